Source: an optimization exercise on an open RTL-to-GDS flow (aim: small area and a short achievable clock period). Production flows keep margins and buffers that such runs may drop. In this exercise RTL edits were held to simulation tests only and were not proved equivalent to the original. Runs are listed by start time; runs that overlapped did not see each other's results, and the first one shown may already differ from the original design. The series may have gaps, and a smaller design here may also do less where the tests do not look. No activity file was given, so power comes from the tool's default toggle rates.

[flow/design.v]
module bit32_2to1mux(out,sel,in1,in2);
input [31:0] in1,in2;
output [31:0] out;
input sel;
assign out = sel ? in2 : in1;
endmodule
module bit32AND (out,in1,in2);
input [31:0] in1,in2;
output [31:0] out;
assign {out}=in1 &in2;
endmodule
module bit32OR (out,in1,in2);
input [31:0] in1,in2;
output [31:0] out;
assign {out}=in1 | in2;
endmodule
module FA_dataflow (Cout, Sum,In1,In2,Cin);
input[31:0] In1,In2;
input Cin;
output Cout;
output[31:0] Sum;
assign {Cout,Sum}=In1+In2+Cin;
endmodule
module bit32_3to1_mux(out,sel,in1,in2,in3);
    input [31:0] in1, in2, in3;
    output [31:0] out;
    input [1:0] sel;
    wire[31:0] out1;
    bit32_2to1mux mux1(out1,sel[0],in1,in2);
    bit32_2to1mux mux2(out,sel[1],out1,in3);
endmodule
module ALU(in1, in2,binvert,carryin,op,result,carryout);
    input [31:0] in1,in2;
    output [31:0] result;
    input [1:0] op;
    input carryin;
    input binvert;
    output carryout;
    wire [31:0] andresult,orresult,sum,
    binvertresult;
    wire[31:0] b_inv;
    assign b_inv = ~in2;    
    bit32_2to1mux mux1(binvertresult,
    binvert,in2,b_inv);
    bit32AND ander(andresult,in1,binvertresult);
    bit32OR orer(orresult,in1,binvertresult);
    FA_dataflow adde(carryout,sum,in1,binvertresult,
    carryin);
    bit32_3to1_mux mux2(result,op,andresult,
    orresult,sum);
endmodule
module alu_control(o0,o1,o2,op, ALUOp1, ALUOp0);
    output o0,o1,o2;
    input [5:0] op;
    input ALUOp1, ALUOp0;
    assign o2 = ALUOp0 | (ALUOp1 & op[1]);
    assign o1 = (~ALUOp1) | (~op[2]);
    assign o0 = ALUOp1 & (op[3] | op[0]);
endmodule
module ANDarray (RegDst,ALUSrc, MemtoReg, RegWrite, MemRead, MemWrite,Branch,ALUOp0,ALUOp1,Op);
input [5:0] Op;
output RegDst,ALUSrc,MemtoReg, RegWrite, MemRead, MemWrite,Branch,ALUOp0,ALUOp1;
wire Rformat, lw,sw,beq,addi;
assign Rformat= (~Op[0])& (~Op[1])& (~Op[2])& (~Op[3])& (~Op[4])& (~Op[5]);
assign lw = (Op[5]) & (~Op[4]) & (~Op[3]) & (~Op[2]) & (Op[1]) & (Op[0]);
assign sw = (Op[5]) & (~Op[4]) & (Op[3]) & (~Op[2]) & (Op[1]) & (Op[0]);
assign beq = (~Op[5]) & (~Op[4]) & (~Op[3]) & (Op[2]) & (~Op[1]) & (~Op[0]);
assign addi = (~Op[5]) & (~Op[4]) & (Op[3]) & (~Op[2]) & (~Op[1]) & (~Op[0]);
assign RegDst=Rformat;
assign ALUSrc = lw | sw | addi;
assign MemtoReg = lw;
assign RegWrite = Rformat | lw | addi;
assign MemRead = lw;
assign MemWrite = sw;
assign Branch = beq;
assign ALUOp1 = Rformat;
assign ALUOp0 = beq;
endmodule
module sign_extender(outp, inp);
output[31:0] outp;
input[15:0] inp;
assign outp = (inp[15]==1)? {16'hFFFF,inp} : {16'h0000,inp};
endmodule
module RegFile32(clk,reset,ReadReg1,ReadReg2,WriteData,WriteReg,RegWrite,ReadData1,ReadData2); 
input clk, reset, RegWrite;
input[31:0] WriteData;
output[31:0] ReadData1, ReadData2;
input[4:0] ReadReg1, ReadReg2, WriteReg;
reg[1023:0] registers;
always @ (posedge clk or negedge reset)
begin
if (!reset)
registers <= 1024'b00;
else if (RegWrite)
registers[WriteReg*32 +: 32] <= WriteData;
end
assign ReadData1 = registers[ReadReg1*32 +: 32];
assign ReadData2 = registers[ReadReg2*32 +: 32];
endmodule
module data_memory(clk,Address,WriteData,MemWrite,ReadData); 
input clk, MemWrite;
input[31:0] WriteData;
output[31:0] ReadData;
input[4:0] Address;
reg[1023:0] registers;
always @ (posedge clk)
begin
if (MemWrite)
registers[Address*32 +: 32] <= WriteData;
end
assign ReadData = registers[Address*32 +: 32];
endmodule
module SCDDataPath(ALUout, instr, reset, clk);
output[31:0] ALUout;
input clk, reset;
input[31:0] instr;
wire[31:0] ReadMemData,in1,in2,aluresult,signextended,instruction, ReadData1, ReadData2, WriteData;
wire RegDst, ALUSrc, MemtoReg, RegWrite, MemRead, MemWrite, Branch, ALUOp0, ALUOp1, ALUOp2;
wire o0, o1, o2, carryout;
wire[4:0] WriteReg;
assign instruction = instr;
ANDarray control_unit(RegDst,ALUSrc, MemtoReg, RegWrite, MemRead, MemWrite,Branch,ALUOp0,ALUOp1,instruction[31:26]);
assign WriteReg = (RegDst==1)? instruction[15:11] : instruction[20:16];
RegFile32 register_file(clk,reset,instruction[25:21],instruction[20:16],WriteData,WriteReg,RegWrite,ReadData1,ReadData2);
sign_extender sign_extend(signextended, instruction[15:0]);
bit32_2to1mux alu_src_mux(in2,ALUSrc,ReadData2,signextended);
alu_control alu_con_instancce(o0,o1,o2,instruction[5:0], ALUOp1, ALUOp0);
ALU alu_instance(ReadData1,in2,o2,o2,{o1,o0},ALUout,carryout);
data_memory data_mem_instance(clk,ALUout[4:0],ReadData2,MemWrite,ReadMemData);
bit32_2to1mux data_mem_mux(WriteData,MemtoReg,ALUout,ReadMemData);
endmodule
[flow/run.sh]
#!/bin/bash
# synth_recipe.tcl (not shown) runs the flow's synth.tcl, then flattens the netlist and writes it again
# the make line also repeats each setting of config.mk as NAME=value (left out here)
make -C /OpenROAD-flow-scripts/flow DESIGN_CONFIG=/design/flow/config.mk WORK_HOME=/design/flow/orfs CLKGATE_MAP_FILE= SYNTH_SCRIPT=/design/flow/synth_recipe.tcl finish
[flow/config.mk]
export PLATFORM = sky130hd
export DESIGN_NAME = SCDDataPath
export DESIGN_NICKNAME = SCDDataPath
export VERILOG_FILES = /design/flow/design.v
export SDC_FILE = /design/flow/constraint.sdc
export NUM_CORES = 4
export LEC_CHECK = 0
export CAP_MARGIN = 20
export CORE_MARGIN = 2
export CORE_UTILIZATION = 40
export SLEW_MARGIN = 20
[flow/constraint.sdc]
create_clock -name core_clock -period 10.5 [get_ports {clk}]
set_input_delay 2.1000 -clock core_clock [delete_from_list [all_inputs] [get_ports {clk}]]
set_output_delay 2.1000 -clock core_clock [all_outputs]
set_load 0.01 [all_outputs]
==> run_summary.xml, run 1 <==
<?xml version="1.0" encoding="UTF-8"?>
<metrics>
  <group name="clocking">
    <metric name="cts_buffers" unit="">221</metric>
    <metric name="clk_root_buffer_cell" unit="">clkbuf_16</metric>
    <metric name="clockBufferDepth" unit="">3</metric>
    <metric name="cts_hold_buffers" unit="">0</metric>
    <metric name="tritoncts" unit="">yes</metric>
    <metric name="cts.sink_count" unit="">2048</metric>
    <metric name="cts.reportedPaths.clkPinSlew" unit="ns">0.06</metric>
    <metric name="worstSkewPairLatency" unit="ns">0.90</metric>
    <metric name="number_of_h_tree_levels" unit="">4</metric>
  </group>
  <group name="synthesis">
    <metric name="postSynthNetCount" unit="">7922</metric>
    <metric name="yosys-top-cells-area" unit="">edfxtp_1 (28%), dfrtp_1 (23%), mux4_2 (18%)</metric>
    <metric name="synth.top_cell.area_share" unit="%">27.6</metric>
    <metric name="synthesis.area_per_instance" unit="um2">14.3</metric>
    <metric name="netlist_instances" unit="">7818</metric>
    <metric name="ys_warn_count" unit="">2</metric>
    <metric name="synth_area" unit="um2">112000</metric>
    <metric name="synth-async-reset-ratio" unit="%">50.0</metric>
    <metric name="most_common_cell_in_the_netlist" unit="">mux2_2</metric>
    <metric name="synth_top_cells_by_count" unit="">mux2_2 (1,378), dfrtp_1 (1,024), edfxtp_1 (1,024)</metric>
    <metric name="synth-edff-count" unit="">1024</metric>
    <metric name="synth_seq_cells" unit="">2048</metric>
    <metric name="cell_type_with_the_largest_total_area_after_synthesis" unit="">edfxtp_1</metric>
    <metric name="synth_seq_area_share" unit="%">50.5</metric>
    <metric name="ys.flop_type" unit="">edfxtp_1</metric>
    <metric name="yosys.cell_types.count" unit="">94</metric>
  </group>
  <group name="cells_and_area">
    <metric name="fin_nets" unit="">7737</metric>
    <metric name="final.fill_count" unit="">24300</metric>
    <metric name="layout_cells_sized_above_1" unit="%">39.7</metric>
    <metric name="seqCellArea" unit="um2">56400</metric>
    <metric name="fin_cells" unit="">11500</metric>
    <metric name="fin_util" unit="%">45.0</metric>
    <metric name="synthToLayoutAreaGrowth" unit="%">11.7</metric>
    <metric name="final_area" unit="um2">125000</metric>
    <metric name="multiInputGateArea" unit="um2">51900</metric>
  </group>
  <group name="drt">
    <metric name="vias_per_cell" unit="">6.37</metric>
    <metric name="totalWireLength" unit="um">355000</metric>
    <metric name="firstDrtPassIters" unit="">6</metric>
    <metric name="drc_violation_count_after_routing" unit="">0</metric>
    <metric name="via_count" unit="">73400</metric>
    <metric name="route.antenna.remaining_nets" unit="">0</metric>
    <metric name="drtIter0Drc" unit="">8576</metric>
    <metric name="routedWlPerCell" unit="um">30.8</metric>
  </group>
  <group name="power_and_ir_drop">
    <metric name="worst_ir_drop_vdd" unit="uV">142</metric>
    <metric name="sw_frac_of_total" unit="%">24.9</metric>
    <metric name="power.net_switching" unit="mW">4.64</metric>
    <metric name="leakagePower" unit="nW">46.4</metric>
    <metric name="power" unit="mW">18.6</metric>
    <metric name="pwr-share-seq" unit="%">45.7</metric>
    <metric name="share_clk_of_total_power" unit="%">43.7</metric>
    <metric name="power.internal" unit="mW">14.0</metric>
    <metric name="comb_power_share" unit="%">10.6</metric>
    <metric name="power.density_cell_area" unit="nW/um2">149</metric>
  </group>
  <group name="setup_path">
    <metric name="r2r_slack" unit="ns">3.31</metric>
    <metric name="crit-reg2reg-launch" unit="">register_file.registers[898]</metric>
    <metric name="largest_fanout_of_any_net_on_the_critical_path" unit="">25</metric>
    <metric name="worst-r2r-cell-count" unit="">20</metric>
    <metric name="start_kind" unit="">primary input</metric>
    <metric name="cp_data_arrival_time" unit="ns">8.19</metric>
    <metric name="crit_path_end_kind" unit="">output port</metric>
    <metric name="crit_path_end" unit="">ALUout[23]</metric>
    <metric name="timing.setup.critical_path_class" unit="">in -&gt; out</metric>
    <metric name="most_frequent_cp_cell" unit="">mux4_2</metric>
    <metric name="crit_path_cells" unit="">buf_8 -&gt; buf_12 -&gt; mux4_2 -&gt; mux4_2 -&gt; mux2_2 -&gt; mux2i_1 -&gt; xnor2_1 -&gt; ha_1 -&gt; a21o_1 -&gt; a221o_1 -&gt; a221oi_1 -&gt; o21ai_0 -&gt; a211oi_1 -&gt; o311a_1 -&gt; o31a_1 -&gt; clkdlybuf4s50_1</metric>
    <metric name="slowest_stage" unit="">clkdlybuf4s50_1</metric>
    <metric name="timing_startpoint_of_the_critical_path" unit="">instr[16]</metric>
    <metric name="cp_slowest_stage_delay" unit="ns">0.65</metric>
    <metric name="critical_path_required" unit="ns">8.40</metric>
    <metric name="r2r_end" unit="">data_mem_instance.registers[779]</metric>
  </group>
  <group name="timing">
    <metric name="timing.final.setup_violations" unit="">0</metric>
    <metric name="timing.max_slew.rel_slack" unit="%">22.1</metric>
    <metric name="period_share" unit="%">98.0</metric>
    <metric name="min_hold_slack" unit="ns">0.496</metric>
    <metric name="report.final.hold_viol_count" unit="">0</metric>
    <metric name="maxClockFrequency" unit="MHz">97.2</metric>
    <metric name="rsz_0062_raised_after_global_routing" unit="">no</metric>
    <metric name="finClkSkew" unit="ns">0.0945</metric>
    <metric name="maxSlewViolCount" unit="">0</metric>
    <metric name="timing_worst_slew_pin_value" unit="ns">1.17</metric>
    <metric name="final_critical_path_required_period" unit="ns">10.29</metric>
  </group>
  <group name="worst_hold_path">
    <metric name="worstHoldStart" unit="">register_file.registers[464]</metric>
    <metric name="hp-class" unit="">reg -&gt; reg</metric>
  </group>
  <group name="flow_run">
    <metric name="timing.max_cap.violations" unit="">0</metric>
  </group>
  <group name="global_route">
    <metric name="grt_pass1_vias" unit="">73300</metric>
    <metric name="grt_start_max_net_pins" unit="">183</metric>
    <metric name="groute.usage.overall" unit="%">24.6</metric>
    <metric name="grt_antenna_before_repair" unit="">15</metric>
    <metric name="grt_remaining_overflow" unit="">0</metric>
    <metric name="grt_first_pass_wirelength" unit="um">520000</metric>
  </group>
  <group name="floorplanning">
    <metric name="top_ports" unit="">66</metric>
    <metric name="die_h" unit="um">532</metric>
    <metric name="floorplan.core_area" unit="um2">277000</metric>
    <metric name="design.die.area" unit="um2">283000</metric>
    <metric name="fp-row-count" unit="">193</metric>
    <metric name="initial_core_util" unit="%">40.3</metric>
    <metric name="floorplan.die.width" unit="um">532</metric>
  </group>
  <group name="placement">
    <metric name="port_buffers" unit="">65</metric>
    <metric name="post_dp_cell_area" unit="um2">117000</metric>
    <metric name="place_congestion" unit="">0.887</metric>
    <metric name="dpl.cell_count" unit="">11100</metric>
    <metric name="place_hpwl" unit="um">225000</metric>
  </group>
  <group name="outcome">
    <metric name="run_status" unit="">complete, no violations</metric>
  </group>
</metrics>
==> cell usage in the layout (no fill, tap or decap), types with 98 or more instances in the layout <==
cell and n:
nand2_1 687, o221ai_1 128, edfxtp_1 1024, o21ai_0 573, buf_4 307, a22oi_1 140
nor2_1 98, dfrtp_1 1024, mux2i_1 167, clkbuf_16 223, mux2_2 1378, mux4_2 876
==> metrics by stage <==
stage          setup WS (ns)  setup TNS (ns)
2_1_floorplan         -24.58               -
3_3_place_gp        -0.00684        -0.00684
3_5_place_dp          0.0125               0
4_1_cts               0.0121               0
5_1_grt              0.00758               0
6_report               0.214               0
==> critical path, delay by kind of cell <==
kind	cells	cell delay [ns]
adders and majority gates	1	0.45
xor gates and xnor gates	1	0.15
AOI/OAI and AO/OA	7	2.34
buffers and inverters	3	1.26
muxes	4	1.77
==> registers in the layout, summed over array words and instances (netlist names) <==
| register | flops |
|---|---|
| data_mem_instance.registers | 1024 |
| register_file.registers | 1024 |
==> power groups by stage <==
| stage | combinational (mW) | clock, mW | sequential, mW |
|---|---|---|---|
| 6_report | 1.97 | 8.13 | 8.52 |
| 5_1_grt | 2.09 | 8.60 | 8.52 |
| 4_1_cts | 1.98 | 8.26 | 8.51 |
| 3_5_place_dp | 1.97 | 0 | 8.67 |
| 3_3_place_gp | 1.96 | 0 | 8.67 |
| 2_1_floorplan | 1.33 | 0 | 8.69 |
==> layer usage <==
metal	up-vias	global-route usage, %	wire length [um]
met3	697	4.93	27800
met1	39300	33.6	147000
li1	30200	-	-
met2	3261	39.2	167000
met5	-	0	28
met4	4	8.61	13400
==> logic make-up after synthesis <==
| logic type | after synthesis | share of synthesized area [%] |
|---|---|---|
| muxes | 2488 | 33.8 |
| DFF | 2048 | 50.5 |
| AOI/OAI and AO/OA | 1186 | 6.88 |
| and+or+nand+nor | 1059 | 4.12 |
| buffers and inverters | 912 | 3.50 |
| adders and majority gates | 70 | 0.792 |
| xor gates and xnor gates | 55 | 0.432 |
==> worst min path at each step <==
stage / endpoint / slack (ns) / cells past startpoint
after floorplan: register_file.registers[193] / 0.46 / 2
after global placement: register_file.registers[878] / 0.48 / 2
after detailed placement: register_file.registers[464] / 0.49 / 2
after CTS: register_file.registers[464] / 0.50 / 2
after global routing: register_file.registers[746] / 0.52 / 2
final: register_file.registers[464] / 0.50 / 2
==> final cells by class <==
class                      instances  share of cell area [%]
sequential                      2048                    45.2
multi-input combinational       4858                    41.6
clock buffer                     297                    4.96
tap                             3705                    3.72
timing repair buffer             412                    3.06
clock inverter                   112                    1.10
inverter                          92                   0.294
antenna                            8                  0.0161
==> timing repair <==
action,4_1_cts,5_1_grt
resized for setup,0,3
setup buffers,0,0
setup endpoints to repair,0,1
==> inputs of run 2 (changes only) <==
==> flow/design.v (replaced) <==
module bit32_2to1mux(out, sel, in1, in2);
input [31:0] in1, in2;
output [31:0] out;
input sel;
assign out = sel ? in2 : in1;
endmodule
module bop_bit(out, r, alusrc, k);
output out;
input r, alusrc, k;
assign out = (r & ~alusrc) ^ k;
endmodule
module g_inv(y, a);
output y;
input a;
assign y = ~a;
endmodule
module g_nand2(y, a, b);
output y;
input a, b;
assign y = ~(a & b);
endmodule
module g_nor2(y, a, b);
output y;
input a, b;
assign y = ~(a | b);
endmodule
module g_nand3(y, a, b, c);
output y;
input a, b, c;
assign y = ~(a & b & c);
endmodule
module g_and3(y, a, b, c);
output y;
input a, b, c;
assign y = a & b & c;
endmodule
module g_and2(y, a, b);
output y;
input a, b;
assign y = a & b;
endmodule
module g_nand4(y, a, b, c, d);
output y;
input a, b, c, d;
assign y = ~(a & b & c & d);
endmodule
module g_a22oi(y, a1, a2, b1, b2);
output y;
input a1, a2, b1, b2;
assign y = ~((a1 & a2) | (b1 & b2));
endmodule
module g_a21oi(y, a1, a2, b1);
output y;
input a1, a2, b1;
assign y = ~((a1 & a2) | b1);
endmodule
module g_o21ai(y, a1, a2, b1);
output y;
input a1, a2, b1;
assign y = ~((a1 | a2) & b1);
endmodule
module g_xor2(y, a, b);
output y;
input a, b;
assign y = a ^ b;
endmodule
module g_xnor2(y, a, b);
output y;
input a, b;
assign y = ~(a ^ b);
endmodule
module g_xor2o(y, a, b);
output y;
input a, b;
assign y = a ^ b;
endmodule
module g_xnor2o(y, a, b);
output y;
input a, b;
assign y = ~(a ^ b);
endmodule
module ks_carry(c, gn, tn);
output [31:0] c;
input [31:0] gn, tn;
wire G1_31;
wire T1_31;
wire G1_30;
wire T1_30;
wire G1_29;
wire T1_29;
wire G1_28;
wire T1_28;
wire G1_27;
wire T1_27;
wire G1_26;
wire T1_26;
wire G1_25;
wire T1_25;
wire G1_24;
wire T1_24;
wire G1_23;
wire T1_23;
wire G1_22;
wire T1_22;
wire G1_21;
wire T1_21;
wire G1_20;
wire T1_20;
wire G1_19;
wire T1_19;
wire G1_18;
wire T1_18;
wire G1_17;
wire T1_17;
wire G1_16;
wire T1_16;
wire G1_15;
wire T1_15;
wire G1_14;
wire T1_14;
wire G1_13;
wire T1_13;
wire G1_12;
wire T1_12;
wire G1_11;
wire T1_11;
wire G1_10;
wire T1_10;
wire G1_9;
wire T1_9;
wire G1_8;
wire T1_8;
wire G1_7;
wire T1_7;
wire G1_6;
wire T1_6;
wire G1_5;
wire T1_5;
wire G1_4;
wire T1_4;
wire G1_3;
wire T1_3;
wire G1_2;
wire T1_2;
wire G1_1;
wire G2_31;
wire T2_31;
wire G2_30;
wire T2_30;
wire G2_29;
wire T2_29;
wire G2_28;
wire T2_28;
wire G2_27;
wire T2_27;
wire G2_26;
wire T2_26;
wire G2_25;
wire T2_25;
wire G2_24;
wire T2_24;
wire G2_23;
wire T2_23;
wire G2_22;
wire T2_22;
wire G2_21;
wire T2_21;
wire G2_20;
wire T2_20;
wire G2_19;
wire T2_19;
wire G2_18;
wire T2_18;
wire G2_17;
wire T2_17;
wire G2_16;
wire T2_16;
wire G2_15;
wire T2_15;
wire G2_14;
wire T2_14;
wire G2_13;
wire T2_13;
wire G2_12;
wire T2_12;
wire G2_11;
wire T2_11;
wire G2_10;
wire T2_10;
wire G2_9;
wire T2_9;
wire G2_8;
wire T2_8;
wire G2_7;
wire T2_7;
wire G2_6;
wire T2_6;
wire G2_5;
wire T2_5;
wire G2_4;
wire T2_4;
wire G2_3;
wire G2_2;
wire gn_0_i;
wire G3_31;
wire T3_31;
wire G3_30;
wire T3_30;
wire G3_29;
wire T3_29;
wire G3_28;
wire T3_28;
wire G3_27;
wire T3_27;
wire G3_26;
wire T3_26;
wire G3_25;
wire T3_25;
wire G3_24;
wire T3_24;
wire G3_23;
wire T3_23;
wire G3_22;
wire T3_22;
wire G3_21;
wire T3_21;
wire G3_20;
wire T3_20;
wire G3_19;
wire T3_19;
wire G3_18;
wire T3_18;
wire G3_17;
wire T3_17;
wire G3_16;
wire T3_16;
wire G3_15;
wire T3_15;
wire G3_14;
wire T3_14;
wire G3_13;
wire T3_13;
wire G3_12;
wire T3_12;
wire G3_11;
wire T3_11;
wire G3_10;
wire T3_10;
wire G3_9;
wire T3_9;
wire G3_8;
wire T3_8;
wire G3_7;
wire G3_6;
wire G3_5;
wire G1_1_i;
wire G3_4;
wire G4_31;
wire T4_31;
wire G4_30;
wire T4_30;
wire G4_29;
wire T4_29;
wire G4_28;
wire T4_28;
wire G4_27;
wire T4_27;
wire G4_26;
wire T4_26;
wire G4_25;
wire T4_25;
wire G4_24;
wire T4_24;
wire G4_23;
wire T4_23;
wire G4_22;
wire T4_22;
wire G4_21;
wire T4_21;
wire G4_20;
wire T4_20;
wire G4_19;
wire T4_19;
wire G4_18;
wire T4_18;
wire G4_17;
wire T4_17;
wire G4_16;
wire T4_16;
wire G4_15;
wire G4_14;
wire G4_13;
wire G4_12;
wire G4_11;
wire G2_3_i;
wire G4_10;
wire G2_2_i;
wire G4_9;
wire G4_8;
wire G5_31;
wire G5_30;
wire G5_29;
wire G5_28;
wire G5_27;
wire G5_26;
wire G5_25;
wire G5_24;
wire G5_23;
wire G3_7_i;
wire G5_22;
wire G3_6_i;
wire G5_21;
wire G3_5_i;
wire G5_20;
wire G3_4_i;
wire G5_19;
wire G5_18;
wire G5_17;
wire G5_16;
wire G4_8_i;
wire G4_9_i;
wire G4_10_i;
wire G4_11_i;
wire G4_12_i;
wire G4_13_i;
wire G4_14_i;
wire G4_15_i;
g_o21ai u1(G1_31, tn[31], gn[30], gn[31]);
g_nor2 u2(T1_31, tn[31], tn[30]);
g_o21ai u3(G1_30, tn[30], gn[29], gn[30]);
g_nor2 u4(T1_30, tn[30], tn[29]);
g_o21ai u5(G1_29, tn[29], gn[28], gn[29]);
g_nor2 u6(T1_29, tn[29], tn[28]);
g_o21ai u7(G1_28, tn[28], gn[27], gn[28]);
g_nor2 u8(T1_28, tn[28], tn[27]);
g_o21ai u9(G1_27, tn[27], gn[26], gn[27]);
g_nor2 u10(T1_27, tn[27], tn[26]);
g_o21ai u11(G1_26, tn[26], gn[25], gn[26]);
g_nor2 u12(T1_26, tn[26], tn[25]);
g_o21ai u13(G1_25, tn[25], gn[24], gn[25]);
g_nor2 u14(T1_25, tn[25], tn[24]);
g_o21ai u15(G1_24, tn[24], gn[23], gn[24]);
g_nor2 u16(T1_24, tn[24], tn[23]);
g_o21ai u17(G1_23, tn[23], gn[22], gn[23]);
g_nor2 u18(T1_23, tn[23], tn[22]);
g_o21ai u19(G1_22, tn[22], gn[21], gn[22]);
g_nor2 u20(T1_22, tn[22], tn[21]);
g_o21ai u21(G1_21, tn[21], gn[20], gn[21]);
g_nor2 u22(T1_21, tn[21], tn[20]);
g_o21ai u23(G1_20, tn[20], gn[19], gn[20]);
g_nor2 u24(T1_20, tn[20], tn[19]);
g_o21ai u25(G1_19, tn[19], gn[18], gn[19]);
g_nor2 u26(T1_19, tn[19], tn[18]);
g_o21ai u27(G1_18, tn[18], gn[17], gn[18]);
g_nor2 u28(T1_18, tn[18], tn[17]);
g_o21ai u29(G1_17, tn[17], gn[16], gn[17]);
g_nor2 u30(T1_17, tn[17], tn[16]);
g_o21ai u31(G1_16, tn[16], gn[15], gn[16]);
g_nor2 u32(T1_16, tn[16], tn[15]);
g_o21ai u33(G1_15, tn[15], gn[14], gn[15]);
g_nor2 u34(T1_15, tn[15], tn[14]);
g_o21ai u35(G1_14, tn[14], gn[13], gn[14]);
g_nor2 u36(T1_14, tn[14], tn[13]);
g_o21ai u37(G1_13, tn[13], gn[12], gn[13]);
g_nor2 u38(T1_13, tn[13], tn[12]);
g_o21ai u39(G1_12, tn[12], gn[11], gn[12]);
g_nor2 u40(T1_12, tn[12], tn[11]);
g_o21ai u41(G1_11, tn[11], gn[10], gn[11]);
g_nor2 u42(T1_11, tn[11], tn[10]);
g_o21ai u43(G1_10, tn[10], gn[9], gn[10]);
g_nor2 u44(T1_10, tn[10], tn[9]);
g_o21ai u45(G1_9, tn[9], gn[8], gn[9]);
g_nor2 u46(T1_9, tn[9], tn[8]);
g_o21ai u47(G1_8, tn[8], gn[7], gn[8]);
g_nor2 u48(T1_8, tn[8], tn[7]);
g_o21ai u49(G1_7, tn[7], gn[6], gn[7]);
g_nor2 u50(T1_7, tn[7], tn[6]);
g_o21ai u51(G1_6, tn[6], gn[5], gn[6]);
g_nor2 u52(T1_6, tn[6], tn[5]);
g_o21ai u53(G1_5, tn[5], gn[4], gn[5]);
g_nor2 u54(T1_5, tn[5], tn[4]);
g_o21ai u55(G1_4, tn[4], gn[3], gn[4]);
g_nor2 u56(T1_4, tn[4], tn[3]);
g_o21ai u57(G1_3, tn[3], gn[2], gn[3]);
g_nor2 u58(T1_3, tn[3], tn[2]);
g_o21ai u59(G1_2, tn[2], gn[1], gn[2]);
g_nor2 u60(T1_2, tn[2], tn[1]);
g_o21ai u61(G1_1, tn[1], gn[0], gn[1]);
g_a21oi u62(G2_31, T1_31, G1_29, G1_31);
g_nand2 u63(T2_31, T1_31, T1_29);
g_a21oi u64(G2_30, T1_30, G1_28, G1_30);
g_nand2 u65(T2_30, T1_30, T1_28);
g_a21oi u66(G2_29, T1_29, G1_27, G1_29);
g_nand2 u67(T2_29, T1_29, T1_27);
g_a21oi u68(G2_28, T1_28, G1_26, G1_28);
g_nand2 u69(T2_28, T1_28, T1_26);
g_a21oi u70(G2_27, T1_27, G1_25, G1_27);
g_nand2 u71(T2_27, T1_27, T1_25);
g_a21oi u72(G2_26, T1_26, G1_24, G1_26);
g_nand2 u73(T2_26, T1_26, T1_24);
g_a21oi u74(G2_25, T1_25, G1_23, G1_25);
g_nand2 u75(T2_25, T1_25, T1_23);
g_a21oi u76(G2_24, T1_24, G1_22, G1_24);
g_nand2 u77(T2_24, T1_24, T1_22);
g_a21oi u78(G2_23, T1_23, G1_21, G1_23);
g_nand2 u79(T2_23, T1_23, T1_21);
g_a21oi u80(G2_22, T1_22, G1_20, G1_22);
g_nand2 u81(T2_22, T1_22, T1_20);
g_a21oi u82(G2_21, T1_21, G1_19, G1_21);
g_nand2 u83(T2_21, T1_21, T1_19);
g_a21oi u84(G2_20, T1_20, G1_18, G1_20);
g_nand2 u85(T2_20, T1_20, T1_18);
g_a21oi u86(G2_19, T1_19, G1_17, G1_19);
g_nand2 u87(T2_19, T1_19, T1_17);
g_a21oi u88(G2_18, T1_18, G1_16, G1_18);
g_nand2 u89(T2_18, T1_18, T1_16);
g_a21oi u90(G2_17, T1_17, G1_15, G1_17);
g_nand2 u91(T2_17, T1_17, T1_15);
g_a21oi u92(G2_16, T1_16, G1_14, G1_16);
g_nand2 u93(T2_16, T1_16, T1_14);
g_a21oi u94(G2_15, T1_15, G1_13, G1_15);
g_nand2 u95(T2_15, T1_15, T1_13);
g_a21oi u96(G2_14, T1_14, G1_12, G1_14);
g_nand2 u97(T2_14, T1_14, T1_12);
g_a21oi u98(G2_13, T1_13, G1_11, G1_13);
g_nand2 u99(T2_13, T1_13, T1_11);
g_a21oi u100(G2_12, T1_12, G1_10, G1_12);
g_nand2 u101(T2_12, T1_12, T1_10);
g_a21oi u102(G2_11, T1_11, G1_9, G1_11);
g_nand2 u103(T2_11, T1_11, T1_9);
g_a21oi u104(G2_10, T1_10, G1_8, G1_10);
g_nand2 u105(T2_10, T1_10, T1_8);
g_a21oi u106(G2_9, T1_9, G1_7, G1_9);
g_nand2 u107(T2_9, T1_9, T1_7);
g_a21oi u108(G2_8, T1_8, G1_6, G1_8);
g_nand2 u109(T2_8, T1_8, T1_6);
g_a21oi u110(G2_7, T1_7, G1_5, G1_7);
g_nand2 u111(T2_7, T1_7, T1_5);
g_a21oi u112(G2_6, T1_6, G1_4, G1_6);
g_nand2 u113(T2_6, T1_6, T1_4);
g_a21oi u114(G2_5, T1_5, G1_3, G1_5);
g_nand2 u115(T2_5, T1_5, T1_3);
g_a21oi u116(G2_4, T1_4, G1_2, G1_4);
g_nand2 u117(T2_4, T1_4, T1_2);
g_a21oi u118(G2_3, T1_3, G1_1, G1_3);
g_inv u119(gn_0_i, gn[0]);
g_a21oi u120(G2_2, T1_2, gn_0_i, G1_2);
g_o21ai u121(G3_31, T2_31, G2_27, G2_31);
g_nor2 u122(T3_31, T2_31, T2_27);
g_o21ai u123(G3_30, T2_30, G2_26, G2_30);
g_nor2 u124(T3_30, T2_30, T2_26);
g_o21ai u125(G3_29, T2_29, G2_25, G2_29);
g_nor2 u126(T3_29, T2_29, T2_25);
g_o21ai u127(G3_28, T2_28, G2_24, G2_28);
g_nor2 u128(T3_28, T2_28, T2_24);
g_o21ai u129(G3_27, T2_27, G2_23, G2_27);
g_nor2 u130(T3_27, T2_27, T2_23);
g_o21ai u131(G3_26, T2_26, G2_22, G2_26);
g_nor2 u132(T3_26, T2_26, T2_22);
g_o21ai u133(G3_25, T2_25, G2_21, G2_25);
g_nor2 u134(T3_25, T2_25, T2_21);
g_o21ai u135(G3_24, T2_24, G2_20, G2_24);
g_nor2 u136(T3_24, T2_24, T2_20);
g_o21ai u137(G3_23, T2_23, G2_19, G2_23);
g_nor2 u138(T3_23, T2_23, T2_19);
g_o21ai u139(G3_22, T2_22, G2_18, G2_22);
g_nor2 u140(T3_22, T2_22, T2_18);
g_o21ai u141(G3_21, T2_21, G2_17, G2_21);
g_nor2 u142(T3_21, T2_21, T2_17);
g_o21ai u143(G3_20, T2_20, G2_16, G2_20);
g_nor2 u144(T3_20, T2_20, T2_16);
g_o21ai u145(G3_19, T2_19, G2_15, G2_19);
g_nor2 u146(T3_19, T2_19, T2_15);
g_o21ai u147(G3_18, T2_18, G2_14, G2_18);
g_nor2 u148(T3_18, T2_18, T2_14);
g_o21ai u149(G3_17, T2_17, G2_13, G2_17);
g_nor2 u150(T3_17, T2_17, T2_13);
g_o21ai u151(G3_16, T2_16, G2_12, G2_16);
g_nor2 u152(T3_16, T2_16, T2_12);
g_o21ai u153(G3_15, T2_15, G2_11, G2_15);
g_nor2 u154(T3_15, T2_15, T2_11);
g_o21ai u155(G3_14, T2_14, G2_10, G2_14);
g_nor2 u156(T3_14, T2_14, T2_10);
g_o21ai u157(G3_13, T2_13, G2_9, G2_13);
g_nor2 u158(T3_13, T2_13, T2_9);
g_o21ai u159(G3_12, T2_12, G2_8, G2_12);
g_nor2 u160(T3_12, T2_12, T2_8);
g_o21ai u161(G3_11, T2_11, G2_7, G2_11);
g_nor2 u162(T3_11, T2_11, T2_7);
g_o21ai u163(G3_10, T2_10, G2_6, G2_10);
g_nor2 u164(T3_10, T2_10, T2_6);
g_o21ai u165(G3_9, T2_9, G2_5, G2_9);
g_nor2 u166(T3_9, T2_9, T2_5);
g_o21ai u167(G3_8, T2_8, G2_4, G2_8);
g_nor2 u168(T3_8, T2_8, T2_4);
g_o21ai u169(G3_7, T2_7, G2_3, G2_7);
g_o21ai u170(G3_6, T2_6, G2_2, G2_6);
g_inv u171(G1_1_i, G1_1);
g_o21ai u172(G3_5, T2_5, G1_1_i, G2_5);
g_o21ai u173(G3_4, T2_4, gn[0], G2_4);
g_a21oi u174(G4_31, T3_31, G3_23, G3_31);
g_nand2 u175(T4_31, T3_31, T3_23);
g_a21oi u176(G4_30, T3_30, G3_22, G3_30);
g_nand2 u177(T4_30, T3_30, T3_22);
g_a21oi u178(G4_29, T3_29, G3_21, G3_29);
g_nand2 u179(T4_29, T3_29, T3_21);
g_a21oi u180(G4_28, T3_28, G3_20, G3_28);
g_nand2 u181(T4_28, T3_28, T3_20);
g_a21oi u182(G4_27, T3_27, G3_19, G3_27);
g_nand2 u183(T4_27, T3_27, T3_19);
g_a21oi u184(G4_26, T3_26, G3_18, G3_26);
g_nand2 u185(T4_26, T3_26, T3_18);
g_a21oi u186(G4_25, T3_25, G3_17, G3_25);
g_nand2 u187(T4_25, T3_25, T3_17);
g_a21oi u188(G4_24, T3_24, G3_16, G3_24);
g_nand2 u189(T4_24, T3_24, T3_16);
g_a21oi u190(G4_23, T3_23, G3_15, G3_23);
g_nand2 u191(T4_23, T3_23, T3_15);
g_a21oi u192(G4_22, T3_22, G3_14, G3_22);
g_nand2 u193(T4_22, T3_22, T3_14);
g_a21oi u194(G4_21, T3_21, G3_13, G3_21);
g_nand2 u195(T4_21, T3_21, T3_13);
g_a21oi u196(G4_20, T3_20, G3_12, G3_20);
g_nand2 u197(T4_20, T3_20, T3_12);
g_a21oi u198(G4_19, T3_19, G3_11, G3_19);
g_nand2 u199(T4_19, T3_19, T3_11);
g_a21oi u200(G4_18, T3_18, G3_10, G3_18);
g_nand2 u201(T4_18, T3_18, T3_10);
g_a21oi u202(G4_17, T3_17, G3_9, G3_17);
g_nand2 u203(T4_17, T3_17, T3_9);
g_a21oi u204(G4_16, T3_16, G3_8, G3_16);
g_nand2 u205(T4_16, T3_16, T3_8);
g_a21oi u206(G4_15, T3_15, G3_7, G3_15);
g_a21oi u207(G4_14, T3_14, G3_6, G3_14);
g_a21oi u208(G4_13, T3_13, G3_5, G3_13);
g_a21oi u209(G4_12, T3_12, G3_4, G3_12);
g_inv u210(G2_3_i, G2_3);
g_a21oi u211(G4_11, T3_11, G2_3_i, G3_11);
g_inv u212(G2_2_i, G2_2);
g_a21oi u213(G4_10, T3_10, G2_2_i, G3_10);
g_a21oi u214(G4_9, T3_9, G1_1, G3_9);
g_a21oi u215(G4_8, T3_8, gn_0_i, G3_8);
g_o21ai u216(G5_31, T4_31, G4_15, G4_31);
g_o21ai u217(G5_30, T4_30, G4_14, G4_30);
g_o21ai u218(G5_29, T4_29, G4_13, G4_29);
g_o21ai u219(G5_28, T4_28, G4_12, G4_28);
g_o21ai u220(G5_27, T4_27, G4_11, G4_27);
g_o21ai u221(G5_26, T4_26, G4_10, G4_26);
g_o21ai u222(G5_25, T4_25, G4_9, G4_25);
g_o21ai u223(G5_24, T4_24, G4_8, G4_24);
g_inv u224(G3_7_i, G3_7);
g_o21ai u225(G5_23, T4_23, G3_7_i, G4_23);
g_inv u226(G3_6_i, G3_6);
g_o21ai u227(G5_22, T4_22, G3_6_i, G4_22);
g_inv u228(G3_5_i, G3_5);
g_o21ai u229(G5_21, T4_21, G3_5_i, G4_21);
g_inv u230(G3_4_i, G3_4);
g_o21ai u231(G5_20, T4_20, G3_4_i, G4_20);
g_o21ai u232(G5_19, T4_19, G2_3, G4_19);
g_o21ai u233(G5_18, T4_18, G2_2, G4_18);
g_o21ai u234(G5_17, T4_17, G1_1_i, G4_17);
g_o21ai u235(G5_16, T4_16, gn[0], G4_16);
assign c[0] = gn_0_i;
assign c[1] = G1_1;
assign c[2] = G2_2_i;
assign c[3] = G2_3_i;
assign c[4] = G3_4;
assign c[5] = G3_5;
assign c[6] = G3_6;
assign c[7] = G3_7;
g_inv u236(G4_8_i, G4_8);
assign c[8] = G4_8_i;
g_inv u237(G4_9_i, G4_9);
assign c[9] = G4_9_i;
g_inv u238(G4_10_i, G4_10);
assign c[10] = G4_10_i;
g_inv u239(G4_11_i, G4_11);
assign c[11] = G4_11_i;
g_inv u240(G4_12_i, G4_12);
assign c[12] = G4_12_i;
g_inv u241(G4_13_i, G4_13);
assign c[13] = G4_13_i;
g_inv u242(G4_14_i, G4_14);
assign c[14] = G4_14_i;
g_inv u243(G4_15_i, G4_15);
assign c[15] = G4_15_i;
assign c[16] = G5_16;
assign c[17] = G5_17;
assign c[18] = G5_18;
assign c[19] = G5_19;
assign c[20] = G5_20;
assign c[21] = G5_21;
assign c[22] = G5_22;
assign c[23] = G5_23;
assign c[24] = G5_24;
assign c[25] = G5_25;
assign c[26] = G5_26;
assign c[27] = G5_27;
assign c[28] = G5_28;
assign c[29] = G5_29;
assign c[30] = G5_30;
assign c[31] = G5_31;
endmodule
module predec5(pa, pb, a);
output [3:0] pa;
output [7:0] pb;
input [4:0] a;
assign pa = 4'b1 << a[1:0];
assign pb = 8'b1 << a[4:2];
endmodule
module ALU(in1, in2, carryin, op, result, resout);
input [31:0] in1, in2;
input carryin;
input [1:0] op;
output [31:0] result, resout;
wire [31:0] gn, tn, hn, c, pre;
wire cin = carryin & op[1];
alu_pg pg(gn, tn, hn, in1, in2, op[1], cin);
alu_pre pl(pre, tn, hn, op);
ks_carry ks(c, gn, tn);
genvar j;
generate
for (j = 0; j < 32; j = j + 1) begin : bt
  if (j == 0) begin
    g_xor2 x(result[j], pre[j], cin);
    g_xor2o xo(resout[j], pre[j], cin);
  end else begin
    g_xor2 x(result[j], pre[j], c[j-1]);
    g_xor2o xo(resout[j], pre[j], c[j-1]);
  end
end
endgenerate
endmodule
module alu_pre(pre, tn, hn, op);
output [31:0] pre;
input [31:0] tn, hn;
input [1:0] op;
genvar j;
generate
for (j = 0; j < 32; j = j + 1) begin : bt
  pre_bit p(pre[j], tn[j], hn[j], op[1], op[0]);
end
endgenerate
endmodule
module pre_bit(pre, tn, hn, o1, o0);
output pre;
input tn, hn, o1, o0;
assign pre = o1 ? (~tn & hn) : (o0 ? ~tn : ~hn);
endmodule
module alu_pg(gn, tn, hn, a, b, en, cin);
output [31:0] gn, tn, hn;
input [31:0] a, b;
input en, cin;
genvar j;
generate
for (j = 0; j < 32; j = j + 1) begin : bt
  if (j == 0) begin
    assign gn[0] = ~((a[0] & b[0] & en) | ((a[0] | b[0]) & cin));
  end else begin
    g_nand3 n(gn[j], a[j], b[j], en);
  end
  g_nor2 t(tn[j], a[j], b[j]);
  g_nand2 h(hn[j], a[j], b[j]);
end
endgenerate
endmodule
module alu_control(o0,o1,o2,op, ALUOp1, ALUOp0);
    output o0,o1,o2;
    input [5:0] op;
    input ALUOp1, ALUOp0;
    assign o2 = ALUOp0 | (ALUOp1 & op[1]);
    assign o1 = (~ALUOp1) | (~op[2]);
    assign o0 = ALUOp1 & (op[3] | op[0]);
endmodule
module alu_early(k, imm, alusrc, o2);
output [31:0] k;
input [31:0] imm;
input alusrc, o2;
assign k = alusrc ? imm : {32{o2}};
endmodule
module ANDarray (RegDst,ALUSrc, MemtoReg, RegWrite, MemRead, MemWrite,Branch,ALUOp0,ALUOp1,Op);
input [5:0] Op;
output RegDst,ALUSrc,MemtoReg, RegWrite, MemRead, MemWrite, Branch, ALUOp0, ALUOp1;
wire Rformat, lw,sw,beq,addi;
assign Rformat= (~Op[0])& (~Op[1])& (~Op[2])& (~Op[3])& (~Op[4])& (~Op[5]);
assign lw = (Op[5]) & (~Op[4]) & (~Op[3]) & (~Op[2]) & (Op[1]) & (Op[0]);
assign sw = (Op[5]) & (~Op[4]) & (Op[3]) & (~Op[2]) & (Op[1]) & (Op[0]);
assign beq = (~Op[5]) & (~Op[4]) & (~Op[3]) & (Op[2]) & (~Op[1]) & (~Op[0]);
assign addi = (~Op[5]) & (~Op[4]) & (Op[3]) & (~Op[2]) & (~Op[1]) & (~Op[0]);
assign RegDst=Rformat;
assign ALUSrc = lw | sw | addi;
assign MemtoReg = lw;
assign RegWrite = Rformat | lw | addi;
assign MemRead = lw;
assign MemWrite = sw;
assign Branch = beq;
assign ALUOp1 = Rformat;
assign ALUOp0 = beq;
endmodule
module sign_extender(outp, inp);
output[31:0] outp;
input[15:0] inp;
assign outp = {{16{inp[15]}}, inp};
endmodule
module RegFile32(clk, reset, ReadReg1, ReadReg2, WriteData, WriteReg, RegWrite,
                 ReadData1, H2);
input clk, reset, RegWrite;
input [31:0] WriteData;
input [4:0] ReadReg1, ReadReg2, WriteReg;
output [31:0] ReadData1;
output [63:0] H2;
reg [31:0] regs [0:31];
reg [31:0] valid;
wire [31:0] sel1, sel2;
wire [1023:0] flat;
wire [127:0] Q1, Q2;
wire [63:0] H1;
wire [3:0] pa1, pa2;
wire [7:0] pb1, pb2;
predec5 pd1(pa1, pb1, ReadReg1);
predec5 pd2(pa2, pb2, ReadReg2);
genvar i, j;
generate
for (i = 0; i < 32; i = i + 1) begin : g
  always @(posedge clk)
    if (RegWrite && WriteReg == i) regs[i] <= WriteData;
  always @(posedge clk or negedge reset)
    if (!reset) valid[i] <= 1'b0;
    else if (RegWrite && WriteReg == i) valid[i] <= 1'b1;
  g_and3 s1(sel1[i], pa1[i % 4], pb1[i / 4], valid[i]);
  g_and3 s2(sel2[i], pa2[i % 4], pb2[i / 4], valid[i]);
end
for (i = 0; i < 32; i = i + 1) begin : f
  assign flat[i*32 +: 32] = regs[i];
end
endgenerate
andor32q t1(Q1, sel1, flat);
andor32q t2(Q2, sel2, flat);
qcomb c1(H1, Q1);
qcomb c2(H2, Q2);
for (j = 0; j < 32; j = j + 1) begin : ot
  g_nand2 f1(ReadData1[j], H1[2*j], H1[2*j+1]);
end
endmodule
module andor32q(q, sel, d);
output [127:0] q;
input [31:0] sel;
input [1023:0] d;
reg [31:0] r [0:3];
integer k, m;
always @* begin
  for (m = 0; m < 4; m = m + 1) begin
    r[m] = 32'b0;
    for (k = 0; k < 8; k = k + 1)
      r[m] = r[m] | ({32{sel[8*m+k]}} & d[(8*m+k)*32 +: 32]);
  end
end
genvar j, n;
generate
for (j = 0; j < 32; j = j + 1) begin : bt
  for (n = 0; n < 4; n = n + 1) begin : qt
    assign q[4*j+n] = r[n][j];
  end
end
endgenerate
endmodule
module qcomb(h, q);
output [63:0] h;
input [127:0] q;
genvar j;
generate
for (j = 0; j < 64; j = j + 1) begin : bt
  g_nor2 n(h[j], q[2*j], q[2*j+1]);
end
endgenerate
endmodule
module data_memory(clk, Address, WriteData, MemWrite, ReadData);
input clk, MemWrite;
input [31:0] WriteData;
output [31:0] ReadData;
input [4:0] Address;
reg [31:0] mem [0:31];
wire [31:0] sel;
wire [1023:0] flat;
wire [127:0] Q;
wire [63:0] H;
wire [3:0] pa;
wire [7:0] pb;
predec5 pd(pa, pb, Address);
genvar i, j;
generate
for (i = 0; i < 32; i = i + 1) begin : g
  always @(posedge clk)
    if (MemWrite && Address == i) mem[i] <= WriteData;
  g_and2 s(sel[i], pa[i % 4], pb[i / 4]);
end
for (i = 0; i < 32; i = i + 1) begin : f
  assign flat[i*32 +: 32] = mem[i];
end
endgenerate
andor32q t(Q, sel, flat);
qcomb c(H, Q);
for (j = 0; j < 32; j = j + 1) begin : ot
  g_nand2 f(ReadData[j], H[2*j], H[2*j+1]);
end
endmodule
module SCDDataPath(ALUout, instr, reset, clk);
output [31:0] ALUout;
input clk, reset;
input [31:0] instr;
wire RegDst, ALUSrc, MemtoReg, RegWrite, MemRead, MemWrite, Branch, ALUOp0, ALUOp1;
wire o0, o1, o2;
wire [31:0] ReadData1, ReadData2, BOperand, AluRes, WriteData, ReadMemData, signextended, k;
wire [63:0] H2;
wire [4:0] WriteReg;
ANDarray control_unit(RegDst, ALUSrc, MemtoReg, RegWrite, MemRead, MemWrite, Branch, ALUOp0, ALUOp1, instr[31:26]);
alu_control alu_con(o0, o1, o2, instr[5:0], ALUOp1, ALUOp0);
sign_extender sign_extend(signextended, instr[15:0]);
alu_early early(k, signextended, ALUSrc, o2);
assign WriteReg = RegDst ? instr[15:11] : instr[20:16];
RegFile32 register_file(clk, reset, instr[25:21], instr[20:16], WriteData, WriteReg, RegWrite,
                        ReadData1, H2);
genvar j;
generate
for (j = 0; j < 32; j = j + 1) begin : bt
  wire rb;
  g_nand2 rd2(ReadData2[j], H2[2*j], H2[2*j+1]);
  g_a21oi rbm(rb, H2[2*j], H2[2*j+1], ALUSrc);
  g_xor2 bx(BOperand[j], rb, k[j]);
end
endgenerate
bit32_2to1mux wd(WriteData, MemtoReg, AluRes, ReadMemData);
ALU alu_instance(ReadData1, BOperand, o2, {o1, o0}, AluRes, ALUout);
data_memory data_mem(clk, AluRes[4:0], ReadData2, MemWrite, ReadMemData);
endmodule
--- a/flow/config.mk
+++ b/flow/config.mk
@@ -8,4 +8,9 @@
 export CAP_MARGIN = 20
 export CORE_MARGIN = 2
 export CORE_UTILIZATION = 40
+export CTS_BUF_LIST = sky130_fd_sc_hd__clkbuf_8 sky130_fd_sc_hd__clkbuf_16
+export CTS_CLUSTER_DIAMETER = 100
+export CTS_CLUSTER_SIZE = 30
+export SETUP_SLACK_MARGIN = 3
 export SLEW_MARGIN = 20
+export SYNTH_HIERARCHICAL = 1
==> run 2 against run 1 <==
Sequential cell count grew 32. Global-route usage grew 2.5 points. Critical endpoint is now ALUout[28]. Largest power group unchanged. Highest routed layer unchanged. Non-clock buffer count grew 168. Largest cell class unchanged.
==> run_summary.xml, run 2 <==
<?xml version="1.0" encoding="UTF-8"?>
<metrics>
  <group name="cells_and_area">
    <metric name="layout_cells_sized_above_1" unit="%">26.6</metric>
    <metric name="fin_nets" unit="">5893</metric>
    <metric name="seqCellArea" unit="um2">62300</metric>
    <metric name="multiInputGateArea" unit="um2">26600</metric>
    <metric name="highest_count_cells_in_the_layout_ignoring_fill_and_taps" unit="">edfxtp_1 (2,048), a22oi_1 (1,441), nand4_1 (386)</metric>
    <metric name="final.fill_count" unit="">18300</metric>
    <metric name="final_common_cell" unit="">edfxtp_1</metric>
    <metric name="fin_util" unit="%">47.0</metric>
    <metric name="synthToLayoutAreaGrowth" unit="%">16.7</metric>
    <metric name="top_regs" unit="">data_mem.mem: 1024 flops, register_file.regs: 1024 flops, register_file.valid: 32 flops</metric>
    <metric name="final_area" unit="um2">101000</metric>
  </group>
  <group name="drt">
    <metric name="drtIter0Drc" unit="">9404</metric>
    <metric name="routedWlPerCell" unit="um">35.3</metric>
    <metric name="firstDrtPassIters" unit="">8</metric>
    <metric name="via_count" unit="">58500</metric>
    <metric name="route.antenna.remaining_nets" unit="">0</metric>
    <metric name="totalWireLength" unit="um">309000</metric>
    <metric name="vias_per_cell" unit="">6.70</metric>
    <metric name="drc_violation_count_after_routing" unit="">0</metric>
  </group>
  <group name="clocking">
    <metric name="number_of_h_tree_levels" unit="">3</metric>
    <metric name="clockBufferDepth" unit="">3</metric>
    <metric name="cts.reportedPaths.clkPinSlew" unit="ns">0.11</metric>
    <metric name="clk_root_buffer_cell" unit="">clkbuf_16</metric>
    <metric name="worstSkewPairLatency" unit="ns">0.81</metric>
    <metric name="cts.sink_count" unit="">2080</metric>
    <metric name="tritoncts" unit="">yes</metric>
    <metric name="cts_buffers" unit="">84</metric>
  </group>
  <group name="timing">
    <metric name="timing_worst_slew_pin_value" unit="ns">1.20</metric>
    <metric name="finClkSkew" unit="ns">0.0406</metric>
    <metric name="maxSlewViolCount" unit="">0</metric>
    <metric name="period_share" unit="%">74.7</metric>
    <metric name="min_hold_slack" unit="ns">0.517</metric>
    <metric name="report.final.hold_viol_count" unit="">0</metric>
    <metric name="setup_total_negative_slack" unit="ns">0</metric>
    <metric name="timing.final.setup_violations" unit="">0</metric>
    <metric name="maxClockFrequency" unit="MHz">127</metric>
    <metric name="timing.max_slew.rel_slack" unit="%">20.1</metric>
    <metric name="worst_slack" unit="ns">2.65</metric>
    <metric name="rsz_0062_raised_after_global_routing" unit="">yes</metric>
    <metric name="final_critical_path_required_period" unit="ns">7.85</metric>
  </group>
  <group name="synthesis">
    <metric name="synth_area" unit="um2">86500</metric>
    <metric name="netlist_instances" unit="">5562</metric>
    <metric name="synthesis.area_per_instance" unit="um2">15.6</metric>
    <metric name="ys_warn_count" unit="">12</metric>
    <metric name="postSynthNetCount" unit="">5596</metric>
  </group>
  <group name="setup_path">
    <metric name="crit_path_end_kind" unit="">output port</metric>
    <metric name="cp_data_arrival_time" unit="ns">5.75</metric>
    <metric name="critical_path_required" unit="ns">8.40</metric>
    <metric name="start_kind" unit="">primary input</metric>
    <metric name="timing.setup.critical_path_class" unit="">in -&gt; out</metric>
    <metric name="cell_type_group_with_the_largest_total_delay_on_the_critical_path" unit="">buffers and inverters</metric>
    <metric name="cp_slowest_stage_delay" unit="ns">0.28</metric>
    <metric name="crit_path_cells" unit="">buf_12 -&gt; nor2b_4 -&gt; buf_8 -&gt; and3_4 -&gt; buf_12 -&gt; buf_4 -&gt; a22oi_2 -&gt; nand4_1 -&gt; nor2_4 -&gt; a21oi_2 -&gt; xor2_2 -&gt; buf_4 -&gt; nor2_4 -&gt; o21ai_2 -&gt; buf_4 -&gt; a21oi_4 -&gt; buf_12 -&gt; o21ai_4 -&gt; a21oi_4 -&gt; o21ai_4 -&gt; xor2_4 -&gt; buf_6</metric>
    <metric name="critical_path_buf_inv_count" unit="">8</metric>
    <metric name="slowest_stage" unit="">nand4_1</metric>
    <metric name="largest_fanout_of_any_net_on_the_critical_path" unit="">7</metric>
  </group>
  <group name="placement">
    <metric name="port_buffers" unit="">65</metric>
    <metric name="post_dp_cell_area" unit="um2">91800</metric>
    <metric name="place_congestion" unit="">0.958</metric>
    <metric name="pre_cts_slack" unit="ns">0.839</metric>
    <metric name="place_hpwl" unit="um">187000</metric>
  </group>
  <group name="power_and_ir_drop">
    <metric name="power.density_cell_area" unit="nW/um2">147</metric>
    <metric name="leakagePower" unit="nW">31.6</metric>
    <metric name="worst_ir_drop_vdd" unit="uV">141</metric>
  </group>
  <group name="global_route">
    <metric name="grt_remaining_overflow" unit="">0</metric>
    <metric name="grt_start_max_net_pins" unit="">52</metric>
    <metric name="grt_pass1_vias" unit="">55000</metric>
    <metric name="grt_first_pass_wirelength" unit="um">423000</metric>
    <metric name="groute.usage.overall" unit="%">27.2</metric>
    <metric name="grt_antenna_before_repair" unit="">23</metric>
  </group>
  <group name="floorplanning">
    <metric name="die_h" unit="um">469</metric>
    <metric name="fp-row-count" unit="">170</metric>
    <metric name="design.die.area" unit="um2">220000</metric>
    <metric name="top_ports" unit="">66</metric>
    <metric name="floorplan.core_area" unit="um2">215000</metric>
    <metric name="floorplan.die.width" unit="um">469</metric>
    <metric name="initial_core_util" unit="%">40.3</metric>
  </group>
  <group name="outcome">
    <metric name="run_status" unit="">complete, no violations</metric>
  </group>
  <group name="flow_run">
    <metric name="timing.max_cap.violations" unit="">0</metric>
  </group>
  <group name="worst_hold_path">
    <metric name="hp-class" unit="">reg -&gt; reg</metric>
  </group>
</metrics>
-- run 2: path summary, 6_finish.rpt --
| path | endpoint | depth (start not counted) | start | slack [ns] |
|---|---|---|---|---|
| setup / recovery | ALUout[28] | 22 | instr[17] | 2.65 |
| hold / removal | register_file.valid[8] | 1 | register_file.valid[8] | 0.52 |
| setup reg to reg | register_file.regs[16][11] | 23 | register_file.valid[19] | 4.08 |
| hold reg to reg | register_file.valid[8] | 1 | register_file.valid[8] | 0.52 |
| max in group asynchronous | register_file.valid[29] | 2 | reset | 8.32 |
| min in group asynchronous | register_file.valid[15] | 2 | reset | 1.78 |
-- run 2: power by group --
group | switching, mW | total (mW) | internal [mW]
logic | 1.02 | 1.40 | 0.379
registers | 0.0151 | 9.27 | 9.25
clock network | 2.60 | 4.16 | 1.56
-- run 2: metal layers --
layer,global-route usage (%),share of wire (%),vias to the layer above
met5,0,0.0084,-
met4,13.9,6.1,4
met3,6.84,12,761
met2,40.6,44,4244
met1,36.7,38,30000
li1,-,-,23500
-- run 2: through the flow --
step | power [mW] | cells
finish | 14.8 | 8737
global route | 15.1 | 8724
CTS | 14.8 | 8644
detailed placement | 10.6 | 8349
global placement | 10.6 | 8348
floorplan | 10.0 | 5562
-- run 2: area by class of cell --
cell class	count	share of cell area, %
Antenna cell	13	0.0322
Clock buffer	85	2.11
Clock inverter	28	0.377
Inverter	16	0.0843
Multi-Input combinational cell	3097	26.4
Sequential cell	2080	61.7
Tap cell	2838	3.52
Timing Repair Buffer	580	5.81
-- run 2: repair_timing --
item | 4_1_cts | 5_1_grt
hold buffers | 0 | 0
buffers inserted | 156 | 72
setup endpoints to repair | 1479 | 1056
resized for setup | 947 | 175
pin swaps | 253 | 148
cloned | 26 | 7
==> inputs of run 3 (changes only) <==
--- a/flow/design.v
+++ b/flow/design.v
@@ -4,6 +4,11 @@
 input sel;
 assign out = sel ? in2 : in1;
 endmodule
+module addr_add(addr, a, imm);
+output [4:0] addr;
+input [4:0] a, imm;
+assign addr = a + imm;
+endmodule
 module bop_bit(out, r, alusrc, k);
 output out;
 input r, alusrc, k;
@@ -44,6 +49,16 @@
 input a, b, c, d;
 assign y = ~(a & b & c & d);
 endmodule
+module g_nor3(y, a, b, c);
+output y;
+input a, b, c;
+assign y = ~(a | b | c);
+endmodule
+module g_a21o(y, a1, a2, b1);
+output y;
+input a1, a2, b1;
+assign y = (a1 & a2) | b1;
+endmodule
 module g_a22oi(y, a1, a2, b1, b2);
 output y;
 input a1, a2, b1, b2;
@@ -676,7 +691,23 @@
 output [31:0] k;
 input [31:0] imm;
 input alusrc, o2;
-assign k = alusrc ? imm : {32{o2}};
+genvar j;
+generate
+for (j = 0; j < 32; j = j + 1) begin : bt
+  g_a21o a(k[j], alusrc, imm[j], o2);
+end
+endgenerate
+endmodule
+module alusrc_dec(alusrc, op);
+output alusrc;
+input [5:0] op;
+wire a, b0, b, y, z;
+g_nand3 ga(a, op[5], op[1], op[0]);
+g_nor3 gb0(b0, op[5], op[1], op[0]);
+g_nand2 gb(b, op[3], b0);
+g_nand2 gy(y, a, b);
+g_nor2 gz(z, op[4], op[2]);
+g_and2 gs(alusrc, y, z);
 endmodule
 module ANDarray (RegDst,ALUSrc, MemtoReg, RegWrite, MemRead, MemWrite,Branch,ALUOp0,ALUOp1,Op);
 input [5:0] Op;
@@ -813,7 +844,9 @@
 wire [31:0] ReadData1, ReadData2, BOperand, AluRes, WriteData, ReadMemData, signextended, k;
 wire [63:0] H2;
 wire [4:0] WriteReg;
-ANDarray control_unit(RegDst, ALUSrc, MemtoReg, RegWrite, MemRead, MemWrite, Branch, ALUOp0, ALUOp1, instr[31:26]);
+wire ALUSrcCtl;
+ANDarray control_unit(RegDst, ALUSrcCtl, MemtoReg, RegWrite, MemRead, MemWrite, Branch, ALUOp0, ALUOp1, instr[31:26]);
+alusrc_dec alusrc_fast(ALUSrc, instr[31:26]);
 alu_control alu_con(o0, o1, o2, instr[5:0], ALUOp1, ALUOp0);
 sign_extender sign_extend(signextended, instr[15:0]);
 alu_early early(k, signextended, ALUSrc, o2);
@@ -831,5 +864,7 @@
 endgenerate
 bit32_2to1mux wd(WriteData, MemtoReg, AluRes, ReadMemData);
 ALU alu_instance(ReadData1, BOperand, o2, {o1, o0}, AluRes, ALUout);
-data_memory data_mem(clk, AluRes[4:0], ReadData2, MemWrite, ReadMemData);
+wire [4:0] MemAddr;
+addr_add aadd(MemAddr, ReadData1[4:0], instr[4:0]);
+data_memory data_mem(clk, MemAddr, ReadData2, MemWrite, ReadMemData);
 endmodule
--- a/flow/config.mk
+++ b/flow/config.mk
@@ -9,8 +9,8 @@
 export CORE_MARGIN = 2
 export CORE_UTILIZATION = 40
 export CTS_BUF_LIST = sky130_fd_sc_hd__clkbuf_8 sky130_fd_sc_hd__clkbuf_16
-export CTS_CLUSTER_DIAMETER = 100
-export CTS_CLUSTER_SIZE = 30
+export CTS_CLUSTER_DIAMETER = 80
+export CTS_CLUSTER_SIZE = 20
 export SETUP_SLACK_MARGIN = 3
 export SLEW_MARGIN = 20
 export SYNTH_HIERARCHICAL = 1
==> run 3 against run 2 <==
Area after synthesis shrank 0.17%. Global-route usage decreased by 0.39 points. Utilization grew 0.35 points. Critical endpoint is now ALUout[25]. Critical path type unchanged. Setup slack worse by 0.014 ns.
==> run_summary.xml, run 3 <==
<?xml version="1.0" encoding="UTF-8"?>
<metrics>
  <group name="synthesis">
    <metric name="ys_warn_count" unit="">12</metric>
    <metric name="synth_area" unit="um2">86400</metric>
    <metric name="netlist_instances" unit="">5578</metric>
    <metric name="postSynthNetCount" unit="">5617</metric>
    <metric name="synthesis.area_per_instance" unit="um2">15.5</metric>
  </group>
  <group name="setup_path">
    <metric name="crit_path_cells" unit="">buf_8 -&gt; and2_4 -&gt; and3_1 -&gt; buf_6 -&gt; a22oi_1 -&gt; nand4_1 -&gt; nor2_4 -&gt; a21oi_2 -&gt; xor2_2 -&gt; nor2_4 -&gt; o21ai_4 -&gt; buf_4 -&gt; a21oi_4 -&gt; o21ai_1 -&gt; a21oi_2 -&gt; o21ai_4 -&gt; xor2_2 -&gt; buf_2</metric>
    <metric name="critical_path_required" unit="ns">8.40</metric>
    <metric name="largest_fanout_of_any_net_on_the_critical_path" unit="">19</metric>
    <metric name="cp_data_arrival_time" unit="ns">5.76</metric>
    <metric name="timing.setup.critical_path_class" unit="">in -&gt; out</metric>
    <metric name="crit_path_end_kind" unit="">output port</metric>
    <metric name="slowest_stage" unit="">nand4_1</metric>
    <metric name="start_kind" unit="">primary input</metric>
    <metric name="cp_slowest_stage_delay" unit="ns">0.55</metric>
  </group>
  <group name="cells_and_area">
    <metric name="fin_nets" unit="">5959</metric>
    <metric name="top_regs" unit="">data_mem.mem: 1024 flops, register_file.regs: 1024 flops, register_file.valid: 32 flops</metric>
    <metric name="highest_count_cells_in_the_layout_ignoring_fill_and_taps" unit="">edfxtp_1 (2,048), a22oi_1 (1,450), nand4_1 (386)</metric>
    <metric name="fin_util" unit="%">47.4</metric>
    <metric name="fin_cells" unit="">8827</metric>
    <metric name="final_common_cell" unit="">edfxtp_1</metric>
    <metric name="layout_cells_sized_above_1" unit="%">25.4</metric>
    <metric name="final.fill_count" unit="">18100</metric>
    <metric name="synthToLayoutAreaGrowth" unit="%">17.6</metric>
  </group>
  <group name="clocking">
    <metric name="number_of_h_tree_levels" unit="">3</metric>
    <metric name="clk_root_buffer_cell" unit="">clkbuf_16</metric>
    <metric name="cts.reportedPaths.clkPinSlew" unit="ns">0.09</metric>
    <metric name="cts_buffers" unit="">116</metric>
    <metric name="cts.sink_count" unit="">2080</metric>
    <metric name="worstSkewPairLatency" unit="ns">0.81</metric>
    <metric name="clockBufferDepth" unit="">3</metric>
    <metric name="tritoncts" unit="">yes</metric>
  </group>
  <group name="floorplanning">
    <metric name="fp-row-count" unit="">170</metric>
    <metric name="design.die.area" unit="um2">220000</metric>
    <metric name="die_h" unit="um">469</metric>
    <metric name="floorplan.die.width" unit="um">469</metric>
    <metric name="top_ports" unit="">66</metric>
    <metric name="initial_core_util" unit="%">40.3</metric>
    <metric name="floorplan.core_area" unit="um2">215000</metric>
  </group>
  <group name="drt">
    <metric name="totalWireLength" unit="um">305000</metric>
    <metric name="routedWlPerCell" unit="um">34.5</metric>
    <metric name="firstDrtPassIters" unit="">6</metric>
    <metric name="route.antenna.remaining_nets" unit="">0</metric>
    <metric name="drc_violation_count_after_routing" unit="">0</metric>
    <metric name="drtIter0Drc" unit="">9203</metric>
    <metric name="vias_per_cell" unit="">6.54</metric>
    <metric name="via_count" unit="">57700</metric>
  </group>
  <group name="power_and_ir_drop">
    <metric name="sw_frac_of_total" unit="%">24.0</metric>
    <metric name="power.density_cell_area" unit="nW/um2">151</metric>
    <metric name="worst_ir_drop_vdd" unit="uV">173</metric>
    <metric name="comb_power_share" unit="%">9.1</metric>
    <metric name="pwr-share-seq" unit="%">60.2</metric>
    <metric name="power.internal" unit="mW">11.7</metric>
    <metric name="leakagePower" unit="nW">33.0</metric>
    <metric name="power.net_switching" unit="mW">3.70</metric>
    <metric name="power" unit="mW">15.4</metric>
    <metric name="share_clk_of_total_power" unit="%">30.6</metric>
  </group>
  <group name="flow_run">
    <metric name="timing.max_cap.violations" unit="">0</metric>
  </group>
  <group name="timing">
    <metric name="period_share" unit="%">74.9</metric>
    <metric name="min_hold_slack" unit="ns">0.498</metric>
    <metric name="timing.max_slew.rel_slack" unit="%">30.7</metric>
    <metric name="finClkSkew" unit="ns">0.0533</metric>
    <metric name="maxSlewViolCount" unit="">0</metric>
    <metric name="maxClockFrequency" unit="MHz">127</metric>
    <metric name="timing.final.setup_violations" unit="">0</metric>
    <metric name="rsz_0062_raised_after_global_routing" unit="">yes</metric>
    <metric name="setup_total_negative_slack" unit="ns">0</metric>
    <metric name="timing_worst_slew_pin_value" unit="ns">1.04</metric>
    <metric name="report.final.hold_viol_count" unit="">0</metric>
    <metric name="final_critical_path_required_period" unit="ns">7.86</metric>
  </group>
  <group name="global_route">
    <metric name="grt_first_pass_wirelength" unit="um">418000</metric>
    <metric name="use_met2" unit="%">39.4</metric>
    <metric name="grt_pass1_vias" unit="">54100</metric>
    <metric name="grt_remaining_overflow" unit="">0</metric>
    <metric name="groute.usage.overall" unit="%">26.8</metric>
    <metric name="met1_usage" unit="%">37.0</metric>
    <metric name="grt_antenna_before_repair" unit="">12</metric>
    <metric name="globalRouteMet3Util" unit="%">6.38</metric>
    <metric name="global_route.peak_usage_layer" unit="">met2</metric>
    <metric name="grt_start_max_net_pins" unit="">53</metric>
  </group>
  <group name="outcome">
    <metric name="run_status" unit="">complete, no violations</metric>
  </group>
  <group name="placement">
    <metric name="port_buffers" unit="">65</metric>
    <metric name="place_congestion" unit="">0.930</metric>
    <metric name="place_hpwl" unit="um">183000</metric>
    <metric name="dpl.cell_count" unit="">8390</metric>
  </group>
  <group name="worst_hold_path">
    <metric name="hp-class" unit="">reg -&gt; reg</metric>
  </group>
</metrics>
## run 3: per-stage QoR
step / cell area, um2 / worst slack, ns
after floorplan: 86400 / 3.12
after global placement: 90700 / 0.498
after detailed placement: 90800 / 0.455
after CTS: 99700 / 2.76
after global routing: 102000 / 2.61
final: 102000 / 2.64
## run 3: critical path, delay by kind of cell
kind | cells | cell delay, ns
simple gates | 5 | 1.66
xor+xnor | 2 | 0.40
buf+inv | 4 | 0.65
compound gates | 7 | 0.92
## run 3: final timing paths
path	from	endpoint	slack, ns	cells after the start
max	instr[17]	ALUout[25]	2.64	18
min	register_file.valid[31]	register_file.valid[31]	0.50	1
max reg2reg	register_file.valid[19]	register_file.regs[0][31]	4.45	21
min reg2reg	register_file.valid[31]	register_file.valid[31]	0.50	1
max in group asynchronous	reset	register_file.valid[14]	8.45	2
min in group asynchronous	reset	register_file.valid[17]	1.69	2
## run 3: power by group through the flow
stage | sequential (mW) | clock, mW | combinational, mW
CTS | 9.26 | 4.73 | 1.31
global placement | 9.45 | 0 | 1.15
global route | 9.26 | 5.01 | 1.44
detailed placement | 9.45 | 0 | 1.17
floorplan | 9.44 | 0 | 0.525
finish | 9.26 | 4.71 | 1.41
## run 3: area by class of cell
type	count	area, um2	share of cell area (%)
Timing Repair Buffer	599	6570	6.47
Tap cell	2838	3550	3.49
Clock inverter	56	297	0.292
Clock buffer	120	2990	2.94
Sequential cell	2080	62300	61.3
Inverter	20	96.3	0.0948
Multi-Input combinational cell	3103	25800	25.4
Antenna cell	11	27.5	0.0271
## run 3: timing repair
action / CTS / global route
buffers inserted: 152 / 66
hold buffers: 0 / 0
gates cloned: 25 / 5
resized for setup: 1006 / 248
setup endpoints to repair: 1192 / 1055
pin swaps: 289 / 227
## run 3: metal layers
metal	vias up	share of wire (%)
met3	591	11
met2	3748	44
li1	23700	-
met5	-	0.027
met4	14	6.0
met1	29700	39
==> inputs of run 4 (changes only) <==
==> flow/design.v (replaced) <==
module bit32_2to1mux(out, sel, in1, in2);
input [31:0] in1, in2;
output [31:0] out;
input sel;
assign out = sel ? in2 : in1;
endmodule
module wdata_n(out, sel, alu, h);
input [31:0] alu;
input [63:0] h;
output [31:0] out;
input sel;
genvar j;
generate
for (j = 0; j < 32; j = j + 1) begin : bt
  assign out[j] = ~(sel ? (h[2*j] | h[2*j+1]) : alu[j]);
end
endgenerate
endmodule
module addr_add(addr, an, imm);
output [4:0] addr;
input [4:0] an, imm;
assign addr = ~an + imm;
endmodule
module bop_bit(out, r, alusrc, k);
output out;
input r, alusrc, k;
assign out = (r & ~alusrc) ^ k;
endmodule
module g_inv(y, a);
output y;
input a;
assign y = ~a;
endmodule
module g_nand2(y, a, b);
output y;
input a, b;
assign y = ~(a & b);
endmodule
module g_nor2(y, a, b);
output y;
input a, b;
assign y = ~(a | b);
endmodule
module g_nand3(y, a, b, c);
output y;
input a, b, c;
assign y = ~(a & b & c);
endmodule
module g_and3(y, a, b, c);
output y;
input a, b, c;
assign y = a & b & c;
endmodule
module g_and2(y, a, b);
output y;
input a, b;
assign y = a & b;
endmodule
module g_nand4(y, a, b, c, d);
output y;
input a, b, c, d;
assign y = ~(a & b & c & d);
endmodule
module g_nor3(y, a, b, c);
output y;
input a, b, c;
assign y = ~(a | b | c);
endmodule
module g_a21o(y, a1, a2, b1);
output y;
input a1, a2, b1;
assign y = (a1 & a2) | b1;
endmodule
module g_a22oi(y, a1, a2, b1, b2);
output y;
input a1, a2, b1, b2;
assign y = ~((a1 & a2) | (b1 & b2));
endmodule
module g_a21oi(y, a1, a2, b1);
output y;
input a1, a2, b1;
assign y = ~((a1 & a2) | b1);
endmodule
module g_o21ai(y, a1, a2, b1);
output y;
input a1, a2, b1;
assign y = ~((a1 | a2) & b1);
endmodule
module g_xor2(y, a, b);
output y;
input a, b;
assign y = a ^ b;
endmodule
module g_xnor2(y, a, b);
output y;
input a, b;
assign y = ~(a ^ b);
endmodule
module g_xor2o(y, a, b);
output y;
input a, b;
assign y = a ^ b;
endmodule
module g_xnor2o(y, a, b);
output y;
input a, b;
assign y = ~(a ^ b);
endmodule
module ks_carry(c, g, t);
output [31:0] c;
input [31:0] g, t;
wire G1_31;
wire T1_31;
wire G1_30;
wire T1_30;
wire G1_29;
wire T1_29;
wire G1_28;
wire T1_28;
wire G1_27;
wire T1_27;
wire G1_26;
wire T1_26;
wire G1_25;
wire T1_25;
wire G1_24;
wire T1_24;
wire G1_23;
wire T1_23;
wire G1_22;
wire T1_22;
wire G1_21;
wire T1_21;
wire G1_20;
wire T1_20;
wire G1_19;
wire T1_19;
wire G1_18;
wire T1_18;
wire G1_17;
wire T1_17;
wire G1_16;
wire T1_16;
wire G1_15;
wire T1_15;
wire G1_14;
wire T1_14;
wire G1_13;
wire T1_13;
wire G1_12;
wire T1_12;
wire G1_11;
wire T1_11;
wire G1_10;
wire T1_10;
wire G1_9;
wire T1_9;
wire G1_8;
wire T1_8;
wire G1_7;
wire T1_7;
wire G1_6;
wire T1_6;
wire G1_5;
wire T1_5;
wire G1_4;
wire T1_4;
wire G1_3;
wire T1_3;
wire G1_2;
wire T1_2;
wire G1_1;
wire G2_31;
wire T2_31;
wire G2_30;
wire T2_30;
wire G2_29;
wire T2_29;
wire G2_28;
wire T2_28;
wire G2_27;
wire T2_27;
wire G2_26;
wire T2_26;
wire G2_25;
wire T2_25;
wire G2_24;
wire T2_24;
wire G2_23;
wire T2_23;
wire G2_22;
wire T2_22;
wire G2_21;
wire T2_21;
wire G2_20;
wire T2_20;
wire G2_19;
wire T2_19;
wire G2_18;
wire T2_18;
wire G2_17;
wire T2_17;
wire G2_16;
wire T2_16;
wire G2_15;
wire T2_15;
wire G2_14;
wire T2_14;
wire G2_13;
wire T2_13;
wire G2_12;
wire T2_12;
wire G2_11;
wire T2_11;
wire G2_10;
wire T2_10;
wire G2_9;
wire T2_9;
wire G2_8;
wire T2_8;
wire G2_7;
wire T2_7;
wire G2_6;
wire T2_6;
wire G2_5;
wire T2_5;
wire G2_4;
wire T2_4;
wire G2_3;
wire G2_2;
wire g_0_i;
wire G3_31;
wire T3_31;
wire G3_30;
wire T3_30;
wire G3_29;
wire T3_29;
wire G3_28;
wire T3_28;
wire G3_27;
wire T3_27;
wire G3_26;
wire T3_26;
wire G3_25;
wire T3_25;
wire G3_24;
wire T3_24;
wire G3_23;
wire T3_23;
wire G3_22;
wire T3_22;
wire G3_21;
wire T3_21;
wire G3_20;
wire T3_20;
wire G3_19;
wire T3_19;
wire G3_18;
wire T3_18;
wire G3_17;
wire T3_17;
wire G3_16;
wire T3_16;
wire G3_15;
wire T3_15;
wire G3_14;
wire T3_14;
wire G3_13;
wire T3_13;
wire G3_12;
wire T3_12;
wire G3_11;
wire T3_11;
wire G3_10;
wire T3_10;
wire G3_9;
wire T3_9;
wire G3_8;
wire T3_8;
wire G3_7;
wire G3_6;
wire G3_5;
wire G1_1_i;
wire G3_4;
wire G4_31;
wire T4_31;
wire G4_30;
wire T4_30;
wire G4_29;
wire T4_29;
wire G4_28;
wire T4_28;
wire G4_27;
wire T4_27;
wire G4_26;
wire T4_26;
wire G4_25;
wire T4_25;
wire G4_24;
wire T4_24;
wire G4_23;
wire T4_23;
wire G4_22;
wire T4_22;
wire G4_21;
wire T4_21;
wire G4_20;
wire T4_20;
wire G4_19;
wire T4_19;
wire G4_18;
wire T4_18;
wire G4_17;
wire T4_17;
wire G4_16;
wire T4_16;
wire G4_15;
wire G4_14;
wire G4_13;
wire G4_12;
wire G4_11;
wire G2_3_i;
wire G4_10;
wire G2_2_i;
wire G4_9;
wire G4_8;
wire G5_31;
wire G5_30;
wire G5_29;
wire G5_28;
wire G5_27;
wire G5_26;
wire G5_25;
wire G5_24;
wire G5_23;
wire G3_7_i;
wire G5_22;
wire G3_6_i;
wire G5_21;
wire G3_5_i;
wire G5_20;
wire G3_4_i;
wire G5_19;
wire G5_18;
wire G5_17;
wire G5_16;
wire G5_16_i;
wire G5_17_i;
wire G5_18_i;
wire G5_19_i;
wire G5_20_i;
wire G5_21_i;
wire G5_22_i;
wire G5_23_i;
wire G5_24_i;
wire G5_25_i;
wire G5_26_i;
wire G5_27_i;
wire G5_28_i;
wire G5_29_i;
wire G5_30_i;
wire G5_31_i;
g_a21oi u1(G1_31, t[31], g[30], g[31]);
g_nand2 u2(T1_31, t[31], t[30]);
g_a21oi u3(G1_30, t[30], g[29], g[30]);
g_nand2 u4(T1_30, t[30], t[29]);
g_a21oi u5(G1_29, t[29], g[28], g[29]);
g_nand2 u6(T1_29, t[29], t[28]);
g_a21oi u7(G1_28, t[28], g[27], g[28]);
g_nand2 u8(T1_28, t[28], t[27]);
g_a21oi u9(G1_27, t[27], g[26], g[27]);
g_nand2 u10(T1_27, t[27], t[26]);
g_a21oi u11(G1_26, t[26], g[25], g[26]);
g_nand2 u12(T1_26, t[26], t[25]);
g_a21oi u13(G1_25, t[25], g[24], g[25]);
g_nand2 u14(T1_25, t[25], t[24]);
g_a21oi u15(G1_24, t[24], g[23], g[24]);
g_nand2 u16(T1_24, t[24], t[23]);
g_a21oi u17(G1_23, t[23], g[22], g[23]);
g_nand2 u18(T1_23, t[23], t[22]);
g_a21oi u19(G1_22, t[22], g[21], g[22]);
g_nand2 u20(T1_22, t[22], t[21]);
g_a21oi u21(G1_21, t[21], g[20], g[21]);
g_nand2 u22(T1_21, t[21], t[20]);
g_a21oi u23(G1_20, t[20], g[19], g[20]);
g_nand2 u24(T1_20, t[20], t[19]);
g_a21oi u25(G1_19, t[19], g[18], g[19]);
g_nand2 u26(T1_19, t[19], t[18]);
g_a21oi u27(G1_18, t[18], g[17], g[18]);
g_nand2 u28(T1_18, t[18], t[17]);
g_a21oi u29(G1_17, t[17], g[16], g[17]);
g_nand2 u30(T1_17, t[17], t[16]);
g_a21oi u31(G1_16, t[16], g[15], g[16]);
g_nand2 u32(T1_16, t[16], t[15]);
g_a21oi u33(G1_15, t[15], g[14], g[15]);
g_nand2 u34(T1_15, t[15], t[14]);
g_a21oi u35(G1_14, t[14], g[13], g[14]);
g_nand2 u36(T1_14, t[14], t[13]);
g_a21oi u37(G1_13, t[13], g[12], g[13]);
g_nand2 u38(T1_13, t[13], t[12]);
g_a21oi u39(G1_12, t[12], g[11], g[12]);
g_nand2 u40(T1_12, t[12], t[11]);
g_a21oi u41(G1_11, t[11], g[10], g[11]);
g_nand2 u42(T1_11, t[11], t[10]);
g_a21oi u43(G1_10, t[10], g[9], g[10]);
g_nand2 u44(T1_10, t[10], t[9]);
g_a21oi u45(G1_9, t[9], g[8], g[9]);
g_nand2 u46(T1_9, t[9], t[8]);
g_a21oi u47(G1_8, t[8], g[7], g[8]);
g_nand2 u48(T1_8, t[8], t[7]);
g_a21oi u49(G1_7, t[7], g[6], g[7]);
g_nand2 u50(T1_7, t[7], t[6]);
g_a21oi u51(G1_6, t[6], g[5], g[6]);
g_nand2 u52(T1_6, t[6], t[5]);
g_a21oi u53(G1_5, t[5], g[4], g[5]);
g_nand2 u54(T1_5, t[5], t[4]);
g_a21oi u55(G1_4, t[4], g[3], g[4]);
g_nand2 u56(T1_4, t[4], t[3]);
g_a21oi u57(G1_3, t[3], g[2], g[3]);
g_nand2 u58(T1_3, t[3], t[2]);
g_a21oi u59(G1_2, t[2], g[1], g[2]);
g_nand2 u60(T1_2, t[2], t[1]);
g_a21oi u61(G1_1, t[1], g[0], g[1]);
g_o21ai u62(G2_31, T1_31, G1_29, G1_31);
g_nor2 u63(T2_31, T1_31, T1_29);
g_o21ai u64(G2_30, T1_30, G1_28, G1_30);
g_nor2 u65(T2_30, T1_30, T1_28);
g_o21ai u66(G2_29, T1_29, G1_27, G1_29);
g_nor2 u67(T2_29, T1_29, T1_27);
g_o21ai u68(G2_28, T1_28, G1_26, G1_28);
g_nor2 u69(T2_28, T1_28, T1_26);
g_o21ai u70(G2_27, T1_27, G1_25, G1_27);
g_nor2 u71(T2_27, T1_27, T1_25);
g_o21ai u72(G2_26, T1_26, G1_24, G1_26);
g_nor2 u73(T2_26, T1_26, T1_24);
g_o21ai u74(G2_25, T1_25, G1_23, G1_25);
g_nor2 u75(T2_25, T1_25, T1_23);
g_o21ai u76(G2_24, T1_24, G1_22, G1_24);
g_nor2 u77(T2_24, T1_24, T1_22);
g_o21ai u78(G2_23, T1_23, G1_21, G1_23);
g_nor2 u79(T2_23, T1_23, T1_21);
g_o21ai u80(G2_22, T1_22, G1_20, G1_22);
g_nor2 u81(T2_22, T1_22, T1_20);
g_o21ai u82(G2_21, T1_21, G1_19, G1_21);
g_nor2 u83(T2_21, T1_21, T1_19);
g_o21ai u84(G2_20, T1_20, G1_18, G1_20);
g_nor2 u85(T2_20, T1_20, T1_18);
g_o21ai u86(G2_19, T1_19, G1_17, G1_19);
g_nor2 u87(T2_19, T1_19, T1_17);
g_o21ai u88(G2_18, T1_18, G1_16, G1_18);
g_nor2 u89(T2_18, T1_18, T1_16);
g_o21ai u90(G2_17, T1_17, G1_15, G1_17);
g_nor2 u91(T2_17, T1_17, T1_15);
g_o21ai u92(G2_16, T1_16, G1_14, G1_16);
g_nor2 u93(T2_16, T1_16, T1_14);
g_o21ai u94(G2_15, T1_15, G1_13, G1_15);
g_nor2 u95(T2_15, T1_15, T1_13);
g_o21ai u96(G2_14, T1_14, G1_12, G1_14);
g_nor2 u97(T2_14, T1_14, T1_12);
g_o21ai u98(G2_13, T1_13, G1_11, G1_13);
g_nor2 u99(T2_13, T1_13, T1_11);
g_o21ai u100(G2_12, T1_12, G1_10, G1_12);
g_nor2 u101(T2_12, T1_12, T1_10);
g_o21ai u102(G2_11, T1_11, G1_9, G1_11);
g_nor2 u103(T2_11, T1_11, T1_9);
g_o21ai u104(G2_10, T1_10, G1_8, G1_10);
g_nor2 u105(T2_10, T1_10, T1_8);
g_o21ai u106(G2_9, T1_9, G1_7, G1_9);
g_nor2 u107(T2_9, T1_9, T1_7);
g_o21ai u108(G2_8, T1_8, G1_6, G1_8);
g_nor2 u109(T2_8, T1_8, T1_6);
g_o21ai u110(G2_7, T1_7, G1_5, G1_7);
g_nor2 u111(T2_7, T1_7, T1_5);
g_o21ai u112(G2_6, T1_6, G1_4, G1_6);
g_nor2 u113(T2_6, T1_6, T1_4);
g_o21ai u114(G2_5, T1_5, G1_3, G1_5);
g_nor2 u115(T2_5, T1_5, T1_3);
g_o21ai u116(G2_4, T1_4, G1_2, G1_4);
g_nor2 u117(T2_4, T1_4, T1_2);
g_o21ai u118(G2_3, T1_3, G1_1, G1_3);
g_inv u119(g_0_i, g[0]);
g_o21ai u120(G2_2, T1_2, g_0_i, G1_2);
g_a21oi u121(G3_31, T2_31, G2_27, G2_31);
g_nand2 u122(T3_31, T2_31, T2_27);
g_a21oi u123(G3_30, T2_30, G2_26, G2_30);
g_nand2 u124(T3_30, T2_30, T2_26);
g_a21oi u125(G3_29, T2_29, G2_25, G2_29);
g_nand2 u126(T3_29, T2_29, T2_25);
g_a21oi u127(G3_28, T2_28, G2_24, G2_28);
g_nand2 u128(T3_28, T2_28, T2_24);
g_a21oi u129(G3_27, T2_27, G2_23, G2_27);
g_nand2 u130(T3_27, T2_27, T2_23);
g_a21oi u131(G3_26, T2_26, G2_22, G2_26);
g_nand2 u132(T3_26, T2_26, T2_22);
g_a21oi u133(G3_25, T2_25, G2_21, G2_25);
g_nand2 u134(T3_25, T2_25, T2_21);
g_a21oi u135(G3_24, T2_24, G2_20, G2_24);
g_nand2 u136(T3_24, T2_24, T2_20);
g_a21oi u137(G3_23, T2_23, G2_19, G2_23);
g_nand2 u138(T3_23, T2_23, T2_19);
g_a21oi u139(G3_22, T2_22, G2_18, G2_22);
g_nand2 u140(T3_22, T2_22, T2_18);
g_a21oi u141(G3_21, T2_21, G2_17, G2_21);
g_nand2 u142(T3_21, T2_21, T2_17);
g_a21oi u143(G3_20, T2_20, G2_16, G2_20);
g_nand2 u144(T3_20, T2_20, T2_16);
g_a21oi u145(G3_19, T2_19, G2_15, G2_19);
g_nand2 u146(T3_19, T2_19, T2_15);
g_a21oi u147(G3_18, T2_18, G2_14, G2_18);
g_nand2 u148(T3_18, T2_18, T2_14);
g_a21oi u149(G3_17, T2_17, G2_13, G2_17);
g_nand2 u150(T3_17, T2_17, T2_13);
g_a21oi u151(G3_16, T2_16, G2_12, G2_16);
g_nand2 u152(T3_16, T2_16, T2_12);
g_a21oi u153(G3_15, T2_15, G2_11, G2_15);
g_nand2 u154(T3_15, T2_15, T2_11);
g_a21oi u155(G3_14, T2_14, G2_10, G2_14);
g_nand2 u156(T3_14, T2_14, T2_10);
g_a21oi u157(G3_13, T2_13, G2_9, G2_13);
g_nand2 u158(T3_13, T2_13, T2_9);
g_a21oi u159(G3_12, T2_12, G2_8, G2_12);
g_nand2 u160(T3_12, T2_12, T2_8);
g_a21oi u161(G3_11, T2_11, G2_7, G2_11);
g_nand2 u162(T3_11, T2_11, T2_7);
g_a21oi u163(G3_10, T2_10, G2_6, G2_10);
g_nand2 u164(T3_10, T2_10, T2_6);
g_a21oi u165(G3_9, T2_9, G2_5, G2_9);
g_nand2 u166(T3_9, T2_9, T2_5);
g_a21oi u167(G3_8, T2_8, G2_4, G2_8);
g_nand2 u168(T3_8, T2_8, T2_4);
g_a21oi u169(G3_7, T2_7, G2_3, G2_7);
g_a21oi u170(G3_6, T2_6, G2_2, G2_6);
g_inv u171(G1_1_i, G1_1);
g_a21oi u172(G3_5, T2_5, G1_1_i, G2_5);
g_a21oi u173(G3_4, T2_4, g[0], G2_4);
g_o21ai u174(G4_31, T3_31, G3_23, G3_31);
g_nor2 u175(T4_31, T3_31, T3_23);
g_o21ai u176(G4_30, T3_30, G3_22, G3_30);
g_nor2 u177(T4_30, T3_30, T3_22);
g_o21ai u178(G4_29, T3_29, G3_21, G3_29);
g_nor2 u179(T4_29, T3_29, T3_21);
g_o21ai u180(G4_28, T3_28, G3_20, G3_28);
g_nor2 u181(T4_28, T3_28, T3_20);
g_o21ai u182(G4_27, T3_27, G3_19, G3_27);
g_nor2 u183(T4_27, T3_27, T3_19);
g_o21ai u184(G4_26, T3_26, G3_18, G3_26);
g_nor2 u185(T4_26, T3_26, T3_18);
g_o21ai u186(G4_25, T3_25, G3_17, G3_25);
g_nor2 u187(T4_25, T3_25, T3_17);
g_o21ai u188(G4_24, T3_24, G3_16, G3_24);
g_nor2 u189(T4_24, T3_24, T3_16);
g_o21ai u190(G4_23, T3_23, G3_15, G3_23);
g_nor2 u191(T4_23, T3_23, T3_15);
g_o21ai u192(G4_22, T3_22, G3_14, G3_22);
g_nor2 u193(T4_22, T3_22, T3_14);
g_o21ai u194(G4_21, T3_21, G3_13, G3_21);
g_nor2 u195(T4_21, T3_21, T3_13);
g_o21ai u196(G4_20, T3_20, G3_12, G3_20);
g_nor2 u197(T4_20, T3_20, T3_12);
g_o21ai u198(G4_19, T3_19, G3_11, G3_19);
g_nor2 u199(T4_19, T3_19, T3_11);
g_o21ai u200(G4_18, T3_18, G3_10, G3_18);
g_nor2 u201(T4_18, T3_18, T3_10);
g_o21ai u202(G4_17, T3_17, G3_9, G3_17);
g_nor2 u203(T4_17, T3_17, T3_9);
g_o21ai u204(G4_16, T3_16, G3_8, G3_16);
g_nor2 u205(T4_16, T3_16, T3_8);
g_o21ai u206(G4_15, T3_15, G3_7, G3_15);
g_o21ai u207(G4_14, T3_14, G3_6, G3_14);
g_o21ai u208(G4_13, T3_13, G3_5, G3_13);
g_o21ai u209(G4_12, T3_12, G3_4, G3_12);
g_inv u210(G2_3_i, G2_3);
g_o21ai u211(G4_11, T3_11, G2_3_i, G3_11);
g_inv u212(G2_2_i, G2_2);
g_o21ai u213(G4_10, T3_10, G2_2_i, G3_10);
g_o21ai u214(G4_9, T3_9, G1_1, G3_9);
g_o21ai u215(G4_8, T3_8, g_0_i, G3_8);
g_a21oi u216(G5_31, T4_31, G4_15, G4_31);
g_a21oi u217(G5_30, T4_30, G4_14, G4_30);
g_a21oi u218(G5_29, T4_29, G4_13, G4_29);
g_a21oi u219(G5_28, T4_28, G4_12, G4_28);
g_a21oi u220(G5_27, T4_27, G4_11, G4_27);
g_a21oi u221(G5_26, T4_26, G4_10, G4_26);
g_a21oi u222(G5_25, T4_25, G4_9, G4_25);
g_a21oi u223(G5_24, T4_24, G4_8, G4_24);
g_inv u224(G3_7_i, G3_7);
g_a21oi u225(G5_23, T4_23, G3_7_i, G4_23);
g_inv u226(G3_6_i, G3_6);
g_a21oi u227(G5_22, T4_22, G3_6_i, G4_22);
g_inv u228(G3_5_i, G3_5);
g_a21oi u229(G5_21, T4_21, G3_5_i, G4_21);
g_inv u230(G3_4_i, G3_4);
g_a21oi u231(G5_20, T4_20, G3_4_i, G4_20);
g_a21oi u232(G5_19, T4_19, G2_3, G4_19);
g_a21oi u233(G5_18, T4_18, G2_2, G4_18);
g_a21oi u234(G5_17, T4_17, G1_1_i, G4_17);
g_a21oi u235(G5_16, T4_16, g[0], G4_16);
assign c[0] = g[0];
assign c[1] = G1_1_i;
assign c[2] = G2_2;
assign c[3] = G2_3;
assign c[4] = G3_4_i;
assign c[5] = G3_5_i;
assign c[6] = G3_6_i;
assign c[7] = G3_7_i;
assign c[8] = G4_8;
assign c[9] = G4_9;
assign c[10] = G4_10;
assign c[11] = G4_11;
assign c[12] = G4_12;
assign c[13] = G4_13;
assign c[14] = G4_14;
assign c[15] = G4_15;
g_inv u236(G5_16_i, G5_16);
assign c[16] = G5_16_i;
g_inv u237(G5_17_i, G5_17);
assign c[17] = G5_17_i;
g_inv u238(G5_18_i, G5_18);
assign c[18] = G5_18_i;
g_inv u239(G5_19_i, G5_19);
assign c[19] = G5_19_i;
g_inv u240(G5_20_i, G5_20);
assign c[20] = G5_20_i;
g_inv u241(G5_21_i, G5_21);
assign c[21] = G5_21_i;
g_inv u242(G5_22_i, G5_22);
assign c[22] = G5_22_i;
g_inv u243(G5_23_i, G5_23);
assign c[23] = G5_23_i;
g_inv u244(G5_24_i, G5_24);
assign c[24] = G5_24_i;
g_inv u245(G5_25_i, G5_25);
assign c[25] = G5_25_i;
g_inv u246(G5_26_i, G5_26);
assign c[26] = G5_26_i;
g_inv u247(G5_27_i, G5_27);
assign c[27] = G5_27_i;
g_inv u248(G5_28_i, G5_28);
assign c[28] = G5_28_i;
g_inv u249(G5_29_i, G5_29);
assign c[29] = G5_29_i;
g_inv u250(G5_30_i, G5_30);
assign c[30] = G5_30_i;
g_inv u251(G5_31_i, G5_31);
assign c[31] = G5_31_i;
endmodule
module predec5(pa, pb, a);
output [3:0] pa;
output [7:0] pb;
input [4:0] a;
assign pa = 4'b1 << a[1:0];
assign pb = 8'b1 << a[4:2];
endmodule
module ALU(an, bn, carryin, op, o1n, result, resout);
input [31:0] an, bn;
input carryin, o1n;
input [1:0] op;
output [31:0] result, resout;
wire [31:0] g, t, c, pre;
wire cin = carryin & op[1];
wire [31:0] h;
alu_pg pg(g, t, h, an, bn, o1n, cin);
alu_pre pl(pre, t, h, op);
ks_carry ks(c, g, t);
genvar j;
generate
for (j = 0; j < 32; j = j + 1) begin : bt
  if (j == 0) begin
    g_xor2 x(result[j], pre[j], cin);
    g_xor2o xo(resout[j], pre[j], cin);
  end else begin
    g_xor2 x(result[j], pre[j], c[j-1]);
    g_xor2o xo(resout[j], pre[j], c[j-1]);
  end
end
endgenerate
endmodule
module alu_pre(pre, t, h, op);
output [31:0] pre;
input [31:0] t, h;
input [1:0] op;
genvar j;
generate
for (j = 0; j < 32; j = j + 1) begin : bt
  pre_bit p(pre[j], t[j], h[j], op[1], op[0]);
end
endgenerate
endmodule
module pre_bit(pre, t, h, o1, o0);
output pre;
input t, h, o1, o0;
assign pre = o1 ? (t & ~h) : (o0 ? t : h);
endmodule
module alu_pg(g, t, h, an, bn, o1n, cin);
output [31:0] g, t, h;
input [31:0] an, bn;
input o1n, cin;
genvar j;
generate
for (j = 0; j < 32; j = j + 1) begin : bt
  if (j == 0) begin
    assign g[0] = ~(an[0] | bn[0] | o1n) | (~(an[0] & bn[0]) & cin);
  end else begin
    g_nor3 n(g[j], an[j], bn[j], o1n);
  end
  g_nand2 tt(t[j], an[j], bn[j]);
  g_nor2 hh(h[j], an[j], bn[j]);
end
endgenerate
endmodule
module alu_control(o0,o1,o2,op, ALUOp1, ALUOp0);
    output o0,o1,o2;
    input [5:0] op;
    input ALUOp1, ALUOp0;
    assign o2 = ALUOp0 | (ALUOp1 & op[1]);
    assign o1 = (~ALUOp1) | (~op[2]);
    assign o0 = ALUOp1 & (op[3] | op[0]);
endmodule
module alu_logic(o1n, op, ALUOp1);
    output o1n;
    input [5:0] op;
    input ALUOp1;
    assign o1n = ALUOp1 & op[2];
endmodule
module alu_early(k, imm, alusrc, o2);
output [31:0] k;
input [31:0] imm;
input alusrc, o2;
genvar j;
generate
for (j = 0; j < 32; j = j + 1) begin : bt
  g_a21o a(k[j], alusrc, imm[j], o2);
end
endgenerate
endmodule
module alusrc_dec(alusrc, alusrcn, op);
output alusrc, alusrcn;
input [5:0] op;
wire a, b0, b, y, z;
g_nand3 ga(a, op[5], op[1], op[0]);
g_nor3 gb0(b0, op[5], op[1], op[0]);
g_nand2 gb(b, op[3], b0);
g_nand2 gy(y, a, b);
g_nor2 gz(z, op[4], op[2]);
g_and2 gs(alusrc, y, z);
g_nand2 gsn(alusrcn, y, z);
endmodule
module ANDarray (RegDst,ALUSrc, MemtoReg, RegWrite, MemRead, MemWrite,Branch,ALUOp0,ALUOp1,Op);
input [5:0] Op;
output RegDst,ALUSrc,MemtoReg, RegWrite, MemRead, MemWrite, Branch, ALUOp0, ALUOp1;
wire Rformat, lw,sw,beq,addi;
assign Rformat= (~Op[0])& (~Op[1])& (~Op[2])& (~Op[3])& (~Op[4])& (~Op[5]);
assign lw = (Op[5]) & (~Op[4]) & (~Op[3]) & (~Op[2]) & (Op[1]) & (Op[0]);
assign sw = (Op[5]) & (~Op[4]) & (Op[3]) & (~Op[2]) & (Op[1]) & (Op[0]);
assign beq = (~Op[5]) & (~Op[4]) & (~Op[3]) & (Op[2]) & (~Op[1]) & (~Op[0]);
assign addi = (~Op[5]) & (~Op[4]) & (Op[3]) & (~Op[2]) & (~Op[1]) & (~Op[0]);
assign RegDst=Rformat;
assign ALUSrc = lw | sw | addi;
assign MemtoReg = lw;
assign RegWrite = Rformat | lw | addi;
assign MemRead = lw;
assign MemWrite = sw;
assign Branch = beq;
assign ALUOp1 = Rformat;
assign ALUOp0 = beq;
endmodule
module sign_extender(outp, inp);
output[31:0] outp;
input[15:0] inp;
assign outp = {{16{inp[15]}}, inp};
endmodule
module RegFile32(clk, reset, ReadReg1, ReadReg2, WriteDataN, WriteReg, RegWrite,
                 ReadData1N, H2);
input clk, reset, RegWrite;
input [31:0] WriteDataN;
input [4:0] ReadReg1, ReadReg2, WriteReg;
output [31:0] ReadData1N;
output [63:0] H2;
reg [31:0] regs [0:31];
reg [31:0] valid;
wire [31:0] sel1, sel2;
wire [1023:0] flat;
wire [255:0] Q1, Q2;
wire [63:0] H1;
wire [3:0] pa1, pa2;
wire [7:0] pb1, pb2;
predec5 pd1(pa1, pb1, ReadReg1);
predec5 pd2(pa2, pb2, ReadReg2);
genvar i, j;
generate
for (i = 0; i < 32; i = i + 1) begin : g
  always @(posedge clk)
    if (RegWrite && WriteReg == i) regs[i] <= WriteDataN;
  always @(posedge clk or negedge reset)
    if (!reset) valid[i] <= 1'b0;
    else if (RegWrite && WriteReg == i) valid[i] <= 1'b1;
  g_nand3 s1(sel1[i], pa1[i % 4], pb1[i / 4], valid[i]);
  g_nand3 s2(sel2[i], pa2[i % 4], pb2[i / 4], valid[i]);
end
for (i = 0; i < 32; i = i + 1) begin : f
  assign flat[i*32 +: 32] = regs[i];
end
endgenerate
andor32q t1(Q1, sel1, flat);
andor32q t2(Q2, sel2, flat);
qcomb c1(H1, Q1);
qcomb c2(H2, Q2);
for (j = 0; j < 32; j = j + 1) begin : ot
  g_nor2 f1(ReadData1N[j], H1[2*j], H1[2*j+1]);
end
endmodule
module andor32q(q, seln, dn);
output [255:0] q;
input [31:0] seln;
input [1023:0] dn;
reg [31:0] r [0:7];
integer k, m;
always @* begin
  for (m = 0; m < 8; m = m + 1) begin
    r[m] = 32'b0;
    for (k = 0; k < 4; k = k + 1)
      r[m] = r[m] | ~({32{seln[4*m+k]}} | dn[(4*m+k)*32 +: 32]);
  end
end
genvar j, n;
generate
for (j = 0; j < 32; j = j + 1) begin : bt
  for (n = 0; n < 8; n = n + 1) begin : qt
    assign q[8*j+n] = ~r[n][j];
  end
end
endgenerate
endmodule
module qcomb(h, q);
output [63:0] h;
input [255:0] q;
genvar j;
generate
for (j = 0; j < 64; j = j + 1) begin : bt
  g_nand4 n(h[j], q[4*j], q[4*j+1], q[4*j+2], q[4*j+3]);
end
endgenerate
endmodule
module data_memory(clk, Address, WriteDataN, MemWrite, H);
input clk, MemWrite;
input [31:0] WriteDataN;
output [63:0] H;
input [4:0] Address;
reg [31:0] mem [0:31];
wire [31:0] sel;
wire [1023:0] flat;
wire [255:0] Q;
wire [3:0] pa;
wire [7:0] pb;
predec5 pd(pa, pb, Address);
genvar i, j;
generate
for (i = 0; i < 32; i = i + 1) begin : g
  always @(posedge clk)
    if (MemWrite && Address == i) mem[i] <= WriteDataN;
  g_nand2 s(sel[i], pa[i % 4], pb[i / 4]);
end
for (i = 0; i < 32; i = i + 1) begin : f
  assign flat[i*32 +: 32] = mem[i];
end
endgenerate
andor32q t(Q, sel, flat);
qcomb c(H, Q);
endmodule
module SCDDataPath(ALUout, instr, reset, clk);
output [31:0] ALUout;
input clk, reset;
input [31:0] instr;
wire RegDst, ALUSrc, ALUSrcN, MemtoReg, RegWrite, MemRead, MemWrite, Branch, ALUOp0, ALUOp1;
wire o0, o1, o2, o1n;
wire [31:0] ReadData1N, ReadData2N, BOperandN, AluRes, WriteDataN, signextended, k;
wire [63:0] H2, HM;
wire [4:0] WriteReg;
wire ALUSrcCtl;
ANDarray control_unit(RegDst, ALUSrcCtl, MemtoReg, RegWrite, MemRead, MemWrite, Branch, ALUOp0, ALUOp1, instr[31:26]);
alusrc_dec alusrc_fast(ALUSrc, ALUSrcN, instr[31:26]);
alu_control alu_con(o0, o1, o2, instr[5:0], ALUOp1, ALUOp0);
alu_logic alu_lg(o1n, instr[5:0], ALUOp1);
sign_extender sign_extend(signextended, instr[15:0]);
alu_early early(k, signextended, ALUSrc, o2);
assign WriteReg = RegDst ? instr[15:11] : instr[20:16];
RegFile32 register_file(clk, reset, instr[25:21], instr[20:16], WriteDataN, WriteReg, RegWrite,
                        ReadData1N, H2);
genvar j;
generate
for (j = 0; j < 32; j = j + 1) begin : bt
  wire rbn;
  g_nor2 rd2(ReadData2N[j], H2[2*j], H2[2*j+1]);
  g_o21ai rbm(rbn, H2[2*j], H2[2*j+1], ALUSrcN);
  g_xor2 bx(BOperandN[j], rbn, k[j]);
end
endgenerate
wdata_n wd(WriteDataN, MemtoReg, AluRes, HM);
ALU alu_instance(ReadData1N, BOperandN, o2, {o1, o0}, o1n, AluRes, ALUout);
wire [4:0] MemAddr;
addr_add aadd(MemAddr, ReadData1N[4:0], instr[4:0]);
data_memory data_mem(clk, MemAddr, ReadData2N, MemWrite, HM);
endmodule
==> run 4 against run 3 <==
Critical path depth grew 4. Final area increased by 0.58%. Sequential power hardly changed. Die area down 0.98%. Register-to-register slack got worse by 0.59 ns. Synthesized cell count is 7.7% higher. Total power up 0.12%. Via count rose by 6.3%. Fmax down 2.0%. Utilization is 0.79 points higher.
==> run_summary.xml, run 4 <==
<?xml version="1.0" encoding="UTF-8"?>
<metrics>
  <group name="drt">
    <metric name="firstDrtPassIters" unit="">8</metric>
    <metric name="wl_met2" unit="um">140000</metric>
    <metric name="routedWlPerCell" unit="um">32.9</metric>
    <metric name="routed-wl-met3" unit="um">38800</metric>
    <metric name="vias_per_cell" unit="">6.49</metric>
    <metric name="routed.top_layer" unit="">met5</metric>
    <metric name="via_count" unit="">61300</metric>
    <metric name="totalWireLength" unit="um">311000</metric>
    <metric name="routedLengthMet1" unit="um">112000</metric>
    <metric name="drc_violation_count_after_routing" unit="">0</metric>
    <metric name="drtIter0Drc" unit="">9863</metric>
    <metric name="route.antenna.remaining_nets" unit="">0</metric>
  </group>
  <group name="power_and_ir_drop">
    <metric name="power.net_switching" unit="mW">3.69</metric>
    <metric name="comb_power_share" unit="%">9.0</metric>
    <metric name="share_clk_of_total_power" unit="%">30.7</metric>
    <metric name="worst_ir_drop_vdd" unit="uV">151</metric>
    <metric name="leakagePower" unit="nW">32.8</metric>
    <metric name="power.density_cell_area" unit="nW/um2">151</metric>
    <metric name="power.internal" unit="mW">11.7</metric>
    <metric name="pwr-share-seq" unit="%">60.3</metric>
    <metric name="sw_frac_of_total" unit="%">24.0</metric>
  </group>
  <group name="floorplanning">
    <metric name="fp-row-count" unit="">169</metric>
    <metric name="floorplan.die.width" unit="um">466</metric>
    <metric name="design.die.area" unit="um2">218000</metric>
    <metric name="die_h" unit="um">466</metric>
    <metric name="floorplan.core_area" unit="um2">212000</metric>
    <metric name="top_ports" unit="">66</metric>
    <metric name="initial_core_util" unit="%">40.3</metric>
  </group>
  <group name="timing">
    <metric name="timing.final.setup_violations" unit="">0</metric>
    <metric name="report.final.hold_viol_count" unit="">0</metric>
    <metric name="setup_total_negative_slack" unit="ns">0</metric>
    <metric name="rsz_0062_raised_after_global_routing" unit="">yes</metric>
    <metric name="min_hold_slack" unit="ns">0.581</metric>
    <metric name="worst_slack" unit="ns">2.48</metric>
    <metric name="maxClockFrequency" unit="MHz">125</metric>
    <metric name="timing.max_slew.rel_slack" unit="%">19.0</metric>
    <metric name="timing_worst_slew_pin_value" unit="ns">1.21</metric>
    <metric name="final_critical_path_required_period" unit="ns">8.02</metric>
    <metric name="maxSlewViolCount" unit="">0</metric>
    <metric name="period_share" unit="%">76.4</metric>
    <metric name="finClkSkew" unit="ns">0.0424</metric>
  </group>
  <group name="clocking">
    <metric name="tritoncts" unit="">yes</metric>
    <metric name="worstSkewPairLatency" unit="ns">0.82</metric>
    <metric name="cts.reportedPaths.clkPinSlew" unit="ns">0.08</metric>
    <metric name="cts_buffers" unit="">117</metric>
    <metric name="clockBufferDepth" unit="">3</metric>
    <metric name="cts_hold_buffers" unit="">0</metric>
    <metric name="clk_root_buffer_cell" unit="">clkbuf_16</metric>
    <metric name="number_of_h_tree_levels" unit="">3</metric>
    <metric name="cts.sink_count" unit="">2080</metric>
  </group>
  <group name="setup_path">
    <metric name="r2r_slack" unit="ns">3.86</metric>
    <metric name="start_kind" unit="">primary input</metric>
    <metric name="worst-r2r-cell-count" unit="">40</metric>
    <metric name="critical_path_buf_inv_count" unit="">9</metric>
    <metric name="crit_path_end_kind" unit="">output port</metric>
    <metric name="cp_slowest_stage_delay" unit="ns">0.51</metric>
    <metric name="crit_path_cells" unit="">buf_6 -&gt; and3b_2 -&gt; buf_12 -&gt; nand3_4 -&gt; buf_12 -&gt; bufbuf_16 -&gt; buf_4 -&gt; o22ai_1 -&gt; nor2_1 -&gt; nand4_1 -&gt; nor2_4 -&gt; nand2_4 -&gt; a21oi_4 -&gt; buf_6 -&gt; o21ai_4 -&gt; a21oi_4 -&gt; buf_4 -&gt; o21ai_2 -&gt; a21oi_2 -&gt; inv_2 -&gt; xor2_4 -&gt; buf_6</metric>
    <metric name="largest_fanout_of_any_net_on_the_critical_path" unit="">8</metric>
    <metric name="crit-reg2reg-launch" unit="">register_file.valid[12]</metric>
    <metric name="slowest_stage" unit="">nand4_1</metric>
    <metric name="most_frequent_cp_cell" unit="">buf_6</metric>
    <metric name="cp_data_arrival_time" unit="ns">5.92</metric>
    <metric name="cell_type_group_with_the_largest_total_delay_on_the_critical_path" unit="">simple AND/OR/NAND/NOR gates</metric>
    <metric name="critical_path_required" unit="ns">8.40</metric>
    <metric name="timing.setup.critical_path_class" unit="">in -&gt; out</metric>
    <metric name="r2r_end" unit="">register_file.regs[11][21]</metric>
  </group>
  <group name="placement">
    <metric name="place_congestion" unit="">0.938</metric>
    <metric name="place_hpwl" unit="um">183000</metric>
    <metric name="pre_cts_slack" unit="ns">0.271</metric>
    <metric name="port_buffers" unit="">65</metric>
  </group>
  <group name="global_route">
    <metric name="grt_first_pass_wirelength" unit="um">423000</metric>
    <metric name="grt_antenna_before_repair" unit="">17</metric>
    <metric name="grt_pass1_vias" unit="">56300</metric>
    <metric name="groute.usage.overall" unit="%">27.3</metric>
    <metric name="grt_remaining_overflow" unit="">0</metric>
    <metric name="grt_start_max_net_pins" unit="">65</metric>
  </group>
  <group name="worst_hold_path">
    <metric name="worst_hold_path.num_cells" unit="">1</metric>
    <metric name="worstHoldStart" unit="">register_file.valid[7]</metric>
    <metric name="hp-class" unit="">reg -&gt; reg</metric>
    <metric name="whs_endpoint" unit="">register_file.valid[7]</metric>
  </group>
  <group name="cells_and_area">
    <metric name="final_common_cell" unit="">edfxtp_1</metric>
    <metric name="fin_nets" unit="">6623</metric>
    <metric name="synthToLayoutAreaGrowth" unit="%">19.5</metric>
    <metric name="highest_count_cells_in_the_layout_ignoring_fill_and_taps" unit="">edfxtp_1 (2,048), o22ai_1 (1,495), nor2_1 (798)</metric>
    <metric name="top_regs" unit="">data_mem.mem: 1024 flops, register_file.regs: 1024 flops, register_file.valid: 32 flops</metric>
    <metric name="fin_util" unit="%">48.1</metric>
    <metric name="final.fill_count" unit="">17800</metric>
    <metric name="layout_cells_sized_above_1" unit="%">24.4</metric>
  </group>
  <group name="synthesis">
    <metric name="synth_area" unit="um2">85500</metric>
    <metric name="netlist_instances" unit="">6008</metric>
    <metric name="synthesis.area_per_instance" unit="um2">14.2</metric>
    <metric name="postSynthNetCount" unit="">6047</metric>
    <metric name="ys_warn_count" unit="">12</metric>
  </group>
  <group name="outcome">
    <metric name="run_status" unit="">complete, no violations</metric>
  </group>
  <group name="flow_run">
    <metric name="timing.max_cap.violations" unit="">0</metric>
  </group>
</metrics>
run 4: changes by cell type in the layout (fill, tap and decap cells not counted), moves of 39 or more:
cell,previous run,this run
nor2_4,211,100
nand3_4,5,52
buf_6,85,124
o22ai_1,0,1495
nand4_1,386,194
a22oi_2,86,0
nor2_1,85,798
buf_4,348,522
o22ai_2,0,63
a22oi_1,1450,0
run 4: worst max path at each step:
stage	start	to	slack [ns]	cells past startpoint
CTS	instr[19]	ALUout[23]	2.49	22
detailed placement	instr[17]	ALUout[27]	0.27	19
global route	instr[24]	ALUout[29]	2.44	24
finish	instr[25]	ALUout[25]	2.48	22
global placement	instr[17]	ALUout[27]	0.12	19
floorplan	instr[26]	ALUout[24]	3.01	14
run 4: metal layers:
layer,vias to the layer above,global-route usage [%]
li1,25100,-
met1,30800,35.9
met2,4553,42.1
met3,927,6.24
met4,10,14.7
met5,-,0
run 4: area by class of cell:
cell class / instances / area [um2] / share of cell area (%)
diodes: 7 / 17.5 / 0.0171
clock buffers: 118 / 2940 / 2.88
clock inverters: 40 / 338 / 0.330
inverters: 62 / 244 / 0.239
multi-input cells: 3494 / 24100 / 23.6
flip-flops and latches: 2080 / 62300 / 60.9
well taps: 2821 / 3530 / 3.45
repair buffers: 829 / 8710 / 8.53
run 4: power by group through the flow:
stage	logic (mW)	registers (mW)	clock network, mW
finish	1.39	9.28	4.73
floorplan	0.556	9.46	0
global route	1.43	9.28	5.03
detailed placement	1.17	9.46	0
global placement	1.15	9.46	0
CTS	1.29	9.28	4.74
run 4: repair_timing:
| action | in CTS | in global routing |
|---|---|---|
| buffers inserted | 311 | 115 |
| gates resized for setup | 747 | 318 |
| endpoints found under the setup margin | 1092 | 1022 |
| pin swaps | 190 | 172 |
| cloned | 30 | 7 |
run 4: per-stage QoR:
step,cell area [um2],total power [mW],instances
finish,102000,15.4,9451
CTS,99700,15.3,9322
global route,102000,15.7,9445
detailed placement,90300,10.6,8823
global placement,90300,10.6,8822
floorplan,85600,10.0,6008
run 4: worst reg2reg max path, delay by kind of cell (launching register included):
family	cells	cell delay, ns
flops	1	0.74
compound gates	7	1.01
xor+xnor	2	0.54
buf+inv	27	3.50
simple gates	4	0.58
==> inputs of run 5 (changes only) <==
==> flow/design.v: back to that of run 3 <==
--- a/flow/config.mk
+++ b/flow/config.mk
@@ -7,7 +7,7 @@
 export LEC_CHECK = 0
 export CAP_MARGIN = 20
 export CORE_MARGIN = 2
-export CORE_UTILIZATION = 40
+export CORE_UTILIZATION = 50
 export CTS_BUF_LIST = sky130_fd_sc_hd__clkbuf_8 sky130_fd_sc_hd__clkbuf_16
 export CTS_CLUSTER_DIAMETER = 80
 export CTS_CLUSTER_SIZE = 20
==> run 5 against run 4 <==
First-iteration DRC count shrank 15%. Critical path type unchanged. Worst hold slack lost 0.070 ns. Clock-buffer cell count grew 8. Combinational power shrank 7%. Clock skew grew 0.010 ns. Cell count shrank 13%. Sequential share of layout area grew 1.5 points. Critical endpoint is now ALUout[22]. Area after synthesis grew 1.0%. Via count shrank 6.1%. Sequential power is essentially flat. Final area shrank 2.3%.
==> run_summary.xml, run 5 <==
<?xml version="1.0" encoding="UTF-8"?>
<metrics>
  <group name="outcome">
    <metric name="run_status" unit="">complete, no violations</metric>
  </group>
  <group name="power_and_ir_drop">
    <metric name="power.internal" unit="mW">11.8</metric>
    <metric name="power.density_cell_area" unit="nW/um2">155</metric>
    <metric name="power.net_switching" unit="mW">3.66</metric>
    <metric name="pwr-share-seq" unit="%">59.9</metric>
    <metric name="worst_ir_drop_vdd" unit="uV">161</metric>
    <metric name="leakagePower" unit="nW">32.2</metric>
    <metric name="comb_power_share" unit="%">8.4</metric>
    <metric name="sw_frac_of_total" unit="%">23.7</metric>
    <metric name="share_clk_of_total_power" unit="%">31.7</metric>
  </group>
  <group name="placement">
    <metric name="place_hpwl" unit="um">181000</metric>
    <metric name="post_dp_cell_area" unit="um2">90400</metric>
    <metric name="port_buffers" unit="">65</metric>
    <metric name="place_congestion" unit="">0.980</metric>
  </group>
  <group name="synthesis">
    <metric name="postSynthNetCount" unit="">5617</metric>
    <metric name="synth_area" unit="um2">86400</metric>
    <metric name="synthesis.area_per_instance" unit="um2">15.5</metric>
    <metric name="ys_warn_count" unit="">12</metric>
    <metric name="netlist_instances" unit="">5578</metric>
  </group>
  <group name="cells_and_area">
    <metric name="final.fill_count" unit="">13000</metric>
    <metric name="final_common_cell" unit="">edfxtp_1</metric>
    <metric name="highest_count_cells_in_the_layout_ignoring_fill_and_taps" unit="">edfxtp_1 (2,048), a22oi_1 (1,488), nand4_1 (386)</metric>
    <metric name="multiInputGateArea" unit="um2">25200</metric>
    <metric name="synthToLayoutAreaGrowth" unit="%">15.6</metric>
    <metric name="fin_nets" unit="">5913</metric>
    <metric name="seqCellArea" unit="um2">62300</metric>
    <metric name="final_area" unit="um2">99800</metric>
    <metric name="layout_cells_sized_above_1" unit="%">24.0</metric>
    <metric name="top_regs" unit="">data_mem.mem: 1024 flops, register_file.regs: 1024 flops, register_file.valid: 32 flops</metric>
    <metric name="fin_util" unit="%">58.1</metric>
  </group>
  <group name="drt">
    <metric name="drtIter0Drc" unit="">8391</metric>
    <metric name="routedWlPerCell" unit="um">35.9</metric>
    <metric name="via_count" unit="">57600</metric>
    <metric name="firstDrtPassIters" unit="">7</metric>
    <metric name="drc_violation_count_after_routing" unit="">0</metric>
    <metric name="totalWireLength" unit="um">296000</metric>
    <metric name="vias_per_cell" unit="">6.99</metric>
    <metric name="route.antenna.remaining_nets" unit="">0</metric>
  </group>
  <group name="timing">
    <metric name="report.final.hold_viol_count" unit="">0</metric>
    <metric name="setup_total_negative_slack" unit="ns">0</metric>
    <metric name="maxClockFrequency" unit="MHz">129</metric>
    <metric name="rsz_0062_raised_after_global_routing" unit="">yes</metric>
    <metric name="timing.max_slew.rel_slack" unit="%">22.6</metric>
    <metric name="final_critical_path_required_period" unit="ns">7.78</metric>
    <metric name="maxSlewViolCount" unit="">0</metric>
    <metric name="timing.final.setup_violations" unit="">0</metric>
    <metric name="timing_worst_slew_pin_value" unit="ns">1.16</metric>
    <metric name="finClkSkew" unit="ns">0.0528</metric>
    <metric name="period_share" unit="%">74.1</metric>
  </group>
  <group name="setup_path">
    <metric name="crit_path_cells" unit="">buf_12 -&gt; and3b_2 -&gt; buf_4 -&gt; and3_4 -&gt; a22oi_1 -&gt; nand4_1 -&gt; nor2_1 -&gt; a21oi_2 -&gt; xor2_2 -&gt; nor2_4 -&gt; buf_12 -&gt; nor2_4 -&gt; nand2_4 -&gt; nor2_4 -&gt; nand2_1 -&gt; o21ai_4 -&gt; xor2_4 -&gt; clkdlybuf4s15_2</metric>
    <metric name="cp_slowest_stage_delay" unit="ns">0.41</metric>
    <metric name="timing.setup.critical_path_class" unit="">in -&gt; out</metric>
    <metric name="largest_fanout_of_any_net_on_the_critical_path" unit="">12</metric>
    <metric name="r2r_slack" unit="ns">4.32</metric>
    <metric name="cp_data_arrival_time" unit="ns">5.68</metric>
    <metric name="critical_path_buf_inv_count" unit="">4</metric>
    <metric name="cell_type_group_with_the_largest_total_delay_on_the_critical_path" unit="">simple AND/OR/NAND/NOR gates</metric>
    <metric name="most_frequent_cp_cell" unit="">nor2_4</metric>
    <metric name="critical_path_required" unit="ns">8.40</metric>
    <metric name="crit_path_end_kind" unit="">output port</metric>
    <metric name="slowest_stage" unit="">and3_4</metric>
    <metric name="start_kind" unit="">primary input</metric>
  </group>
  <group name="clocking">
    <metric name="worstSkewPairLatency" unit="ns">0.84</metric>
    <metric name="cts.sink_count" unit="">2080</metric>
    <metric name="number_of_h_tree_levels" unit="">3</metric>
    <metric name="clk_root_buffer_cell" unit="">clkbuf_16</metric>
    <metric name="clockBufferDepth" unit="">3</metric>
    <metric name="tritoncts" unit="">yes</metric>
    <metric name="cts_hold_buffers" unit="">0</metric>
    <metric name="cts.reportedPaths.clkPinSlew" unit="ns">0.08</metric>
    <metric name="cts_buffers" unit="">121</metric>
  </group>
  <group name="floorplanning">
    <metric name="fp-row-count" unit="">152</metric>
    <metric name="top_ports" unit="">66</metric>
    <metric name="floorplan.core_area" unit="um2">172000</metric>
    <metric name="floorplan.die.width" unit="um">420</metric>
    <metric name="die_h" unit="um">420</metric>
    <metric name="initial_core_util" unit="%">50.3</metric>
    <metric name="design.die.area" unit="um2">176000</metric>
  </group>
  <group name="global_route">
    <metric name="met1_usage" unit="%">42.7</metric>
    <metric name="grt_pass1_vias" unit="">55000</metric>
    <metric name="grt_first_pass_wirelength" unit="um">409000</metric>
    <metric name="grt_start_max_net_pins" unit="">71</metric>
    <metric name="global_route.peak_usage_layer" unit="">met2</metric>
    <metric name="globalRouteMet3Util" unit="%">6.07</metric>
    <metric name="grt_antenna_before_repair" unit="">10</metric>
    <metric name="grt_remaining_overflow" unit="">0</metric>
    <metric name="groute.usage.overall" unit="%">32.8</metric>
    <metric name="use_met2" unit="%">52.2</metric>
  </group>
  <group name="worst_hold_path">
    <metric name="hp-class" unit="">reg -&gt; reg</metric>
  </group>
  <group name="flow_run">
    <metric name="timing.max_cap.violations" unit="">0</metric>
  </group>
</metrics>
[run 5: cell type report]
class / count / share of cell area (%)
Sequential cell: 2080 / 62.4
Multi-Input combinational cell: 3105 / 25.2
Timing Repair Buffer: 546 / 5.86
Clock buffer: 126 / 3.15
Tap cell: 2310 / 2.89
Clock inverter: 38 / 0.348
Inverter: 20 / 0.0952
Antenna cell: 9 / 0.0226
[run 5: worst register-to-register path, stage by stage (launching register included)]
cell,delay (ns)
dfrtp_1,0.61
and3_2,0.38
buf_4,0.30
a22oi_1,0.12
nand4_1,0.14
nor2_1,0.09
nand2_4,0.13
inv_1,0.08
fa_1,0.76
clkinvlp_4,0.37
nor2b_1,0.43
and2_1,0.32
buf_4,0.27
a22oi_1,0.23
nand4_1,0.31
nor2_1,0.74
nand2_1,0.13
mux2_4,0.44
[run 5: metal layers]
| layer | vias to the layer above | routed length (um) |
|---|---|---|
| li1 | 23500 | - |
| met5 | - | 11 |
| met3 | 856 | 27900 |
| met2 | 3656 | 138000 |
| met1 | 29500 | 110000 |
| met4 | 2 | 20500 |
[run 5: worst paths after layout]
| path | start | end | depth (start not counted) |
|---|---|---|---|
| worst min register to register | register_file.valid[18] | register_file.valid[18] | 1 |
| min in group asynchronous | reset | register_file.valid[4] | 2 |
| worst max-delay path | instr[18] | ALUout[22] | 18 |
| max in group asynchronous | reset | register_file.valid[24] | 2 |
| worst max register to register | register_file.valid[31] | register_file.regs[4][6] | 17 |
| worst min-delay path | register_file.valid[18] | register_file.valid[18] | 1 |
[run 5: power groups by stage]
| stage | Combinational (mW) | Sequential [mW] | Clock (mW) |
|---|---|---|---|
| finish | 1.29 | 9.26 | 4.90 |
| global route | 1.33 | 9.26 | 5.19 |
| CTS | 1.22 | 9.26 | 4.93 |
| detailed placement | 1.10 | 9.45 | 0 |
| global placement | 1.08 | 9.45 | 0 |
| floorplan | 0.525 | 9.44 | 0 |
[run 5: what timing repair did]
item / CTS / global route
hold endpoints to repair: 0 / 0
pin swaps: 201 / 132
endpoints found under the setup margin: 1143 / 917
gates resized for setup: 903 / 176
setup buffers: 123 / 53
cloned: 14 / 8
[run 5: through the flow]
| step | setup slack, ns | power [mW] | hold slack, ns | std cells |
|---|---|---|---|---|
| 2_1_floorplan | 3.12 | 9.97 | 0.451 | 5578 |
| 3_3_place_gp | 0.667 | 10.5 | 0.469 | 7858 |
| 3_5_place_dp | 0.778 | 10.5 | 0.475 | 7861 |
| 4_1_cts | 2.81 | 15.4 | 0.507 | 8162 |
| 5_1_grt | 2.72 | 15.8 | 0.533 | 8227 |
| 6_report | 2.72 | 15.5 | 0.511 | 8234 |
==> inputs of run 6 (changes only) <==
--- a/flow/config.mk
+++ b/flow/config.mk
@@ -11,6 +11,7 @@
 export CTS_BUF_LIST = sky130_fd_sc_hd__clkbuf_8 sky130_fd_sc_hd__clkbuf_16
 export CTS_CLUSTER_DIAMETER = 80
 export CTS_CLUSTER_SIZE = 20
+export GPL_ROUTABILITY_DRIVEN = 0
 export SETUP_SLACK_MARGIN = 3
 export SLEW_MARGIN = 20
 export SYNTH_HIERARCHICAL = 1
==> run 6 against run 5 <==
Largest power group unchanged. Register-to-register slack got worse by 0.27 ns. Fmax decreased by 0.60%. Synthesized cell count is the same. Critical endpoint is now ALUout[26]. Still clean.
==> run_summary.xml, run 6 <==
<?xml version="1.0" encoding="UTF-8"?>
<metrics>
  <group name="synthesis">
    <metric name="postSynthNetCount" unit="">5617</metric>
    <metric name="netlist_instances" unit="">5578</metric>
    <metric name="synthesis.area_per_instance" unit="um2">15.5</metric>
    <metric name="synth_area" unit="um2">86400</metric>
    <metric name="ys_warn_count" unit="">12</metric>
  </group>
  <group name="cells_and_area">
    <metric name="synthToLayoutAreaGrowth" unit="%">16.8</metric>
    <metric name="layout_cells_sized_above_1" unit="%">25.5</metric>
    <metric name="final_common_cell" unit="">edfxtp_1</metric>
    <metric name="fin_cells" unit="">8313</metric>
    <metric name="fin_nets" unit="">5993</metric>
    <metric name="highest_count_cells_in_the_layout_ignoring_fill_and_taps" unit="">edfxtp_1 (2,048), a22oi_1 (1,469), nand4_1 (386)</metric>
    <metric name="fin_util" unit="%">58.8</metric>
    <metric name="top_regs" unit="">data_mem.mem: 1024 flops, register_file.regs: 1024 flops, register_file.valid: 32 flops</metric>
  </group>
  <group name="floorplanning">
    <metric name="floorplan.core_area" unit="um2">172000</metric>
    <metric name="fp-row-count" unit="">152</metric>
    <metric name="initial_core_util" unit="%">50.3</metric>
    <metric name="die_h" unit="um">420</metric>
    <metric name="top_ports" unit="">66</metric>
    <metric name="floorplan.die.width" unit="um">420</metric>
    <metric name="design.die.area" unit="um2">176000</metric>
  </group>
  <group name="power_and_ir_drop">
    <metric name="power.net_switching" unit="mW">3.81</metric>
    <metric name="leakagePower" unit="nW">32.7</metric>
    <metric name="power.internal" unit="mW">12.0</metric>
    <metric name="comb_power_share" unit="%">8.5</metric>
    <metric name="pwr-share-seq" unit="%">58.8</metric>
    <metric name="worst_ir_drop_vdd" unit="uV">179</metric>
    <metric name="power.density_cell_area" unit="nW/um2">156</metric>
    <metric name="sw_frac_of_total" unit="%">24.2</metric>
    <metric name="share_clk_of_total_power" unit="%">32.8</metric>
  </group>
  <group name="placement">
    <metric name="pre_cts_slack" unit="ns">0.551</metric>
    <metric name="place_hpwl" unit="um">178000</metric>
    <metric name="dpl.cell_count" unit="">7855</metric>
    <metric name="port_buffers" unit="">65</metric>
  </group>
  <group name="timing">
    <metric name="worst_slack" unit="ns">2.68</metric>
    <metric name="setup_total_negative_slack" unit="ns">0</metric>
    <metric name="final_critical_path_required_period" unit="ns">7.82</metric>
    <metric name="timing.final.setup_violations" unit="">0</metric>
    <metric name="report.final.hold_viol_count" unit="">0</metric>
    <metric name="rsz_0062_raised_after_global_routing" unit="">yes</metric>
    <metric name="timing_worst_slew_pin_value" unit="ns">1.06</metric>
    <metric name="maxClockFrequency" unit="MHz">128</metric>
    <metric name="period_share" unit="%">74.5</metric>
    <metric name="maxSlewViolCount" unit="">0</metric>
    <metric name="finClkSkew" unit="ns">0.0360</metric>
    <metric name="timing.max_slew.rel_slack" unit="%">29.1</metric>
  </group>
  <group name="drt">
    <metric name="routedWlPerCell" unit="um">36.3</metric>
    <metric name="route.antenna.remaining_nets" unit="">0</metric>
    <metric name="vias_per_cell" unit="">7.04</metric>
    <metric name="via_count" unit="">58500</metric>
    <metric name="firstDrtPassIters" unit="">8</metric>
    <metric name="drc_violation_count_after_routing" unit="">0</metric>
    <metric name="totalWireLength" unit="um">301000</metric>
    <metric name="drtIter0Drc" unit="">9299</metric>
  </group>
  <group name="worst_hold_path">
    <metric name="whs_endpoint" unit="">register_file.valid[30]</metric>
    <metric name="worstHoldStart" unit="">register_file.valid[30]</metric>
    <metric name="worst_hold_path.num_cells" unit="">1</metric>
    <metric name="hp-class" unit="">reg -&gt; reg</metric>
  </group>
  <group name="global_route">
    <metric name="grt_pass1_vias" unit="">55400</metric>
    <metric name="grt_antenna_before_repair" unit="">8</metric>
    <metric name="grt_start_max_net_pins" unit="">95</metric>
    <metric name="grt_first_pass_wirelength" unit="um">414000</metric>
    <metric name="groute.usage.overall" unit="%">33.4</metric>
    <metric name="grt_remaining_overflow" unit="">0</metric>
  </group>
  <group name="setup_path">
    <metric name="start_kind" unit="">primary input</metric>
    <metric name="crit_path_end_kind" unit="">output port</metric>
    <metric name="r2r_end" unit="">register_file.regs[10][1]</metric>
    <metric name="timing.setup.critical_path_class" unit="">in -&gt; out</metric>
    <metric name="r2r_slack" unit="ns">4.05</metric>
    <metric name="crit-reg2reg-launch" unit="">register_file.valid[31]</metric>
    <metric name="cp_data_arrival_time" unit="ns">5.72</metric>
    <metric name="largest_fanout_of_any_net_on_the_critical_path" unit="">8</metric>
    <metric name="critical_path_required" unit="ns">8.40</metric>
    <metric name="worst-r2r-cell-count" unit="">19</metric>
  </group>
  <group name="outcome">
    <metric name="run_status" unit="">complete, no violations</metric>
  </group>
  <group name="clocking">
    <metric name="cts.reportedPaths.clkPinSlew" unit="ns">0.09</metric>
    <metric name="cts.sink_count" unit="">2080</metric>
    <metric name="worstSkewPairLatency" unit="ns">0.84</metric>
    <metric name="tritoncts" unit="">yes</metric>
    <metric name="cts_buffers" unit="">130</metric>
    <metric name="number_of_h_tree_levels" unit="">4</metric>
    <metric name="clockBufferDepth" unit="">3</metric>
    <metric name="clk_root_buffer_cell" unit="">clkbuf_16</metric>
  </group>
  <group name="flow_run">
    <metric name="timing.max_cap.violations" unit="">0</metric>
  </group>
</metrics>
## run 6: per-layer routing
| metal | wire (um) | track usage, % | vias up |
|---|---|---|---|
| met4 | 21500 | 20.2 | 4 |
| met1 | 109000 | 42.9 | 29800 |
| li1 | - | - | 23800 |
| met5 | 22 | 0 | - |
| met2 | 139000 | 52.3 | 4025 |
| met3 | 31700 | 7.09 | 918 |
## run 6: how the worst max path moves through the flow
stage / endpoint / slack [ns] / startpoint
6_report: ALUout[26] / 2.68 / instr[17]
5_1_grt: ALUout[26] / 2.64 / instr[17]
4_1_cts: ALUout[31] / 2.82 / instr[17]
3_5_place_dp: ALUout[17] / 0.55 / instr[16]
3_3_place_gp: ALUout[17] / 0.59 / instr[16]
2_1_floorplan: data_mem.mem[28][0] / 3.12 / instr[23]
## run 6: through the flow
stage	total power, mW	hold WS (ns)	instance area (um2)
floorplan	9.97	0.451	86400
global placement	10.5	0.487	90400
detailed placement	10.6	0.482	90400
CTS	15.7	0.521	99400
global route	16.1	0.534	101000
finish	15.8	0.528	101000
## run 6: worst max-delay path, cell delays in order
cell and delay, ns:
buf_12 0.12, nor2b_4 0.14, buf_6 0.14, and3_4 0.18, buf_12 0.16, buf_12 0.16, a22oi_2 0.14, nand4_1 0.32
nor2_4 0.25, a21oi_4 0.09, xor2_4 0.19, nor2_4 0.25, o21ai_4 0.15, a21oi_4 0.23, o21ai_4 0.11, a21oi_4 0.34
o21ai_2 0.12, xor2_1 0.17, buf_4 0.19, buf_6 0.12
## run 6: what timing repair did
action	in CTS	in global routing
cloned	31	4
buffers inserted	172	70
endpoints found under the hold margin	0	0
endpoints found under the setup margin	1056	832
pin swaps	282	184
gates resized for setup	946	199
hold buffers	0	0
## run 6: power groups by stage
stage	registers, mW	clock network, mW	logic, mW
2_1_floorplan	9.44	0	0.525
3_3_place_gp	9.45	0	1.10
3_5_place_dp	9.45	0	1.12
4_1_cts	9.26	5.21	1.25
5_1_grt	9.26	5.47	1.37
6_report	9.26	5.17	1.33
## run 6: cell type report
cell class	count	area (um2)
inverters	20	90.1
well taps	2310	2890
diodes	5	12.5
fillers	12800	70800
flip-flops and latches	2080	62300
clock inverters	43	489
clock buffers	133	3320
repair buffers	606	6400
multi-input cells	3116	25400
==> inputs of run 7 (changes only) <==
--- a/flow/design.v
+++ b/flow/design.v
@@ -59,6 +59,11 @@
 input a1, a2, b1;
 assign y = (a1 & a2) | b1;
 endmodule
+module g_or3(y, a, b, c);
+output y;
+input a, b, c;
+assign y = a | b | c;
+endmodule
 module g_a22oi(y, a1, a2, b1, b2);
 output y;
 input a1, a2, b1, b2;
@@ -795,6 +800,38 @@
 end
 endgenerate
 endmodule
+module andor32g(g, sel, d);
+output [351:0] g;
+input [31:0] sel;
+input [1023:0] d;
+genvar j, m;
+generate
+for (j = 0; j < 32; j = j + 1) begin : bt
+  for (m = 0; m < 11; m = m + 1) begin : gt
+    if (m < 10) begin
+      assign g[11*j+m] = ~((sel[3*m] & d[(3*m)*32+j]) | (sel[3*m+1] & d[(3*m+1)*32+j])
+                           | (sel[3*m+2] & d[(3*m+2)*32+j]));
+    end else begin
+      assign g[11*j+m] = ~((sel[30] & d[30*32+j]) | (sel[31] & d[31*32+j]));
+    end
+  end
+end
+endgenerate
+endmodule
+module gcomb(out, g);
+output [31:0] out;
+input [351:0] g;
+genvar j;
+generate
+for (j = 0; j < 32; j = j + 1) begin : bt
+  wire [2:0] h;
+  g_nand4 n0(h[0], g[11*j], g[11*j+1], g[11*j+2], g[11*j+3]);
+  g_nand4 n1(h[1], g[11*j+4], g[11*j+5], g[11*j+6], g[11*j+7]);
+  g_nand3 n2(h[2], g[11*j+8], g[11*j+9], g[11*j+10]);
+  g_or3 o(out[j], h[0], h[1], h[2]);
+end
+endgenerate
+endmodule
 module qcomb(h, q);
 output [63:0] h;
 input [127:0] q;
@@ -813,8 +850,7 @@
 reg [31:0] mem [0:31];
 wire [31:0] sel;
 wire [1023:0] flat;
-wire [127:0] Q;
-wire [63:0] H;
+wire [351:0] Q;
 wire [3:0] pa;
 wire [7:0] pb;
 predec5 pd(pa, pb, Address);
@@ -829,11 +865,8 @@
   assign flat[i*32 +: 32] = mem[i];
 end
 endgenerate
-andor32q t(Q, sel, flat);
-qcomb c(H, Q);
-for (j = 0; j < 32; j = j + 1) begin : ot
-  g_nand2 f(ReadData[j], H[2*j], H[2*j+1]);
-end
+andor32g t(Q, sel, flat);
+gcomb c(ReadData, Q);
 endmodule
 module SCDDataPath(ALUout, instr, reset, clk);
 output [31:0] ALUout;
--- a/flow/config.mk
+++ b/flow/config.mk
@@ -11,7 +11,6 @@
 export CTS_BUF_LIST = sky130_fd_sc_hd__clkbuf_8 sky130_fd_sc_hd__clkbuf_16
 export CTS_CLUSTER_DIAMETER = 80
 export CTS_CLUSTER_SIZE = 20
-export GPL_ROUTABILITY_DRIVEN = 0
 export SETUP_SLACK_MARGIN = 3
 export SLEW_MARGIN = 20
 export SYNTH_HIERARCHICAL = 1
==> run 7 against run 6 <==
Largest power group unchanged. Wire length down 3.0%. Sequential power about the same. Total power about the same. Via count down 1.7%. Area after synthesis down 0.76%. Synthesized cell count down 4.6%. Clock power about the same. Worst hold slack worse by 0.0084 ns. Cell count down 5.1%. Fmax down 1.2%.
==> run_summary.xml, run 7 <==
<?xml version="1.0" encoding="UTF-8"?>
<metrics>
  <group name="clocking">
    <metric name="cts.reportedPaths.clkPinSlew" unit="ns">0.08</metric>
    <metric name="cts_buffers" unit="">130</metric>
    <metric name="tritoncts" unit="">yes</metric>
    <metric name="cts_hold_buffers" unit="">0</metric>
    <metric name="worstSkewPairLatency" unit="ns">0.83</metric>
    <metric name="number_of_h_tree_levels" unit="">4</metric>
    <metric name="cts.sink_count" unit="">2080</metric>
    <metric name="clk_root_buffer_cell" unit="">clkbuf_16</metric>
    <metric name="clockBufferDepth" unit="">3</metric>
  </group>
  <group name="power_and_ir_drop">
    <metric name="power.net_switching" unit="mW">3.72</metric>
    <metric name="pwr-share-seq" unit="%">58.7</metric>
    <metric name="power.density_cell_area" unit="nW/um2">159</metric>
    <metric name="power.internal" unit="mW">12.1</metric>
    <metric name="worst_ir_drop_vdd" unit="uV">181</metric>
    <metric name="power" unit="mW">15.8</metric>
    <metric name="sw_frac_of_total" unit="%">23.6</metric>
    <metric name="share_clk_of_total_power" unit="%">32.9</metric>
    <metric name="leakagePower" unit="nW">32.2</metric>
    <metric name="comb_power_share" unit="%">8.4</metric>
  </group>
  <group name="timing">
    <metric name="finClkSkew" unit="ns">0.0402</metric>
    <metric name="timing.max_slew.rel_slack" unit="%">18.6</metric>
    <metric name="worst_slack" unit="ns">2.58</metric>
    <metric name="period_share" unit="%">75.4</metric>
    <metric name="maxClockFrequency" unit="MHz">126</metric>
    <metric name="timing.final.setup_violations" unit="">0</metric>
    <metric name="report.final.hold_viol_count" unit="">0</metric>
    <metric name="setup_total_negative_slack" unit="ns">0</metric>
    <metric name="maxSlewViolCount" unit="">0</metric>
    <metric name="final_critical_path_required_period" unit="ns">7.92</metric>
    <metric name="timing_worst_slew_pin_value" unit="ns">1.22</metric>
    <metric name="rsz_0062_raised_after_global_routing" unit="">yes</metric>
  </group>
  <group name="floorplanning">
    <metric name="design.die.area" unit="um2">175000</metric>
    <metric name="floorplan.die.width" unit="um">418</metric>
    <metric name="top_ports" unit="">66</metric>
    <metric name="floorplan.core_area" unit="um2">170000</metric>
    <metric name="die_h" unit="um">418</metric>
    <metric name="initial_core_util" unit="%">50.5</metric>
    <metric name="fp-row-count" unit="">151</metric>
  </group>
  <group name="setup_path">
    <metric name="start_kind" unit="">primary input</metric>
    <metric name="cp_data_arrival_time" unit="ns">5.82</metric>
    <metric name="timing.setup.critical_path_class" unit="">in -&gt; out</metric>
    <metric name="critical_path_required" unit="ns">8.40</metric>
    <metric name="crit_path_end_kind" unit="">output port</metric>
    <metric name="largest_fanout_of_any_net_on_the_critical_path" unit="">8</metric>
  </group>
  <group name="synthesis">
    <metric name="synth_area" unit="um2">85700</metric>
    <metric name="ys_warn_count" unit="">12</metric>
    <metric name="netlist_instances" unit="">5322</metric>
    <metric name="postSynthNetCount" unit="">5361</metric>
    <metric name="synthesis.area_per_instance" unit="um2">16.1</metric>
  </group>
  <group name="cells_and_area">
    <metric name="fin_util" unit="%">58.2</metric>
    <metric name="final.fill_count" unit="">12700</metric>
    <metric name="layout_cells_sized_above_1" unit="%">25.3</metric>
    <metric name="highest_count_cells_in_the_layout_ignoring_fill_and_taps" unit="">edfxtp_1 (2,048), a22oi_1 (1,014), buf_4 (349)</metric>
    <metric name="final_common_cell" unit="">edfxtp_1</metric>
    <metric name="synthToLayoutAreaGrowth" unit="%">15.4</metric>
    <metric name="fin_cells" unit="">7886</metric>
    <metric name="fin_nets" unit="">5647</metric>
    <metric name="top_regs" unit="">data_mem.mem: 1024 flops, register_file.regs: 1024 flops, register_file.valid: 32 flops</metric>
  </group>
  <group name="drt">
    <metric name="firstDrtPassIters" unit="">10</metric>
    <metric name="drc_violation_count_after_routing" unit="">0</metric>
    <metric name="totalWireLength" unit="um">292000</metric>
    <metric name="drtIter0Drc" unit="">11000</metric>
    <metric name="routedWlPerCell" unit="um">37.1</metric>
    <metric name="route.antenna.remaining_nets" unit="">0</metric>
    <metric name="vias_per_cell" unit="">7.29</metric>
    <metric name="via_count" unit="">57500</metric>
  </group>
  <group name="worst_hold_path">
    <metric name="hp-class" unit="">reg -&gt; reg</metric>
  </group>
  <group name="outcome">
    <metric name="run_status" unit="">complete, no violations</metric>
  </group>
  <group name="global_route">
    <metric name="grt_first_pass_wirelength" unit="um">401000</metric>
    <metric name="use_met2" unit="%">49.1</metric>
    <metric name="grt_pass1_vias" unit="">53100</metric>
    <metric name="global_route.peak_usage_layer" unit="">met2</metric>
    <metric name="met1_usage" unit="%">45.1</metric>
    <metric name="groute.usage.overall" unit="%">32.3</metric>
    <metric name="grt_start_max_net_pins" unit="">96</metric>
    <metric name="grt_antenna_before_repair" unit="">13</metric>
    <metric name="grt_remaining_overflow" unit="">0</metric>
    <metric name="globalRouteMet3Util" unit="%">6.22</metric>
  </group>
  <group name="placement">
    <metric name="pre_cts_slack" unit="ns">0.825</metric>
    <metric name="port_buffers" unit="">65</metric>
    <metric name="place_congestion" unit="">0.961</metric>
    <metric name="place_hpwl" unit="um">183000</metric>
    <metric name="dpl.cell_count" unit="">7525</metric>
  </group>
  <group name="flow_run">
    <metric name="timing.max_cap.violations" unit="">0</metric>
  </group>
</metrics>
==> run 7: final cells by class <==
| cell class | instances | area, um2 | share of cell area [%] |
|---|---|---|---|
| Clock inverter | 47 | 505 | 0.511 |
| Sequential cell | 2080 | 62300 | 63.0 |
| Inverter | 20 | 83.8 | 0.0847 |
| Clock buffer | 134 | 3350 | 3.39 |
| Timing Repair Buffer | 522 | 5070 | 5.13 |
| Tap cell | 2218 | 2780 | 2.81 |
| Antenna cell | 11 | 27.5 | 0.0278 |
| Multi-Input combinational cell | 2854 | 24800 | 25.1 |
==> run 7: critical path, cell delays in order <==
cell	delay (ns)
buf_12	0.11
nor2b_4	0.12
buf_6	0.13
and3_4	0.25
buf_12	0.14
buf_16	0.15
a22oi_1	0.18
nand4_1	0.31
nor2_4	0.26
a21oi_2	0.10
xor2_2	0.27
nand3_2	0.18
o21ai_4	0.25
a21oi_4	0.11
o21ai_2	0.22
a21oi_4	0.07
buf_12	0.13
o21ai_4	0.24
xor2_2	0.26
buf_2	0.18
==> run 7: worst paths after layout <==
check | slack (ns) | from | cells past startpoint | to
max reg2reg | 4.39 | register_file.valid[19] | 18 | register_file.regs[5][1]
max | 2.58 | instr[16] | 20 | ALUout[27]
max in group asynchronous | 8.47 | reset | 2 | register_file.valid[0]
min in group asynchronous | 1.70 | reset | 2 | register_file.valid[21]
min reg2reg | 0.52 | register_file.valid[10] | 1 | register_file.valid[10]
min | 0.52 | register_file.valid[10] | 1 | register_file.valid[10]
==> run 7: stage by stage <==
| step | hold slack, ns | area (um2) |
|---|---|---|
| 2_1_floorplan | 0.451 | 85700 |
| 3_3_place_gp | 0.479 | 89100 |
| 3_5_place_dp | 0.478 | 89200 |
| 4_1_cts | 0.502 | 97700 |
| 5_1_grt | 0.529 | 98900 |
| 6_report | 0.520 | 98900 |
==> run 7: power by group through the flow <==
stage	Sequential [mW]	Combinational [mW]	Clock, mW
5_1_grt	9.26	1.35	5.50
6_report	9.26	1.32	5.19
3_5_place_dp	9.45	1.08	0
2_1_floorplan	9.44	0.523	0
3_3_place_gp	9.45	1.06	0
4_1_cts	9.26	1.21	5.24
==> run 7: layer usage <==
metal / up-vias / routed length, um
met3: 693 / 35000
met1: 29500 / 109000
met5: - / 69
met4: 10 / 16000
li1: 23000 / -
met2: 4292 / 132000
==> run 7: what timing repair did <==
item,CTS,global route
cloned,13,10
buffers inserted,100,46
pin swaps,274,169
resized for setup,969,158
setup endpoints to repair,1210,1056
==> inputs of run 8 (changes only) <==
==> flow/design.v (replaced) <==
module bit32_2to1mux(out, sel, in1, in2);
input [31:0] in1, in2;
output [31:0] out;
input sel;
assign out = sel ? in2 : in1;
endmodule
module wdata(out, sel, alu, h);
input [31:0] alu;
input [95:0] h;
output [31:0] out;
input sel;
genvar j;
generate
for (j = 0; j < 32; j = j + 1) begin : bt
  assign out[j] = sel ? (h[3*j] | h[3*j+1] | h[3*j+2]) : alu[j];
end
endgenerate
endmodule
module addr_add(addr, an, imm);
output [4:0] addr;
input [4:0] an, imm;
assign addr = ~an + imm;
endmodule
module bop_bit(out, r, alusrc, k);
output out;
input r, alusrc, k;
assign out = (r & ~alusrc) ^ k;
endmodule
module g_inv(y, a);
output y;
input a;
assign y = ~a;
endmodule
module g_nand2(y, a, b);
output y;
input a, b;
assign y = ~(a & b);
endmodule
module g_nor2(y, a, b);
output y;
input a, b;
assign y = ~(a | b);
endmodule
module g_nand3(y, a, b, c);
output y;
input a, b, c;
assign y = ~(a & b & c);
endmodule
module g_and3(y, a, b, c);
output y;
input a, b, c;
assign y = a & b & c;
endmodule
module g_and2(y, a, b);
output y;
input a, b;
assign y = a & b;
endmodule
module g_nand4(y, a, b, c, d);
output y;
input a, b, c, d;
assign y = ~(a & b & c & d);
endmodule
module g_nor3(y, a, b, c);
output y;
input a, b, c;
assign y = ~(a | b | c);
endmodule
module g_a21o(y, a1, a2, b1);
output y;
input a1, a2, b1;
assign y = (a1 & a2) | b1;
endmodule
module g_or3(y, a, b, c);
output y;
input a, b, c;
assign y = a | b | c;
endmodule
module g_o31ai(y, a1, a2, a3, b1);
output y;
input a1, a2, a3, b1;
assign y = ~((a1 | a2 | a3) & b1);
endmodule
module g_a22oi(y, a1, a2, b1, b2);
output y;
input a1, a2, b1, b2;
assign y = ~((a1 & a2) | (b1 & b2));
endmodule
module g_a21oi(y, a1, a2, b1);
output y;
input a1, a2, b1;
assign y = ~((a1 & a2) | b1);
endmodule
module g_o21ai(y, a1, a2, b1);
output y;
input a1, a2, b1;
assign y = ~((a1 | a2) & b1);
endmodule
module g_xor2(y, a, b);
output y;
input a, b;
assign y = a ^ b;
endmodule
module g_xnor2(y, a, b);
output y;
input a, b;
assign y = ~(a ^ b);
endmodule
module g_xor2o(y, a, b);
output y;
input a, b;
assign y = a ^ b;
endmodule
module g_xnor2o(y, a, b);
output y;
input a, b;
assign y = ~(a ^ b);
endmodule
module ks_carry(c, g, t);
output [31:0] c;
input [31:0] g, t;
wire G1_31;
wire T1_31;
wire G1_30;
wire T1_30;
wire G1_29;
wire T1_29;
wire G1_28;
wire T1_28;
wire G1_27;
wire T1_27;
wire G1_26;
wire T1_26;
wire G1_25;
wire T1_25;
wire G1_24;
wire T1_24;
wire G1_23;
wire T1_23;
wire G1_22;
wire T1_22;
wire G1_21;
wire T1_21;
wire G1_20;
wire T1_20;
wire G1_19;
wire T1_19;
wire G1_18;
wire T1_18;
wire G1_17;
wire T1_17;
wire G1_16;
wire T1_16;
wire G1_15;
wire T1_15;
wire G1_14;
wire T1_14;
wire G1_13;
wire T1_13;
wire G1_12;
wire T1_12;
wire G1_11;
wire T1_11;
wire G1_10;
wire T1_10;
wire G1_9;
wire T1_9;
wire G1_8;
wire T1_8;
wire G1_7;
wire T1_7;
wire G1_6;
wire T1_6;
wire G1_5;
wire T1_5;
wire G1_4;
wire T1_4;
wire G1_3;
wire T1_3;
wire G1_2;
wire T1_2;
wire G1_1;
wire G2_31;
wire T2_31;
wire G2_30;
wire T2_30;
wire G2_29;
wire T2_29;
wire G2_28;
wire T2_28;
wire G2_27;
wire T2_27;
wire G2_26;
wire T2_26;
wire G2_25;
wire T2_25;
wire G2_24;
wire T2_24;
wire G2_23;
wire T2_23;
wire G2_22;
wire T2_22;
wire G2_21;
wire T2_21;
wire G2_20;
wire T2_20;
wire G2_19;
wire T2_19;
wire G2_18;
wire T2_18;
wire G2_17;
wire T2_17;
wire G2_16;
wire T2_16;
wire G2_15;
wire T2_15;
wire G2_14;
wire T2_14;
wire G2_13;
wire T2_13;
wire G2_12;
wire T2_12;
wire G2_11;
wire T2_11;
wire G2_10;
wire T2_10;
wire G2_9;
wire T2_9;
wire G2_8;
wire T2_8;
wire G2_7;
wire T2_7;
wire G2_6;
wire T2_6;
wire G2_5;
wire T2_5;
wire G2_4;
wire T2_4;
wire G2_3;
wire G2_2;
wire g_0_i;
wire G3_31;
wire T3_31;
wire G3_30;
wire T3_30;
wire G3_29;
wire T3_29;
wire G3_28;
wire T3_28;
wire G3_27;
wire T3_27;
wire G3_26;
wire T3_26;
wire G3_25;
wire T3_25;
wire G3_24;
wire T3_24;
wire G3_23;
wire T3_23;
wire G3_22;
wire T3_22;
wire G3_21;
wire T3_21;
wire G3_20;
wire T3_20;
wire G3_19;
wire T3_19;
wire G3_18;
wire T3_18;
wire G3_17;
wire T3_17;
wire G3_16;
wire T3_16;
wire G3_15;
wire T3_15;
wire G3_14;
wire T3_14;
wire G3_13;
wire T3_13;
wire G3_12;
wire T3_12;
wire G3_11;
wire T3_11;
wire G3_10;
wire T3_10;
wire G3_9;
wire T3_9;
wire G3_8;
wire T3_8;
wire G3_7;
wire G3_6;
wire G3_5;
wire G1_1_i;
wire G3_4;
wire G4_31;
wire T4_31;
wire G4_30;
wire T4_30;
wire G4_29;
wire T4_29;
wire G4_28;
wire T4_28;
wire G4_27;
wire T4_27;
wire G4_26;
wire T4_26;
wire G4_25;
wire T4_25;
wire G4_24;
wire T4_24;
wire G4_23;
wire T4_23;
wire G4_22;
wire T4_22;
wire G4_21;
wire T4_21;
wire G4_20;
wire T4_20;
wire G4_19;
wire T4_19;
wire G4_18;
wire T4_18;
wire G4_17;
wire T4_17;
wire G4_16;
wire T4_16;
wire G4_15;
wire G4_14;
wire G4_13;
wire G4_12;
wire G4_11;
wire G2_3_i;
wire G4_10;
wire G2_2_i;
wire G4_9;
wire G4_8;
wire G5_31;
wire G5_30;
wire G5_29;
wire G5_28;
wire G5_27;
wire G5_26;
wire G5_25;
wire G5_24;
wire G5_23;
wire G3_7_i;
wire G5_22;
wire G3_6_i;
wire G5_21;
wire G3_5_i;
wire G5_20;
wire G3_4_i;
wire G5_19;
wire G5_18;
wire G5_17;
wire G5_16;
wire G5_16_i;
wire G5_17_i;
wire G5_18_i;
wire G5_19_i;
wire G5_20_i;
wire G5_21_i;
wire G5_22_i;
wire G5_23_i;
wire G5_24_i;
wire G5_25_i;
wire G5_26_i;
wire G5_27_i;
wire G5_28_i;
wire G5_29_i;
wire G5_30_i;
wire G5_31_i;
g_a21oi u1(G1_31, t[31], g[30], g[31]);
g_nand2 u2(T1_31, t[31], t[30]);
g_a21oi u3(G1_30, t[30], g[29], g[30]);
g_nand2 u4(T1_30, t[30], t[29]);
g_a21oi u5(G1_29, t[29], g[28], g[29]);
g_nand2 u6(T1_29, t[29], t[28]);
g_a21oi u7(G1_28, t[28], g[27], g[28]);
g_nand2 u8(T1_28, t[28], t[27]);
g_a21oi u9(G1_27, t[27], g[26], g[27]);
g_nand2 u10(T1_27, t[27], t[26]);
g_a21oi u11(G1_26, t[26], g[25], g[26]);
g_nand2 u12(T1_26, t[26], t[25]);
g_a21oi u13(G1_25, t[25], g[24], g[25]);
g_nand2 u14(T1_25, t[25], t[24]);
g_a21oi u15(G1_24, t[24], g[23], g[24]);
g_nand2 u16(T1_24, t[24], t[23]);
g_a21oi u17(G1_23, t[23], g[22], g[23]);
g_nand2 u18(T1_23, t[23], t[22]);
g_a21oi u19(G1_22, t[22], g[21], g[22]);
g_nand2 u20(T1_22, t[22], t[21]);
g_a21oi u21(G1_21, t[21], g[20], g[21]);
g_nand2 u22(T1_21, t[21], t[20]);
g_a21oi u23(G1_20, t[20], g[19], g[20]);
g_nand2 u24(T1_20, t[20], t[19]);
g_a21oi u25(G1_19, t[19], g[18], g[19]);
g_nand2 u26(T1_19, t[19], t[18]);
g_a21oi u27(G1_18, t[18], g[17], g[18]);
g_nand2 u28(T1_18, t[18], t[17]);
g_a21oi u29(G1_17, t[17], g[16], g[17]);
g_nand2 u30(T1_17, t[17], t[16]);
g_a21oi u31(G1_16, t[16], g[15], g[16]);
g_nand2 u32(T1_16, t[16], t[15]);
g_a21oi u33(G1_15, t[15], g[14], g[15]);
g_nand2 u34(T1_15, t[15], t[14]);
g_a21oi u35(G1_14, t[14], g[13], g[14]);
g_nand2 u36(T1_14, t[14], t[13]);
g_a21oi u37(G1_13, t[13], g[12], g[13]);
g_nand2 u38(T1_13, t[13], t[12]);
g_a21oi u39(G1_12, t[12], g[11], g[12]);
g_nand2 u40(T1_12, t[12], t[11]);
g_a21oi u41(G1_11, t[11], g[10], g[11]);
g_nand2 u42(T1_11, t[11], t[10]);
g_a21oi u43(G1_10, t[10], g[9], g[10]);
g_nand2 u44(T1_10, t[10], t[9]);
g_a21oi u45(G1_9, t[9], g[8], g[9]);
g_nand2 u46(T1_9, t[9], t[8]);
g_a21oi u47(G1_8, t[8], g[7], g[8]);
g_nand2 u48(T1_8, t[8], t[7]);
g_a21oi u49(G1_7, t[7], g[6], g[7]);
g_nand2 u50(T1_7, t[7], t[6]);
g_a21oi u51(G1_6, t[6], g[5], g[6]);
g_nand2 u52(T1_6, t[6], t[5]);
g_a21oi u53(G1_5, t[5], g[4], g[5]);
g_nand2 u54(T1_5, t[5], t[4]);
g_a21oi u55(G1_4, t[4], g[3], g[4]);
g_nand2 u56(T1_4, t[4], t[3]);
g_a21oi u57(G1_3, t[3], g[2], g[3]);
g_nand2 u58(T1_3, t[3], t[2]);
g_a21oi u59(G1_2, t[2], g[1], g[2]);
g_nand2 u60(T1_2, t[2], t[1]);
g_a21oi u61(G1_1, t[1], g[0], g[1]);
g_o21ai u62(G2_31, T1_31, G1_29, G1_31);
g_nor2 u63(T2_31, T1_31, T1_29);
g_o21ai u64(G2_30, T1_30, G1_28, G1_30);
g_nor2 u65(T2_30, T1_30, T1_28);
g_o21ai u66(G2_29, T1_29, G1_27, G1_29);
g_nor2 u67(T2_29, T1_29, T1_27);
g_o21ai u68(G2_28, T1_28, G1_26, G1_28);
g_nor2 u69(T2_28, T1_28, T1_26);
g_o21ai u70(G2_27, T1_27, G1_25, G1_27);
g_nor2 u71(T2_27, T1_27, T1_25);
g_o21ai u72(G2_26, T1_26, G1_24, G1_26);
g_nor2 u73(T2_26, T1_26, T1_24);
g_o21ai u74(G2_25, T1_25, G1_23, G1_25);
g_nor2 u75(T2_25, T1_25, T1_23);
g_o21ai u76(G2_24, T1_24, G1_22, G1_24);
g_nor2 u77(T2_24, T1_24, T1_22);
g_o21ai u78(G2_23, T1_23, G1_21, G1_23);
g_nor2 u79(T2_23, T1_23, T1_21);
g_o21ai u80(G2_22, T1_22, G1_20, G1_22);
g_nor2 u81(T2_22, T1_22, T1_20);
g_o21ai u82(G2_21, T1_21, G1_19, G1_21);
g_nor2 u83(T2_21, T1_21, T1_19);
g_o21ai u84(G2_20, T1_20, G1_18, G1_20);
g_nor2 u85(T2_20, T1_20, T1_18);
g_o21ai u86(G2_19, T1_19, G1_17, G1_19);
g_nor2 u87(T2_19, T1_19, T1_17);
g_o21ai u88(G2_18, T1_18, G1_16, G1_18);
g_nor2 u89(T2_18, T1_18, T1_16);
g_o21ai u90(G2_17, T1_17, G1_15, G1_17);
g_nor2 u91(T2_17, T1_17, T1_15);
g_o21ai u92(G2_16, T1_16, G1_14, G1_16);
g_nor2 u93(T2_16, T1_16, T1_14);
g_o21ai u94(G2_15, T1_15, G1_13, G1_15);
g_nor2 u95(T2_15, T1_15, T1_13);
g_o21ai u96(G2_14, T1_14, G1_12, G1_14);
g_nor2 u97(T2_14, T1_14, T1_12);
g_o21ai u98(G2_13, T1_13, G1_11, G1_13);
g_nor2 u99(T2_13, T1_13, T1_11);
g_o21ai u100(G2_12, T1_12, G1_10, G1_12);
g_nor2 u101(T2_12, T1_12, T1_10);
g_o21ai u102(G2_11, T1_11, G1_9, G1_11);
g_nor2 u103(T2_11, T1_11, T1_9);
g_o21ai u104(G2_10, T1_10, G1_8, G1_10);
g_nor2 u105(T2_10, T1_10, T1_8);
g_o21ai u106(G2_9, T1_9, G1_7, G1_9);
g_nor2 u107(T2_9, T1_9, T1_7);
g_o21ai u108(G2_8, T1_8, G1_6, G1_8);
g_nor2 u109(T2_8, T1_8, T1_6);
g_o21ai u110(G2_7, T1_7, G1_5, G1_7);
g_nor2 u111(T2_7, T1_7, T1_5);
g_o21ai u112(G2_6, T1_6, G1_4, G1_6);
g_nor2 u113(T2_6, T1_6, T1_4);
g_o21ai u114(G2_5, T1_5, G1_3, G1_5);
g_nor2 u115(T2_5, T1_5, T1_3);
g_o21ai u116(G2_4, T1_4, G1_2, G1_4);
g_nor2 u117(T2_4, T1_4, T1_2);
g_o21ai u118(G2_3, T1_3, G1_1, G1_3);
g_inv u119(g_0_i, g[0]);
g_o21ai u120(G2_2, T1_2, g_0_i, G1_2);
g_a21oi u121(G3_31, T2_31, G2_27, G2_31);
g_nand2 u122(T3_31, T2_31, T2_27);
g_a21oi u123(G3_30, T2_30, G2_26, G2_30);
g_nand2 u124(T3_30, T2_30, T2_26);
g_a21oi u125(G3_29, T2_29, G2_25, G2_29);
g_nand2 u126(T3_29, T2_29, T2_25);
g_a21oi u127(G3_28, T2_28, G2_24, G2_28);
g_nand2 u128(T3_28, T2_28, T2_24);
g_a21oi u129(G3_27, T2_27, G2_23, G2_27);
g_nand2 u130(T3_27, T2_27, T2_23);
g_a21oi u131(G3_26, T2_26, G2_22, G2_26);
g_nand2 u132(T3_26, T2_26, T2_22);
g_a21oi u133(G3_25, T2_25, G2_21, G2_25);
g_nand2 u134(T3_25, T2_25, T2_21);
g_a21oi u135(G3_24, T2_24, G2_20, G2_24);
g_nand2 u136(T3_24, T2_24, T2_20);
g_a21oi u137(G3_23, T2_23, G2_19, G2_23);
g_nand2 u138(T3_23, T2_23, T2_19);
g_a21oi u139(G3_22, T2_22, G2_18, G2_22);
g_nand2 u140(T3_22, T2_22, T2_18);
g_a21oi u141(G3_21, T2_21, G2_17, G2_21);
g_nand2 u142(T3_21, T2_21, T2_17);
g_a21oi u143(G3_20, T2_20, G2_16, G2_20);
g_nand2 u144(T3_20, T2_20, T2_16);
g_a21oi u145(G3_19, T2_19, G2_15, G2_19);
g_nand2 u146(T3_19, T2_19, T2_15);
g_a21oi u147(G3_18, T2_18, G2_14, G2_18);
g_nand2 u148(T3_18, T2_18, T2_14);
g_a21oi u149(G3_17, T2_17, G2_13, G2_17);
g_nand2 u150(T3_17, T2_17, T2_13);
g_a21oi u151(G3_16, T2_16, G2_12, G2_16);
g_nand2 u152(T3_16, T2_16, T2_12);
g_a21oi u153(G3_15, T2_15, G2_11, G2_15);
g_nand2 u154(T3_15, T2_15, T2_11);
g_a21oi u155(G3_14, T2_14, G2_10, G2_14);
g_nand2 u156(T3_14, T2_14, T2_10);
g_a21oi u157(G3_13, T2_13, G2_9, G2_13);
g_nand2 u158(T3_13, T2_13, T2_9);
g_a21oi u159(G3_12, T2_12, G2_8, G2_12);
g_nand2 u160(T3_12, T2_12, T2_8);
g_a21oi u161(G3_11, T2_11, G2_7, G2_11);
g_nand2 u162(T3_11, T2_11, T2_7);
g_a21oi u163(G3_10, T2_10, G2_6, G2_10);
g_nand2 u164(T3_10, T2_10, T2_6);
g_a21oi u165(G3_9, T2_9, G2_5, G2_9);
g_nand2 u166(T3_9, T2_9, T2_5);
g_a21oi u167(G3_8, T2_8, G2_4, G2_8);
g_nand2 u168(T3_8, T2_8, T2_4);
g_a21oi u169(G3_7, T2_7, G2_3, G2_7);
g_a21oi u170(G3_6, T2_6, G2_2, G2_6);
g_inv u171(G1_1_i, G1_1);
g_a21oi u172(G3_5, T2_5, G1_1_i, G2_5);
g_a21oi u173(G3_4, T2_4, g[0], G2_4);
g_o21ai u174(G4_31, T3_31, G3_23, G3_31);
g_nor2 u175(T4_31, T3_31, T3_23);
g_o21ai u176(G4_30, T3_30, G3_22, G3_30);
g_nor2 u177(T4_30, T3_30, T3_22);
g_o21ai u178(G4_29, T3_29, G3_21, G3_29);
g_nor2 u179(T4_29, T3_29, T3_21);
g_o21ai u180(G4_28, T3_28, G3_20, G3_28);
g_nor2 u181(T4_28, T3_28, T3_20);
g_o21ai u182(G4_27, T3_27, G3_19, G3_27);
g_nor2 u183(T4_27, T3_27, T3_19);
g_o21ai u184(G4_26, T3_26, G3_18, G3_26);
g_nor2 u185(T4_26, T3_26, T3_18);
g_o21ai u186(G4_25, T3_25, G3_17, G3_25);
g_nor2 u187(T4_25, T3_25, T3_17);
g_o21ai u188(G4_24, T3_24, G3_16, G3_24);
g_nor2 u189(T4_24, T3_24, T3_16);
g_o21ai u190(G4_23, T3_23, G3_15, G3_23);
g_nor2 u191(T4_23, T3_23, T3_15);
g_o21ai u192(G4_22, T3_22, G3_14, G3_22);
g_nor2 u193(T4_22, T3_22, T3_14);
g_o21ai u194(G4_21, T3_21, G3_13, G3_21);
g_nor2 u195(T4_21, T3_21, T3_13);
g_o21ai u196(G4_20, T3_20, G3_12, G3_20);
g_nor2 u197(T4_20, T3_20, T3_12);
g_o21ai u198(G4_19, T3_19, G3_11, G3_19);
g_nor2 u199(T4_19, T3_19, T3_11);
g_o21ai u200(G4_18, T3_18, G3_10, G3_18);
g_nor2 u201(T4_18, T3_18, T3_10);
g_o21ai u202(G4_17, T3_17, G3_9, G3_17);
g_nor2 u203(T4_17, T3_17, T3_9);
g_o21ai u204(G4_16, T3_16, G3_8, G3_16);
g_nor2 u205(T4_16, T3_16, T3_8);
g_o21ai u206(G4_15, T3_15, G3_7, G3_15);
g_o21ai u207(G4_14, T3_14, G3_6, G3_14);
g_o21ai u208(G4_13, T3_13, G3_5, G3_13);
g_o21ai u209(G4_12, T3_12, G3_4, G3_12);
g_inv u210(G2_3_i, G2_3);
g_o21ai u211(G4_11, T3_11, G2_3_i, G3_11);
g_inv u212(G2_2_i, G2_2);
g_o21ai u213(G4_10, T3_10, G2_2_i, G3_10);
g_o21ai u214(G4_9, T3_9, G1_1, G3_9);
g_o21ai u215(G4_8, T3_8, g_0_i, G3_8);
g_a21oi u216(G5_31, T4_31, G4_15, G4_31);
g_a21oi u217(G5_30, T4_30, G4_14, G4_30);
g_a21oi u218(G5_29, T4_29, G4_13, G4_29);
g_a21oi u219(G5_28, T4_28, G4_12, G4_28);
g_a21oi u220(G5_27, T4_27, G4_11, G4_27);
g_a21oi u221(G5_26, T4_26, G4_10, G4_26);
g_a21oi u222(G5_25, T4_25, G4_9, G4_25);
g_a21oi u223(G5_24, T4_24, G4_8, G4_24);
g_inv u224(G3_7_i, G3_7);
g_a21oi u225(G5_23, T4_23, G3_7_i, G4_23);
g_inv u226(G3_6_i, G3_6);
g_a21oi u227(G5_22, T4_22, G3_6_i, G4_22);
g_inv u228(G3_5_i, G3_5);
g_a21oi u229(G5_21, T4_21, G3_5_i, G4_21);
g_inv u230(G3_4_i, G3_4);
g_a21oi u231(G5_20, T4_20, G3_4_i, G4_20);
g_a21oi u232(G5_19, T4_19, G2_3, G4_19);
g_a21oi u233(G5_18, T4_18, G2_2, G4_18);
g_a21oi u234(G5_17, T4_17, G1_1_i, G4_17);
g_a21oi u235(G5_16, T4_16, g[0], G4_16);
assign c[0] = g[0];
assign c[1] = G1_1_i;
assign c[2] = G2_2;
assign c[3] = G2_3;
assign c[4] = G3_4_i;
assign c[5] = G3_5_i;
assign c[6] = G3_6_i;
assign c[7] = G3_7_i;
assign c[8] = G4_8;
assign c[9] = G4_9;
assign c[10] = G4_10;
assign c[11] = G4_11;
assign c[12] = G4_12;
assign c[13] = G4_13;
assign c[14] = G4_14;
assign c[15] = G4_15;
g_inv u236(G5_16_i, G5_16);
assign c[16] = G5_16_i;
g_inv u237(G5_17_i, G5_17);
assign c[17] = G5_17_i;
g_inv u238(G5_18_i, G5_18);
assign c[18] = G5_18_i;
g_inv u239(G5_19_i, G5_19);
assign c[19] = G5_19_i;
g_inv u240(G5_20_i, G5_20);
assign c[20] = G5_20_i;
g_inv u241(G5_21_i, G5_21);
assign c[21] = G5_21_i;
g_inv u242(G5_22_i, G5_22);
assign c[22] = G5_22_i;
g_inv u243(G5_23_i, G5_23);
assign c[23] = G5_23_i;
g_inv u244(G5_24_i, G5_24);
assign c[24] = G5_24_i;
g_inv u245(G5_25_i, G5_25);
assign c[25] = G5_25_i;
g_inv u246(G5_26_i, G5_26);
assign c[26] = G5_26_i;
g_inv u247(G5_27_i, G5_27);
assign c[27] = G5_27_i;
g_inv u248(G5_28_i, G5_28);
assign c[28] = G5_28_i;
g_inv u249(G5_29_i, G5_29);
assign c[29] = G5_29_i;
g_inv u250(G5_30_i, G5_30);
assign c[30] = G5_30_i;
g_inv u251(G5_31_i, G5_31);
assign c[31] = G5_31_i;
endmodule
module predec5(pa, pb, a);
output [3:0] pa;
output [7:0] pb;
input [4:0] a;
assign pa = 4'b1 << a[1:0];
assign pb = 8'b1 << a[4:2];
endmodule
module ALU(an, bn, carryin, op, o1n, result, resout);
input [31:0] an, bn;
input carryin, o1n;
input [1:0] op;
output [31:0] result, resout;
wire [31:0] g, t, c, pre;
wire cin = carryin & op[1];
wire [31:0] h;
alu_pg pg(g, t, h, an, bn, o1n, cin);
alu_pre pl(pre, t, h, op);
ks_carry ks(c, g, t);
genvar j;
generate
for (j = 0; j < 32; j = j + 1) begin : bt
  if (j == 0) begin
    g_xor2 x(result[j], pre[j], cin);
    g_xor2o xo(resout[j], pre[j], cin);
  end else begin
    g_xor2 x(result[j], pre[j], c[j-1]);
    g_xor2o xo(resout[j], pre[j], c[j-1]);
  end
end
endgenerate
endmodule
module alu_pre(pre, t, h, op);
output [31:0] pre;
input [31:0] t, h;
input [1:0] op;
genvar j;
generate
for (j = 0; j < 32; j = j + 1) begin : bt
  pre_bit p(pre[j], t[j], h[j], op[1], op[0]);
end
endgenerate
endmodule
module pre_bit(pre, t, h, o1, o0);
output pre;
input t, h, o1, o0;
assign pre = o1 ? (t & ~h) : (o0 ? t : h);
endmodule
module alu_pg(g, t, h, an, bn, o1n, cin);
output [31:0] g, t, h;
input [31:0] an, bn;
input o1n, cin;
genvar j;
generate
for (j = 0; j < 32; j = j + 1) begin : bt
  if (j == 0) begin
    assign g[0] = ~(an[0] | bn[0] | o1n) | (~(an[0] & bn[0]) & cin);
  end else begin
    g_nor3 n(g[j], an[j], bn[j], o1n);
  end
  g_nand2 tt(t[j], an[j], bn[j]);
  g_nor2 hh(h[j], an[j], bn[j]);
end
endgenerate
endmodule
module alu_control(o0,o1,o2,op, ALUOp1, ALUOp0);
    output o0,o1,o2;
    input [5:0] op;
    input ALUOp1, ALUOp0;
    assign o2 = ALUOp0 | (ALUOp1 & op[1]);
    assign o1 = (~ALUOp1) | (~op[2]);
    assign o0 = ALUOp1 & (op[3] | op[0]);
endmodule
module alu_logic(o1n, op, ALUOp1);
    output o1n;
    input [5:0] op;
    input ALUOp1;
    assign o1n = ALUOp1 & op[2];
endmodule
module alu_early(k, imm, alusrc, o2);
output [31:0] k;
input [31:0] imm;
input alusrc, o2;
genvar j;
generate
for (j = 0; j < 32; j = j + 1) begin : bt
  g_a21o a(k[j], alusrc, imm[j], o2);
end
endgenerate
endmodule
module alusrc_dec(alusrc, alusrcn, op);
output alusrc, alusrcn;
input [5:0] op;
wire a, b0, b, y, z;
g_nand3 ga(a, op[5], op[1], op[0]);
g_nor3 gb0(b0, op[5], op[1], op[0]);
g_nand2 gb(b, op[3], b0);
g_nand2 gy(y, a, b);
g_nor2 gz(z, op[4], op[2]);
g_and2 gs(alusrc, y, z);
g_nand2 gsn(alusrcn, y, z);
endmodule
module ANDarray (RegDst,ALUSrc, MemtoReg, RegWrite, MemRead, MemWrite,Branch,ALUOp0,ALUOp1,Op);
input [5:0] Op;
output RegDst,ALUSrc,MemtoReg, RegWrite, MemRead, MemWrite, Branch, ALUOp0, ALUOp1;
wire Rformat, lw,sw,beq,addi;
assign Rformat= (~Op[0])& (~Op[1])& (~Op[2])& (~Op[3])& (~Op[4])& (~Op[5]);
assign lw = (Op[5]) & (~Op[4]) & (~Op[3]) & (~Op[2]) & (Op[1]) & (Op[0]);
assign sw = (Op[5]) & (~Op[4]) & (Op[3]) & (~Op[2]) & (Op[1]) & (Op[0]);
assign beq = (~Op[5]) & (~Op[4]) & (~Op[3]) & (Op[2]) & (~Op[1]) & (~Op[0]);
assign addi = (~Op[5]) & (~Op[4]) & (Op[3]) & (~Op[2]) & (~Op[1]) & (~Op[0]);
assign RegDst=Rformat;
assign ALUSrc = lw | sw | addi;
assign MemtoReg = lw;
assign RegWrite = Rformat | lw | addi;
assign MemRead = lw;
assign MemWrite = sw;
assign Branch = beq;
assign ALUOp1 = Rformat;
assign ALUOp0 = beq;
endmodule
module sign_extender(outp, inp);
output[31:0] outp;
input[15:0] inp;
assign outp = {{16{inp[15]}}, inp};
endmodule
module RegFile32(clk, reset, ReadReg1, ReadReg2, WriteData, WriteReg, RegWrite,
                 ReadData1N, H2);
input clk, reset, RegWrite;
input [31:0] WriteData;
input [4:0] ReadReg1, ReadReg2, WriteReg;
output [31:0] ReadData1N;
output [95:0] H2;
reg [31:0] regs [0:31];
reg [31:0] valid;
wire [31:0] sel1, sel2;
wire [1023:0] flat;
wire [351:0] Q1, Q2;
wire [95:0] H1;
wire [3:0] pa1, pa2;
wire [7:0] pb1, pb2;
predec5 pd1(pa1, pb1, ReadReg1);
predec5 pd2(pa2, pb2, ReadReg2);
genvar i, j;
generate
for (i = 0; i < 32; i = i + 1) begin : g
  always @(posedge clk)
    if (RegWrite && WriteReg == i) regs[i] <= WriteData;
  always @(posedge clk or negedge reset)
    if (!reset) valid[i] <= 1'b0;
    else if (RegWrite && WriteReg == i) valid[i] <= 1'b1;
  g_and3 s1(sel1[i], pa1[i % 4], pb1[i / 4], valid[i]);
  g_and3 s2(sel2[i], pa2[i % 4], pb2[i / 4], valid[i]);
end
for (i = 0; i < 32; i = i + 1) begin : f
  assign flat[i*32 +: 32] = regs[i];
end
endgenerate
andor32g t1(Q1, sel1, flat);
andor32g t2(Q2, sel2, flat);
gcomb c1(H1, Q1);
gcomb c2(H2, Q2);
for (j = 0; j < 32; j = j + 1) begin : ot
  g_nor3 f1(ReadData1N[j], H1[3*j], H1[3*j+1], H1[3*j+2]);
end
endmodule
module andor32g(g, sel, d);
output [351:0] g;
input [31:0] sel;
input [1023:0] d;
genvar j, m;
generate
for (j = 0; j < 32; j = j + 1) begin : bt
  for (m = 0; m < 11; m = m + 1) begin : gt
    if (m < 10) begin
      assign g[11*j+m] = ~((sel[3*m] & d[(3*m)*32+j]) | (sel[3*m+1] & d[(3*m+1)*32+j])
                           | (sel[3*m+2] & d[(3*m+2)*32+j]));
    end else begin
      assign g[11*j+m] = ~((sel[30] & d[30*32+j]) | (sel[31] & d[31*32+j]));
    end
  end
end
endgenerate
endmodule
module gcomb(h, g);
output [95:0] h;
input [351:0] g;
genvar j;
generate
for (j = 0; j < 32; j = j + 1) begin : bt
  g_nand4 n0(h[3*j], g[11*j], g[11*j+1], g[11*j+2], g[11*j+3]);
  g_nand4 n1(h[3*j+1], g[11*j+4], g[11*j+5], g[11*j+6], g[11*j+7]);
  g_nand3 n2(h[3*j+2], g[11*j+8], g[11*j+9], g[11*j+10]);
end
endgenerate
endmodule
module data_memory(clk, Address, WriteData, MemWrite, H);
input clk, MemWrite;
input [31:0] WriteData;
output [95:0] H;
input [4:0] Address;
reg [31:0] mem [0:31];
wire [31:0] sel;
wire [1023:0] flat;
wire [351:0] Q;
wire [3:0] pa;
wire [7:0] pb;
predec5 pd(pa, pb, Address);
genvar i, j;
generate
for (i = 0; i < 32; i = i + 1) begin : g
  always @(posedge clk)
    if (MemWrite && Address == i) mem[i] <= WriteData;
  g_and2 s(sel[i], pa[i % 4], pb[i / 4]);
end
for (i = 0; i < 32; i = i + 1) begin : f
  assign flat[i*32 +: 32] = mem[i];
end
endgenerate
andor32g t(Q, sel, flat);
gcomb c(H, Q);
endmodule
module SCDDataPath(ALUout, instr, reset, clk);
output [31:0] ALUout;
input clk, reset;
input [31:0] instr;
wire RegDst, ALUSrc, ALUSrcN, MemtoReg, RegWrite, MemRead, MemWrite, Branch, ALUOp0, ALUOp1;
wire o0, o1, o2, o1n;
wire [31:0] ReadData1N, ReadData2, BOperandN, AluRes, WriteData, signextended, k;
wire [95:0] H2, HM;
wire [4:0] WriteReg;
wire ALUSrcCtl;
ANDarray control_unit(RegDst, ALUSrcCtl, MemtoReg, RegWrite, MemRead, MemWrite, Branch, ALUOp0, ALUOp1, instr[31:26]);
alusrc_dec alusrc_fast(ALUSrc, ALUSrcN, instr[31:26]);
alu_control alu_con(o0, o1, o2, instr[5:0], ALUOp1, ALUOp0);
alu_logic alu_lg(o1n, instr[5:0], ALUOp1);
sign_extender sign_extend(signextended, instr[15:0]);
alu_early early(k, signextended, ALUSrc, o2);
assign WriteReg = RegDst ? instr[15:11] : instr[20:16];
RegFile32 register_file(clk, reset, instr[25:21], instr[20:16], WriteData, WriteReg, RegWrite,
                        ReadData1N, H2);
genvar j;
generate
for (j = 0; j < 32; j = j + 1) begin : bt
  wire rbn;
  g_or3 rd2(ReadData2[j], H2[3*j], H2[3*j+1], H2[3*j+2]);
  g_o31ai rbm(rbn, H2[3*j], H2[3*j+1], H2[3*j+2], ALUSrcN);
  g_xor2 bx(BOperandN[j], rbn, k[j]);
end
endgenerate
wdata wd(WriteData, MemtoReg, AluRes, HM);
ALU alu_instance(ReadData1N, BOperandN, o2, {o1, o0}, o1n, AluRes, ALUout);
wire [4:0] MemAddr;
addr_add aadd(MemAddr, ReadData1N[4:0], instr[4:0]);
data_memory data_mem(clk, MemAddr, ReadData2, MemWrite, HM);
endmodule
==> run 8 against run 7 <==
First-iteration DRC count rose by 31%. Clock skew up 0.0064 ns. Setup slack got worse by 0.21 ns. Total power shrank 3.2%. Sequential share of layout area up 0.91 points. Cell count decreased by 3.4%. Area after synthesis decreased by 1.2%. Sequential cell count stayed put. Clock-buffer cell count shrank 15. Final area shrank 1.4%. Die area decreased by 1.2%.
==> run_summary.xml, run 8 <==
<?xml version="1.0" encoding="UTF-8"?>
<metrics>
  <group name="cells_and_area">
    <metric name="top_regs" unit="">data_mem.mem: 1024 flops, register_file.regs: 1024 flops, register_file.valid: 32 flops</metric>
    <metric name="layout_cells_sized_above_1" unit="%">26.1</metric>
    <metric name="final_common_cell" unit="">edfxtp_1</metric>
    <metric name="synthToLayoutAreaGrowth" unit="%">15.1</metric>
    <metric name="highest_count_cells_in_the_layout_ignoring_fill_and_taps" unit="">edfxtp_1 (2,048), a222oi_1 (960), buf_4 (479)</metric>
    <metric name="final.fill_count" unit="">12800</metric>
    <metric name="fin_nets" unit="">5401</metric>
    <metric name="final_area" unit="um2">97500</metric>
  </group>
  <group name="synthesis">
    <metric name="synth_area" unit="um2">84700</metric>
    <metric name="ys_warn_count" unit="">10</metric>
    <metric name="netlist_instances" unit="">4889</metric>
    <metric name="postSynthNetCount" unit="">4928</metric>
    <metric name="synthesis.area_per_instance" unit="um2">17.3</metric>
  </group>
  <group name="global_route">
    <metric name="grt_remaining_overflow" unit="">0</metric>
    <metric name="grt_pass1_vias" unit="">54000</metric>
    <metric name="global_route.peak_usage_layer" unit="">met2</metric>
    <metric name="groute.usage.overall" unit="%">33.4</metric>
    <metric name="use_met2" unit="%">53.7</metric>
    <metric name="grt_start_max_net_pins" unit="">66</metric>
    <metric name="grt_first_pass_wirelength" unit="um">409000</metric>
    <metric name="globalRouteMet3Util" unit="%">6.56</metric>
    <metric name="met1_usage" unit="%">42.3</metric>
    <metric name="grt_antenna_before_repair" unit="">12</metric>
  </group>
  <group name="timing">
    <metric name="setup_total_negative_slack" unit="ns">0</metric>
    <metric name="maxClockFrequency" unit="MHz">123</metric>
    <metric name="maxSlewViolCount" unit="">0</metric>
    <metric name="timing.max_slew.rel_slack" unit="%">30.8</metric>
    <metric name="report.final.hold_viol_count" unit="">0</metric>
    <metric name="timing.final.setup_violations" unit="">0</metric>
    <metric name="final_critical_path_required_period" unit="ns">8.13</metric>
    <metric name="finClkSkew" unit="ns">0.0466</metric>
    <metric name="rsz_0062_raised_after_global_routing" unit="">yes</metric>
    <metric name="period_share" unit="%">77.4</metric>
    <metric name="timing_worst_slew_pin_value" unit="ns">1.04</metric>
    <metric name="worst_slack" unit="ns">2.37</metric>
  </group>
  <group name="floorplanning">
    <metric name="top_ports" unit="">66</metric>
    <metric name="initial_core_util" unit="%">50.2</metric>
    <metric name="floorplan.die.width" unit="um">416</metric>
    <metric name="design.die.area" unit="um2">173000</metric>
    <metric name="die_h" unit="um">416</metric>
    <metric name="fp-row-count" unit="">151</metric>
    <metric name="floorplan.core_area" unit="um2">169000</metric>
  </group>
  <group name="clocking">
    <metric name="worstSkewPairLatency" unit="ns">0.80</metric>
    <metric name="cts.sink_count" unit="">2080</metric>
    <metric name="cts.reportedPaths.clkPinSlew" unit="ns">0.08</metric>
    <metric name="tritoncts" unit="">yes</metric>
    <metric name="number_of_h_tree_levels" unit="">3</metric>
    <metric name="clockBufferDepth" unit="">3</metric>
    <metric name="cts_buffers" unit="">117</metric>
    <metric name="clk_root_buffer_cell" unit="">clkbuf_16</metric>
    <metric name="cts_hold_buffers" unit="">0</metric>
  </group>
  <group name="setup_path">
    <metric name="most_frequent_cp_cell" unit="">buf_6</metric>
    <metric name="slowest_stage" unit="">a222oi_1</metric>
    <metric name="timing.setup.critical_path_class" unit="">in -&gt; out</metric>
    <metric name="crit_path_cells" unit="">buf_12 -&gt; and2_4 -&gt; buf_6 -&gt; and3_4 -&gt; buf_12 -&gt; a222oi_1 -&gt; nand4_1 -&gt; buf_6 -&gt; o31ai_4 -&gt; xor2_2 -&gt; nand2_2 -&gt; buf_4 -&gt; nand2_2 -&gt; o21ai_4 -&gt; a21oi_2 -&gt; buf_4 -&gt; o21ai_4 -&gt; buf_6 -&gt; a21oi_4 -&gt; inv_2 -&gt; xor2_4 -&gt; buf_6</metric>
    <metric name="r2r_slack" unit="ns">3.78</metric>
    <metric name="worst-r2r-cell-count" unit="">41</metric>
    <metric name="critical_path_required" unit="ns">8.40</metric>
    <metric name="cp_data_arrival_time" unit="ns">6.03</metric>
    <metric name="cell_type_group_with_the_largest_total_delay_on_the_critical_path" unit="">buffers and inverters</metric>
    <metric name="crit_path_end_kind" unit="">output port</metric>
    <metric name="critical_path_buf_inv_count" unit="">9</metric>
    <metric name="largest_fanout_of_any_net_on_the_critical_path" unit="">7</metric>
    <metric name="path_depth" unit="">22</metric>
    <metric name="start_kind" unit="">primary input</metric>
    <metric name="cp_slowest_stage_delay" unit="ns">0.34</metric>
  </group>
  <group name="placement">
    <metric name="place_hpwl" unit="um">187000</metric>
    <metric name="pre_cts_slack" unit="ns">0.465</metric>
    <metric name="place_congestion" unit="">0.961</metric>
    <metric name="post_dp_cell_area" unit="um2">88900</metric>
    <metric name="port_buffers" unit="">65</metric>
  </group>
  <group name="power_and_ir_drop">
    <metric name="pwr-share-seq" unit="%">60.7</metric>
    <metric name="power.net_switching" unit="mW">3.57</metric>
    <metric name="comb_power_share" unit="%">8.8</metric>
    <metric name="sw_frac_of_total" unit="%">23.4</metric>
    <metric name="power.density_cell_area" unit="nW/um2">157</metric>
    <metric name="share_clk_of_total_power" unit="%">30.5</metric>
    <metric name="leakagePower" unit="nW">32.4</metric>
    <metric name="worst_ir_drop_vdd" unit="uV">144</metric>
    <metric name="power.internal" unit="mW">11.7</metric>
  </group>
  <group name="drt">
    <metric name="route.antenna.remaining_nets" unit="">0</metric>
    <metric name="routedWlPerCell" unit="um">39.5</metric>
    <metric name="totalWireLength" unit="um">301000</metric>
    <metric name="drtIter0Drc" unit="">14400</metric>
    <metric name="drc_violation_count_after_routing" unit="">0</metric>
    <metric name="vias_per_cell" unit="">7.45</metric>
    <metric name="firstDrtPassIters" unit="">14</metric>
    <metric name="via_count" unit="">56800</metric>
  </group>
  <group name="worst_hold_path">
    <metric name="hp-class" unit="">reg -&gt; reg</metric>
    <metric name="worst_hold_path.num_cells" unit="">1</metric>
  </group>
  <group name="outcome">
    <metric name="run_status" unit="">complete, no violations</metric>
  </group>
  <group name="flow_run">
    <metric name="timing.max_cap.violations" unit="">0</metric>
  </group>
</metrics>
==> run 8: power by group through the flow <==
stage,logic [mW],clock network (mW),registers (mW)
3_5_place_dp,1.15,0,9.45
3_3_place_gp,1.14,0,9.45
2_1_floorplan,0.527,0,9.45
6_report,1.35,4.66,9.26
5_1_grt,1.39,4.95,9.26
4_1_cts,1.25,4.68,9.26
==> run 8: per-layer routing <==
layer  part of all wire [%]  vias up  routed length, um
met5                  0.013        -                 38
met4                    7.1        4              21400
met3                     12      886              36800
met2                     47     4639             141000
met1                     34    28700             102000
li1                       -    22600                  -
==> run 8: worst register-to-register path, delay by kind of cell (launching register included) <==
kind                      cells  cell delay (ns)
DFF                           1             0.41
AOI/OAI and AO/OA             8             1.49
buffers and inverters        27             3.21
xor gates and xnor gates      2             0.45
and+or+nand+nor               4             0.91
==> run 8: worst paths after layout <==
kind,startpoint,end
setup / recovery,instr[17],ALUout[27]
hold / removal,register_file.valid[30],register_file.valid[30]
setup reg to reg,register_file.valid[10],register_file.regs[22][28]
hold reg to reg,register_file.valid[30],register_file.valid[30]
max in group asynchronous,reset,register_file.valid[30]
min in group asynchronous,reset,register_file.valid[8]
==> run 8: metrics by stage <==
stage	hold slack, ns	util (%)	power, mW	std cells
2_1_floorplan	0.451	-	9.97	4889
3_3_place_gp	0.467	52.6	10.6	7175
3_5_place_dp	0.471	52.7	10.6	7175
4_1_cts	0.498	56.6	15.2	7511
5_1_grt	0.526	57.7	15.6	7614
6_report	0.500	57.7	15.3	7618
==> run 8: timing repair <==
item / CTS / global route
pin swaps: 224 / 186
setup buffers: 178 / 95
setup endpoints to repair: 1136 / 886
resized for setup: 569 / 253
gates cloned: 5 / 8
==> run 8: cell type report <==
type,instances,area [um2],area share (%)
Clock buffer,119,2980,3.05
Antenna cell,4,10.0,0.0103
Multi-Input combinational cell,2369,21700,22.3
Sequential cell,2080,62300,63.9
Timing Repair Buffer,732,7230,7.42
Clock inverter,34,223,0.228
Inverter,62,250,0.257
Tap cell,2218,2780,2.85
==> inputs of run 9 (changes only) <==
==> flow/design.v: back to that of run 3 <==
--- a/flow/config.mk
+++ b/flow/config.mk
@@ -7,7 +7,7 @@
 export LEC_CHECK = 0
 export CAP_MARGIN = 20
 export CORE_MARGIN = 2
-export CORE_UTILIZATION = 50
+export CORE_UTILIZATION = 55
 export CTS_BUF_LIST = sky130_fd_sc_hd__clkbuf_8 sky130_fd_sc_hd__clkbuf_16
 export CTS_CLUSTER_DIAMETER = 80
 export CTS_CLUSTER_SIZE = 20
==> run 9 against run 8 <==
Sequential cell count did not move. Worst hold slack better by 0.0061 ns. Critical path type unchanged. Global-route usage increased by 3.0 points. Still clean. Total power is 1.5% higher. Critical path depth shrank 3. Clock skew grew 0.015 ns. Fmax up 1.3%. Highest routed layer is now met4. Sequential power is essentially flat. First-iteration DRC count shrank 36%. Via count up 2.4%. Synthesized cell count increased by 14%. Non-clock buffer count fell by 199.
==> run_summary.xml, run 9 <==
<?xml version="1.0" encoding="UTF-8"?>
<metrics>
  <group name="setup_path">
    <metric name="largest_fanout_of_any_net_on_the_critical_path" unit="">7</metric>
    <metric name="cp_data_arrival_time" unit="ns">5.92</metric>
    <metric name="crit-reg2reg-launch" unit="">register_file.valid[3]</metric>
    <metric name="r2r_end" unit="">register_file.regs[29][8]</metric>
    <metric name="critical_path_required" unit="ns">8.40</metric>
    <metric name="r2r_slack" unit="ns">4.56</metric>
    <metric name="start_kind" unit="">primary input</metric>
    <metric name="worst-r2r-cell-count" unit="">17</metric>
    <metric name="timing.setup.critical_path_class" unit="">in -&gt; out</metric>
    <metric name="timing_startpoint_of_the_critical_path" unit="">instr[20]</metric>
    <metric name="crit_path_end" unit="">ALUout[26]</metric>
    <metric name="crit_path_end_kind" unit="">output port</metric>
  </group>
  <group name="placement">
    <metric name="place_hpwl" unit="um">189000</metric>
    <metric name="post_dp_cell_area" unit="um2">90000</metric>
    <metric name="port_buffers" unit="">65</metric>
    <metric name="place_congestion" unit="">1.05</metric>
    <metric name="dpl.cell_count" unit="">7631</metric>
    <metric name="pre_cts_slack" unit="ns">0.695</metric>
  </group>
  <group name="synthesis">
    <metric name="synthesis.area_per_instance" unit="um2">15.5</metric>
    <metric name="ys_warn_count" unit="">12</metric>
    <metric name="postSynthNetCount" unit="">5617</metric>
    <metric name="netlist_instances" unit="">5578</metric>
    <metric name="synth_area" unit="um2">86400</metric>
  </group>
  <group name="timing">
    <metric name="report.final.hold_viol_count" unit="">0</metric>
    <metric name="period_share" unit="%">76.4</metric>
    <metric name="timing.final.setup_violations" unit="">0</metric>
    <metric name="final_critical_path_required_period" unit="ns">8.02</metric>
    <metric name="setup_total_negative_slack" unit="ns">0</metric>
    <metric name="finClkSkew" unit="ns">0.0617</metric>
    <metric name="timing.max_slew.rel_slack" unit="%">26.6</metric>
    <metric name="timing_worst_slew_pin_value" unit="ns">1.10</metric>
    <metric name="maxClockFrequency" unit="MHz">125</metric>
    <metric name="worst_slack" unit="ns">2.48</metric>
    <metric name="rsz_0062_raised_after_global_routing" unit="">yes</metric>
    <metric name="maxSlewViolCount" unit="">0</metric>
  </group>
  <group name="floorplanning">
    <metric name="top_ports" unit="">66</metric>
    <metric name="initial_core_util" unit="%">55.4</metric>
    <metric name="floorplan.die.width" unit="um">400</metric>
    <metric name="fp-row-count" unit="">145</metric>
    <metric name="floorplan.core_area" unit="um2">156000</metric>
    <metric name="die_h" unit="um">400</metric>
    <metric name="design.die.area" unit="um2">160000</metric>
  </group>
  <group name="drt">
    <metric name="route.antenna.remaining_nets" unit="">0</metric>
    <metric name="routed.top_layer" unit="">met4</metric>
    <metric name="routedLengthMet1" unit="um">116000</metric>
    <metric name="routed-wl-met3" unit="um">38000</metric>
    <metric name="firstDrtPassIters" unit="">8</metric>
    <metric name="drc_violation_count_after_routing" unit="">0</metric>
    <metric name="totalWireLength" unit="um">299000</metric>
    <metric name="via_count" unit="">58100</metric>
    <metric name="routedWlPerCell" unit="um">37.4</metric>
    <metric name="wl_met2" unit="um">130000</metric>
    <metric name="vias_per_cell" unit="">7.28</metric>
    <metric name="drtIter0Drc" unit="">9188</metric>
  </group>
  <group name="clocking">
    <metric name="clk_root_buffer_cell" unit="">clkbuf_16</metric>
    <metric name="clockBufferDepth" unit="">3</metric>
    <metric name="worstSkewPairLatency" unit="ns">0.80</metric>
    <metric name="cts_hold_buffers" unit="">0</metric>
    <metric name="cts_buffers" unit="">119</metric>
    <metric name="cts.reportedPaths.clkPinSlew" unit="ns">0.08</metric>
    <metric name="tritoncts" unit="">yes</metric>
    <metric name="number_of_h_tree_levels" unit="">3</metric>
    <metric name="cts.sink_count" unit="">2080</metric>
  </group>
  <group name="power_and_ir_drop">
    <metric name="leakagePower" unit="nW">32.1</metric>
    <metric name="power.density_cell_area" unit="nW/um2">157</metric>
    <metric name="worst_ir_drop_vdd" unit="uV">164</metric>
  </group>
  <group name="outcome">
    <metric name="run_status" unit="">complete, no violations</metric>
  </group>
  <group name="cells_and_area">
    <metric name="fin_cells" unit="">7984</metric>
    <metric name="final_area" unit="um2">98800</metric>
    <metric name="synthToLayoutAreaGrowth" unit="%">14.4</metric>
    <metric name="fin_nets" unit="">5899</metric>
    <metric name="top_regs" unit="">data_mem.mem: 1024 flops, register_file.regs: 1024 flops, register_file.valid: 32 flops</metric>
    <metric name="highest_count_cells_in_the_layout_ignoring_fill_and_taps" unit="">edfxtp_1 (2,048), a22oi_1 (1,510), nand4_1 (386)</metric>
    <metric name="layout_cells_sized_above_1" unit="%">23.4</metric>
    <metric name="final_common_cell" unit="">edfxtp_1</metric>
  </group>
  <group name="global_route">
    <metric name="grt_remaining_overflow" unit="">0</metric>
    <metric name="grt_antenna_before_repair" unit="">24</metric>
    <metric name="grt_pass1_vias" unit="">54100</metric>
    <metric name="grt_start_max_net_pins" unit="">95</metric>
    <metric name="grt_first_pass_wirelength" unit="um">411000</metric>
    <metric name="groute.usage.overall" unit="%">36.4</metric>
  </group>
  <group name="flow_run">
    <metric name="timing.max_cap.violations" unit="">0</metric>
  </group>
  <group name="worst_hold_path">
    <metric name="hp-class" unit="">reg -&gt; reg</metric>
  </group>
</metrics>
==> run 9: area by class of cell <==
cell class,count,area (um2)
antenna,17,42.5
tap,2058,2570
timing repair buffer,533,5280
fill,11500,57200
inverter,20,115
multi-input combinational,3106,25000
sequential,2080,62300
clock inverter,46,430
clock buffer,124,3100
==> run 9: per-layer routing <==
layer	vias up	global-route usage, %
met2	4074	53.0
met4	0	14.6
li1	23500	-
met5	-	0
met1	29900	52.4
met3	609	9.57
==> run 9: worst max-delay path: stages <==
cell	delay, ns
buf_12	0.12
buf_6	0.11
and3_4	0.19
and3_4	0.22
buf_12	0.14
buf_4	0.16
a22oi_1	0.21
nand4_1	0.47
nor2_2	0.33
a21oi_2	0.10
xor2_2	0.27
nand3_1	0.19
o21ai_2	0.31
a21oi_2	0.12
o21ai_1	0.24
a21oi_2	0.08
o21ai_4	0.11
xor2_4	0.25
clkbuf_2	0.18
==> run 9: report_power, final <==
part	switching [mW]	internal (mW)
registers	0.0126	9.25
logic	1.02	0.348
clock network	2.66	2.21
==> run 9: how the worst min path moves through the flow <==
| stage | from | endpoint | depth (start not counted) |
|---|---|---|---|
| 2_1_floorplan | register_file.valid[0] | register_file.valid[0] | 1 |
| 3_3_place_gp | register_file.valid[28] | register_file.valid[28] | 1 |
| 5_1_grt | register_file.valid[23] | register_file.valid[23] | 1 |
| 3_5_place_dp | register_file.valid[25] | register_file.valid[25] | 1 |
| 6_report | register_file.valid[19] | register_file.valid[19] | 1 |
| 4_1_cts | register_file.valid[19] | register_file.valid[19] | 1 |
==> run 9: through the flow <==
stage / power, mW / hold slack, ns / utilization (%)
2_1_floorplan: 9.97 / 0.451 / -
3_3_place_gp: 10.6 / 0.469 / 57.7
3_5_place_dp: 10.6 / 0.474 / 57.7
4_1_cts: 15.4 / 0.503 / 62.7
5_1_grt: 15.8 / 0.518 / 63.3
6_report: 15.5 / 0.506 / 63.3
==> run 9: timing repair <==
| action | CTS | global route |
|---|---|---|
| buffers inserted | 105 | 50 |
| endpoints found under the setup margin | 1056 | 1056 |
| pin swaps | 208 | 117 |
| gates resized for setup | 915 | 164 |
| gates cloned | 10 | 1 |
==> inputs of run 10 (changes only) <==
--- a/flow/config.mk
+++ b/flow/config.mk
@@ -7,10 +7,10 @@
 export LEC_CHECK = 0
 export CAP_MARGIN = 20
 export CORE_MARGIN = 2
-export CORE_UTILIZATION = 55
+export CORE_UTILIZATION = 50
 export CTS_BUF_LIST = sky130_fd_sc_hd__clkbuf_8 sky130_fd_sc_hd__clkbuf_16
-export CTS_CLUSTER_DIAMETER = 80
-export CTS_CLUSTER_SIZE = 20
+export CTS_CLUSTER_DIAMETER = 90
+export CTS_CLUSTER_SIZE = 24
 export SETUP_SLACK_MARGIN = 3
 export SLEW_MARGIN = 20
 export SYNTH_HIERARCHICAL = 1
==> run 10 against run 9 <==
Still clean. Clock skew fell by 0.0066 ns. Total power fell by 3.5%. Clock power decreased by 9.4%. Utilization decreased by 5.7 points. Non-clock buffer count up 2. Clock-buffer cell count is 24 lower. Wire length fell by 1.5%. Largest power group unchanged. Highest routed layer is now met5.
==> run_summary.xml, run 10 <==
<?xml version="1.0" encoding="UTF-8"?>
<metrics>
  <group name="floorplanning">
    <metric name="fp-row-count" unit="">152</metric>
    <metric name="die_h" unit="um">420</metric>
    <metric name="floorplan.core_area" unit="um2">172000</metric>
    <metric name="initial_core_util" unit="%">50.3</metric>
    <metric name="top_ports" unit="">66</metric>
    <metric name="floorplan.die.width" unit="um">420</metric>
    <metric name="design.die.area" unit="um2">176000</metric>
  </group>
  <group name="worst_hold_path">
    <metric name="hp-class" unit="">reg -&gt; reg</metric>
  </group>
  <group name="timing">
    <metric name="timing.final.setup_violations" unit="">0</metric>
    <metric name="maxClockFrequency" unit="MHz">129</metric>
    <metric name="report.final.hold_viol_count" unit="">0</metric>
    <metric name="setup_total_negative_slack" unit="ns">0</metric>
    <metric name="timing_worst_slew_pin_value" unit="ns">1.05</metric>
    <metric name="maxSlewViolCount" unit="">0</metric>
    <metric name="timing.max_slew.rel_slack" unit="%">30.1</metric>
    <metric name="final_critical_path_required_period" unit="ns">7.74</metric>
    <metric name="finClkSkew" unit="ns">0.0551</metric>
    <metric name="rsz_0062_raised_after_global_routing" unit="">yes</metric>
    <metric name="period_share" unit="%">73.7</metric>
    <metric name="worst_slack" unit="ns">2.76</metric>
  </group>
  <group name="synthesis">
    <metric name="synth_area" unit="um2">86400</metric>
    <metric name="synthesis.area_per_instance" unit="um2">15.5</metric>
    <metric name="ys_warn_count" unit="">12</metric>
    <metric name="netlist_instances" unit="">5578</metric>
    <metric name="postSynthNetCount" unit="">5617</metric>
  </group>
  <group name="drt">
    <metric name="route.antenna.remaining_nets" unit="">0</metric>
    <metric name="totalWireLength" unit="um">294000</metric>
    <metric name="vias_per_cell" unit="">7.00</metric>
    <metric name="drtIter0Drc" unit="">8255</metric>
    <metric name="drc_violation_count_after_routing" unit="">0</metric>
    <metric name="firstDrtPassIters" unit="">10</metric>
    <metric name="routedWlPerCell" unit="um">35.9</metric>
    <metric name="via_count" unit="">57400</metric>
  </group>
  <group name="power_and_ir_drop">
    <metric name="sw_frac_of_total" unit="%">24.0</metric>
    <metric name="power.density_cell_area" unit="nW/um2">151</metric>
    <metric name="power.internal" unit="mW">11.4</metric>
    <metric name="power.net_switching" unit="mW">3.58</metric>
    <metric name="leakagePower" unit="nW">31.8</metric>
    <metric name="worst_ir_drop_vdd" unit="uV">185</metric>
    <metric name="share_clk_of_total_power" unit="%">29.5</metric>
    <metric name="pwr-share-seq" unit="%">61.9</metric>
    <metric name="comb_power_share" unit="%">8.6</metric>
  </group>
  <group name="clocking">
    <metric name="cts_buffers" unit="">100</metric>
    <metric name="cts.sink_count" unit="">2080</metric>
    <metric name="cts_hold_buffers" unit="">0</metric>
    <metric name="clockBufferDepth" unit="">3</metric>
    <metric name="cts.reportedPaths.clkPinSlew" unit="ns">0.09</metric>
    <metric name="number_of_h_tree_levels" unit="">3</metric>
    <metric name="clk_root_buffer_cell" unit="">clkbuf_16</metric>
    <metric name="tritoncts" unit="">yes</metric>
    <metric name="worstSkewPairLatency" unit="ns">0.81</metric>
  </group>
  <group name="global_route">
    <metric name="groute.usage.overall" unit="%">32.6</metric>
    <metric name="grt_remaining_overflow" unit="">0</metric>
    <metric name="grt_antenna_before_repair" unit="">6</metric>
    <metric name="grt_pass1_vias" unit="">54600</metric>
    <metric name="grt_first_pass_wirelength" unit="um">406000</metric>
    <metric name="grt_start_max_net_pins" unit="">71</metric>
  </group>
  <group name="placement">
    <metric name="place_hpwl" unit="um">181000</metric>
    <metric name="port_buffers" unit="">65</metric>
    <metric name="dpl.cell_count" unit="">7861</metric>
    <metric name="place_congestion" unit="">0.980</metric>
    <metric name="pre_cts_slack" unit="ns">0.778</metric>
  </group>
  <group name="cells_and_area">
    <metric name="highest_count_cells_in_the_layout_ignoring_fill_and_taps" unit="">edfxtp_1 (2,048), a22oi_1 (1,496), nand4_1 (386)</metric>
    <metric name="final.fill_count" unit="">13000</metric>
    <metric name="fin_cells" unit="">8200</metric>
    <metric name="top_regs" unit="">data_mem.mem: 1024 flops, register_file.regs: 1024 flops, register_file.valid: 32 flops</metric>
    <metric name="synthToLayoutAreaGrowth" unit="%">14.7</metric>
    <metric name="final_common_cell" unit="">edfxtp_1</metric>
    <metric name="layout_cells_sized_above_1" unit="%">23.5</metric>
    <metric name="fin_nets" unit="">5882</metric>
  </group>
  <group name="setup_path">
    <metric name="slowest_stage" unit="">and3_4</metric>
    <metric name="cp_data_arrival_time" unit="ns">5.64</metric>
    <metric name="start_kind" unit="">primary input</metric>
    <metric name="timing.setup.critical_path_class" unit="">in -&gt; out</metric>
    <metric name="critical_path_buf_inv_count" unit="">8</metric>
    <metric name="critical_path_required" unit="ns">8.40</metric>
    <metric name="largest_fanout_of_any_net_on_the_critical_path" unit="">8</metric>
    <metric name="most_frequent_cp_cell" unit="">buf_4</metric>
    <metric name="cp_slowest_stage_delay" unit="ns">0.38</metric>
    <metric name="crit_path_end_kind" unit="">output port</metric>
    <metric name="cell_type_group_with_the_largest_total_delay_on_the_critical_path" unit="">buffers and inverters</metric>
    <metric name="crit_path_cells" unit="">buf_6 -&gt; nor2_4 -&gt; and3_4 -&gt; clkbuf_16 -&gt; a22oi_1 -&gt; nand4_1 -&gt; nor2_1 -&gt; buf_4 -&gt; a21oi_4 -&gt; xor2_2 -&gt; buf_4 -&gt; nor2_4 -&gt; buf_4 -&gt; nor2_4 -&gt; nand2_4 -&gt; o21ai_4 -&gt; buf_6 -&gt; a21oi_4 -&gt; o21ai_4 -&gt; xor2_2 -&gt; buf_4 -&gt; buf_6</metric>
  </group>
  <group name="outcome">
    <metric name="run_status" unit="">complete, no violations</metric>
  </group>
  <group name="flow_run">
    <metric name="timing.max_cap.violations" unit="">0</metric>
  </group>
</metrics>
## run 10: changes by cell type in the layout (fill, tap and decap cells not counted), sizes merged
cell / delta
and2: -1
and3: -1
buf: -1
bufbuf: -3
bufinv: -2
clkbuf: -19
clkdlybuf4s50: +1
clkinv: +5
clkinvlp: -1
diode: -13
inv: -3
nand2: +1
o21a: +1
## run 10: layout make-up
type | count | area, um2 | area share, %
Inverter | 20 | 88.8 | 0.0897
Clock buffer | 100 | 2500 | 2.53
Sequential cell | 2080 | 62300 | 62.9
Antenna cell | 4 | 10.0 | 0.0101
Clock inverter | 45 | 395 | 0.399
Tap cell | 2310 | 2890 | 2.92
Timing Repair Buffer | 535 | 5550 | 5.60
Multi-Input combinational cell | 3106 | 25300 | 25.6
## run 10: worst register-to-register path: cells and delay by family (launching register included)
family / cells / cell delay [ns]
flip-flops: 1 / 0.64
adder cells (fa/ha/maj): 1 / 0.71
buffers and inverters: 4 / 1.06
AND/OR/NAND/NOR: 9 / 2.64
AO/OA/AOI/OAI: 2 / 0.30
multiplexers: 1 / 0.47
## run 10: metal layers
metal | vias to the layer above | GRT usage, % | routed length, um
met3 | 848 | 5.71 | 27700
met5 | - | 0 | 14
met1 | 29300 | 42.7 | 109000
met4 | 2 | 17.3 | 19800
li1 | 23500 | - | -
met2 | 3732 | 52.1 | 137000
## run 10: worst paths after layout
check,from,end,slack (ns),cells past startpoint
worst max-delay path,instr[16],ALUout[30],2.76,22
worst min-delay path,register_file.valid[18],register_file.valid[18],0.51,1
worst max register to register,register_file.valid[31],register_file.regs[0][27],4.31,17
worst min register to register,register_file.valid[18],register_file.valid[18],0.51,1
max in group asynchronous,reset,register_file.valid[24],8.39,2
min in group asynchronous,reset,register_file.valid[14],1.73,2
## run 10: repair_timing
item | 4_1_cts | 5_1_grt
endpoints found under the setup margin | 1146 | 1043
resized for setup | 856 | 217
pin swaps | 164 | 181
gates cloned | 14 | 6
setup buffers | 100 | 68
## run 10: stage by stage
stage / cell area (um2) / hold slack, ns / power, mW / util [%]
after CTS: 97400 / 0.509 / 14.9 / 56.7
after floorplan: 86400 / 0.451 / 9.97 / -
after global routing: 99000 / 0.529 / 15.3 / 57.7
after global placement: 90300 / 0.469 / 10.5 / 52.6
after detailed placement: 90400 / 0.475 / 10.5 / 52.6
final: 99100 / 0.513 / 15.0 / 57.7
## run 10: power by group through the flow
stage,Combinational [mW],Clock (mW),Sequential [mW]
2_1_floorplan,0.525,0,9.44
3_3_place_gp,1.08,0,9.45
3_5_place_dp,1.10,0,9.45
4_1_cts,1.21,4.44,9.26
5_1_grt,1.32,4.69,9.26
6_report,1.28,4.41,9.26

[port drivers added, routing unchanged]
In the flow no input, the clock included, has a driving cell. The finished layouts below were timed again as built, in two steps.
Step 1 assumes that a clkbuf_16 drives the clock port and a buf_2 every other input.
Step 2, shift: input delay + t, output delay - t, t = (earliest + latest rising clock arrival at the registers) / 2. This alone moves slack from input paths to output paths.
Three values: ideal, step 1, step 2; two values: the first two.
run | shift t [ns] | slack for setup (ns) | slew at the worst register clock pin (ns)
run 1 | 0.951 | 0.214 / 0.162 / 0.162 | 0.07 / 0.07
run 2 | 0.879 | 2.654 / 2.501 / 1.935 | 0.12 / 0.12
run 3 | 0.877 | 2.639 / 2.534 / 2.189 | 0.09 / 0.09
run 4 | 0.896 | 2.478 / 2.440 / 1.836 | 0.10 / 0.10
run 5 | 0.895 | 2.723 / 2.629 / 2.260 | 0.09 / 0.09
run 6 | 0.903 | 2.676 / 2.627 / 2.075 | 0.09 / 0.09
run 7 | 0.901 | 2.583 / 2.535 / 2.173 | 0.09 / 0.09
run 8 | 0.855 | 2.373 / 2.326 / 1.739 | 0.09 / 0.09
run 9 | 0.866 | 2.480 / 2.431 / 2.151 | 0.09 / 0.09
run 10 | 0.863 | 2.757 / 2.722 / 2.250 | 0.10 / 0.10
After both steps setup and hold are still met in every run listed. The setup slack of run 2, which loses most, moves by -0.153 ns with the drivers and by -0.719 ns with both steps.
